Background: an optimization exercise with open tools, aiming at small area, a short achievable clock period and few clock cycles. Do not read the settings as production practice.
In this exercise RTL edits were held to simulation tests only and were not proved equivalent to the original.
Runs are listed by start time; runs that overlapped did not see each other's results, and the first one shown may already differ from the original design.
Not every run is shown, and edits may drop behaviour that the tests do not exercise.

==> flow/design.v <==
`timescale 10ns / 10ns
module block_ram #(
    parameter DATA = 8,
    parameter SIZE = 65_536,
    localparam ADDR = $clog2(SIZE)
) (
    input clk,
    input write_enable,
    input [DATA - 1:0] data,
    input [ADDR - 1:0] addr,
    output [DATA - 1:0] data_out
);
    logic [DATA - 1:0] mem [SIZE - 1:0];
    logic [DATA - 1:0] out;
    always @ (posedge clk) begin
        if (write_enable) begin
            mem[addr] <= data;
        end
        out <= mem[addr];
    end
    assign data_out = out;
endmodule
`timescale 10ns / 10ns
module arrayblock #(
    parameter ARR_SIZE = 1024,
    localparam ADDR = $clog2(ARR_SIZE)
) (
    input clk,
    input rst,
    input write,
    input trigger,
    input [ADDR - 1:0] addr,
    input [31:0] writevalue,
    output [31:0] readvalue,
    output done
);
    logic [31:0] read_out;
    logic [31:0] write_in;
    logic [ADDR - 1:0] mem_addr;
    logic writing;
    block_ram #(
        .DATA(32),
        .SIZE(ARR_SIZE)
    ) arrmem (
        .clk(clk),
        .write_enable(writing),
        .data(write_in),
        .addr(mem_addr),
        .data_out(read_out)
    );
    logic [1:0] state;
    const logic [1:0] IDLE  = 2'b00;
    const logic [1:0] READ  = 2'b01;
    const logic [1:0] WRITE = 2'b10;
    logic is_done;
    always @ (posedge clk) begin
        case (state)
            IDLE: begin
                writing <= 0;
                is_done <= 0;
            end
            WRITE: begin
                state <= IDLE;
                is_done <= 1;
            end
            READ: begin
                state <= IDLE;
                is_done <= 1;
            end
            default: begin end
        endcase
        if (trigger) begin
            mem_addr <= addr;
            if (write) begin
                writing <= 1;
                state <= WRITE;
                write_in <= writevalue;
            end
            else begin
                writing <= 0;
                state <= READ;
            end
        end
        if (rst) begin
            state <= IDLE;
            write_in <= 32'h0000_0000;
            writing <= 0;
            is_done <= 0;
        end
    end
    assign readvalue[31:0] = read_out[31:0];
    assign done = is_done;
endmodule
`timescale 10ns / 10ns
module stack #(
    parameter STACKDATA = 32,
    parameter STACKSIZE = 65_536
) (
    input clk,
    input rst,
    input push,
    input trigger,
    input [STACKDATA - 1:0] writevalue,
    output [STACKDATA - 1:0] readvalue,
    output done
);
    logic writing;
    logic [STACKDATA - 1:0] word_in;
    logic [STACKDATA - 1:0] word_out;
    logic [15:0] addr;
    block_ram #(
        .DATA(STACKDATA),
        .SIZE(STACKSIZE)
    ) memory (
        .clk(clk),
        .write_enable(writing),
        .data(word_in),
        .addr(addr),
        .data_out(word_out)
    );
    logic [15:0] top_of_stack;
    logic [1:0] state;
    const logic [1:0] IDLE  = 2'b00;
    const logic [1:0] WRITE = 2'b01;
    const logic [1:0] READ  = 2'b10;
    logic is_done;
    always @ (posedge clk) begin
        case (state)
            IDLE: begin
                writing <= 0;
                is_done <= 0;
            end
            WRITE: begin
                top_of_stack <= top_of_stack + 1;
                state <= IDLE;
                is_done <= 1;
            end
            READ: begin
                top_of_stack <= top_of_stack - 1;
                state <= IDLE;
                is_done <= 1;
            end
            default: begin end
        endcase
        if (trigger) begin
            if (push) begin
                writing <= 1;
                state <= WRITE;
                word_in <= writevalue;
                addr <= top_of_stack;
            end
            else begin
                writing <= 0;
                state <= READ;
                addr <= top_of_stack - 1;
            end
        end
        if (rst) begin
            state <= IDLE;
            addr <= 16'h0000;
            top_of_stack <= 16'h0000;
            word_in <= 32'h0000_0000;
            writing <= 0;
            is_done <= 0;
        end
    end
    assign readvalue[STACKDATA - 1:0] = word_out[STACKDATA - 1:0];
    assign done = is_done;
endmodule
`timescale 10ns / 10ns
module alu(
    input [31:0] operand_a,
    input [31:0] operand_b,
    input [3:0] op_select,
    output logic [31:0] result
);
    const logic [3:0] IADD = 4'b0000;
    const logic [3:0] ISUB = 4'b0001;
    const logic [3:0] IMUL = 4'b0010;
    const logic [3:0] INEG = 4'b0101;
    const logic [3:0] ISHL = 4'b1100;
    const logic [3:0] ISHR = 4'b1101;
    const logic [3:0] IAND = 4'b1111;
    const logic [3:0] IOR  = 4'b1000;
    const logic [3:0] IXOR = 4'b1001;
    always_comb
        begin
            case (op_select)
                IADD: begin
                    result = operand_a + operand_b;
                end
                ISUB: begin
                    result = operand_a - operand_b;
                end
                IMUL: begin
                    result = operand_a[15:0] * operand_b[15:0];
                end
                IAND: begin
                    result = operand_a & operand_b;
                end
                IOR: begin
                    result = operand_a | operand_b;
                end
                IXOR: begin
                    result = operand_a ^ operand_b;
                end
                INEG: begin
                    result = ~operand_a + 1;
                end
                ISHL: begin
                    result = operand_a << (operand_b & 32'h0000_001f);
                end
                ISHR: begin
                    result = operand_a >> (operand_b & 32'h0000_001f);
                end
                default: begin
                    result = 32'hXXXX;
                end
            endcase
        end
endmodule
`timescale 10ns / 10ns
module divmod #(
    parameter WIDTH = 32
) (
    input clk,
    input rst,
    input trigger,
    output done,
    input [WIDTH - 1:0] a,
    input [WIDTH - 1:0] b,
    output [WIDTH - 1:0] q,
    output [WIDTH - 1:0] r
);
    logic calc, is_done;
    logic [WIDTH - 1:0] divisor;
    logic [WIDTH - 1:0] quot, rem, quot_next;
    logic [WIDTH:0] acc, acc_next;
    logic [$clog2(WIDTH) - 1:0] iter;
    always_comb begin
        if (acc >= { 1'b0, divisor }) begin
            acc_next = acc - divisor;
            { acc_next, quot_next } = { acc_next[WIDTH - 1:0], quot, 1'b1 };
        end else begin
            { acc_next, quot_next } = { acc, quot } << 1;
        end
    end
    always @ (posedge clk) begin
        if (is_done) begin
            is_done <= 0;
        end
        if (calc) begin
            if (iter == WIDTH - 1) begin
                is_done <= 1;
                calc <= 0;
                quot <= quot_next;
                rem <= acc_next[WIDTH:1];
            end else begin
                iter <= iter + 1;
                acc <= acc_next;
                quot <= quot_next;
            end
        end
        if (rst) begin
            calc <= 0;
            is_done <= 0;
        end
        if (trigger) begin
            calc <= 1;
            iter <= 0;
            divisor <= b;
            { acc, quot } <= { { WIDTH { 1'b0 } }, a, 1'b0 };
        end
    end
    assign q = quot;
    assign r = rem;
    assign done = is_done;
endmodule
localparam NOP = 8'h00;
localparam ICONST_M1 = 8'h02;
localparam ICONST_0  = 8'h03;
localparam ICONST_1  = 8'h04;
localparam ICONST_2  = 8'h05;
localparam ICONST_3  = 8'h06;
localparam ICONST_4  = 8'h07;
localparam ICONST_5  = 8'h08;
localparam BIPUSH = 8'h10;
localparam SIPUSH = 8'h11;
localparam LDC = 8'h12;
localparam ILOAD = 8'h15;
localparam ILOAD_0 = 8'h1a;
localparam ILOAD_1 = 8'h1b;
localparam ILOAD_2 = 8'h1c;
localparam ILOAD_3 = 8'h1d;
localparam ALOAD_0 = 8'h2a;
localparam ALOAD_1 = 8'h2b;
localparam ALOAD_2 = 8'h2c;
localparam ALOAD_3 = 8'h2d;
localparam IALOAD = 8'h2e;
localparam BALOAD = 8'h33;
localparam ISTORE = 8'h36;
localparam ISTORE_0 = 8'h3b;
localparam ISTORE_1 = 8'h3c;
localparam ISTORE_2 = 8'h3d;
localparam ISTORE_3 = 8'h3e;
localparam ASTORE_0 = 8'h4b;
localparam ASTORE_1 = 8'h4c;
localparam ASTORE_2 = 8'h4d;
localparam ASTORE_3 = 8'h4e;
localparam IASTORE = 8'h4f;
localparam BASTORE = 8'h54;
localparam POP = 8'h57;
localparam DUP = 8'h59;
localparam IADD = 8'h60;  
localparam ISUB = 8'h64;  
localparam IMUL = 8'h68;  
localparam IDIV = 8'h6c;  
localparam IREM = 8'h70;  
localparam INEG = 8'h74;  
localparam ISHL = 8'h78;  
localparam ISHR = 8'h7a;  
localparam IAND = 8'h7e;  
localparam IOR  = 8'h80;  
localparam IXOR = 8'h82;  
localparam IINC = 8'h84;  
localparam IFEQ = 8'h99;
localparam IFNE = 8'h9a;
localparam IFLT = 8'h9b;
localparam IFGE = 8'h9c;
localparam IFGT = 8'h9d;
localparam IFLE = 8'h9e;
localparam IF_ICMPEQ = 8'h9f;
localparam IF_ICMPNE = 8'ha0;
localparam IF_ICMPLT = 8'ha1;
localparam IF_ICMPGE = 8'ha2;
localparam IF_ICMPGT = 8'ha3;
localparam IF_ICMPLE = 8'ha4;
localparam GOTO = 8'ha7;
localparam IRETURN = 8'hac;
localparam ARETURN = 8'hb0;
localparam RETURN  = 8'hb1;
localparam INVOKESTATIC = 8'hb8;
localparam NEWARRAY = 8'hbc;
localparam EQ = 3'b000;
localparam NE = 3'b001;
localparam LT = 3'b010;
localparam LE = 3'b011;
localparam GE = 3'b100;
localparam GT = 3'b101;
`timescale 10ns / 10ns
module decoder(
    input [7:0] opcode,
    output [3:0] aluop,
    output isaluop,
    output isdivrem,
    output iscmp,
    output [3:0] cmptype,
    output isargpush,
    output isconstpush,
    output [2:0] constval,
    output isgoto,
    output islvaread,
    output islvawrite,
    output [1:0] lvaindex,
    output isnewarray,
    output isarrread,
    output isarrwrite,
    output ispop,
    output isdup,
    output isldc,
    output isiinc,
    output [1:0] argc,        
    output [1:0] stackargs,   
    output stackwb            
);
    logic [3:0] alu_op;
    logic is_aluop;
    logic is_divrem;
    logic is_cmp;
    logic [3:0] cmp_type;
    logic is_constpush;
    logic [31:0] const_val;
    logic is_argpush;
    logic is_goto;
    logic is_lvaread;
    logic is_lvawrite;
    logic [1:0] lva_index;
    logic is_newarray;
    logic is_arrread;
    logic is_arrwrite;
    logic is_pop;
    logic is_dup;
    logic is_ldc;
    logic is_iinc;
    logic [1:0] arg_c;
    logic [1:0] stack_args;
    logic stack_wb;
    always @ (opcode) begin
        alu_op = 4'h0;
        is_aluop = 0;
        is_divrem = 0;
        is_cmp = 0;
        cmp_type = 4'h0;
        is_argpush = 0;
        is_goto = 0;
        is_lvaread = 0;
        is_lvawrite = 0;
        lva_index = 2'b00;
        is_newarray = 0;
        is_arrread = 0;
        is_arrwrite = 0;
        is_pop = 0;
        is_dup = 0;
        is_ldc = 0;
        is_iinc = 0;
        arg_c = 2'b00;
        stack_args = 2'b00;
        stack_wb = 0;
        is_constpush = 0;
        const_val = 3'b000;
        casez (opcode)
            NOP: begin end  
              8'h0?: begin
                is_constpush = 1;
                case (opcode[3:0])
                    4'h2: begin const_val = 3'b111; end  
                    4'h3: begin const_val = 3'b000; end  
                    4'h4: begin const_val = 3'b001; end  
                    4'h5: begin const_val = 3'b010; end  
                    4'h6: begin const_val = 3'b011; end  
                    4'h7: begin const_val = 3'b100; end  
                    4'h8: begin const_val = 3'b101; end  
                    default: begin end
                endcase
                stack_wb = 1;
            end
            SIPUSH: begin
                is_argpush = 1;
                arg_c = 2'b10;
                stack_wb = 1;
            end
            BIPUSH: begin
                is_argpush = 1;
                arg_c = 2'b01;
                stack_wb = 1;
            end
            LDC: begin
                is_ldc = 1;
                arg_c = 2'b01;
                stack_wb = 1;
            end
            ILOAD: begin
                is_lvaread = 1;
                arg_c = 2'b01;
                stack_wb = 1;
            end
              8'h1?: begin
                is_lvaread = 1;
                case (opcode[3:0])
                    4'ha: begin lva_index = 2'b00; end  
                    4'hb: begin lva_index = 2'b01; end  
                    4'hc: begin lva_index = 2'b10; end  
                    4'hd: begin lva_index = 2'b11; end  
                    default: begin end
                endcase
                stack_wb = 1;
            end
            IALOAD: begin
                is_arrread = 1;
                stack_args = 2'b10;
                stack_wb = 1;
            end
              8'h2?: begin
                is_lvaread = 1;
                case (opcode[3:0])
                    4'ha: begin lva_index = 2'b00; end  
                    4'hb: begin lva_index = 2'b01; end  
                    4'hc: begin lva_index = 2'b10; end  
                    4'hd: begin lva_index = 2'b11; end  
                    default: begin end
                endcase
                stack_wb = 1;
            end
            BALOAD: begin
                is_arrread = 1;
                stack_args = 2'b10;
                stack_wb = 1;
            end
            ISTORE: begin
                is_lvawrite = 1;
                arg_c = 2'b01;
                stack_args = 2'b01;
            end
              8'h3?: begin
                is_lvawrite = 1;
                case (opcode[3:0])
                    4'hb: begin lva_index = 2'b00; end  
                    4'hc: begin lva_index = 2'b01; end  
                    4'hd: begin lva_index = 2'b10; end  
                    4'he: begin lva_index = 2'b11; end  
                    default: begin end
                endcase
                stack_args = 2'b01;
            end
            IASTORE: begin
                is_arrwrite = 1;
                stack_args = 2'b11;
            end
              8'h4?: begin
                is_lvawrite = 1;
                case (opcode[3:0])
                    4'hb: begin lva_index = 2'b00; end  
                    4'hc: begin lva_index = 2'b01; end  
                    4'hd: begin lva_index = 2'b10; end  
                    4'he: begin lva_index = 2'b11; end  
                    default: begin end
                endcase
                stack_args = 2'b01;
            end
            BASTORE: begin
                is_arrwrite = 1;
                stack_args = 2'b11;
            end
            POP: begin
                is_pop = 1;
                stack_args = 2'b01;
            end
            DUP: begin
                is_dup = 1;
                stack_args = 2'b01;
            end
              8'h6?: begin
                alu_op = {opcode[7], opcode[4], opcode[3], opcode[2]};
                is_aluop = 1;
                stack_args = 2'b10;
                stack_wb = 1;
                if (opcode == IDIV) begin
                    is_divrem = 1;
                end
            end
            INEG: begin
                alu_op = 4'b0101;
                is_aluop = 1;
                stack_args = 2'b01;
                stack_wb = 1;
            end
              8'h7?: begin
                if (opcode[3]) begin  
                    alu_op = {~opcode[7], opcode[4], opcode[2], opcode[1]};
                end
                else begin  
                    alu_op = {opcode[7], opcode[4], opcode[3], opcode[2]};
                    is_divrem = 1;
                end
                is_aluop = 1;
                stack_args = 2'b10;
                stack_wb = 1;
            end
            IINC: begin
                is_iinc = 1;
                arg_c = 2'b10;
            end
              8'h8?: begin
                alu_op = {opcode[7], opcode[4], opcode[2], opcode[1]};
                is_aluop = 1;
                stack_args = 2'b10;
                stack_wb = 1;
            end
            GOTO: begin
                arg_c = 2'b10;
                is_goto = 1;
            end
            IRETURN: begin end
            ARETURN: begin end
            RETURN: begin end
            NEWARRAY: begin
                is_newarray = 1;
                arg_c = 2'b01;
                stack_args = 2'b01;
                stack_wb = 1;
            end
              8'b10??????: begin
                if (opcode >= 8'h99 || opcode <= 8'ha4) begin
                    is_cmp = 1;
                    case (opcode[3:0])
                        4'h9: begin
                            stack_args = 2'b01;
                            cmp_type[2:0] = EQ;
                        end
                        4'ha: begin
                            stack_args = 2'b01;
                            cmp_type[2:0] = NE;
                        end
                        4'hb: begin
                            stack_args = 2'b01;
                            cmp_type[2:0] = LT;
                        end
                        4'hc: begin
                            stack_args = 2'b01;
                            cmp_type[2:0] = GE;
                        end
                        4'hd: begin
                            stack_args = 2'b01;
                            cmp_type[2:0] = GT;
                        end
                        4'he: begin
                            stack_args = 2'b01;
                            cmp_type[2:0] = LE;
                        end
                        4'hf: begin
                            stack_args = 2'b10;
                            cmp_type[3] = 1;
                            cmp_type[2:0] = EQ;
                        end
                        4'h0: begin
                            stack_args = 2'b10;
                            cmp_type[3] = 1;
                            cmp_type[2:0] = NE;
                        end
                        4'h1: begin
                            stack_args = 2'b10;
                            cmp_type[3] = 1;
                            cmp_type[2:0] = LT;
                        end
                        4'h2: begin
                            stack_args = 2'b10;
                            cmp_type[3] = 1;
                            cmp_type[2:0] = GE;
                        end
                        4'h3: begin
                            stack_args = 2'b10;
                            cmp_type[3] = 1;
                            cmp_type[2:0] = GT;
                        end
                        4'h4: begin
                            stack_args = 2'b10;
                            cmp_type[3] = 1;
                            cmp_type[2:0] = LE;
                        end
                        default: begin end
                    endcase
                    arg_c = 2'b10;
                end
            end
            default: begin
                alu_op = 4'hX;
            end
        endcase
    end
    assign aluop = alu_op;
    assign isaluop = is_aluop;
    assign isdivrem = is_divrem;
    assign iscmp = is_cmp;
    assign cmptype = cmp_type;
    assign isargpush = is_argpush;
    assign isgoto = is_goto;
    assign islvaread = is_lvaread;
    assign islvawrite = is_lvawrite;
    assign lvaindex = lva_index;
    assign isnewarray = is_newarray;
    assign isarrread = is_arrread;
    assign isarrwrite = is_arrwrite;
    assign ispop = is_pop;
    assign isdup = is_dup;
    assign isldc = is_ldc;
    assign isiinc = is_iinc;
    assign argc = arg_c;
    assign stackargs = stack_args;
    assign stackwb = stack_wb;
    assign isconstpush = is_constpush;
    assign constval = const_val;
endmodule
`timescale 10ns / 10ns
module control(
    input clk,
    input rst,
    input [7:0] op_code,             
    input [7:0] arg1,                
    input [7:0] arg2,                
    output [15:0] offset,            
    output op_done,                  
    input [31:0] ldconst,            
    output lvaop,                    
    output lvatrigger,               
    output [7:0] lvaindex,           
    input [31:0] lvaread,            
    output [31:0] lvawrite,          
    input lvadone,                   
    input lvamove,                   
    output lvamovedone,              
    output arrop,                    
    output arrtrigger,               
    output [15:0] arraddr,           
    input [31:0] arrreadvalue,       
    output [31:0] arrwritevalue,     
    input arrdone,                   
    output evalpush,                 
    output evaltrigger,              
    input [31:0] evalread,           
    output [31:0] evalwrite,         
    input evaldone,                  
    output idle                      
);
    logic done;                      
    logic [3:0] aluop;               
    logic isaluop;                   
    logic isdivrem;                  
    logic iscmp;                     
    logic [3:0] cmptype;             
    logic isconstpush;               
    logic [2:0] constval;            
    logic isargpush;                 
    logic isgoto;                    
    logic islvaread;                 
    logic islvawrite;                
    logic [1:0] lvadecodedindex;     
    logic isnewarray;                
    logic isarrread;                 
    logic isarrwrite;                
    logic ispop;                     
    logic isdup;                     
    logic isldc;                     
    logic islvainc;                  
    logic [1:0] argc;                
    logic [1:0] stackargs;           
    logic stackwb;                   
    decoder decoder (
        .opcode(op_code),
        .aluop(aluop),
        .isaluop(isaluop),
        .isdivrem(isdivrem),
        .iscmp(iscmp),
        .cmptype(cmptype),
        .isconstpush(isconstpush),
        .constval(constval),
        .isargpush(isargpush),
        .isgoto(isgoto),
        .islvaread(islvaread),
        .islvawrite(islvawrite),
        .lvaindex(lvadecodedindex),
        .isnewarray(isnewarray),
        .isarrread(isarrread),
        .isarrwrite(isarrwrite),
        .ispop(ispop),
        .isdup(isdup),
        .isldc(isldc),
        .isiinc(islvainc),
        .argc(argc),
        .stackargs(stackargs),
        .stackwb(stackwb)
    );
    logic [31:0] operand_a;          
    logic [31:0] operand_b;          
    logic [31:0] result;          
    alu alu (
        .operand_a(operand_a),
        .operand_b(operand_b),
        .op_select(aluop),
        .result(result)
    );
    logic divtrigger, divdone;
    logic [31:0] divquot, divrem;
    divmod #(
        .WIDTH(32)
    ) divider (
        .clk(clk),
        .rst(rst),
        .trigger(divtrigger),
        .done(divdone),
        .a(operand_a),
        .b(operand_b),
        .q(divquot),
        .r(divrem)
    );
    logic [1:0] stackarg_counter;    
    logic [1:0] stackwrite_counter;  
    logic [3:0] state;
    const logic [3:0] IDLE        = 4'b0000;
    const logic [3:0] FETCH       = 4'b0001;
    const logic [3:0] DECODE      = 4'b0010;
    const logic [3:0] S_LOAD      = 4'b0011;
    const logic [3:0] DIV_WAIT    = 4'b0100;
    const logic [3:0] LVA_START   = 4'b0101;
    const logic [3:0] LVA_WAIT    = 4'b0110;
    const logic [3:0] LVA_INC     = 4'b0111;
    const logic [3:0] LVA_INCWAIT = 4'b1000;
    const logic [3:0] ARR_START   = 4'b1001;
    const logic [3:0] ARR_WAIT    = 4'b1010;
    const logic [3:0] DUP_START   = 4'b1011;
    const logic [3:0] DUP_WAIT    = 4'b1100;
    const logic [3:0] COMP        = 4'b1101;
    const logic [3:0] EXEC        = 4'b1110;
    const logic [3:0] WRITE       = 4'b1111;
    const logic [1:0] FETCH_WAIT = 2'b11;
    logic [1:0] fetch_wait;
    logic [15:0] pc_offset;          
    logic [31:0] compvalue;          
    logic jump;                      
    logic stack_push;                
    logic [31:0] stack_write;        
    logic stack_trigger;             
    logic lva_op;                    
    logic [7:0] lva_index;           
    logic [31:0] lva_write;          
    logic lva_trigger;               
    logic arr_op;                    
    logic [15:0] arr_addr;           
    logic [31:0] arr_write;          
    logic arr_trigger;               
    logic [2:0] lvamove_state;
    const logic [2:0] LVAMOVE_IDLE      = 3'b000;
    const logic [2:0] LVAMOVE_STACKLOAD = 3'b001;
    const logic [2:0] LVAMOVE_STACKWAIT = 3'b010;
    const logic [2:0] LVAMOVE_WRITE     = 3'b011;
    const logic [2:0] LVAMOVE_WAIT      = 3'b100;
    logic lvamove_done;
    always @ (posedge clk) begin
        if (lvamove) begin
            lvamove_state <= LVAMOVE_STACKLOAD;
        end
        if (lvamove_state != LVAMOVE_IDLE) begin
            case (lvamove_state)
                LVAMOVE_STACKLOAD: begin
                    stack_push <= 0;
                    stack_trigger <= 1;
                    lvamove_state <= LVAMOVE_STACKWAIT;
                end
                LVAMOVE_STACKWAIT: begin
                    if (evaldone) begin
                        lva_op <= 1;
                        lvamove_state <= LVAMOVE_WRITE;
                        lva_write[31:0] <= evalread[31:0];
                    end
                    stack_trigger <= 0;
                end
                LVAMOVE_WRITE: begin
                    lva_trigger <= 1;
                    lvamove_state <= LVAMOVE_WAIT;
                end
                LVAMOVE_WAIT: begin
                    if (lvadone) begin
                        lvamove_done <= 1;
                        lvamove_state <= LVAMOVE_IDLE;
                    end
                    lva_op <= 0;
                    lva_trigger <= 0;
                end
                default: begin
                end
            endcase
        end
        else begin
            lvamove_done <= 0;
        end
        case (state)
            IDLE: begin
                done <= 0;
                jump <= 0;
                if (fetch_wait == 0) begin
                    if (op_code != NOP &&
                        op_code != INVOKESTATIC &&
                        op_code != IRETURN && 
                        op_code != ARETURN && 
                        op_code != RETURN) 
                    begin
                        state <= FETCH;
                    end
                    else begin
                        state <= IDLE;
                    end
                end
                fetch_wait <= fetch_wait - 1;
            end
            FETCH: begin
                if (isconstpush || isargpush || isgoto || islvaread || isldc || islvainc) begin
                    state <= DECODE;
                end
                else if (isaluop || iscmp || islvawrite || isnewarray || isarrread || isarrwrite || ispop || isdup) begin
                    state <= DECODE;
                    stackarg_counter <= stackargs;
                end
            end
            DECODE: begin
                if (isconstpush || isargpush || isgoto || isldc) begin
                    state <= EXEC;
                end
                if (isaluop || iscmp || ispop || isdup || islvawrite || isnewarray || isarrread || isarrwrite) begin
                    stack_push <= 0;
                    stack_trigger <= 1;
                    stackarg_counter <= stackarg_counter - 1;
                    state <= S_LOAD;
                end
                if (isgoto) begin
                    jump <= 1;
                end
                if (islvaread || islvawrite || islvainc) begin
                    if (argc > 2'b00) begin
                        lva_index <= arg1;
                    end
                    else begin
                        lva_index <= { { 6 { 1'b0 } }, lvadecodedindex };
                    end
                    if (islvaread || islvainc) begin
                        lva_op <= 0;
                        state <= LVA_START;
                    end
                end
            end
            S_LOAD: begin
                if (evaldone) begin
                    case (stackarg_counter)
                        2'b11: begin
                            stackarg_counter <= stackarg_counter - 1;
                        end
                        2'b10: begin
                            if (isarrwrite) begin
                                operand_b[31:0] <= evalread[31:0];
                            end
                            stack_push <= 0;
                            stack_trigger <= 1;
                            stackarg_counter <= stackarg_counter - 1;
                        end
                        2'b01: begin
                            if (isaluop || iscmp) begin
                                operand_b[31:0] <= evalread[31:0];
                            end
                            if (isarrread || isarrwrite) begin
                                operand_a[15:0] <= evalread[15:0];
                            end
                            stack_push <= 0;
                            stack_trigger <= 1;
                            stackarg_counter <= stackarg_counter - 1;
                        end
                        2'b00: begin
                            if (isaluop || iscmp) begin
                                operand_a[31:0] <= evalread[31:0];
                            end
                            if (iscmp) begin
                                compvalue[31:0] <= cmptype[3] ? operand_b : 32'h0000_0000;
                                state <= COMP;
                            end
                            else if (islvawrite) begin
                                lva_op <= 1;
                                operand_a[31:0] <= evalread[31:0];
                                state <= LVA_START;
                            end
                            else if (isarrread || isarrwrite) begin
                                arr_op <= isarrwrite;
                                state <= ARR_START;
                            end
                            else if (isnewarray) begin
                                stack_write[31:0] <= 32'h0000_0000;
                                state <= EXEC;
                            end
                            else if (isdup) begin
                                operand_a[31:0] <= evalread[31:0];
                                stackwrite_counter <= 2'b10;
                                state <= DUP_START;
                            end
                            else begin
                                if (isdivrem) begin
                                    divtrigger <= 1;
                                    state <= DIV_WAIT;
                                end else begin
                                    state <= EXEC;
                                end
                            end
                        end
                        default: begin end
                    endcase
                end
                else begin
                    stack_trigger <= 0;
                end
            end
            DIV_WAIT: begin
                divtrigger <= 0;
                if (divdone) begin
                    if (op_code == IDIV) begin
                        stack_write[31:0] <= divquot[31:0];
                    end else if (op_code == IREM) begin
                        stack_write[31:0] <= divrem[31:0];
                    end
                    stack_push <= 1;
                    state <= WRITE;
                    stack_trigger <= 1;
                end
            end
            LVA_START: begin
                lva_trigger <= 1;
                if (islvaread || islvainc) begin
                    state <= LVA_WAIT;
                end
                else if (islvawrite) begin
                    lva_write[31:0] <= operand_a[31:0];
                    state <= LVA_WAIT;
                end
            end
            LVA_WAIT: begin
                if (lvadone) begin
                    if (islvaread || islvawrite) begin
                        state <= EXEC;
                    end
                    else if (islvainc) begin
                        lva_write[31:0] <= lvaread[31:0] + arg2[7:0];
                        lva_op <= 1;
                        state <= LVA_INC;
                    end
                end
                lva_trigger <= 0;
            end
            LVA_INC: begin
                lva_trigger <= 1;
                state <= LVA_INCWAIT;
            end
            LVA_INCWAIT: begin
                if (lvadone) begin
                    lva_op <= 0;
                    state <= EXEC;
                end
                lva_trigger <= 0;
            end
            ARR_START: begin
                arr_write[31:0] <= operand_b[31:0];
                arr_addr[15:0] <= operand_a[15:0];
                arr_trigger <= 1;
                state <= ARR_WAIT;
            end
            ARR_WAIT: begin
                if (arrdone) begin
                    arr_op <= 0;
                    state <= EXEC;
                end
                arr_trigger <= 0;
            end
            DUP_START: begin
                if (stackwrite_counter == 2'b00) begin
                    state <= IDLE;
                    done <= 1;
                    fetch_wait <= FETCH_WAIT;
                end
                else begin
                    stack_push <= 1;
                    stack_write[31:0] <= operand_a[31:0];
                    stack_trigger <= 1;
                    state <= DUP_WAIT;
                end
            end
            DUP_WAIT: begin
                if (evaldone) begin
                    stackwrite_counter <= stackwrite_counter - 1;
                    state <= DUP_START;
                end
                stack_trigger <= 0;
            end
            COMP: begin  
                case (cmptype[2:0])
                    EQ: begin
                        jump <= operand_a == compvalue;
                    end
                    NE: begin
                        jump <= operand_a != compvalue;
                    end
                    LT: begin
                        if (operand_a[31] == 1 && compvalue[31] == 0) begin
                            jump <= 1;
                        end
                        else if (operand_a[31] == 0 && compvalue[31] == 1) begin
                            jump <= 0;
                        end
                        else begin
                            jump <= operand_a < compvalue;
                        end
                    end
                    LE: begin
                        if (operand_a[31] == 1 && compvalue[31] == 0) begin
                            jump <= 1;
                        end
                        else if (operand_a[31] == 0 && compvalue[31] == 1) begin
                            jump <= 0;
                        end
                        else begin
                            jump <= operand_a <= compvalue;
                        end
                    end
                    GE: begin
                        if (operand_a[31] == 1 && compvalue[31] == 0) begin
                            jump <= 0;
                        end
                        else if (operand_a[31] == 0 && compvalue[31] == 1) begin
                            jump <= 1;
                        end
                        else begin
                            jump <= operand_a >= compvalue;
                        end
                    end
                    GT: begin
                        if (operand_a[31] == 1 && compvalue[31] == 0) begin
                            jump <= 0;
                        end
                        else if (operand_a[31] == 0 && compvalue[31] == 1) begin
                            jump <= 1;
                        end
                        else begin
                            jump <= operand_a > compvalue;
                        end
                    end
                    default: begin end
                endcase
                state <= EXEC;
            end
            EXEC: begin
                if (isconstpush) begin
                    if (constval[2:0] == 3'b111) begin
                        stack_write[31:0] <= 32'hffff_ffff;
                    end
                    else begin
                        stack_write[31:0] <= { { 29 { 1'b0 } }, constval[2:0] };
                    end
                end
                if (isaluop) begin
                    stack_write[31:0] <= result[31:0];
                end
                if (isargpush) begin
                    if (argc == 2'b01) begin
                        stack_write[31:0] <= { { 24 { arg1[7] } }, arg1[7:0] };
                    end
                    else if (argc == 2'b10) begin
                        stack_write[31:0] <= { { 16 { arg1[7] } }, arg1[7:0], arg2[7:0] };
                    end
                end
                if (islvaread) begin
                    stack_write[31:0] <= lvaread[31:0];
                end
                if (isarrread) begin
                    stack_write[31:0] <= arrreadvalue[31:0];
                end
                if (isldc) begin
                    stack_write[31:0] <= ldconst[31:0];
                end
                if (stackwb) begin
                    stack_push <= 1;
                    state <= WRITE;
                    stack_trigger <= 1;
                end
                else begin
                    state <= IDLE;
                    done <= 1;
                    fetch_wait <= FETCH_WAIT;
                end
            end
            WRITE: begin
                if (stackwb) begin
                    if (evaldone) begin
                        state <= IDLE;
                        done <= 1;
                        fetch_wait <= FETCH_WAIT;
                    end
                    else begin
                        stack_trigger <= 0;
                    end
                end
            end
            default: begin end
        endcase
        if (jump) begin
            pc_offset <= {arg1, arg2};
        end
        else begin
            pc_offset <= argc + 1;
        end
        if (rst) begin
            state <= IDLE;
            pc_offset <= 16'h0000;
            compvalue <= 32'h0000_0000;
            jump <= 0;
            operand_a <= 32'h0000_0000;
            operand_b <= 32'h0000_0000;
            lvamove_state <= LVAMOVE_IDLE;
            lvamove_done <= 0;
            arr_op <= 0;
            arr_addr <= 16'h0000;
            arr_write <= 32'h0000_0000;
            arr_trigger <= 0;
            lva_op <= 0;
            lva_index <= 16'h0000;
            lva_write <= 32'h0000_0000;
            lva_trigger <= 0;
            stack_push <= 0;
            stack_write <= 32'h0000_0000;
            stack_trigger <= 0;
            fetch_wait <= FETCH_WAIT;
            done <= 0;
            divtrigger <= 0;
        end
    end
    assign op_done = done;
    assign idle = (state == IDLE) && (fetch_wait == 0);
    assign lvaindex = lva_index;
    assign lvaop = lva_op;
    assign lvawrite = lva_write;
    assign lvatrigger = lva_trigger;
    assign lvamovedone = lvamove_done;
    assign arrop = arr_op;
    assign arrtrigger = arr_trigger;
    assign arraddr = arr_addr;
    assign arrwritevalue = arr_write;
    assign evalpush = stack_push;
    assign evaltrigger = stack_trigger;
    assign evalwrite = stack_write;
    assign offset = pc_offset;
endmodule
`timescale 10ns / 10ns
module cpu(
    input clk,
    input rst,
    input [7:0] op_code,             
    input [7:0] arg1,                
    input [7:0] arg2,                
    input [31:0] dataparams,         
    output [15:0] dataindex,         
    output [15:0] program_counter,   
    output arr_trigger,              
    output arr_write,                
    output [15:0] arr_addr,          
    output [31:0] arr_wdata,         
    input [31:0] arr_rdata,          
    input arr_done,                  
    output halted                    
);
    logic arrwrite;                  
    logic arrtrigger;                
    logic [15:0] arraddr;            
    logic [31:0] arrwritevalue;      
    logic [31:0] arrreadvalue;       
    logic arrdone;                   
    assign arr_trigger = arrtrigger;
    assign arr_write = arrwrite;
    assign arr_addr = arraddr;
    assign arr_wdata = arrwritevalue;
    assign arrreadvalue = arr_rdata;
    assign arrdone = arr_done;
    logic lvawrite;                 
    logic lvatrigger;               
    logic [15:0] lvaaddr;           
    logic [31:0] lvain;             
    logic [31:0] lvaout;            
    logic lvadone;                  
    arrayblock #(
        .ARR_SIZE(32)
    ) localvars (
        .clk(clk),
        .rst(rst),
        .write(lvawrite),
        .trigger(lvatrigger),
        .addr(lvaaddr),
        .writevalue(lvain),
        .readvalue(lvaout),
        .done(lvadone)
    );
    logic [7:0] lvaindex;           
    logic [15:0] lvaoffset;         
    logic opdone;                   
    logic [15:0] offset;            
    logic [31:0] ldconst;
    logic evalpush;                  
    logic evaltrigger;               
    logic [31:0] evalread;           
    logic [31:0] evalwrite;          
    logic evaldone;                  
    logic lvamove;                   
    logic lvamovedone;               
    logic ctlidle;                   
    control control_unit (
        .clk(clk),
        .rst(rst),
        .op_code(op_code),
        .arg1(arg1),
        .arg2(arg2),
        .ldconst(ldconst),
        .lvadone(lvadone),
        .lvaread(lvaout),
        .lvawrite(lvain),
        .lvaindex(lvaindex),
        .lvaop(lvawrite),
        .lvatrigger(lvatrigger),
        .lvamove(lvamove),
        .lvamovedone(lvamovedone),
        .arrop(arrwrite),
        .arrtrigger(arrtrigger),
        .arraddr(arraddr),
        .arrwritevalue(arrwritevalue),
        .arrreadvalue(arrreadvalue),
        .arrdone(arrdone),
        .evalpush(evalpush),
        .evaltrigger(evaltrigger),
        .evalread(evalread),
        .evalwrite(evalwrite),
        .evaldone(evaldone),
        .offset(offset),
        .op_done(opdone),
        .idle(ctlidle)
    );
    logic callpush;                  
    logic calltrigger;               
    logic [39:0] callwrite;          
    logic [39:0] callread;           
    logic calldone;                  
    stack #(
        .STACKDATA(40),
        .STACKSIZE(16)
    ) callstack (
        .clk(clk),
        .rst(rst),
        .push(callpush),
        .trigger(calltrigger),
        .writevalue(callwrite),
        .readvalue(callread),
        .done(calldone)
    );
    stack #(
        .STACKDATA(32),
        .STACKSIZE(16)
    ) eval_stack (
        .clk(clk),
        .rst(rst),
        .push(evalpush),
        .trigger(evaltrigger),
        .writevalue(evalwrite),
        .readvalue(evalread),
        .done(evaldone)
    );
    logic [3:0] invoke_state;
    const logic [3:0] IDLE        = 4'b0000;
    const logic [3:0] LOADPARAMS  = 4'b0001;
    const logic [3:0] PARAMWAIT   = 4'b0010;
    const logic [3:0] FETCHPARAMS = 4'b0011;
    const logic [3:0] LVALOAD     = 4'b0100;
    const logic [3:0] LVAMOVE     = 4'b0101;
    const logic [3:0] LVAWAIT     = 4'b0110;
    const logic [3:0] LVADONE     = 4'b0111;
    const logic [3:0] CS_PUSH     = 4'b1000;
    const logic [3:0] CS_WAIT     = 4'b1001;
    const logic [3:0] INVOKE      = 4'b1010;
    const logic [3:0] RET         = 4'b1011;
    const logic [3:0] INVOKEDONE  = 4'b1100;
    logic [15:0] pc;                 
    logic [15:0] data_index;         
    logic [15:0] codeaddr;           
    logic [7:0] argcount;            
    logic [7:0] lvamax;              
    logic [7:0] lvamax_caller;       
    always @ (posedge clk) begin
        if (opdone) begin
            pc <= pc + offset;
        end
        if (op_code != INVOKESTATIC) begin
            lvaaddr <= lvaoffset - lvamax + lvaindex;
        end
        if (op_code == LDC) begin
            data_index[15:0] <= { 8'h00, arg1 };
            ldconst[31:0] <= dataparams[31:0];
        end
        case (invoke_state)
            IDLE: begin
                invoke_state <= IDLE;
            end
            LOADPARAMS: begin
                data_index[15:0] <= { arg1, arg2 };
                lvamax_caller[7:0] <= lvamax[7:0];
                invoke_state <= PARAMWAIT;
            end
            PARAMWAIT: begin
                invoke_state <= FETCHPARAMS;
            end
            FETCHPARAMS: begin
                codeaddr[15:0] <= dataparams[31:16];
                argcount[7:0] <= dataparams[15:8];
                lvamax[7:0] <= dataparams[7:0];
                invoke_state <= LVALOAD;
            end
            LVALOAD: begin
                lvaoffset <= lvaoffset + lvamax;
                invoke_state <= LVAMOVE;
            end
            LVAMOVE: begin
                if (argcount > 0) begin
                    lvamove <= 1;
                    lvaaddr <= lvaoffset - lvamax + argcount - 1;
                    invoke_state <= LVAWAIT;
                end
                else begin
                    invoke_state <= LVADONE;
                end
            end
            LVAWAIT: begin
                if (lvamovedone) begin
                    argcount <= argcount - 1;
                    invoke_state <= LVAMOVE;
                end
                lvamove <= 0;
            end
            LVADONE: begin
                invoke_state <= CS_PUSH;
            end
            CS_PUSH: begin
                callwrite[39:24] = pc + 3;
                callwrite[23:0] = { lvamax_caller, lvaoffset - lvamax };
                callpush <= 1;
                calltrigger <= 1;
                invoke_state <= CS_WAIT;
            end
            CS_WAIT: begin
                if (calldone) begin
                    callpush <= 0;
                    invoke_state <= INVOKE;
                end
                calltrigger <= 0;
            end
            INVOKE: begin
                pc <= codeaddr;
                invoke_state <= INVOKEDONE;
            end
            RET: begin
                if (calldone) begin
                    pc <= callread[39:24];
                    lvamax[7:0] <= callread[23:16];
                    lvaoffset <= callread[15:0];
                    invoke_state <= INVOKEDONE;
                end
                calltrigger <= 0;
            end
            INVOKEDONE: begin
                invoke_state <= IDLE;
            end
            default: begin
            end
        endcase
        if (op_code == INVOKESTATIC) begin
            if (invoke_state == IDLE) begin
                invoke_state <= LOADPARAMS;
            end
        end
        if (op_code == IRETURN || op_code == ARETURN || op_code == RETURN) begin
            if (invoke_state == IDLE) begin
                callpush <= 0;
                calltrigger <= 1;
                invoke_state <= RET;
            end
        end     
        if (rst) begin
            pc <= 16'h0000;
            data_index <= 16'h0000;
            lvaoffset <= 16'h0000;
            lvamax <= 8'h00;
            invoke_state <= PARAMWAIT;
            lvamove <= 0;
            callpush <= 0;
            calltrigger <= 0;
        end
    end
    logic halt_r;
    always @ (posedge clk) begin
        if (rst) begin
            halt_r <= 0;
        end
        else if (ctlidle && op_code == NOP && invoke_state == IDLE) begin
            halt_r <= 1;
        end
    end
    assign halted = halt_r;
    assign program_counter = pc;
    assign dataindex = data_index;
endmodule
==> flow/run.sh <==
#!/bin/bash
# synth_recipe.tcl (not shown) runs the flow's synth.tcl, then flattens the netlist and writes it again
# the make line also repeats each setting of config.mk as NAME=value (left out here)
make -C /OpenROAD-flow-scripts/flow DESIGN_CONFIG=/design/flow/config.mk WORK_HOME=/design/flow/orfs CLKGATE_MAP_FILE= SYNTH_SCRIPT=/design/flow/synth_recipe.tcl finish
==> flow/config.mk <==
export PLATFORM = sky130hd
export DESIGN_NAME = cpu
export DESIGN_NICKNAME = cpu
export VERILOG_FILES = /design/flow/design.v
export SDC_FILE = /design/flow/constraint.sdc
export NUM_CORES = 4
export LEC_CHECK = 0
export CAP_MARGIN = 20
export CORE_MARGIN = 2
export CORE_UTILIZATION = 40
export PLACE_DENSITY = 0.6
export SLEW_MARGIN = 20
==> flow/constraint.sdc <==
create_clock -name core_clock -period 9.0 [get_ports {clk}]
set_input_delay 1.8000 -clock core_clock [delete_from_list [all_inputs] [get_ports {clk}]]
set_output_delay 1.8000 -clock core_clock [all_outputs]
set_load 0.01 [all_outputs]
==> results of run 1 <==
==> through the flow <==
stage	instance area, µm²	hold WS [ns]	utilization	cells	worst slack, ns
detailed placement	135000	0.405	0.426	13400	1.07
finish	144000	0.417	0.458	13900	1.00
global placement	135000	0.400	0.426	13400	1.13
global route	144000	0.430	0.458	13900	0.505
floorplan	127000	0.400	-	9361	1.23
CTS	144000	0.420	0.457	13900	1.07
==> sequential cells by signal, indices dropped and copies added, names as in the netlist, 33 cells and up <==
signal / flops
localvars.arrmem.mem: 1024
callstack.memory.mem: 416
control_unit.divider.acc: 33
eval_stack.memory.mem: 512
==> metal layers <==
metal,track usage,up-vias,share of wire
met5,0,-,0.00023
li1,-,35700,-
met3,0.0505,971,0.083
met1,0.388,44400,0.40
met2,0.445,4361,0.45
met4,0.159,16,0.064
==> final cells by class <==
class	instances	share of cell area
multi-input cells	5576	0.333
well taps	4160	0.0360
diodes	19	0.000329
repair buffers	462	0.0274
clock inverters	126	0.00979
clock buffers	414	0.0579
flip-flops and latches	2695	0.523
inverters	493	0.0128
==> placed cells by master (no fill, tap or decap), types with 67 or more instances in the layout <==
| cell type | instances |
|---|---|
| o21ai_0 | 286 |
| ha_1 | 334 |
| xnor2_1 | 134 |
| a21oi_1 | 557 |
| clkbuf_16 | 306 |
| clkdlybuf4s50_1 | 172 |
| buf_4 | 285 |
| mux4_2 | 623 |
| o211ai_1 | 67 |
| inv_1 | 470 |
| nand3_1 | 145 |
| fa_1 | 207 |
| mux2i_1 | 153 |
| clkbuf_1 | 79 |
| edfxtp_1 | 2144 |
| nor2_1 | 696 |
| nand2_1 | 884 |
| a22oi_1 | 151 |
| a211oi_1 | 100 |
| dfxtp_1 | 524 |
| nor3_1 | 112 |
==> worst max path at each step <==
stage	end	cells past startpoint	slack, ns	startpoint
floorplan	control_unit.stack_write[27]	28	1.23	control_unit.operand_b[2]
global placement	control_unit.stack_write[20]	25	1.13	control_unit.operand_a[7]
detailed placement	control_unit.stack_write[20]	25	1.07	control_unit.operand_a[5]
CTS	control_unit.stack_write[20]	25	1.07	control_unit.operand_a[5]
global route	control_unit.stack_write[20]	25	0.51	control_unit.operand_a[5]
finish	control_unit.stack_write[20]	25	1.00	control_unit.operand_a[5]
==> cell families after synthesis <==
| kind of cell | Yosys count | synth area share |
|---|---|---|
| buffers and inverters | 1090 | 0.0333 |
| adders and majority gates | 541 | 0.0655 |
| AOI/OAI and AO/OA | 1738 | 0.0888 |
| muxes | 819 | 0.126 |
| and+or+nand+nor | 2288 | 0.0793 |
| DFF | 2695 | 0.594 |
| xor gates and xnor gates | 190 | 0.0131 |
==> summary.md, run 1 <==
| Metric | Value |
|---|---|
| Status | finished clean |
| Async S/R FF share, synth | 0 |
| Ranking of synthesized cells by area | edfxtp_1 51%, mux4_2 11%, dfxtp_1 8.7%, ha_1 3.3%, fa_1 3.3% |
| Nets | 10.2k |
| Final Setup Violations | 0 |
| EDFF count, synth | 2144 |
| Clock H-tree levels | 5 |
| WL final | 473 mm |
| Final setup TNS | 0 ns |
| Vias | 85.5k |
| Layout area overhead | 13.7% |
| Die height | 568 µm |
| Antenna violations before repair | 42 |
| Top-count cell post-synth | edfxtp_1 |
| Syn nets | 9993 |
| Most frequent cells after synthesis | 2144 x edfxtp_1, 889 x nand2_1, 756 x nor2_1 |
| Hold buffers post-CTS | 0 |
| Max cap viols | 0 |
| Count of cell types in the netlist | 106 |
| Longest Clk Path Bufs | 4 |
| Synthesized area | 127000 µm² |
| # IOs | 174 |
| R2r setup slk | 1.00 ns |
| Vias in the first global route | 83.6k |
| Final-report hold violation count | 0 |
| Synthesis-stage register bit count | 2695 |
| Crit path buf inv count | 6 |
| Core area | 315000 µm² |
| DRT iter0 DRCs | 11.1k |
| Vias/cell | 6.13 |
| Clock latency on the worst-skew pair | 0.96 ns |
| Worst slew pin tran | 1.27 ns |
| RSZ-0062 raised after global routing | false |
| WL/cell | 33.9 µm |
| Post-CTS setup repair buffer count | 0 |
| Worst path required time | 9.87 ns |
| Num CTS Buffers | 297 |
| Hold WC Path Type | register to register |
| CP most frequent cell | fa_1 |
| Worst Hold End | callwrite[20] |
| FILL cells | 27.8k |
| Sequential area share after synthesis | 0.594 |
| Final period utilization | 0.889 |
| Std-Cell Rows | 206 |
| First-pass GRT wire length | 660 mm |
| Worst Reg-to-Reg Cells | 25 |
| Synth Flop Type | edfxtp_1 |
| Number of port buffers | 173 |
| Worst EP arrival | 8.86 ns |
| Die area | 322000 µm² |
| Post-Syn Instances | 9361 |
| Largest net degree at the start of global routing | 143 |
| Worst r2r dst | control_unit.stack_write[20] |
| Reg area | 75500 µm² |
| Clock slew at reported path FFs | 0.07 ns |
| Slew HR | 0.147 |
| Clock Skew | 0.0719 ns |
| Synthesized area per cell | 13.6 µm² |
| HP Start | lvamax_caller[4] |
| Family with the most delay on the worst path | adder cells |
| Fmax | 125 MHz |
| DRT Pass-1 Iters | 6 |
| TritonCTS clock tree | done |
| Slowest cell delay on critical path | 0.79 ns |
| Critical path type | register to register |
| Initial Utilization | 0.403 |
| Hold Path Depth | 0 |
| Startpoint class of the critical path | register |
| Leading area contributor after synthesis | edfxtp_1 |
| Multi-input logic area | 48100 µm² |
| Post-synth top area share | 0.507 |
| Slew Limit Fails | 0 |
| Critical path capture point type | register |
| CP Max Fanout | 13 |
| Antenna viol nets, final | 0 |
| Worst r2r src | control_unit.operand_a[5] |
| Yosys warns | 14 |
| Total gr overflow | 0 |
| Clock root cell | clkbuf_16 |
| DRC | 0 |
| Die Wd | 568 µm |
| Final min period | 8.00 ns |
| Post-cts resize count | 0 |
| Routability Congestion | 1.04 |
| Gr usage total | 0.289 |
| CP max-delay cell | dfxtp_1 |
| Layout cells sized above 1 | 0.163 |
| TritonCTS Sinks | 2695 |
| Post-detail-place hpwl | 319 mm |
Testbench counts, summed over its fixed seeds: cycles 1,468,194.
Power of run 1 is not shown: the default activity estimate is doubtful for this run.
==> run 2, diff against run 1 <==
==> flow/design.v (replaced) <==
`timescale 10ns / 10ns
module cpu(
    input clk,
    input rst,
    input [7:0] op_code,
    input [7:0] arg1,
    input [7:0] arg2,
    input [31:0] dataparams,
    output [15:0] dataindex,
    output [15:0] program_counter,
    output arr_trigger,
    output arr_write,
    output [15:0] arr_addr,
    output [31:0] arr_wdata,
    input [31:0] arr_rdata,
    input arr_done,
    output halted
);
    localparam [1:0] S_BOOT0 = 2'd0, S_BOOT1 = 2'd1, S_RUN = 2'd2, S_HALT = 2'd3;
    reg [1:0] st;
    reg [1:0] ph;                    
    reg [15:0] cur_pc;               
    reg [15:0] tgt_r;                
    reg take_r;                      
    reg busy;                        
    reg [31:0] T, N;                 
    reg [31:0] sram [0:13];          
    reg [3:0] p;                     
    reg [31:0] lva [0:31];           
    reg [4:0] fb, ftop;              
    reg [20:0] cs [0:14];            
    reg [3:0] csp;
    reg [15:0] inv_addr;             
    reg [7:0] mcnt;                  
    reg [31:0] Q;                    
    reg [5:0] dcnt;                  
    function [32:0] kadd32(input [31:0] a, input [31:0] b, input cin);
        reg [31:0] g, pp, G, P, c;
        integer k, d;
        begin
            g = a & b;
            pp = a ^ b;
            G = g;
            P = pp;
            for (d = 1; d < 32; d = d * 2)
                for (k = 31; k >= d; k = k - 1) begin
                    G[k] = G[k] | (P[k] & G[k - d]);
                    P[k] = P[k] & P[k - d];
                end
            c[0] = cin;
            for (k = 1; k < 32; k = k + 1)
                c[k] = G[k - 1] | (P[k - 1] & cin);
            kadd32 = {G[31] | (P[31] & cin), pp ^ c};
        end
    endfunction
    function [15:0] kadd16(input [15:0] a, input [15:0] b);
        reg [15:0] g, pp, G, P, c;
        integer k, d;
        begin
            g = a & b;
            pp = a ^ b;
            G = g;
            P = pp;
            for (d = 1; d < 16; d = d * 2)
                for (k = 15; k >= d; k = k - 1) begin
                    G[k] = G[k] | (P[k] & G[k - d]);
                    P[k] = P[k] & P[k - d];
                end
            c[0] = 1'b0;
            for (k = 1; k < 16; k = k + 1)
                c[k] = G[k - 1];
            kadd16 = pp ^ c;
        end
    endfunction
    function [31:0] mul16(input [15:0] a, input [15:0] b);
        reg [31:0] c1_0, c1_1, c1_2, c1_3, c1_4, c2_0, c2_1, c2_2, c3_0, c3_1, c4_0, c4_1, c5_0, c6_0, r0, r1, r10, r11, r12, r13, r14, r15, r2, r3, r4, r5, r6, r7, r8, r9, s1_0, s1_1, s1_2, s1_3, s1_4, s2_0, s2_1, s2_2, s3_0, s3_1, s4_0, s4_1, s5_0, s6_0;
        reg [32:0] sum;
        begin
            r0 = b[0] ? ({16'd0, a} << 0) : 32'd0;
            r1 = b[1] ? ({16'd0, a} << 1) : 32'd0;
            r2 = b[2] ? ({16'd0, a} << 2) : 32'd0;
            r3 = b[3] ? ({16'd0, a} << 3) : 32'd0;
            r4 = b[4] ? ({16'd0, a} << 4) : 32'd0;
            r5 = b[5] ? ({16'd0, a} << 5) : 32'd0;
            r6 = b[6] ? ({16'd0, a} << 6) : 32'd0;
            r7 = b[7] ? ({16'd0, a} << 7) : 32'd0;
            r8 = b[8] ? ({16'd0, a} << 8) : 32'd0;
            r9 = b[9] ? ({16'd0, a} << 9) : 32'd0;
            r10 = b[10] ? ({16'd0, a} << 10) : 32'd0;
            r11 = b[11] ? ({16'd0, a} << 11) : 32'd0;
            r12 = b[12] ? ({16'd0, a} << 12) : 32'd0;
            r13 = b[13] ? ({16'd0, a} << 13) : 32'd0;
            r14 = b[14] ? ({16'd0, a} << 14) : 32'd0;
            r15 = b[15] ? ({16'd0, a} << 15) : 32'd0;
            s1_0 = r0 ^ r1 ^ r2;
            c1_0 = ((r0 & r1) | (r0 & r2) | (r1 & r2)) << 1;
            s1_1 = r3 ^ r4 ^ r5;
            c1_1 = ((r3 & r4) | (r3 & r5) | (r4 & r5)) << 1;
            s1_2 = r6 ^ r7 ^ r8;
            c1_2 = ((r6 & r7) | (r6 & r8) | (r7 & r8)) << 1;
            s1_3 = r9 ^ r10 ^ r11;
            c1_3 = ((r9 & r10) | (r9 & r11) | (r10 & r11)) << 1;
            s1_4 = r12 ^ r13 ^ r14;
            c1_4 = ((r12 & r13) | (r12 & r14) | (r13 & r14)) << 1;
            s2_0 = s1_0 ^ c1_0 ^ s1_1;
            c2_0 = ((s1_0 & c1_0) | (s1_0 & s1_1) | (c1_0 & s1_1)) << 1;
            s2_1 = c1_1 ^ s1_2 ^ c1_2;
            c2_1 = ((c1_1 & s1_2) | (c1_1 & c1_2) | (s1_2 & c1_2)) << 1;
            s2_2 = s1_3 ^ c1_3 ^ s1_4;
            c2_2 = ((s1_3 & c1_3) | (s1_3 & s1_4) | (c1_3 & s1_4)) << 1;
            s3_0 = s2_0 ^ c2_0 ^ s2_1;
            c3_0 = ((s2_0 & c2_0) | (s2_0 & s2_1) | (c2_0 & s2_1)) << 1;
            s3_1 = c2_1 ^ s2_2 ^ c2_2;
            c3_1 = ((c2_1 & s2_2) | (c2_1 & c2_2) | (s2_2 & c2_2)) << 1;
            s4_0 = s3_0 ^ c3_0 ^ s3_1;
            c4_0 = ((s3_0 & c3_0) | (s3_0 & s3_1) | (c3_0 & s3_1)) << 1;
            s4_1 = c3_1 ^ c1_4 ^ r15;
            c4_1 = ((c3_1 & c1_4) | (c3_1 & r15) | (c1_4 & r15)) << 1;
            s5_0 = s4_0 ^ c4_0 ^ s4_1;
            c5_0 = ((s4_0 & c4_0) | (s4_0 & s4_1) | (c4_0 & s4_1)) << 1;
            s6_0 = s5_0 ^ c5_0 ^ c4_1;
            c6_0 = ((s5_0 & c5_0) | (s5_0 & c4_1) | (c5_0 & c4_1)) << 1;
            sum = kadd32(s6_0, c6_0, 1'b0);
            mul16 = sum[31:0];
        end
    endfunction
    localparam [7:0]
        OP_NOP = 8'h00, OP_BIPUSH = 8'h10, OP_SIPUSH = 8'h11, OP_LDC = 8'h12,
        OP_ILOAD = 8'h15, OP_IALOAD = 8'h2e, OP_BALOAD = 8'h33, OP_ISTORE = 8'h36,
        OP_IASTORE = 8'h4f, OP_BASTORE = 8'h54, OP_POP = 8'h57, OP_DUP = 8'h59,
        OP_IADD = 8'h60, OP_ISUB = 8'h64, OP_IMUL = 8'h68, OP_IDIV = 8'h6c,
        OP_IREM = 8'h70, OP_INEG = 8'h74, OP_ISHL = 8'h78, OP_ISHR = 8'h7a,
        OP_IAND = 8'h7e, OP_IOR = 8'h80, OP_IXOR = 8'h82, OP_IINC = 8'h84,
        OP_GOTO = 8'ha7, OP_IRETURN = 8'hac, OP_ARETURN = 8'hb0, OP_RETURN = 8'hb1,
        OP_INVOKE = 8'hb8, OP_NEWARRAY = 8'hbc;
    wire [7:0] op = op_code;
    wire d_iconst  = (op >= 8'h02) && (op <= 8'h08);
    wire d_iload_n = (op >= 8'h1a && op <= 8'h1d) || (op >= 8'h2a && op <= 8'h2d);
    wire d_istore_n = (op >= 8'h3b && op <= 8'h3e) || (op >= 8'h4b && op <= 8'h4e);
    wire d_if      = (op >= 8'h99) && (op <= 8'h9e);
    wire d_ificmp  = (op >= 8'h9f) && (op <= 8'ha4);
    wire d_iload   = d_iload_n || op == OP_ILOAD;
    wire d_istore  = d_istore_n || op == OP_ISTORE;
    wire d_iaload  = op == OP_IALOAD || op == OP_BALOAD;
    wire d_iastore = op == OP_IASTORE || op == OP_BASTORE;
    wire d_ret     = op == OP_IRETURN || op == OP_ARETURN || op == OP_RETURN;
    wire d_div     = op == OP_IDIV || op == OP_IREM;
    wire d_alu2    = op == OP_IADD || op == OP_ISUB || op == OP_IMUL || op == OP_ISHL ||
                     op == OP_ISHR || op == OP_IAND || op == OP_IOR || op == OP_IXOR;
    reg [1:0] len;
    always @(*) begin
        if (op == OP_SIPUSH || op == OP_IINC || d_if || d_ificmp || op == OP_GOTO || op == OP_INVOKE)
            len = 2'd3;
        else if (op == OP_BIPUSH || op == OP_LDC || op == OP_ILOAD || op == OP_ISTORE || op == OP_NEWARRAY)
            len = 2'd2;
        else
            len = 2'd1;
    end
    reg [4:0] lidx;
    always @(*) begin
        if (op == OP_ILOAD || op == OP_ISTORE || op == OP_IINC)
            lidx = arg1[4:0];
        else if (d_iload_n)
            lidx = {3'b000, op[1:0] ^ 2'b10};
        else
            lidx = {3'b000, op[1:0] + 2'b01};
    end
    wire [3:0] pm1 = p - 4'd1;
    wire [3:0] pm2 = p - 4'd2;
    reg rd_sel2;
    wire [31:0] rd = sram[rd_sel2 ? pm2 : pm1];
    wire [4:0] laddr = fb + lidx;
    wire [31:0] lrd = lva[laddr];
    wire [20:0] cs_top = cs[csp - 4'd1];
    wire t_eqz = (T == 32'd0);
    wire t_ltz = T[31];
    wire nt_eq = (N == T);
    wire [32:0] nt_sub = kadd32(N, ~T, 1'b1);
    wire nt_lt = (N[31] != T[31]) ? N[31] : !nt_sub[32];
    reg cond;
    always @(*) begin
        case (op)
            8'h99: cond = t_eqz;
            8'h9a: cond = !t_eqz;
            8'h9b: cond = t_ltz;
            8'h9c: cond = !t_ltz;
            8'h9d: cond = !t_ltz && !t_eqz;
            8'h9e: cond = t_ltz || t_eqz;
            8'h9f: cond = nt_eq;
            8'ha0: cond = !nt_eq;
            8'ha1: cond = nt_lt;
            8'ha2: cond = !nt_lt;
            8'ha3: cond = !nt_lt && !nt_eq;
            default: cond = nt_lt || nt_eq;
        endcase
    end
    reg [4:0] msb_n, msb_t;
    integer i;
    always @(*) begin
        msb_n = 5'd0;
        msb_t = 5'd0;
        for (i = 0; i < 32; i = i + 1) begin
            if (N[i]) msb_n = i[4:0];
            if (T[i]) msb_t = i[4:0];
        end
    end
    wire div_zero = (N == 32'd0) || (msb_n < msb_t);    
    wire [4:0] dshift = msb_n - msb_t;
    wire [31:0] sh_in  = d_div ? T : N;
    wire [4:0]  sh_amt = d_div ? dshift : T[4:0];
    wire [31:0] shl = sh_in << sh_amt;
    wire [31:0] shr = N >> T[4:0];
    wire [32:0] sum_add = kadd32(N, T, 1'b0);
    reg [31:0] alu;
    always @(*) begin
        case (op)
            OP_IADD: alu = sum_add[31:0];
            OP_ISUB: alu = nt_sub[31:0];
            OP_IMUL: alu = mul16(N[15:0], T[15:0]);
            OP_ISHL: alu = shl;
            OP_ISHR: alu = shr;
            OP_IAND: alu = N & T;
            OP_IOR:  alu = N | T;
            default: alu = N ^ T;
        endcase
    end
    wire [32:0] dsub1 = kadd32(N, ~T, 1'b1);
    wire dge1 = dsub1[32];
    wire [31:0] dr1 = dge1 ? dsub1[31:0] : N;
    wire [31:0] dd1 = {1'b0, T[31:1]};
    wire [32:0] dsub2 = kadd32(dr1, ~dd1, 1'b1);
    wire dge2 = dsub2[32];
    wire [31:0] dr2 = dge2 ? dsub2[31:0] : dr1;
    wire [31:0] dd2 = {2'b00, T[31:2]};
    wire dtwo = (dcnt >= 6'd2);
    wire [31:0] dr_n = dtwo ? dr2 : dr1;
    wire [31:0] dd_n = dtwo ? dd2 : dd1;
    wire [31:0] dq_n = dtwo ? {Q[29:0], dge1, dge2} : {Q[30:0], dge1};
    wire dlast = (dcnt <= 6'd2);
    reg [15:0] pc_out;
    reg [1:0] st_n, ph_n;
    reg [31:0] T_n, N_n;
    reg [3:0] p_n;
    reg s_we;
    reg l_we;
    reg [4:0] l_wa;
    reg [31:0] l_wd;
    reg c_push, c_pop;
    reg [4:0] fb_n, ftop_n;
    reg take_n;
    reg trig, awr;
    reg [15:0] aaddr;
    reg halt_now;
    reg [15:0] inv_addr_n;
    reg [7:0] mcnt_n;
    reg [31:0] Q_n;
    reg [5:0] dcnt_n;
    wire [32:0] inc_sum = kadd32(lrd, {24'd0, arg2}, 1'b0);
    wire [32:0] neg_t = kadd32(32'd0, ~T, 1'b1);
    wire can_trig = !busy || arr_done;
    wire [15:0] pc_p1 = kadd16(cur_pc, 16'd1);
    wire [15:0] pc_p2 = kadd16(cur_pc, 16'd2);
    wire [15:0] pc_p3 = kadd16(cur_pc, 16'd3);
    wire [15:0] seq_pc = (len == 2'd3) ? pc_p3 : (len == 2'd2) ? pc_p2 : pc_p1;
    always @(*) begin
        pc_out = cur_pc;
        st_n = st;
        ph_n = 2'd0;
        T_n = T;
        N_n = N;
        p_n = p;
        s_we = 1'b0;
        rd_sel2 = 1'b0;
        l_we = 1'b0;
        l_wa = laddr;
        l_wd = T;
        c_push = 1'b0;
        c_pop = 1'b0;
        fb_n = fb;
        ftop_n = ftop;
        take_n = take_r;
        trig = 1'b0;
        awr = 1'b0;
        aaddr = T[15:0];
        halt_now = 1'b0;
        inv_addr_n = inv_addr;
        mcnt_n = mcnt;
        Q_n = Q;
        dcnt_n = dcnt;
        case (st)
            S_BOOT0: begin
                pc_out = 16'h0000;
                st_n = S_BOOT1;
            end
            S_BOOT1: begin
                pc_out = dataparams[31:16];
                fb_n = 5'd0;
                ftop_n = dataparams[4:0];
                st_n = S_RUN;
            end
            S_HALT: begin
                pc_out = cur_pc;
            end
            default: begin
                pc_out = seq_pc;
                if (op == OP_NOP) begin
                    pc_out = cur_pc;
                    if (can_trig) begin
                        halt_now = 1'b1;
                        st_n = S_HALT;
                    end
                end
                else if (d_iconst || op == OP_BIPUSH || op == OP_SIPUSH || d_iload) begin
                    s_we = 1'b1;
                    N_n = T;
                    p_n = p + 4'd1;
                    if (d_iconst)
                        T_n = {{24{op == 8'h02}}, op - 8'd3};
                    else if (op == OP_BIPUSH)
                        T_n = {{24{arg1[7]}}, arg1};
                    else if (op == OP_SIPUSH)
                        T_n = {{16{arg1[7]}}, arg1, arg2};
                    else
                        T_n = lrd;
                end
                else if (op == OP_LDC) begin
                    if (ph == 2'd0) begin
                        pc_out = cur_pc;
                        ph_n = 2'd1;
                    end else begin
                        s_we = 1'b1;
                        N_n = T;
                        p_n = p + 4'd1;
                        T_n = dataparams;
                    end
                end
                else if (d_istore) begin
                    l_we = 1'b1;
                    T_n = N;
                    N_n = rd;
                    p_n = pm1;
                end
                else if (op == OP_IINC) begin
                    l_we = 1'b1;
                    l_wd = inc_sum[31:0];
                end
                else if (d_alu2) begin
                    T_n = alu;
                    N_n = rd;
                    p_n = pm1;
                end
                else if (op == OP_INEG) begin
                    T_n = neg_t[31:0];
                end
                else if (op == OP_POP) begin
                    T_n = N;
                    N_n = rd;
                    p_n = pm1;
                end
                else if (op == OP_DUP) begin
                    s_we = 1'b1;
                    N_n = T;
                    p_n = p + 4'd1;
                end
                else if (op == OP_NEWARRAY) begin
                    T_n = 32'd0;
                end
                else if (op == OP_GOTO) begin
                    if (ph == 2'd0) begin
                        pc_out = cur_pc;
                        ph_n = 2'd1;
                    end else begin
                        pc_out = tgt_r;
                    end
                end
                else if (d_if) begin
                    if (ph == 2'd0) begin
                        T_n = N;
                        N_n = rd;
                        p_n = pm1;
                        if (cond) begin
                            pc_out = cur_pc;
                            ph_n = 2'd1;
                        end
                    end else begin
                        pc_out = tgt_r;
                    end
                end
                else if (d_ificmp) begin
                    if (ph == 2'd0) begin
                        take_n = cond;
                        T_n = rd;
                        p_n = pm1;
                        pc_out = cur_pc;
                        ph_n = 2'd1;
                    end else begin
                        N_n = rd;
                        p_n = pm1;
                        pc_out = take_r ? tgt_r : seq_pc;
                    end
                end
                else if (d_iaload) begin
                    pc_out = cur_pc;
                    if (ph == 2'd0) begin
                        ph_n = 2'd0;
                        if (can_trig) begin
                            trig = 1'b1;
                            N_n = rd;
                            p_n = pm1;
                            ph_n = 2'd1;
                        end
                    end else begin
                        ph_n = 2'd1;
                        if (arr_done) begin
                            T_n = arr_rdata;
                            pc_out = seq_pc;
                            ph_n = 2'd0;
                        end
                    end
                end
                else if (d_iastore) begin
                    aaddr = N[15:0];
                    awr = 1'b1;
                    if (ph == 2'd0) begin
                        pc_out = cur_pc;
                        if (can_trig) begin
                            trig = 1'b1;
                            rd_sel2 = 1'b1;
                            T_n = rd;
                            p_n = pm2;
                            ph_n = 2'd1;
                        end
                    end else begin
                        N_n = rd;
                        p_n = pm1;
                    end
                end
                else if (d_div) begin
                    if (ph == 2'd0) begin
                        if (div_zero) begin
                            T_n = (op == OP_IREM) ? N : 32'd0;
                            N_n = rd;
                            p_n = pm1;
                        end else begin
                            pc_out = cur_pc;
                            ph_n = 2'd1;
                            T_n = shl;
                            Q_n = 32'd0;
                            dcnt_n = {1'b0, dshift} + 6'd1;
                        end
                    end else begin
                        Q_n = dq_n;
                        dcnt_n = dcnt - (dtwo ? 6'd2 : 6'd1);
                        if (dlast) begin
                            T_n = (op == OP_IREM) ? dr_n : dq_n;
                            N_n = rd;
                            p_n = pm1;
                        end else begin
                            pc_out = cur_pc;
                            ph_n = 2'd1;
                            T_n = dd_n;
                            N_n = dr_n;
                        end
                    end
                end
                else if (d_ret) begin
                    pc_out = cs_top[20:5];
                    fb_n = cs_top[4:0];
                    ftop_n = fb;
                    c_pop = 1'b1;
                end
                else if (op == OP_INVOKE) begin
                    pc_out = cur_pc;
                    if (ph == 2'd0) begin
                        c_push = 1'b1;
                        ph_n = 2'd1;
                    end else if (ph == 2'd1) begin
                        inv_addr_n = dataparams[31:16];
                        fb_n = ftop;
                        ftop_n = ftop + dataparams[4:0];
                        if (dataparams[15:8] == 8'd0) begin
                            pc_out = dataparams[31:16];
                        end else begin
                            l_we = 1'b1;
                            l_wa = ftop + dataparams[12:8] - 5'd1;
                            T_n = N;
                            N_n = rd;
                            p_n = pm1;
                            mcnt_n = dataparams[15:8] - 8'd1;
                            if (dataparams[15:8] == 8'd1)
                                pc_out = dataparams[31:16];
                            else
                                ph_n = 2'd2;
                        end
                    end else begin
                        l_we = 1'b1;
                        l_wa = fb + mcnt[4:0] - 5'd1;
                        T_n = N;
                        N_n = rd;
                        p_n = pm1;
                        mcnt_n = mcnt - 8'd1;
                        if (mcnt == 8'd1)
                            pc_out = inv_addr;
                        else
                            ph_n = 2'd2;
                    end
                end
            end
        endcase
    end
    always @(posedge clk) begin
        cur_pc <= pc_out;
        tgt_r <= kadd16(cur_pc, {arg1, arg2});
        ph <= ph_n;
        st <= st_n;
        T <= T_n;
        N <= N_n;
        p <= p_n;
        fb <= fb_n;
        ftop <= ftop_n;
        take_r <= take_n;
        inv_addr <= inv_addr_n;
        mcnt <= mcnt_n;
        Q <= Q_n;
        dcnt <= dcnt_n;
        busy <= (busy && !arr_done) || trig;
        if (c_push)
            csp <= csp + 4'd1;
        else if (c_pop)
            csp <= csp - 4'd1;
        if (rst) begin
            st <= S_BOOT0;
            ph <= 2'd0;
            p <= 4'd14;
            csp <= 4'd0;
            busy <= 1'b0;
            cur_pc <= 16'h0000;
        end
    end
    always @(posedge clk) begin
        if (s_we && p < 4'd14)
            sram[p] <= N;
        if (l_we && !rst)
            lva[l_wa] <= l_wd;
        if (c_push && !rst)
            cs[csp] <= {seq_pc, fb};
    end
    assign program_counter = pc_out;
    assign dataindex = (st == S_RUN) ? ((op == OP_LDC) ? {8'h00, arg1} : {arg1, arg2}) : 16'h0000;
    assign halted = (st == S_HALT) || halt_now;
    assign arr_trigger = trig;
    assign arr_write = awr;
    assign arr_addr = aaddr;
    assign arr_wdata = T;
endmodule
--- a/flow/config.mk
+++ b/flow/config.mk
@@ -7,2 +7,3 @@
 export LEC_CHECK = 0
+export ABC_CLOCK_PERIOD_IN_PS = 5000
 export CAP_MARGIN = 20
@@ -11,2 +12,3 @@
 export PLACE_DENSITY = 0.6
+export SETUP_SLACK_MARGIN = 3
 export SLEW_MARGIN = 20
==> run 2 against run 1 <==
  * Highest routed layer unchanged
  * Register-to-register slack improved by 0.09 ns
  * Clock skew up 0.020 ns
  * First-iteration DRC count rose by 33%
  * Non-clock buffer count rose by 1071
  * Cell count is 3.0% higher
  * Worst hold slack better by 0.13 ns
  * Critical endpoint is now program_counter[8]
==> summary.md, run 2 <==
| Metric | Value |
|---|---|
| Vias/cell | 6.61 (+7.9%) |
| Top flop regs | lva: 1024 flops, sram: 448 flops, cs: 315 flops |
| Final-report hold violation count | 0 (unchanged) |
| # IOs | 174 (unchanged) |
| Count of cell types in the netlist | 134 (+26%) |
| Final Non-Filler Cells | 14.4k (+3.0%) |
| Total gr overflow | 0 (unchanged) |
| Max reg flops | 1024 (unchanged) |
| Post-Synth XOR/XNOR Area | 0.0171 (+0.00400) |
| Ranking of synthesized cells by area | edfxtp_1 51%, mux4_2 8.4%, fa_1 3.7%, ha_1 3.2%, mux2i_1 3.0% |
| Clock latency on the worst-skew pair | 0.94 ns (-0.02 ns) |
| Most common cell after layout, fill and taps aside | edfxtp_1 |
| Simple-Gate Fraction of Synth Area | 0.104 (+0.0242) |
| Num CTS Buffers | 214 (-28%) |
| Core area | 282000 µm² (-11%) |
| Clock Skew | 0.0918 ns (+0.0200 ns) |
| DRT iter0 DRCs | 14.8k (+33%) |
| RSZ-0062 raised after global routing | true |
| Initial Utilization | 0.401 (-0.00144) |
| Most frequent cells after synthesis | 1923 x edfxtp_1, 881 x nand2_1, 768 x nor2_1 |
| FILL cells | 24.3k (-13%) |
| Fmax | 124 MHz (-0.87%) |
| Syn nets | 9910 (-0.83%) |
| Adder-Cell Fraction of Synth Area | 0.0694 (+0.00387) |
| Synth Flop Type | edfxtp_1 |
| Layout cells sized above 1 | 0.281 (+0.119) |
| Longest Clk Path Bufs | 4 (unchanged) |
| Startpoint class of the critical path | register |
| WL/cell | 39.9 µm (+18%) |
| Placed cell count | 13.5k (+0.93%) |
| Post-synthesis mux area share | 0.121 (-0.00492) |
| CP Max Fanout | 11 (-2) |
| Layout Utilization | 0.505 (+0.0469) |
| EDFF count, synth | 1923 (-10%) |
| Worst EP arrival | 6.27 ns (-2.59 ns) |
| Final period utilization | 0.896 (+0.00779) |
| Antenna violations before repair | 64 (+52%) |
| TritonCTS clock tree | done |
| Post-synth top area share | 0.511 (+0.00391) |
| Std-Cell Rows | 195 (-5.3%) |
| Worst path required time | 7.20 ns (-2.67 ns) |
| Clock H-tree levels | 4 (-1) |
| Final min period | 8.07 ns (+0.0701 ns) |
| Clock root cell | clkbuf_16 |
| WL final | 573 mm (+21%) |
| Final Setup Violations | 0 (unchanged) |
| Hold buffers post-CTS | 0 (unchanged) |
| Async S/R FF share, synth | 0 (unchanged) |
| Max cap viols | 0 (unchanged) |
| Slew Limit Fails | 0 (unchanged) |
| Die Wd | 536 µm (-5.6%) |
| Synthesized area | 113000 µm² (-11%) |
| Number of port buffers | 173 (unchanged) |
| Gr usage total | 0.382 (+0.0932) |
| Synthesized area per cell | 12.1 µm² (-11%) |
| Leading area contributor after synthesis | edfxtp_1 |
| Synthesis-stage register bit count | 1968 (-27%) |
| Worst slew pin tran | 1.40 ns (+0.130 ns) |
| Largest net degree at the start of global routing | 77 (-46%) |
| Final setup TNS | 0 ns (unchanged) |
| Post-detail-place hpwl | 395 mm (+24%) |
| Yosys warns | 1 (-13) |
| DRT Pass-1 Iters | 7 (+1) |
| Routability Congestion | 1.10 (+6.0%) |
| Nets | 11.0k (+8.4%) |
| DRC | 0 (unchanged) |
| Largest family of logic cells by synthesized area | compound AO/OA/AOI/OAI gates |
| Top-count cell post-synth | edfxtp_1 |
| Slew HR | 0.0567 (-0.0907) |
| TritonCTS Sinks | 1968 (-27%) |
| Die height | 536 µm (-5.6%) |
| Post-Syn Instances | 9318 (-0.46%) |
| Layout area overhead | 25.8% |
| Biggest register | lva |
| First-pass GRT wire length | 754 mm (+14%) |
| Synth Area in Compound Gates | 0.129 (+0.0398) |
| Hold WC Path Type | register to register |
| Vias | 95.0k (+11%) |
| Antenna viol nets, final | 0 (unchanged) |
| Status | finished clean |
| Most frequent cells in the layout | 1923 x edfxtp_1, 1021 x buf_4, 854 x nand2_1 |
| Sequential area share after synthesis | 0.519 (-0.0750) |
| Die area | 287000 µm² (-11%) |
| Vias in the first global route | 87.8k (+5.0%) |
| Critical path capture point type | output port |
| Critical path type | register to output port |
| Clock slew at reported path FFs | 0.07 ns (about the same) |
[run 2: repair_timing]
item | CTS | global route
resized for setup | 576 | 684
hold endpoints to repair | 0 | 0
buffers inserted | 144 | 215
pin swaps | 175 | 274
setup endpoints to repair | 2297 | 2067
cloned | 11 | 64
[run 2: stage by stage]
step           area, µm²  setup slack, ns  hold WS [ns]
2_1_floorplan     114000            0.555         0.469
3_3_place_gp      125000          -0.0589         0.525
3_5_place_dp      125000           -0.198         0.540
4_1_cts           136000             1.01         0.548
5_1_grt           142000            0.813         0.585
6_report          142000            0.933         0.551
[run 2: area by class of cell]
cell class,instances,area (µm²),share of cell area
Sequential cell,1968,58700,0.412
Tap cell,3743,4680,0.0329
Clock inverter,123,1370,0.00960
Clock buffer,263,5630,0.0396
Antenna cell,30,75.1,0.000528
Timing Repair Buffer,1533,15200,0.107
Inverter,442,1770,0.0124
Multi-Input combinational cell,6260,54900,0.386
[run 2: worst paths after layout]
kind	from	endpoint	slack [ns]	cells after the start
setup / recovery	T[9]	program_counter[8]	0.93	24
hold / removal	st[1]	st[1]	0.55	2
setup reg to reg	N[3]	T[30]	1.09	35
hold reg to reg	st[1]	st[1]	0.55	2
[run 2: kinds of logic (layout without fill, tap and decap cells)]
| logic type | count (synthesis) | count (layout) |
|---|---|---|
| and+or+nand+nor | 2545 | 2545 |
| adders and majority gates | 501 | 501 |
| muxes | 831 | 837 |
| other | 0 | 30 |
| DFF | 1968 | 1968 |
| xor gates and xnor gates | 219 | 219 |
| buffers and inverters | 1119 | 2361 |
| AOI/OAI and AO/OA | 2135 | 2158 |
[run 2: per-layer routing]
metal,GRT usage,up-vias,share of wire
met5,0,-,0.00039
met4,0.240,38,0.081
met3,0.0927,1630,0.11
met2,0.562,6924,0.43
met1,0.506,48400,0.38
li1,-,38000,-
[run 2: critical path, cell delays in order, from the launching register on]
cell and delay [ns]:
edfxtp_1 0.42, buf_4 0.18, buf_4 0.56, nor4_1 0.13, buf_4 0.20, o41ai_1 0.07, nand2_1 0.10, a21boi_0 0.26
o211a_1 0.44, ha_1 0.39, a21oi_2 0.17, nand2_2 0.07, a211oi_2 0.20, buf_4 0.17, buf_6 0.10, o41ai_4 0.05
buf_6 0.17, buf_12 0.14, nor4_4 0.29, mux2i_1 0.11, o31ai_1 0.22, o211ai_1 0.15, a2111o_1 0.37, and3_4 0.23
buf_6 0.14
Testbench counts for the RTL of run 2, summed over its fixed seeds: cycles 141,372.
Power of run 2 is not shown: the default activity estimate is doubtful for this run.
==> run 3, diff against run 2 <==
--- a/flow/design.v
+++ b/flow/design.v
@@ -23,5 +23,9 @@
     reg [15:0] tgt_r;                
-    reg take_r;                      
     reg busy;                        
-    reg [31:0] T, N;                 
+    reg squash;                      
+    reg dz;                          
+    reg [31:0] T_r, N;               
+    reg byp_dp;                      
+    reg rd_wait;                     
+    wire [31:0] T = byp_dp ? dataparams : rd_wait ? arr_rdata : T_r;
     reg [31:0] sram [0:13];          
@@ -169,4 +173,5 @@
     wire [3:0] pm2 = p - 4'd2;
-    reg rd_sel2;
-    wire [31:0] rd = sram[rd_sel2 ? pm2 : pm1];
+    wire [3:0] pm3 = p - 4'd3;
+    wire [31:0] rd  = sram[d_iastore ? pm2 : pm1];
+    wire [31:0] rdb = sram[d_iastore ? pm3 : pm2];
     wire [4:0] laddr = fb + lidx;
@@ -206,3 +211,3 @@
     end
-    wire div_zero = (N == 32'd0) || (msb_n < msb_t);    
+    wire div_zero = !nt_sub[32];                         
     wire [4:0] dshift = msb_n - msb_t;
@@ -249,3 +254,2 @@
     reg [4:0] fb_n, ftop_n;
-    reg take_n;
     reg trig, awr;
@@ -257,2 +261,3 @@
     reg [5:0] dcnt_n;
+    reg byp_dp_n, rd_wait_n, squash_n, dz_n;
     wire [32:0] inc_sum = kadd32(lrd, {24'd0, arg2}, 1'b0);
@@ -272,3 +277,6 @@
         s_we = 1'b0;
-        rd_sel2 = 1'b0;
+        byp_dp_n = 1'b0;
+        rd_wait_n = rd_wait && !arr_done;
+        squash_n = 1'b0;
+        dz_n = dz;
         l_we = 1'b0;
@@ -280,3 +288,2 @@
         ftop_n = ftop;
-        take_n = take_r;
         trig = 1'b0;
@@ -305,3 +312,11 @@
                 pc_out = seq_pc;
-                if (op == OP_NOP) begin
+                if (squash) begin
+                    pc_out = tgt_r;
+                end
+                else if (rd_wait && !arr_done) begin
+                    pc_out = cur_pc;
+                    T_n = T_r;
+                    ph_n = ph;
+                end
+                else if (op == OP_NOP) begin
                     pc_out = cur_pc;
@@ -326,11 +341,6 @@
                 else if (op == OP_LDC) begin
-                    if (ph == 2'd0) begin
-                        pc_out = cur_pc;
-                        ph_n = 2'd1;
-                    end else begin
-                        s_we = 1'b1;
-                        N_n = T;
-                        p_n = p + 4'd1;
-                        T_n = dataparams;
-                    end
+                    s_we = 1'b1;
+                    N_n = T;
+                    p_n = p + 4'd1;
+                    byp_dp_n = 1'b1;
                 end
@@ -368,52 +378,24 @@
                 else if (op == OP_GOTO) begin
-                    if (ph == 2'd0) begin
-                        pc_out = cur_pc;
-                        ph_n = 2'd1;
-                    end else begin
-                        pc_out = tgt_r;
-                    end
+                    squash_n = 1'b1;
                 end
                 else if (d_if) begin
-                    if (ph == 2'd0) begin
-                        T_n = N;
-                        N_n = rd;
-                        p_n = pm1;
-                        if (cond) begin
-                            pc_out = cur_pc;
-                            ph_n = 2'd1;
-                        end
-                    end else begin
-                        pc_out = tgt_r;
-                    end
+                    T_n = N;
+                    N_n = rd;
+                    p_n = pm1;
+                    squash_n = cond;
                 end
                 else if (d_ificmp) begin
-                    if (ph == 2'd0) begin
-                        take_n = cond;
-                        T_n = rd;
-                        p_n = pm1;
-                        pc_out = cur_pc;
-                        ph_n = 2'd1;
-                    end else begin
-                        N_n = rd;
-                        p_n = pm1;
-                        pc_out = take_r ? tgt_r : seq_pc;
-                    end
+                    T_n = rd;
+                    N_n = rdb;
+                    p_n = pm2;
+                    squash_n = cond;
                 end
                 else if (d_iaload) begin
-                    pc_out = cur_pc;
-                    if (ph == 2'd0) begin
-                        ph_n = 2'd0;
-                        if (can_trig) begin
-                            trig = 1'b1;
-                            N_n = rd;
-                            p_n = pm1;
-                            ph_n = 2'd1;
-                        end
+                    if (can_trig) begin
+                        trig = 1'b1;
+                        N_n = rd;
+                        p_n = pm1;
+                        rd_wait_n = 1'b1;
                     end else begin
-                        ph_n = 2'd1;
-                        if (arr_done) begin
-                            T_n = arr_rdata;
-                            pc_out = seq_pc;
-                            ph_n = 2'd0;
-                        end
+                        pc_out = cur_pc;
                     end
@@ -423,14 +405,9 @@
                     awr = 1'b1;
-                    if (ph == 2'd0) begin
-                        pc_out = cur_pc;
-                        if (can_trig) begin
-                            trig = 1'b1;
-                            rd_sel2 = 1'b1;
-                            T_n = rd;
-                            p_n = pm2;
-                            ph_n = 2'd1;
-                        end
+                    if (can_trig) begin
+                        trig = 1'b1;
+                        T_n = rd;
+                        N_n = rdb;
+                        p_n = pm3;
                     end else begin
-                        N_n = rd;
-                        p_n = pm1;
+                        pc_out = cur_pc;
                     end
@@ -439,13 +416,8 @@
                     if (ph == 2'd0) begin
-                        if (div_zero) begin
-                            T_n = (op == OP_IREM) ? N : 32'd0;
-                            N_n = rd;
-                            p_n = pm1;
-                        end else begin
-                            pc_out = cur_pc;
-                            ph_n = 2'd1;
-                            T_n = shl;
-                            Q_n = 32'd0;
-                            dcnt_n = {1'b0, dshift} + 6'd1;
-                        end
+                        pc_out = cur_pc;
+                        ph_n = 2'd1;
+                        T_n = shl;
+                        Q_n = 32'd0;
+                        dz_n = div_zero;
+                        dcnt_n = {1'b0, dshift} + 6'd1;
                     end else begin
@@ -453,4 +425,7 @@
                         dcnt_n = dcnt - (dtwo ? 6'd2 : 6'd1);
-                        if (dlast) begin
-                            T_n = (op == OP_IREM) ? dr_n : dq_n;
+                        if (dlast || dz) begin
+                            if (dz)
+                                T_n = (op == OP_IREM) ? N : 32'd0;
+                            else
+                                T_n = (op == OP_IREM) ? dr_n : dq_n;
                             N_n = rd;
@@ -515,3 +490,7 @@
         st <= st_n;
-        T <= T_n;
+        T_r <= T_n;
+        byp_dp <= byp_dp_n;
+        rd_wait <= rd_wait_n;
+        squash <= squash_n;
+        dz <= dz_n;
         N <= N_n;
@@ -520,3 +499,2 @@
         ftop <= ftop_n;
-        take_r <= take_n;
         inv_addr <= inv_addr_n;
@@ -536,2 +514,5 @@
             busy <= 1'b0;
+            byp_dp <= 1'b0;
+            rd_wait <= 1'b0;
+            squash <= 1'b0;
             cur_pc <= 16'h0000;
==> run 3 against run 2 <==
  * Global-route usage fell by 1.2 points
  * Clock skew is 0.11 ns higher
  * Register-to-register slack improved by 0.05 ns
  * Clock-buffer cell count shrank 11
  * Now fails the layout checks on capacitance limit, slew limit
  * Utilization rose by 2.1 points
  * Routed wire length fell by 0.67%
==> summary.md, run 3 <==
| Metric | Value |
|---|---|
| Status | finished with violations |
| Violated checks | capacitance limit, slew limit |
| # IOs | 174 (unchanged) |
| Slew HR | -0.0313 (-0.0879) |
| Worst r2r dst | T_r[24] |
| Slew Limit Fails | 59 (+59) |
| Worst Reg-to-Reg Cells | 29 (-17%) |
| Pre-CTS setup slack | -1.41 ns (-1.21 ns) |
| Final min period | 8.09 ns (+0.0225 ns) |
| Hold Path Depth | 2 (unchanged) |
| WL final | 569 mm (-0.67%) |
| Routability Congestion | 1.11 (+0.32%) |
| Layout area overhead | 30.8% |
| Worst path required time | 9.65 ns (+2.45 ns) |
| Clock latency on the worst-skew pair | 1.03 ns (+0.09 ns) |
| Final instance area | 150000 µm² (+5.3%) |
| Max cap viols | 1 (+1) |
| Vias | 97.6k (+2.8%) |
| FILL cells | 24.1k (-0.94%) |
| Routed met3 length | 67.3 mm (+4.4%) |
| Synth Flop Type | edfxtp_1 |
| Largest net degree at the start of global routing | 82 (+6.5%) |
| Std-Cell Rows | 196 (+0.51%) |
| Clock H-tree levels | 4 (unchanged) |
| Post-Syn Instances | 9378 (+0.64%) |
| Count of cell types in the netlist | 120 (-10%) |
| Longest Clk Path Bufs | 4 (unchanged) |
| Antenna violations before repair | 43 (-33%) |
| Critical path type | input port to register |
| Number of port buffers | 173 (unchanged) |
| Yosys warns | 1 (unchanged) |
| TritonCTS Sinks | 1971 (+0.15%) |
| DR top layer | met5 |
| Worst Hold End | st[0] |
| Most frequent cells in the layout | 1923 x edfxtp_1, 1533 x buf_4, 843 x nand2_1 |
| Synthesized area | 114000 µm² (+1.2%) |
| M1 WL | 207 mm (-4.6%) |
| Sequential area share after synthesis | 0.513 (-0.00544) |
| R2r setup slk | 1.14 ns (+0.05 ns) |
| Final Setup Violations | 0 (unchanged) |
| Synthesized area per cell | 12.2 µm² (+0.52%) |
| Initial Utilization | 0.402 (+0.000509) |
| CP most frequent cell | buf_6 |
| Final Non-Filler Cells | 15.0k (+4.4%) |
| RSZ-0062 raised after global routing | true |
| Top flop regs | lva: 1024 flops, sram: 448 flops, cs: 315 flops |
| Family with the most delay on the worst path | adder cells |
| Post-synth top area share | 0.505 (-0.00587) |
| Fmax | 124 MHz (-0.28%) |
| Num CTS Buffers | 215 (+0.47%) |
| DRT iter0 DRCs | 14.4k (-2.5%) |
| Die height | 539 µm (+0.57%) |
| Die Wd | 539 µm (+0.57%) |
| DRT Pass-1 Iters | 6 (-1) |
| CP Max Fanout | 6 (-5) |
| Synthesis-stage register bit count | 1971 (+0.15%) |
| HP Start | st[0] |
| Clock Skew | 0.198 ns (+0.107 ns) |
| Worst EP arrival | 8.74 ns (+2.47 ns) |
| Max reg flops | 1024 (unchanged) |
| Layout Utilization | 0.526 (+0.0211) |
| Worst r2r src | rd_wait |
| TritonCTS clock tree | done |
| Vias in the first global route | 90.7k (+3.3%) |
| Startpoint class of the critical path | input port |
| Post-detail-place hpwl | 391 mm (-0.98%) |
| Async S/R FF share, synth | 0 (unchanged) |
| Critical path capture point type | register |
| Hold WC Path Type | register to register |
| Layout cells sized above 1 | 0.347 (+0.0657) |
| Most frequent cells after synthesis | 1923 x edfxtp_1, 908 x nand2_1, 795 x nor2_1 |
| Vias/cell | 6.51 (-1.6%) |
| Biggest register | lva |
| Core area | 285000 µm² (+1.0%) |
| Ranking of synthesized cells by area | edfxtp_1 50%, mux4_2 10%, fa_1 3.7%, ha_1 3.2%, mux2i_1 3.2% |
| Crit path buf inv count | 9 (+1) |
| Leading area contributor after synthesis | edfxtp_1 |
| Total gr overflow | 0 (unchanged) |
| Clock slew at reported path FFs | 0.06 ns (about the same) |
| Final period utilization | 0.899 (+0.00250) |
| Clock root cell | clkbuf_16 |
| DRC | 0 (unchanged) |
| Final-report hold violation count | 0 (unchanged) |
| Antenna viol nets, final | 0 (unchanged) |
| Dpl cell area | 131000 µm² (+4.4%) |
| First-pass GRT wire length | 747 mm (-0.92%) |
| CP max-delay cell | fa_2 |
| EDFF count, synth | 1923 (unchanged) |
| Placed cell count | 14.1k (+4.0%) |
| WL/cell | 37.9 µm (-4.9%) |
| Die area | 290000 µm² (+1.2%) |
| Most common cell after layout, fill and taps aside | edfxtp_1 |
| Fin worst setup slack | 0.911 ns (-0.0225 ns) |
| Worst slew pin tran | 1.55 ns (+0.147 ns) |
| Slowest cell delay on critical path | 0.60 ns (+0.04 ns) |
| Routed length on met2 | 249 mm (+1.8%) |
| Syn nets | 9973 (+0.64%) |
| Nets | 11.6k (+5.7%) |
| Gr usage total | 0.370 (-0.0122) |
| Top-count cell post-synth | edfxtp_1 |
| Hold buffers post-CTS | 0 (unchanged) |
[run 3: worst max path at each step]
stage,from,end,slack (ns),depth (start not counted)
final,arr_rdata[1],T_r[24],0.91,29
after global routing,arr_rdata[6],T_r[31],0.82,32
after CTS,op_code[0],program_counter[1],0.98,15
after detailed placement,arr_rdata[5],T_r[24],-1.41,29
after global placement,arr_rdata[5],T_r[24],-1.41,29
after floorplan,arr_rdata[2],T_r[31],0.58,31
[run 3: per-layer routing]
metal / global-route usage / vias to the layer above
li1: - / 39400
met1: 0.470 / 49600
met2: 0.558 / 6993
met3: 0.103 / 1656
met4: 0.230 / 32
met5: 0.00477 / -
[run 3: final cells by class]
cell class | instances | area (µm²) | share of cell area
clock inverter | 136 | 1390 | 0.00931
antenna | 26 | 65.1 | 0.000435
tap | 3762 | 4710 | 0.0314
inverter | 437 | 1710 | 0.0114
clock buffer | 252 | 5520 | 0.0369
multi-input combinational | 6313 | 57900 | 0.387
sequential | 1971 | 58700 | 0.392
timing repair buffer | 2103 | 19700 | 0.131
[run 3: repair_timing]
item	CTS	global route
gates resized for setup	581	1056
setup endpoints to repair	2134	2170
cloned	12	68
pin swaps	212	356
setup buffers	128	325
[run 3: through the flow]
step           TNS (ns)  hold slack, ns
3_5_place_dp     -43.78           0.536
3_3_place_gp     -26.40           0.520
5_1_grt               0           0.610
2_1_floorplan         0           0.500
6_report              0           0.570
4_1_cts               0           0.546
[run 3: worst reg2reg max path, delay by kind of cell, from the launching register on]
kind | cells | cell delay (ns)
fa+ha+maj | 7 | 3.34
buf+inv | 9 | 1.39
simple gates | 3 | 0.15
flops | 1 | 0.36
mux | 1 | 0.26
compound gates | 9 | 2.06
[run 3: logic make-up (layout without fill, tap and decap cells)]
logic type | count (synthesis) | in the layout | share of synthesized area
xor gates and xnor gates | 216 | 216 | 0.0168
DFF | 1971 | 1971 | 0.513
adders and majority gates | 504 | 504 | 0.0689
muxes | 940 | 940 | 0.139
other | 0 | 26 | 0
and+or+nand+nor | 2427 | 2427 | 0.0948
AOI/OAI and AO/OA | 2190 | 2226 | 0.126
buffers and inverters | 1130 | 2928 | 0.0407
Testbench counts for the RTL of run 3, summed over its fixed seeds: cycles 128,525.
Power of run 3 is left out: the tool's default activity adds up to more than one toggle a clock period on the data nets, which glitch-free logic cannot reach.
==> run 4, diff against run 3 <==
--- a/flow/design.v
+++ b/flow/design.v
@@ -78,5 +78,4 @@
     endfunction
-    function [31:0] mul16(input [15:0] a, input [15:0] b);
+    function [63:0] mulcs(input [15:0] a, input [15:0] b);
         reg [31:0] c1_0, c1_1, c1_2, c1_3, c1_4, c2_0, c2_1, c2_2, c3_0, c3_1, c4_0, c4_1, c5_0, c6_0, r0, r1, r10, r11, r12, r13, r14, r15, r2, r3, r4, r5, r6, r7, r8, r9, s1_0, s1_1, s1_2, s1_3, s1_4, s2_0, s2_1, s2_2, s3_0, s3_1, s4_0, s4_1, s5_0, s6_0;
-        reg [32:0] sum;
         begin
@@ -126,4 +125,3 @@
             c6_0 = ((s5_0 & c5_0) | (s5_0 & c4_1) | (c5_0 & c4_1)) << 1;
-            sum = kadd32(s6_0, c6_0, 1'b0);
-            mul16 = sum[31:0];
+            mulcs = {c6_0, s6_0};
         end
@@ -151,3 +149,3 @@
     wire d_div     = op == OP_IDIV || op == OP_IREM;
-    wire d_alu2    = op == OP_IADD || op == OP_ISUB || op == OP_IMUL || op == OP_ISHL ||
+    wire d_alu2    = op == OP_IADD || op == OP_ISUB || op == OP_ISHL ||
                      op == OP_ISHR || op == OP_IAND || op == OP_IOR || op == OP_IXOR;
@@ -223,3 +221,2 @@
             OP_ISUB: alu = nt_sub[31:0];
-            OP_IMUL: alu = mul16(N[15:0], T[15:0]);
             OP_ISHL: alu = shl;
@@ -239,7 +236,12 @@
     wire [31:0] dd2 = {2'b00, T[31:2]};
-    wire dtwo = (dcnt >= 6'd2);
-    wire [31:0] dr_n = dtwo ? dr2 : dr1;
-    wire [31:0] dd_n = dtwo ? dd2 : dd1;
-    wire [31:0] dq_n = dtwo ? {Q[29:0], dge1, dge2} : {Q[30:0], dge1};
-    wire dlast = (dcnt <= 6'd2);
+    wire [32:0] dsub3 = kadd32(dr2, ~dd2, 1'b1);
+    wire dge3 = dsub3[32];
+    wire [31:0] dr3 = dge3 ? dsub3[31:0] : dr2;
+    wire [31:0] dd3 = {3'b000, T[31:3]};
+    wire dthree = (dcnt >= 6'd3);
+    wire dtwo = (dcnt == 6'd2);
+    wire [31:0] dr_n = dthree ? dr3 : dtwo ? dr2 : dr1;
+    wire [31:0] dd_n = dthree ? dd3 : dtwo ? dd2 : dd1;
+    wire [31:0] dq_n = dthree ? {Q[28:0], dge1, dge2, dge3} : dtwo ? {Q[29:0], dge1, dge2} : {Q[30:0], dge1};
+    wire dlast = (dcnt <= 6'd3);
     reg [15:0] pc_out;
@@ -262,3 +264,5 @@
     reg byp_dp_n, rd_wait_n, squash_n, dz_n;
-    wire [32:0] inc_sum = kadd32(lrd, {24'd0, arg2}, 1'b0);
+    wire [32:0] inc_sum = kadd32(Q, {24'd0, arg2}, 1'b0);
+    wire [63:0] mul_cs = mulcs(N[15:0], T[15:0]);
+    wire [32:0] mul_sum = kadd32(T_r, Q, 1'b0);
     wire [32:0] neg_t = kadd32(32'd0, ~T, 1'b1);
@@ -353,4 +357,22 @@
                 else if (op == OP_IINC) begin
-                    l_we = 1'b1;
-                    l_wd = inc_sum[31:0];
+                    if (ph == 2'd0) begin
+                        pc_out = cur_pc;
+                        ph_n = 2'd1;
+                        Q_n = lrd;
+                    end else begin
+                        l_we = 1'b1;
+                        l_wd = inc_sum[31:0];
+                    end
+                end
+                else if (op == OP_IMUL) begin
+                    if (ph == 2'd0) begin
+                        pc_out = cur_pc;
+                        ph_n = 2'd1;
+                        T_n = mul_cs[31:0];
+                        Q_n = mul_cs[63:32];
+                    end else begin
+                        T_n = mul_sum[31:0];
+                        N_n = rd;
+                        p_n = pm1;
+                    end
                 end
@@ -424,3 +446,3 @@
                         Q_n = dq_n;
-                        dcnt_n = dcnt - (dtwo ? 6'd2 : 6'd1);
+                        dcnt_n = dcnt - (dthree ? 6'd3 : dtwo ? 6'd2 : 6'd1);
                         if (dlast || dz) begin
--- a/flow/config.mk
+++ b/flow/config.mk
@@ -8,3 +8,3 @@
 export ABC_CLOCK_PERIOD_IN_PS = 5000
-export CAP_MARGIN = 20
+export CAP_MARGIN = 35
 export CORE_MARGIN = 2
@@ -12,3 +12,3 @@
 export PLACE_DENSITY = 0.6
-export SETUP_SLACK_MARGIN = 3
-export SLEW_MARGIN = 20
+export SETUP_SLACK_MARGIN = 2
+export SLEW_MARGIN = 35
==> run 4 against run 3 <==
  * Fails layout checks on setup timing
  * Highest routed layer unchanged
  * Critical endpoint is now T_r[0]
  * Maximum frequency down 18%
  * Cell count is 10% higher
  * Cell area grew 1.5%
  * Area after synthesis is 4.3% higher
  * First-iteration DRC count grew 28%
==> summary.md, run 4 <==
| Metric | Value |
|---|---|
| Clock H-tree levels | 4 (unchanged) |
| Number of port buffers | 173 (unchanged) |
| Synthesis-stage register bit count | 1972 (+0.051%) |
| RSZ-0062 raised after global routing | true |
| Yosys warns | 1 (unchanged) |
| Fmax | 101 MHz (-18%) |
| Most frequent cells in the layout | 1924 x edfxtp_1, 1771 x buf_4, 1448 x nand2_1 |
| DRT iter0 DRCs | 18.4k (+28%) |
| Core area | 297000 µm² (+4.2%) |
| Vias | 111k (+13%) |
| Most common cell after layout, fill and taps aside | edfxtp_1 |
| DRT Pass-1 Iters | 10 (+4) |
| R2r setup slk | -0.72 ns (-1.86 ns) |
| Longest Clk Path Bufs | 4 (unchanged) |
| Count of cell types in the netlist | 135 (+13%) |
| Clock Skew | 0.142 ns (-0.0560 ns) |
| Final-report hold violation count | 0 (unchanged) |
| Die Wd | 550 µm (+2.1%) |
| Status | finished with violations |
| Ranking of synthesized cells by area | edfxtp_1 48%, mux4_2 6.8%, nand2_1 4.7%, fa_1 3.5%, ha_1 3.5% |
| Top flop regs | lva: 1024 flops, sram: 448 flops, cs: 315 flops |
| # IOs | 174 (unchanged) |
| Slew HR | 0.198 (+0.229) |
| Routability Congestion | 1.14 (+2.9%) |
| Top-count cell post-synth | edfxtp_1 |
| Antenna violations before repair | 91 (+110%) |
| Worst EP arrival | 10.67 ns (+1.93 ns) |
| Post-Syn Instances | 10.8k (+15%) |
| Syn nets | 11.4k (+14%) |
| Leading area contributor after synthesis | edfxtp_1 |
| Biggest register | lva |
| WL/cell | 42.4 µm (+12%) |
| Num CTS Buffers | 210 (-2.3%) |
| Sequential area share after synthesis | 0.492 (-0.0209) |
| Layout cells sized above 1 | 0.283 (-0.0636) |
| First-pass GRT wire length | 924 mm (+24%) |
| Nets | 13.0k (+12%) |
| Async S/R FF share, synth | 0 (unchanged) |
| Worst Reg-to-Reg Cells | 42 (+45%) |
| Violated checks | setup timing |
| Fin worst setup slack | -0.915 ns (-1.83 ns) |
| Layout Utilization | 0.512 (-0.0136) |
| Std-Cell Rows | 200 (+2.0%) |
| Worst slew pin tran | 1.20 ns (-0.344 ns) |
| TritonCTS Sinks | 1972 (+0.051%) |
| TritonCTS clock tree | done |
| CP max-delay cell | xnor2_1 |
| EDFF count, synth | 1924 (+0.052%) |
| Final Setup Violations | 65 (+65) |
| Largest net degree at the start of global routing | 102 (+24%) |
| Post-synth top area share | 0.484 (-0.0205) |
| Max cap viols | 0 (-1) |
| Total gr overflow | 0 (unchanged) |
| Vias in the first global route | 104k (+15%) |
| Worst r2r dst | T_r[0] |
| Synthesized area | 119000 µm² (+4.3%) |
| Critical path type | input port to register |
| Antenna viol nets, final | 0 (unchanged) |
| Vias/cell | 6.70 (+2.9%) |
| Clock root cell | clkbuf_16 |
| Layout area overhead | 27.4% |
| Worst path required time | 9.76 ns (+0.11 ns) |
| Initial Utilization | 0.402 (about the same) |
| Gr usage total | 0.451 (+0.0820) |
| Die height | 550 µm (+2.1%) |
| FILL cells | 26.1k (+8.2%) |
| Slowest cell delay on critical path | 0.79 ns (+0.19 ns) |
| Hold WC Path Type | register to register |
| CP Max Fanout | 6 (unchanged) |
| Post-detail-place hpwl | 519 mm (+33%) |
| Startpoint class of the critical path | input port |
| Synth Flop Type | edfxtp_1 |
| Worst r2r src | T_r[4] |
| Clock latency on the worst-skew pair | 0.99 ns (-0.04 ns) |
| Synthesized area per cell | 11.1 µm² (-9.3%) |
| Final min period | 9.91 ns (+1.83 ns) |
| Most frequent cells after synthesis | 1924 x edfxtp_1, 1481 x nand2_1, 795 x nor2_1 |
| Max reg flops | 1024 (unchanged) |
| Die area | 303000 µm² (+4.3%) |
| Setup crit end | T_r[0] |
| WL final | 700 mm (+23%) |
| Clock slew at reported path FFs | 0.06 ns (about the same) |
| DRC | 0 (unchanged) |
| Worst Setup SP | arr_rdata[4] |
| Slew Limit Fails | 0 (-100%) |
| Critical path capture point type | register |
| Final period utilization | 1.10 (+0.203) |
-- run 4: cell type report --
class / instances / area, µm² / area share
Multi-Input combinational cell: 7565 / 60300 / 0.397
Sequential cell: 1972 / 58700 / 0.387
Timing Repair Buffer: 2212 / 19600 / 0.129
Clock buffer: 256 / 5430 / 0.0357
Tap cell: 3939 / 4930 / 0.0324
Inverter: 433 / 1640 / 0.0108
Clock inverter: 107 / 1210 / 0.00796
Antenna cell: 46 / 115 / 0.000757
Timing Repair inverter: 1 / 8.76 / 0.0000576
-- run 4: how the worst min path moves through the flow --
stage	to	slack (ns)	startpoint	depth (start not counted)
2_1_floorplan	tgt_r[0]	0.49	cur_pc[0]	1
3_3_place_gp	cur_pc[4]	0.51	tgt_r[4]	2
3_5_place_dp	cur_pc[4]	0.54	tgt_r[4]	2
4_1_cts	st[0]	0.57	st[0]	2
5_1_grt	st[1]	0.60	st[1]	2
6_report	st[0]	0.58	st[0]	2
-- run 4: metal layers --
| metal | wire, µm | up-vias | part of all wire | track usage |
|---|---|---|---|---|
| met4 | 61500 | 26 | 0.088 | 0.324 |
| met5 | 401 | - | 0.00057 | 0.00578 |
| li1 | - | 44100 | - | - |
| met3 | 82800 | 1957 | 0.12 | 0.131 |
| met2 | 290000 | 8516 | 0.41 | 0.641 |
| met1 | 266000 | 56100 | 0.38 | 0.589 |
-- run 4: logic make-up after synthesis --
family | Yosys count | synth area share
buffers and inverters | 1247 | 0.0419
muxes | 765 | 0.103
adders and majority gates | 541 | 0.0700
xor gates and xnor gates | 246 | 0.0182
and+or+nand+nor | 3393 | 0.127
AOI/OAI and AO/OA | 2620 | 0.148
DFF | 1972 | 0.492
-- run 4: repair_timing --
action | CTS | global route
hold buffers | 0 | 0
pin swaps | 154 | 217
resized for setup | 519 | 411
setup buffers | 85 | 89
cloned | 3 | 1
hold endpoints to repair | 0 | 0
endpoints found under the setup margin | 709 | 254
-- run 4: per-stage QoR --
step                instance area (µm²)  cells  worst slack (ns)  hold slack (ns)  TNS [ns]
detailed placement               140000  15900             -2.47            0.536   -144.82
finish                           152000  16500            -0.915            0.579    -38.23
floorplan                        120000  10800             -1.17            0.491    -62.23
global placement                 140000  15900             -2.26            0.512   -133.13
CTS                              149000  16400            -0.581            0.573    -24.74
global route                     152000  16500            -0.953            0.601    -46.06
-- run 4: worst max-delay path, delay by kind of cell --
family	cells	cell delay (ns)
multiplexers	2	0.28
adder cells (fa/ha/maj)	3	0.81
AND/OR/NAND/NOR	10	2.03
buffers and inverters	10	1.54
XOR/XNOR	1	0.79
AO/OA/AOI/OAI	16	3.37
Testbench counts for the RTL of run 4, summed over its fixed seeds: cycles 129,690.
Power of run 4 is not shown: the default activity estimate is doubtful for this run.
==> run 5, diff against run 4 <==
--- a/flow/design.v
+++ b/flow/design.v
@@ -165,5 +165,5 @@
         else if (d_iload_n)
-            lidx = {3'b000, op[1:0] ^ 2'b10};
+            lidx = {3'b000, ~op[1], op[0]};
         else
-            lidx = {3'b000, op[1:0] + 2'b01};
+            lidx = {3'b000, op[1] ^ op[0], ~op[0]};
     end
@@ -199,15 +199,24 @@
     end
-    reg [4:0] msb_n, msb_t;
-    integer i;
-    always @(*) begin
-        msb_n = 5'd0;
-        msb_t = 5'd0;
-        for (i = 0; i < 32; i = i + 1) begin
-            if (N[i]) msb_n = i[4:0];
-            if (T[i]) msb_t = i[4:0];
+    function [4:0] msb32(input [31:0] x);
+        reg [15:0] y16;
+        reg [7:0] y8;
+        reg [3:0] y4;
+        reg [1:0] y2;
+        begin
+            msb32[4] = |x[31:16];
+            y16 = msb32[4] ? x[31:16] : x[15:0];
+            msb32[3] = |y16[15:8];
+            y8 = msb32[3] ? y16[15:8] : y16[7:0];
+            msb32[2] = |y8[7:4];
+            y4 = msb32[2] ? y8[7:4] : y8[3:0];
+            msb32[1] = |y4[3:2];
+            y2 = msb32[1] ? y4[3:2] : y4[1:0];
+            msb32[0] = y2[1];
         end
-    end
-    wire div_zero = !nt_sub[32];                         
+    endfunction
+    wire [4:0] msb_n = msb32(N);
+    wire [4:0] msb_t = msb32(T_r);
+    wire div_zero = !dsub1[32];                          
     wire [4:0] dshift = msb_n - msb_t;
-    wire [31:0] sh_in  = d_div ? T : N;
+    wire [31:0] sh_in  = d_div ? T_r : N;
     wire [4:0]  sh_amt = d_div ? dshift : T[4:0];
@@ -228,6 +237,6 @@
     end
-    wire [32:0] dsub1 = kadd32(N, ~T, 1'b1);
+    wire [32:0] dsub1 = kadd32(N, ~T_r, 1'b1);
     wire dge1 = dsub1[32];
     wire [31:0] dr1 = dge1 ? dsub1[31:0] : N;
-    wire [31:0] dd1 = {1'b0, T[31:1]};
+    wire [31:0] dd1 = {1'b0, T_r[31:1]};
     wire [32:0] dsub2 = kadd32(dr1, ~dd1, 1'b1);
@@ -235,3 +244,3 @@
     wire [31:0] dr2 = dge2 ? dsub2[31:0] : dr1;
-    wire [31:0] dd2 = {2'b00, T[31:2]};
+    wire [31:0] dd2 = {2'b00, T_r[31:2]};
     wire [32:0] dsub3 = kadd32(dr2, ~dd2, 1'b1);
@@ -239,3 +248,3 @@
     wire [31:0] dr3 = dge3 ? dsub3[31:0] : dr2;
-    wire [31:0] dd3 = {3'b000, T[31:3]};
+    wire [31:0] dd3 = {3'b000, T_r[31:3]};
     wire dthree = (dcnt >= 6'd3);
@@ -246,3 +255,3 @@
     wire dlast = (dcnt <= 6'd3);
-    reg [15:0] pc_out;
+    reg [15:0] pc_ref;
     reg [1:0] st_n, ph_n;
@@ -273,4 +282,41 @@
     wire [15:0] seq_pc = (len == 2'd3) ? pc_p3 : (len == 2'd2) ? pc_p2 : pc_p1;
+    reg [31:0] iconst_val;
+    always @(*) begin
+        case (op[3:0])
+            4'h2: iconst_val = 32'hffff_ffff;
+            4'h4: iconst_val = 32'd1;
+            4'h5: iconst_val = 32'd2;
+            4'h6: iconst_val = 32'd3;
+            4'h7: iconst_val = 32'd4;
+            4'h8: iconst_val = 32'd5;
+            default: iconst_val = 32'd0;
+        endcase
+    end
+    wire f_nop   = (op == OP_NOP);
+    wire f_arr   = d_iaload || d_iastore;
+    wire f_two   = (op == OP_IINC) || (op == OP_IMUL);
+    wire f_inv   = (op == OP_INVOKE);
+    wire div_fin = (ph != 2'd0) && (dlast || dz);
+    wire inv_dp  = f_inv && (ph == 2'd1) && (dataparams[15:9] == 7'd0);
+    wire inv_r   = f_inv && (ph == 2'd2) && (mcnt == 8'd1);
+    wire p_hold  = f_nop || (f_arr && !can_trig) || (f_two && ph == 2'd0) ||
+                   (d_div && !div_fin) || (f_inv && !inv_dp && !inv_r);
+    wire p_adv3  = (len == 2'd3) && !f_inv && !(op == OP_IINC && ph == 2'd0);
+    wire p_adv2  = (len == 2'd2);
+    wire p_adv1  = !(p_hold || p_adv2 || p_adv3 || d_ret || inv_dp || inv_r);
+    wire [15:0] pc_run = ({16{p_adv1}} & pc_p1) | ({16{p_adv2}} & pc_p2) | ({16{p_adv3}} & pc_p3) |
+                         ({16{p_hold}} & cur_pc) | ({16{d_ret}} & cs_top[20:5]) |
+                         ({16{inv_dp}} & dataparams[31:16]) | ({16{inv_r}} & inv_addr);
+    wire [15:0] pc_reg = squash ? tgt_r : cur_pc;
+    reg [15:0] pc_out;
     always @(*) begin
-        pc_out = cur_pc;
+        case (st)
+            S_BOOT0: pc_out = 16'h0000;
+            S_BOOT1: pc_out = dataparams[31:16];
+            S_HALT:  pc_out = cur_pc;
+            default: pc_out = (squash || (rd_wait && !arr_done)) ? pc_reg : pc_run;
+        endcase
+    end
+    always @(*) begin
+        pc_ref = cur_pc;
         st_n = st;
@@ -302,3 +348,3 @@
             S_BOOT0: begin
-                pc_out = 16'h0000;
+                pc_ref = 16'h0000;
                 st_n = S_BOOT1;
@@ -306,3 +352,3 @@
             S_BOOT1: begin
-                pc_out = dataparams[31:16];
+                pc_ref = dataparams[31:16];
                 fb_n = 5'd0;
@@ -312,11 +358,11 @@
             S_HALT: begin
-                pc_out = cur_pc;
+                pc_ref = cur_pc;
             end
             default: begin
-                pc_out = seq_pc;
+                pc_ref = seq_pc;
                 if (squash) begin
-                    pc_out = tgt_r;
+                    pc_ref = tgt_r;
                 end
                 else if (rd_wait && !arr_done) begin
-                    pc_out = cur_pc;
+                    pc_ref = cur_pc;
                     T_n = T_r;
@@ -325,3 +371,3 @@
                 else if (op == OP_NOP) begin
-                    pc_out = cur_pc;
+                    pc_ref = cur_pc;
                     if (can_trig) begin
@@ -336,3 +382,3 @@
                     if (d_iconst)
-                        T_n = {{24{op == 8'h02}}, op - 8'd3};
+                        T_n = iconst_val;
                     else if (op == OP_BIPUSH)
@@ -358,3 +404,3 @@
                     if (ph == 2'd0) begin
-                        pc_out = cur_pc;
+                        pc_ref = cur_pc;
                         ph_n = 2'd1;
@@ -368,3 +414,3 @@
                     if (ph == 2'd0) begin
-                        pc_out = cur_pc;
+                        pc_ref = cur_pc;
                         ph_n = 2'd1;
@@ -421,3 +467,3 @@
                     end else begin
-                        pc_out = cur_pc;
+                        pc_ref = cur_pc;
                     end
@@ -433,3 +479,3 @@
                     end else begin
-                        pc_out = cur_pc;
+                        pc_ref = cur_pc;
                     end
@@ -437,4 +483,7 @@
                 else if (d_div) begin
-                    if (ph == 2'd0) begin
-                        pc_out = cur_pc;
+                    if (ph == 2'd0 && (byp_dp || rd_wait)) begin
+                        pc_ref = cur_pc;
+                    end
+                    else if (ph == 2'd0) begin
+                        pc_ref = cur_pc;
                         ph_n = 2'd1;
@@ -455,3 +504,3 @@
                         end else begin
-                            pc_out = cur_pc;
+                            pc_ref = cur_pc;
                             ph_n = 2'd1;
@@ -463,3 +512,3 @@
                 else if (d_ret) begin
-                    pc_out = cs_top[20:5];
+                    pc_ref = cs_top[20:5];
                     fb_n = cs_top[4:0];
@@ -469,3 +518,3 @@
                 else if (op == OP_INVOKE) begin
-                    pc_out = cur_pc;
+                    pc_ref = cur_pc;
                     if (ph == 2'd0) begin
@@ -478,3 +527,3 @@
                         if (dataparams[15:8] == 8'd0) begin
-                            pc_out = dataparams[31:16];
+                            pc_ref = dataparams[31:16];
                         end else begin
@@ -487,3 +536,3 @@
                             if (dataparams[15:8] == 8'd1)
-                                pc_out = dataparams[31:16];
+                                pc_ref = dataparams[31:16];
                             else
@@ -499,3 +548,3 @@
                         if (mcnt == 8'd1)
-                            pc_out = inv_addr;
+                            pc_ref = inv_addr;
                         else
==> flow/flow/run.sh (new file) <==
#!/bin/bash
# Standard layout, with the port buffers made of plain buf cells instead of
# the delay-buffer cells buffer_ports picks by default.
set -euo pipefail
bash standard.sh BUFFER_PORTS_ARGS="-buffer_cell sky130_fd_sc_hd__buf_4" finish > standard.log 2>&1
==> flow/standard.sh (new file) <==
#!/bin/bash
# synth_recipe.tcl (not shown) runs the flow's synth.tcl, then flattens the netlist and writes it again
# the make line also repeats each setting of config.mk as NAME=value (left out here)
make -C /OpenROAD-flow-scripts/flow DESIGN_CONFIG=/design/flow/config.mk WORK_HOME=/design/flow/orfs CLKGATE_MAP_FILE= SYNTH_SCRIPT=/design/flow/synth_recipe.tcl "${@:-finish}"
removed: flow/run.sh
==> run 5 against run 4 <==
  * Synthesized cell count fell by 7.5%
  * First-iteration DRC count fell by 26%
  * The run now finishes clean
  * Worst hold slack got worse by 0.014 ns
  * Cell area decreased by 6.6%
  * Clock skew decreased by 0.055 ns
==> summary.md, run 5 <==
| Metric | Value |
|---|---|
| Status | finished clean |
| Clock Skew | 0.0872 ns (-0.0552 ns) |
| Async S/R FF share, synth | 0 (unchanged) |
| Vias/cell | 6.62 (-1.1%) |
| Core area | 294000 µm² (-0.92%) |
| Critical path capture point type | register |
| Most frequent cells in the layout | 1924 x edfxtp_1, 1256 x buf_4, 929 x nand2_1 |
| Initial Utilization | 0.402 (about the same) |
| Vias in the first global route | 94.3k (-9.5%) |
| Yosys warns | 1 (unchanged) |
| Hold WC Path Type | register to register |
| Worst path required time | 9.57 ns (-0.19 ns) |
| Routability Congestion | 1.12 (-1.1%) |
| # IOs | 174 (unchanged) |
| Synthesis-stage register bit count | 1972 (unchanged) |
| Max cap viols | 0 (unchanged) |
| Final instance area | 142000 µm² (-6.6%) |
| Hold WS | 0.565 ns (-0.0144 ns) |
| RSZ-0062 raised after global routing | true |
| Layout area overhead | 20.0% |
| Slowest cell delay on critical path | 0.51 ns (-0.28 ns) |
| DRC | 0 (unchanged) |
| Worst Reg-to-Reg Cells | 32 (-24%) |
| Top flop regs | lva: 1024 flops, sram: 448 flops, cs: 315 flops |
| Leading area contributor after synthesis | edfxtp_1 |
| Fmax | 121 MHz (+20%) |
| Clock H-tree levels | 4 (unchanged) |
| DRT Pass-1 Iters | 7 (-3) |
| Final min period | 8.26 ns (-1.65 ns) |
| Layout cells sized above 1 | 0.257 (-0.0261) |
| Most frequent cells after synthesis | 1924 x edfxtp_1, 947 x nand2_1, 853 x nor2_1 |
| Post-synth top area share | 0.489 (+0.00417) |
| Post-Syn Instances | 9970 (-7.5%) |
| Slew Limit Fails | 0 (unchanged) |
| Count of cell types in the netlist | 126 (-6.7%) |
| Die area | 300000 µm² (-0.85%) |
| Final period utilization | 0.918 (-0.184) |
| EDFF count, synth | 1924 (unchanged) |
| TritonCTS clock tree | done |
| Synth Flop Type | edfxtp_1 |
| CP Max Fanout | 24 (+18) |
| Synthesized area per cell | 11.9 µm² (+7.2%) |
| Clock slew at reported path FFs | 0.07 ns (about the same) |
| Die Wd | 548 µm (-0.42%) |
| Syn nets | 10.6k (-6.8%) |
| Max reg flops | 1024 (unchanged) |
| Total gr overflow | 0 (unchanged) |
| Post-detail-place hpwl | 450 mm (-13%) |
| WL/cell | 40.8 µm (-3.8%) |
| Instance count on the critical path | 32 (-24%) |
| Slew HR | 0.211 (+0.0127) |
| Antenna viol nets, final | 0 (unchanged) |
| First-pass GRT wire length | 818 mm (-11%) |
| TritonCTS Sinks | 1972 (unchanged) |
| CP max-delay cell | edfxtp_1 |
| WL final | 610 mm (-13%) |
| Biggest register | lva |
| Std-Cell Rows | 199 (-0.50%) |
| Top-count cell post-synth | edfxtp_1 |
| Ranking of synthesized cells by area | edfxtp_1 49%, mux4_2 9.3%, mux2i_1 4.0%, ha_1 3.9%, fa_1 3.6% |
| Hold Path Depth | 2 (unchanged) |
| Family with the most delay on the worst path | compound AO/OA/AOI/OAI gates |
| Largest net degree at the start of global routing | 89 (-13%) |
| Critical path type | register to register |
| Dpl cell area | 132000 µm² (-6.1%) |
| Sequential area share after synthesis | 0.497 (+0.00424) |
| Startpoint class of the critical path | register |
| Pre-CTS setup slack | 0.211 ns (+2.68 ns) |
| Nets | 11.5k (-12%) |
| Num CTS Buffers | 208 (-0.95%) |
| Clock latency on the worst-skew pair | 0.93 ns (-0.06 ns) |
| Fin worst setup slack | 0.739 ns (+1.65 ns) |
| Vias | 99.2k (-10%) |
| Gr usage total | 0.397 (-0.0544) |
| Crit path buf inv count | 7 (-3) |
| Final Setup Violations | 0 (-100%) |
| CP most frequent cell | buf_4 |
| Most common cell after layout, fill and taps aside | edfxtp_1 |
| DRT iter0 DRCs | 13.6k (-26%) |
| Number of port buffers | 173 (unchanged) |
| Antenna violations before repair | 83 (-8.8%) |
| Worst EP arrival | 8.83 ns (-1.84 ns) |
| Synthesized area | 118000 µm² (-0.85%) |
| Longest Clk Path Bufs | 4 (unchanged) |
| Final-report hold violation count | 0 (unchanged) |
| R2r setup slk | 0.74 ns (+1.46 ns) |
| Die height | 548 µm (-0.42%) |
| Clock root cell | clkbuf_16 |
| Worst slew pin tran | 1.18 ns (-0.0190 ns) |
-- run 5: cell families (layout without fill, tap and decap cells) --
logic type      Yosys count  after routing  synth area share
simple gates           2548           2549            0.0951
compound gates         2449           2449             0.136
flops                  1972           1972             0.497
buf+inv                1166           2198            0.0410
mux                     998            998             0.137
fa+ha+maj               577            577            0.0744
xor+xnor                260            260            0.0194
other cells               0             47                 0
-- run 5: routing by layer --
| layer | up-vias | track usage | share of wire |
|---|---|---|---|
| li1 | 40000 | - | - |
| met1 | 50900 | 0.510 | 0.38 |
| met2 | 6516 | 0.592 | 0.44 |
| met3 | 1711 | 0.0973 | 0.098 |
| met4 | 24 | 0.274 | 0.083 |
| met5 | - | 0 | 0.00026 |
-- run 5: per-stage QoR --
| stage | std cells | util | setup TNS (ns) |
|---|---|---|---|
| global placement | 14400 | 0.446 | -0.770 |
| detailed placement | 14400 | 0.447 | 0 |
| finish | 15000 | 0.483 | 0 |
| CTS | 14900 | 0.477 | 0 |
| global route | 14900 | 0.482 | 0 |
| floorplan | 9970 | - | 0 |
-- run 5: final timing paths --
check	from	endpoint
hold / removal	st[1]	st[1]
setup / recovery	T_r[31]	T_r[21]
hold reg to reg	st[1]	st[1]
setup reg to reg	T_r[31]	T_r[21]
-- run 5: timing repair --
action / 4_1_cts / 5_1_grt
setup buffers: 71 / 62
endpoints found under the setup margin: 82 / 86
hold buffers: 0 / 0
pin swaps: 104 / 133
gates resized for setup: 273 / 207
cloned: 3 / 2
-- run 5: area by class of cell --
type | instances | area [µm²]
multi-input combinational | 6833 | 58300
clock buffer | 245 | 5410
fill | 26200 | 152000
timing repair buffer | 1380 | 11500
clock inverter | 119 | 1200
tap | 3919 | 4900
antenna | 47 | 118
sequential | 1972 | 58700
inverter | 454 | 1730
-- run 5: tightest hold or removal path, delay by kind of cell (launching register included) --
kind / cells / cell delay, ns
DFF: 1 / 0.36
AOI/OAI and AO/OA: 2 / 0.15
Testbench counts for the RTL of run 5, summed over its fixed seeds: cycles 129,690.
Power of run 5 is not shown: the default activity estimate is doubtful for this run.
==> run 6, diff against run 5 <==
--- a/flow/design.v
+++ b/flow/design.v
@@ -26,2 +26,3 @@
     reg dz;                          
+    reg [4:0] dsh;                   
     reg [31:0] T_r, N;               
@@ -221,3 +222,3 @@
     wire [31:0] sh_in  = d_div ? T_r : N;
-    wire [4:0]  sh_amt = d_div ? dshift : T[4:0];
+    wire [4:0]  sh_amt = d_div ? dsh : T[4:0];
     wire [31:0] shl = sh_in << sh_amt;
@@ -245,12 +246,7 @@
     wire [31:0] dd2 = {2'b00, T_r[31:2]};
-    wire [32:0] dsub3 = kadd32(dr2, ~dd2, 1'b1);
-    wire dge3 = dsub3[32];
-    wire [31:0] dr3 = dge3 ? dsub3[31:0] : dr2;
-    wire [31:0] dd3 = {3'b000, T_r[31:3]};
-    wire dthree = (dcnt >= 6'd3);
-    wire dtwo = (dcnt == 6'd2);
-    wire [31:0] dr_n = dthree ? dr3 : dtwo ? dr2 : dr1;
-    wire [31:0] dd_n = dthree ? dd3 : dtwo ? dd2 : dd1;
-    wire [31:0] dq_n = dthree ? {Q[28:0], dge1, dge2, dge3} : dtwo ? {Q[29:0], dge1, dge2} : {Q[30:0], dge1};
-    wire dlast = (dcnt <= 6'd3);
+    wire dtwo = (dcnt >= 6'd2);
+    wire [31:0] dr_n = dtwo ? dr2 : dr1;
+    wire [31:0] dd_n = dtwo ? dd2 : dd1;
+    wire [31:0] dq_n = dtwo ? {Q[29:0], dge1, dge2} : {Q[30:0], dge1};
+    wire dlast = (dcnt <= 6'd2);
     reg [15:0] pc_ref;
@@ -273,2 +269,3 @@
     reg byp_dp_n, rd_wait_n, squash_n, dz_n;
+    reg [4:0] dsh_n;
     wire [32:0] inc_sum = kadd32(Q, {24'd0, arg2}, 1'b0);
@@ -298,23 +295,34 @@
     wire f_inv   = (op == OP_INVOKE);
-    wire div_fin = (ph != 2'd0) && (dlast || dz);
-    wire inv_dp  = f_inv && (ph == 2'd1) && (dataparams[15:9] == 7'd0);
-    wire inv_r   = f_inv && (ph == 2'd2) && (mcnt == 8'd1);
-    wire p_hold  = f_nop || (f_arr && !can_trig) || (f_two && ph == 2'd0) ||
-                   (d_div && !div_fin) || (f_inv && !inv_dp && !inv_r);
-    wire p_adv3  = (len == 2'd3) && !f_inv && !(op == OP_IINC && ph == 2'd0);
-    wire p_adv2  = (len == 2'd2);
-    wire p_adv1  = !(p_hold || p_adv2 || p_adv3 || d_ret || inv_dp || inv_r);
-    wire [15:0] pc_run = ({16{p_adv1}} & pc_p1) | ({16{p_adv2}} & pc_p2) | ({16{p_adv3}} & pc_p3) |
-                         ({16{p_hold}} & cur_pc) | ({16{d_ret}} & cs_top[20:5]) |
-                         ({16{inv_dp}} & dataparams[31:16]) | ({16{inv_r}} & inv_addr);
-    wire [15:0] pc_reg = squash ? tgt_r : cur_pc;
-    reg [15:0] pc_out;
+    reg k_iinc, k_imul, k_div, k_inv;
+    always @(posedge clk) begin
+        k_iinc <= (op == OP_IINC);
+        k_imul <= (op == OP_IMUL);
+        k_div <= d_div;
+        k_inv <= f_inv;
+    end
+    wire div_fin = (ph == 2'd1 && dz) || (ph == 2'd2 && dlast);
+    wire inv_dp  = (ph == 2'd1) && (dataparams[15:9] == 7'd0);
+    wire inv_r   = (ph == 2'd2) && (mcnt == 8'd1);
+    wire rd_stall = rd_wait && !arr_done;
+    reg [15:0] pc_alt;
     always @(*) begin
-        case (st)
-            S_BOOT0: pc_out = 16'h0000;
-            S_BOOT1: pc_out = dataparams[31:16];
-            S_HALT:  pc_out = cur_pc;
-            default: pc_out = (squash || (rd_wait && !arr_done)) ? pc_reg : pc_run;
-        endcase
+        if (st == S_BOOT0)      pc_alt = 16'h0000;
+        else if (st == S_BOOT1) pc_alt = dataparams[31:16];
+        else if (st == S_HALT)  pc_alt = cur_pc;
+        else if (squash)        pc_alt = tgt_r;
+        else if (rd_stall)      pc_alt = cur_pc;
+        else if (k_iinc)        pc_alt = pc_p3;
+        else if (k_imul)        pc_alt = pc_p1;
+        else if (k_div)         pc_alt = div_fin ? pc_p1 : cur_pc;
+        else if (k_inv)         pc_alt = inv_dp ? dataparams[31:16] : inv_r ? inv_addr : cur_pc;
+        else                    pc_alt = cur_pc;
     end
+    wire use_alt = (st != S_RUN) || squash || rd_stall || (ph != 2'd0);
+    wire c_hold = f_nop || f_two || d_div || f_inv || (f_arr && !can_trig);
+    wire c_l2   = (len == 2'd2);
+    wire c_l3   = (len == 2'd3) && (op != OP_IINC) && !f_inv;
+    wire c_l1   = !(c_hold || c_l2 || c_l3 || d_ret);
+    wire [15:0] pc_dec = ({16{c_l1}} & pc_p1) | ({16{c_l2}} & pc_p2) | ({16{c_l3}} & pc_p3) |
+                         ({16{c_hold}} & cur_pc) | ({16{d_ret}} & cs_top[20:5]);
+    wire [15:0] pc_out = use_alt ? pc_alt : pc_dec;
     always @(*) begin
@@ -331,2 +339,3 @@
         dz_n = dz;
+        dsh_n = dsh;
         l_we = 1'b0;
@@ -489,9 +498,14 @@
                         ph_n = 2'd1;
-                        T_n = shl;
                         Q_n = 32'd0;
                         dz_n = div_zero;
+                        dsh_n = dshift;
                         dcnt_n = {1'b0, dshift} + 6'd1;
+                    end
+                    else if (ph == 2'd1 && !dz) begin
+                        pc_ref = cur_pc;
+                        ph_n = 2'd2;
+                        T_n = shl;
                     end else begin
                         Q_n = dq_n;
-                        dcnt_n = dcnt - (dthree ? 6'd3 : dtwo ? 6'd2 : 6'd1);
+                        dcnt_n = dcnt - (dtwo ? 6'd2 : 6'd1);
                         if (dlast || dz) begin
@@ -505,3 +519,3 @@
                             pc_ref = cur_pc;
-                            ph_n = 2'd1;
+                            ph_n = 2'd2;
                             T_n = dd_n;
@@ -566,2 +580,3 @@
         dz <= dz_n;
+        dsh <= dsh_n;
         N <= N_n;
@@ -600,7 +615,7 @@
     assign program_counter = pc_out;
-    assign dataindex = (st == S_RUN) ? ((op == OP_LDC) ? {8'h00, arg1} : {arg1, arg2}) : 16'h0000;
+    assign dataindex = (st == S_RUN) ? (op[7] ? {arg1, arg2} : {8'h00, arg1}) : 16'h0000;
     assign halted = (st == S_HALT) || halt_now;
     assign arr_trigger = trig;
-    assign arr_write = awr;
-    assign arr_addr = aaddr;
+    assign arr_write = op[6];
+    assign arr_addr = op[6] ? N[15:0] : T[15:0];
     assign arr_wdata = T;
==> run 6 against run 5 <==
  * Area after synthesis decreased by 0.42%
  * Utilization down 1.6 points
  * Synthesized cell count decreased by 0.76%
  * Cell count is 3.3% lower
  * Routed wire length grew 4.4%
  * Maximum frequency up 14%
  * Critical endpoint is now T_r[17]
==> summary.md, run 6 <==
| Metric | Value |
|---|---|
| Routability Congestion | 1.22 (+8.8%) |
| Synth Flop Type | edfxtp_1 |
| Total gr overflow | 0 (unchanged) |
| Vias in the first global route | 94.0k (-0.31%) |
| Slew HR | 0.195 (-0.0152) |
| Most frequent cells in the layout | 1929 x edfxtp_1, 904 x nand2_1, 845 x buf_4 |
| Most common cell after layout, fill and taps aside | edfxtp_1 |
| Hold buffers post-CTS | 0 (unchanged) |
| Gr usage total | 0.417 (+0.0197) |
| RSZ-0062 raised after global routing | true |
| Multi-input logic area | 56200 µm² (-3.7%) |
| Clock H-tree levels | 4 (unchanged) |
| Clock latency on the worst-skew pair | 0.96 ns (+0.03 ns) |
| Biggest register | lva |
| Simple-Gate Fraction of Synth Area | 0.0974 (+0.00232) |
| WL/cell | 44.0 µm (+7.9%) |
| DRT Pass-1 Iters | 10 (+3) |
| Post-detail-place hpwl | 455 mm (+1.1%) |
| Syn nets | 10.5k (-1.0%) |
| CP Max Fanout | 16 (-33%) |
| Synth Area in Compound Gates | 0.144 (+0.00763) |
| Most frequent cells after synthesis | 1929 x edfxtp_1, 911 x nand2_1, 777 x nor2_1 |
| Yosys warns | 1 (unchanged) |
| Worst path required time | 9.72 ns (+0.15 ns) |
| TritonCTS Sinks | 1981 (+0.46%) |
| Reg area | 59000 µm² (+0.40%) |
| Die height | 547 µm (-0.21%) |
| Synthesis-stage register bit count | 1981 (+0.46%) |
| Hold WC Path Type | register to register |
| Top flop regs | lva: 1024 flops, sram: 448 flops, cs: 315 flops |
| Async S/R FF share, synth | 0 (unchanged) |
| TritonCTS clock tree | done |
| # IOs | 174 (unchanged) |
| Initial Utilization | 0.402 (-0.000678) |
| Layout area overhead | 16.2% |
| Largest family of logic cells by synthesized area | compound AO/OA/AOI/OAI gates |
| Final setup TNS | 0 ns (unchanged) |
| Count of cell types in the netlist | 125 (-0.79%) |
| Max reg flops | 1024 (unchanged) |
| Synthesized area per cell | 11.9 µm² (+0.34%) |
| Longest Clk Path Bufs | 4 (unchanged) |
| Dpl cell area | 128000 µm² (-2.8%) |
| Final-report hold violation count | 0 (unchanged) |
| Post-synthesis mux area share | 0.128 (-0.00870) |
| DRT iter0 DRCs | 15.1k (+11%) |
| Num CTS Buffers | 214 (+2.9%) |
| Post-Synth XOR/XNOR Area | 0.0172 (-0.00217) |
| First-pass GRT wire length | 846 mm (+3.4%) |
| Final period utilization | 0.804 (-0.114) |
| Fmax | 138 MHz (+14%) |
| Clock slew at reported path FFs | 0.08 ns (about the same) |
| Final Non-Filler Cells | 14.5k (-3.3%) |
| Adder-Cell Fraction of Synth Area | 0.0714 (-0.00298) |
| EDFF count, synth | 1929 (+0.26%) |
| Worst EP arrival | 7.95 ns (-0.88 ns) |
| Sequential area share after synthesis | 0.501 (+0.00406) |
| Largest net degree at the start of global routing | 70 (-21%) |
| Critical path capture point type | register |
| Final instance area | 137000 µm² (-3.5%) |
| Final Setup Violations | 0 (unchanged) |
| Vias/cell | 6.90 (+4.2%) |
| Max cap viols | 0 (unchanged) |
| Status | finished clean |
| Clock root cell | clkbuf_16 |
| Clock Skew | 0.0992 ns (+0.0120 ns) |
| Ranking of synthesized cells by area | edfxtp_1 49%, mux4_2 9.4%, fa_1 3.6%, ha_1 3.6%, nand2_1 2.9% |
| Final min period | 7.23 ns (-1.03 ns) |
| Antenna viol nets, final | 0 (unchanged) |
| Vias | 99.9k (+0.78%) |
| Layout cells sized above 1 | 0.211 (-0.0462) |
| Die area | 299000 µm² (-0.42%) |
| Critical path type | register to register |
| Antenna violations before repair | 99 (+19%) |
| Number of port buffers | 173 (unchanged) |
| Post-Syn Instances | 9894 (-0.76%) |
| Std-Cell Rows | 199 (unchanged) |
| Nets | 10.9k (-4.9%) |
| Top-count cell post-synth | edfxtp_1 |
| Slew Limit Fails | 0 (unchanged) |
| FILL cells | 26.6k (+1.5%) |
| Leading area contributor after synthesis | edfxtp_1 |
| DRC | 0 (unchanged) |
| Worst slew pin tran | 1.20 ns (+0.0136 ns) |
| Synthesized area | 118000 µm² (-0.42%) |
| WL final | 637 mm (+4.4%) |
| Post-synth top area share | 0.492 (+0.00335) |
| Core area | 293000 µm² (-0.25%) |
| Placed cell count | 13.9k (-3.4%) |
| Die Wd | 547 µm (-0.21%) |
| Startpoint class of the critical path | register |
==> run 6: cell count changes in the layout (fill, tap and decap cells not counted), moves of 28 or more <==
cell,before,now
buf_4,1256,845
mux2i_1,462,309
a211oi_1,157,240
and2_1,12,90
nor2_1,773,720
o221ai_1,112,59
o211ai_1,103,144
a31oi_1,82,117
a21oi_2,61,30
ha_4,34,5
o21ai_0,429,401
==> run 6: through the flow <==
step / util / hold slack [ns] / worst slack (ns)
3_5_place_dp: 0.436 / 0.557 / 0.385
5_1_grt: 0.466 / 0.621 / 1.77
6_report: 0.467 / 0.578 / 1.77
2_1_floorplan: - / 0.492 / 2.00
4_1_cts: 0.463 / 0.568 / 1.80
3_3_place_gp: 0.434 / 0.508 / -0.284
==> run 6: worst paths after layout <==
| path | start | endpoint | slack (ns) | cells past startpoint |
|---|---|---|---|---|
| worst max-delay path | T_r[23] | T_r[17] | 1.77 | 25 |
| worst min register to register | st[0] | st[0] | 0.58 | 2 |
| worst max register to register | T_r[23] | T_r[17] | 1.77 | 25 |
| worst min-delay path | st[0] | st[0] | 0.58 | 2 |
==> run 6: repair_timing <==
item / 4_1_cts / 5_1_grt
endpoints found under the hold margin: 0 / 0
cloned: 0 / 2
gates resized for setup: 80 / 77
pin swaps: 10 / 17
setup endpoints to repair: 58 / 241
setup buffers: 41 / 34
==> run 6: cell families (layout without fill, tap and decap cells) <==
| family | count (synthesis) | count (layout) |
|---|---|---|
| xor gates and xnor gates | 229 | 230 |
| AOI/OAI and AO/OA | 2533 | 2533 |
| adders and majority gates | 546 | 546 |
| buffers and inverters | 1177 | 1770 |
| and+or+nand+nor | 2544 | 2545 |
| other | 0 | 74 |
| muxes | 884 | 884 |
| DFF | 1981 | 1981 |
==> run 6: metal layers <==
layer / GRT usage / vias up / routed length [µm]
li1: - / 39100 / -
met1: 0.495 / 50800 / 227000
met2: 0.605 / 7632 / 270000
met3: 0.155 / 2345 / 75100
met4: 0.339 / 40 / 64500
met5: 0.00190 / - / 290
==> run 6: critical path, cell delays in order, from the launching register on <==
cell and delay [ns]:
edfxtp_1 0.69, inv_1 0.21, ha_1 0.39, nand4_1 0.14, nor4_2 0.36, o311ai_2 0.19
o2111ai_2 0.25, a31o_1 0.20, buf_6 0.19, nor2_1 0.06, a21oi_1 0.25, ha_1 0.33
o21ai_0 0.26, a22o_1 0.24, o22ai_1 0.15, or4_1 0.59, nand4_1 0.16, and3_4 0.26
a21oi_4 0.13, buf_4 0.27, a211oi_1 0.21, buf_4 0.18, o21ai_0 0.15, a211o_2 0.53
a221oi_4 0.36, buf_6 0.21
==> run 6: cell type report <==
cell class,count,share of cell area
inverters,445,0.0125
multi-input cells,6738,0.410
clock inverters,140,0.0110
diodes,74,0.00135
repair buffers,932,0.0574
clock buffers,253,0.0408
flip-flops and latches,1981,0.431
well taps,3919,0.0358
Testbench counts for the RTL of run 6, summed over its fixed seeds: cycles 135,839.
Power of run 6 is not shown: the default activity estimate is doubtful for this run.
==> run 7, diff against run 6 <==
--- a/flow/config.mk
+++ b/flow/config.mk
@@ -7,7 +7,6 @@
 export LEC_CHECK = 0
-export ABC_CLOCK_PERIOD_IN_PS = 5000
 export CAP_MARGIN = 35
 export CORE_MARGIN = 2
-export CORE_UTILIZATION = 40
-export PLACE_DENSITY = 0.6
+export CORE_UTILIZATION = 60
+export PLACE_DENSITY = 0.75
 export SETUP_SLACK_MARGIN = 2
==> run 7 against run 6 <==
  * The run now fails in global routing
  * Area after synthesis unchanged
  * Synthesized cell count unchanged
==> summary.md, run 7 <==
| Metric | Value |
|---|---|
| Yosys warns | 1 (unchanged) |
| Post-Syn Instances | 9894 (unchanged) |
| Post-synthesis mux area share | 0.128 (unchanged) |
| Sequential area share after synthesis | 0.501 (unchanged) |
| Post-detail-place hpwl | 439 mm (-3.6%) |
| Synth Area in Compound Gates | 0.144 (unchanged) |
| Syn nets | 10.5k (unchanged) |
| Routability Congestion | 1.28 (+4.9%) |
| Clock root cell | clkbuf_16 |
| Post-synth top area share | 0.492 (unchanged) |
| Clock H-tree levels | 4 (unchanged) |
| Status | aborted with a tool error |
| Last stage | global routing |
| Most frequent cells after synthesis | 1929 x edfxtp_1, 911 x nand2_1, 777 x nor2_1 |
| Post-Synth XOR/XNOR Area | 0.0172 (unchanged) |
| Leading area contributor after synthesis | edfxtp_1 |
| Async S/R FF share, synth | 0 (unchanged) |
| Synthesis-stage register bit count | 1981 (unchanged) |
| EDFF count, synth | 1929 (unchanged) |
| Count of cell types in the netlist | 125 (unchanged) |
| Gr usage total | 0.823 |
| Synth Flop Type | edfxtp_1 |
| Std-Cell Rows | 162 (-19%) |
| Dpl cell area | 125000 µm² (-2.0%) |
| Synthesized area | 118000 µm² (unchanged) |
| Die height | 447 µm (-18%) |
| Die Wd | 447 µm (-18%) |
| Error | [ERROR GRT-0232] Routing congestion too high. Check the congestion heatmap in the GUI. |
| # IOs | 174 (unchanged) |
| Top-count cell post-synth | edfxtp_1 |
| Number of port buffers | 173 (unchanged) |
| Num CTS Buffers | 195 (-8.9%) |
| TritonCTS Sinks | 1981 (unchanged) |
| Synthesized area per cell | 11.9 µm² (unchanged) |
| Initial Utilization | 0.604 (+0.202) |
| Simple-Gate Fraction of Synth Area | 0.0974 (unchanged) |
| Hold buffers post-CTS | 0 (unchanged) |
| Adder-Cell Fraction of Synth Area | 0.0714 (unchanged) |
| Ranking of synthesized cells by area | edfxtp_1 49%, mux4_2 9.4%, fa_1 3.6%, ha_1 3.6%, nand2_1 2.9% |
| Largest family of logic cells by synthesized area | compound AO/OA/AOI/OAI gates |
| Longest Clk Path Bufs | 3 (-1) |
| Largest net degree at the start of global routing | 81 |
| Total gr overflow | 97 |
## run 7: worst max path at each step
stage	startpoint	end
CTS	op_code[1]	program_counter[4]
detailed placement	op_code[1]	T_r[8]
global placement	arr_rdata[4]	T_r[13]
floorplan	arr_rdata[0]	T_r[13]
## run 7: logic make-up after synthesis
logic type | count (synthesis)
compound gates | 2533
xor+xnor | 229
fa+ha+maj | 546
buf+inv | 1177
flops | 1981
mux | 884
simple gates | 2544
## run 7: metrics by stage
stage,std cells,utilization,hold slack (ns),setup WS [ns]
floorplan,9894,-,0.492,2.00
global placement,12600,0.641,0.505,0.804
detailed placement,12600,0.643,0.546,0.650
CTS,13000,0.680,0.586,1.76
## run 7: layer usage
layer,GRT overflow,track usage
met1,5,0.829
met4,42,0.815
met5,1,0.487
met3,7,0.711
met2,42,0.938
## run 7: timing repair
| action | CTS |
|---|---|
| gates resized for setup | 77 |
| pin swaps | 9 |
| endpoints found under the setup margin | 678 |
| buffers inserted | 43 |
| gates cloned | 2 |
==> run 8, diff against run 7 <==
--- a/flow/design.v
+++ b/flow/design.v
@@ -271,3 +271,3 @@
     wire [32:0] inc_sum = kadd32(Q, {24'd0, arg2}, 1'b0);
-    wire [63:0] mul_cs = mulcs(N[15:0], T[15:0]);
+    wire [63:0] mul_cs = mulcs(N[15:0], T_r[15:0]);
     wire [32:0] mul_sum = kadd32(T_r, Q, 1'b0);
@@ -422,3 +422,6 @@
                 else if (op == OP_IMUL) begin
-                    if (ph == 2'd0) begin
+                    if (ph == 2'd0 && (byp_dp || rd_wait)) begin
+                        pc_ref = cur_pc;
+                    end
+                    else if (ph == 2'd0) begin
                         pc_ref = cur_pc;
@@ -616,4 +619,5 @@
     assign dataindex = (st == S_RUN) ? (op[7] ? {arg1, arg2} : {8'h00, arg1}) : 16'h0000;
-    assign halted = (st == S_HALT) || halt_now;
-    assign arr_trigger = trig;
+    wire run_ok = (st == S_RUN) && !squash && !rd_stall;
+    assign halted = (st == S_HALT) || (run_ok && f_nop && can_trig);
+    assign arr_trigger = run_ok && f_arr && can_trig;
     assign arr_write = op[6];
--- a/flow/config.mk
+++ b/flow/config.mk
@@ -7,6 +7,7 @@
 export LEC_CHECK = 0
+export ABC_CLOCK_PERIOD_IN_PS = 5000
 export CAP_MARGIN = 35
 export CORE_MARGIN = 2
-export CORE_UTILIZATION = 60
-export PLACE_DENSITY = 0.75
+export CORE_UTILIZATION = 40
+export PLACE_DENSITY = 0.6
 export SETUP_SLACK_MARGIN = 2
==> run 8 against run 7 <==
  * The run now finishes clean
  * Area after synthesis rose by 0.82%
  * Synthesized cell count rose by 1.9%
==> summary.md, run 8 <==
| Metric | Value |
|---|---|
| Largest family of logic cells by synthesized area | compound AO/OA/AOI/OAI gates |
| Clock latency on the worst-skew pair | 0.97 ns |
| Worst EP arrival | 7.85 ns |
| Critical path capture point type | register |
| Largest net degree at the start of global routing | 90 |
| Clock slew at reported path FFs | 0.07 ns |
| Worst r2r src | T_r[8] |
| Final period utilization | 0.784 |
| Final-report hold violation count | 0 |
| Top flop regs | lva: 1024 flops, sram: 448 flops, cs: 315 flops |
| Initial Utilization | 0.401 (-0.203) |
| WL/cell | 44.4 µm |
| Count of cell types in the netlist | 127 (+1.6%) |
| Worst slew pin tran | 1.18 ns |
| Die height | 549 µm (+23%) |
| DRT iter0 DRCs | 15.6k |
| Post-Synth XOR/XNOR Area | 0.0189 (+0.00165) |
| CP most frequent cell | o21ai_2 |
| Synth Area in Compound Gates | 0.139 (-0.00477) |
| Leading area contributor after synthesis | edfxtp_1 |
| Num CTS Buffers | 213 (+9.2%) |
| Post-synthesis mux area share | 0.133 (+0.00465) |
| EDFF count, synth | 1929 (unchanged) |
| Startpoint class of the critical path | register |
| Syn nets | 10.7k (+2.0%) |
| Core area | 296000 µm² |
| HP Start | st[1] |
| Slew Limit Fails | 0 |
| Simple-Gate Fraction of Synth Area | 0.0987 (+0.00125) |
| DRT Pass-1 Iters | 6 |
| RSZ-0062 raised after global routing | false |
| Vias in the first global route | 97.0k |
| DRC | 0 |
| Ranking of synthesized cells by area | edfxtp_1 49%, mux4_2 9.1%, ha_1 3.7%, mux2i_1 3.6%, fa_1 3.5% |
| Worst Reg-to-Reg Cells | 24 |
| Yosys warns | 1 (unchanged) |
| WL final | 654 mm |
| Worst r2r dst | T_r[10] |
| Clock H-tree levels | 4 (unchanged) |
| Vias/cell | 6.88 |
| Final setup TNS | 0 ns |
| Post-synth top area share | 0.488 (-0.00402) |
| Die area | 301000 µm² |
| Biggest register | lva |
| Sequential area share after synthesis | 0.497 (-0.00409) |
| Fmax | 142 MHz |
| Most common cell after layout, fill and taps aside | edfxtp_1 |
| Slew HR | 0.206 |
| Worst path required time | 9.79 ns |
| Antenna viol nets, final | 0 |
| Top-count cell post-synth | edfxtp_1 |
| CP Max Fanout | 16 |
| Clock root cell | clkbuf_16 |
| Hold WC Path Type | register to register |
| CP Cell Sequence | clkinv_1, ha_1, and3_1, nand4_1, o21ai_2, and3b_4, or2_4, buf_4, mux2_2, ha_1, nand3_1, or4_1, o211ai_4, a41oi_2, o21ai_2, o21ai_2, a21oi_4, buf_12, buf_12, mux2i_2, buf_4, o21ai_1, a221o_1, a211oi_2 |
| Synthesis-stage register bit count | 1981 (unchanged) |
| Slowest cell delay on critical path | 0.60 ns |
| Hold buffers post-CTS | 0 (unchanged) |
| Number of port buffers | 173 (unchanged) |
| Status | finished clean |
| Clock Skew | 0.0916 ns |
| Async S/R FF share, synth | 0 (unchanged) |
| Die Wd | 549 µm (+23%) |
| Post-Syn Instances | 10.1k (+1.9%) |
| # IOs | 174 (unchanged) |
| Hold Path Depth | 2 |
| Most frequent cells after synthesis | 1929 x edfxtp_1, 1084 x nand2_1, 800 x nor2_1 |
| Adder-Cell Fraction of Synth Area | 0.0726 (+0.00121) |
| R2r setup slk | 1.94 ns |
| Synthesized area | 119000 µm² (+0.82%) |
| Max reg flops | 1024 |
| Routability Congestion | 1.15 (-11%) |
| Post-detail-place hpwl | 466 mm (+6.1%) |
| Synth Flop Type | edfxtp_1 |
| Layout cells sized above 1 | 0.208 |
| CP max-delay cell | edfxtp_1 |
| Most frequent cells in the layout | 1929 x edfxtp_1, 1080 x nand2_1, 923 x buf_4 |
| Synthesized area per cell | 11.8 µm² (-1.1%) |
| TritonCTS Sinks | 1981 (unchanged) |
| Total gr overflow | 0 |
| Final min period | 7.06 ns |
| Worst Hold End | st[1] |
| Nets | 11.2k |
| Gr usage total | 0.428 |
| Antenna violations before repair | 104 |
| Vias | 102k |
| Std-Cell Rows | 200 (+23%) |
| Max cap viols | 0 |
| Critical path type | register to register |
| Final Setup Violations | 0 |
| TritonCTS clock tree | done |
| First-pass GRT wire length | 872 mm |
| Longest Clk Path Bufs | 4 (+1) |
| Layout area overhead | 16.2% |
## run 8: cell types whose count changed after synthesis, sizes merged, moves of 27 or more
cell and change:
o221ai +35, and2 -60, a211oi -43, a21oi +41
nor2b -27, mux2i +98, nand2 +172, o211ai -32
nand3 +34
## run 8: what timing repair did
item	CTS	global route
gates resized for setup	65	64
gates cloned	3	0
hold endpoints to repair	0	0
pin swaps	8	7
endpoints found under the setup margin	57	204
buffers inserted	21	15
## run 8: cells by family after synthesis
| group | count (synthesis) |
|---|---|
| AOI/OAI and AO/OA | 2474 |
| xor gates and xnor gates | 254 |
| adders and majority gates | 563 |
| and+or+nand+nor | 2661 |
| buffers and inverters | 1188 |
| muxes | 964 |
| DFF | 1981 |
## run 8: cell type report
cell class | count | area (µm²)
clock inverters | 142 | 1550
repair buffers | 1008 | 8520
multi-input cells | 6917 | 56600
well taps | 3939 | 4930
flip-flops and latches | 1981 | 59000
fillers | 26800 | 158000
clock buffers | 249 | 5490
diodes | 73 | 183
inverters | 444 | 1690
## run 8: metal layers
metal | wire length [µm] | vias up | GRT usage | part of all wire
li1 | - | 39600 | - | -
met1 | 230000 | 51500 | 0.505 | 0.35
met2 | 281000 | 7899 | 0.628 | 0.43
met3 | 75900 | 2438 | 0.147 | 0.12
met4 | 66600 | 58 | 0.357 | 0.10
met5 | 760 | - | 0.00981 | 0.0012
## run 8: worst max path at each step
stage	from	slack, ns	to	cells after the start
floorplan	op_code[0]	1.57	lva[22][0]	22
detailed placement	op_code[1]	0.48	T_r[27]	27
global placement	op_code[1]	0.36	T_r[27]	27
global route	T_r[29]	1.99	T_r[10]	27
finish	T_r[8]	1.94	T_r[10]	24
CTS	op_code[1]	1.94	T_r[2]	25
## run 8: critical path, delay by kind of cell (launching register included)
kind                     cells  cell delay, ns
AO/OA/AOI/OAI                9            2.21
multiplexers                 2            0.64
AND/OR/NAND/NOR              6            1.68
flip-flops                   1            0.60
adder cells (fa/ha/maj)      2            0.74
buffers and inverters        5            1.00
## run 8: through the flow
step	hold slack [ns]	area [µm²]	setup slack, ns	utilization	cells
floorplan	0.512	119000	1.57	-	10100
global placement	0.555	129000	0.364	0.436	14200
detailed placement	0.577	130000	0.478	0.438	14200
CTS	0.589	137000	1.94	0.463	14700
global route	0.624	138000	1.99	0.466	14700
finish	0.614	138000	1.94	0.466	14800
Testbench counts for the RTL of run 8, summed over its fixed seeds: cycles 136,365.
Power of run 8 is not shown: the default activity estimate is doubtful for this run.
==> run 9, diff against run 8 <==
--- a/flow/design.v
+++ b/flow/design.v
@@ -270,5 +270,5 @@
     reg [4:0] dsh_n;
-    wire [32:0] inc_sum = kadd32(Q, {24'd0, arg2}, 1'b0);
+    wire [32:0] inc_sum = kadd32(lrd, {24'd0, arg2}, 1'b0);
     wire [63:0] mul_cs = mulcs(N[15:0], T_r[15:0]);
-    wire [32:0] mul_sum = kadd32(T_r, Q, 1'b0);
+    wire [32:0] mul_sum = kadd32(mul_cs[31:0], mul_cs[63:32], 1'b0);
     wire [32:0] neg_t = kadd32(32'd0, ~T, 1'b1);
@@ -293,8 +293,6 @@
     wire f_arr   = d_iaload || d_iastore;
-    wire f_two   = (op == OP_IINC) || (op == OP_IMUL);
+    wire f_mulw  = (op == OP_IMUL) && (byp_dp || rd_wait);
     wire f_inv   = (op == OP_INVOKE);
-    reg k_iinc, k_imul, k_div, k_inv;
+    reg k_div, k_inv;
     always @(posedge clk) begin
-        k_iinc <= (op == OP_IINC);
-        k_imul <= (op == OP_IMUL);
         k_div <= d_div;
@@ -313,4 +311,2 @@
         else if (rd_stall)      pc_alt = cur_pc;
-        else if (k_iinc)        pc_alt = pc_p3;
-        else if (k_imul)        pc_alt = pc_p1;
         else if (k_div)         pc_alt = div_fin ? pc_p1 : cur_pc;
@@ -320,5 +316,5 @@
     wire use_alt = (st != S_RUN) || squash || rd_stall || (ph != 2'd0);
-    wire c_hold = f_nop || f_two || d_div || f_inv || (f_arr && !can_trig);
+    wire c_hold = f_nop || f_mulw || d_div || f_inv || (f_arr && !can_trig);
     wire c_l2   = (len == 2'd2);
-    wire c_l3   = (len == 2'd3) && (op != OP_IINC) && !f_inv;
+    wire c_l3   = (len == 2'd3) && !f_inv;
     wire c_l1   = !(c_hold || c_l2 || c_l3 || d_ret);
@@ -412,20 +408,8 @@
                 else if (op == OP_IINC) begin
-                    if (ph == 2'd0) begin
-                        pc_ref = cur_pc;
-                        ph_n = 2'd1;
-                        Q_n = lrd;
-                    end else begin
-                        l_we = 1'b1;
-                        l_wd = inc_sum[31:0];
-                    end
+                    l_we = 1'b1;
+                    l_wd = inc_sum[31:0];
                 end
                 else if (op == OP_IMUL) begin
-                    if (ph == 2'd0 && (byp_dp || rd_wait)) begin
-                        pc_ref = cur_pc;
-                    end
-                    else if (ph == 2'd0) begin
+                    if (byp_dp || rd_wait) begin
                         pc_ref = cur_pc;
-                        ph_n = 2'd1;
-                        T_n = mul_cs[31:0];
-                        Q_n = mul_cs[63:32];
                     end else begin
==> run 9 against run 8 <==
  * Global-route usage is 4.7 points lower
  * Worst hold slack worse by 0.018 ns
  * Via count decreased by 6.2%
  * Clock-buffer cell count is 11 higher
  * Critical path depth grew 9
  * Highest routed layer unchanged
  * Critical path type is now input port to register
  * First-iteration DRC count shrank 13%
  * Cell count shrank 3.9%
  * Sequential share of layout area decreased by 0.97 points
  * Flip-flop and latch count decreased by 3
  * Area after synthesis fell by 2.2%
  * Non-clock buffer count rose by 280
==> summary.md, run 9 <==
| Metric | Value |
|---|---|
| Status | finished clean |
| Ranking of synthesized cells by area | edfxtp_1 50%, mux4_2 10%, mux2i_1 4.9%, ha_1 3.7%, fa_1 3.6% |
| Fmax | 134 MHz (-5.6%) |
| Multi-input logic area | 56600 µm² (about the same) |
| Die height | 543 µm (-1.1%) |
| Slew Limit Fails | 0 (unchanged) |
| Num CTS Buffers | 213 (unchanged) |
| # IOs | 174 (unchanged) |
| Post-detail-place hpwl | 397 mm (-15%) |
| Worst slew pin tran | 1.11 ns (-0.0706 ns) |
| Post-Synth XOR/XNOR Area | 0.0171 (-0.00177) |
| Number of port buffers | 173 (unchanged) |
| Biggest register | lva |
| Final setup TNS | 0 ns (unchanged) |
| Slew HR | 0.257 (+0.0504) |
| TritonCTS clock tree | done |
| Sequential area share after synthesis | 0.507 (+0.0106) |
| Worst EP arrival | 8.12 ns (+0.27 ns) |
| Antenna viol nets, final | 0 (unchanged) |
| Critical path type | input port to register |
| Vias in the first global route | 90.5k (-6.7%) |
| Yosys warns | 1 (unchanged) |
| Clock root cell | clkbuf_16 |
| Die area | 295000 µm² (-2.2%) |
| Core area | 288000 µm² (-2.6%) |
| DRT Pass-1 Iters | 7 (+1) |
| Layout cells sized above 1 | 0.272 (+0.0634) |
| Crit path buf inv count | 12 (+7) |
| DRC | 0 (unchanged) |
| Clock H-tree levels | 4 (unchanged) |
| Nets | 10.8k (-3.4%) |
| Synth Area in Compound Gates | 0.126 (-0.0130) |
| WL final | 577 mm (-12%) |
| Top-count cell post-synth | edfxtp_1 |
| Clock slew at reported path FFs | 0.06 ns (about the same) |
| Leading area contributor after synthesis | edfxtp_1 |
| Max cap viols | 0 (unchanged) |
| Worst path required time | 9.64 ns (-0.15 ns) |
| Top flop regs | lva: 1024 flops, sram: 448 flops, cs: 315 flops |
| Post-Syn Instances | 9303 (-7.8%) |
| Clock Skew | 0.0713 ns (-0.0203 ns) |
| Vias | 95.2k (-6.2%) |
| Synth Flop Type | edfxtp_1 |
| Largest family of logic cells by synthesized area | multiplexers |
| Antenna violations before repair | 68 (-35%) |
| Count of cell types in the netlist | 121 (-4.7%) |
| Simple-Gate Fraction of Synth Area | 0.0804 (-0.0183) |
| CP Max Fanout | 8 (-8) |
| Total gr overflow | 0 (unchanged) |
| DRT iter0 DRCs | 13.5k (-13%) |
| Vias/cell | 6.72 (-2.4%) |
| Post-synth top area share | 0.499 (+0.0108) |
| Final-report hold violation count | 0 (unchanged) |
| Synthesis-stage register bit count | 1978 (-0.15%) |
| FILL cells | 25.1k (-6.4%) |
| Final min period | 7.47 ns (+0.418 ns) |
| Syn nets | 9950 (-7.3%) |
| Slowest cell delay on critical path | 0.85 ns (+0.25 ns) |
| Die Wd | 543 µm (-1.1%) |
| Most common cell after layout, fill and taps aside | edfxtp_1 |
| Max reg flops | 1024 (unchanged) |
| Hold WC Path Type | register to register |
| EDFF count, synth | 1928 (-0.052%) |
| RSZ-0062 raised after global routing | true |
| Family with the most delay on the worst path | buffers and inverters |
| Longest Clk Path Bufs | 4 (unchanged) |
| Dpl cell area | 127000 µm² (-1.7%) |
| Final period utilization | 0.830 (+0.0465) |
| Hold buffers post-CTS | 0 (unchanged) |
| First-pass GRT wire length | 772 mm (-11%) |
| Critical path capture point type | register |
| Largest net degree at the start of global routing | 86 (-4.4%) |
| Gr usage total | 0.381 (-0.0469) |
| Synthesized area | 116000 µm² (-2.2%) |
| WL/cell | 40.7 µm (-8.3%) |
| Synthesized area per cell | 12.5 µm² (+6.0%) |
| Initial Utilization | 0.403 (+0.00151) |
| Async S/R FF share, synth | 0 (unchanged) |
| Post-synthesis mux area share | 0.157 (+0.0236) |
| Final Setup Violations | 0 (unchanged) |
| CP most frequent cell | buf_6 |
| Layout area overhead | 21.4% |
| Final instance area | 141000 µm² (+2.2%) |
| CP max-delay cell | fa_4 |
| Std-Cell Rows | 197 (-1.5%) |
| Routability Congestion | 1.08 (-6.0%) |
| Clock latency on the worst-skew pair | 0.90 ns (-0.07 ns) |
| Most frequent cells after synthesis | 1928 x edfxtp_1, 767 x nor2_1, 687 x nand2_1 |
| TritonCTS Sinks | 1978 (-0.15%) |
| Reg area | 58900 µm² (-0.12%) |
| Most frequent cells in the layout | 1928 x edfxtp_1, 1042 x buf_4, 666 x nor2_1 |
| Adder-Cell Fraction of Synth Area | 0.0735 (+0.000890) |
| Startpoint class of the critical path | input port |
-- run 9: layer usage --
metal | share of wire | GRT usage | vias up
li1 | - | - | 37900
met1 | 0.37 | 0.482 | 48700
met2 | 0.43 | 0.561 | 6767
met3 | 0.11 | 0.110 | 1927
met4 | 0.088 | 0.267 | 28
met5 | 0.00060 | 0.00132 | -
-- run 9: final cells by class --
class,instances,area share
antenna,49,0.000870
clock buffer,260,0.0392
inverter,474,0.0135
timing repair inverter,1,0.0000532
multi-input combinational,6229,0.401
tap,3781,0.0335
timing repair buffer,1288,0.0856
clock inverter,123,0.00824
sequential,1978,0.418
-- run 9: final timing paths --
kind / depth (start not counted) / startpoint / endpoint / slack (ns)
setup reg to reg: 28 / T_r[6] / T_r[27] / 1.64
setup / recovery: 33 / op_code[1] / lva[5][20] / 1.53
hold / removal: 2 / st[0] / st[0] / 0.60
hold reg to reg: 2 / st[0] / st[0] / 0.60
-- run 9: what timing repair did --
action	4_1_cts	5_1_grt
setup endpoints to repair	882	838
pin swaps	114	194
gates resized for setup	368	344
buffers inserted	134	120
cloned	30	22
-- run 9: kinds of logic after synthesis --
logic type,after synthesis
adders and majority gates,556
xor gates and xnor gates,224
and+or+nand+nor,2089
buffers and inverters,1114
AOI/OAI and AO/OA,2196
DFF,1978
muxes,1146
-- run 9: metrics by stage --
step	hold WS (ns)	setup slack (ns)	utilization	std cells
3_5_place_dp	0.584	0.0334	0.442	13400
2_1_floorplan	0.535	0.603	-	9303
6_report	0.596	1.53	0.489	14200
4_1_cts	0.594	1.56	0.477	14000
3_3_place_gp	0.547	0.0399	0.441	13400
5_1_grt	0.620	1.38	0.489	14100
-- run 9: worst register-to-register path: cells and delay by family (launching register included) --
family	cells	cell delay [ns]
buffers and inverters	10	1.35
AO/OA/AOI/OAI	8	1.81
flip-flops	1	0.38
AND/OR/NAND/NOR	2	0.13
XOR/XNOR	1	0.14
adder cells (fa/ha/maj)	7	3.30
Testbench counts for the RTL of run 9, summed over its fixed seeds: cycles 130,903.
Power of run 9 is not shown: the default activity estimate is doubtful for this run.
==> run 10, diff against run 9 <==
--- a/flow/design.v
+++ b/flow/design.v
@@ -238,15 +238,40 @@
     end
-    wire [32:0] dsub1 = kadd32(N, ~T_r, 1'b1);
+    reg [32:0] M3;
+    wire [32:0] dsub1 = kadd32(N, ~T_r, 1'b1);                  
+    wire [32:0] dsubh = kadd32(N, ~{1'b0, T_r[31:1]}, 1'b1);    
+    wire [32:0] dsub3 = kadd32(N, ~M3[31:0], 1'b1);             
+    wire dgeh = dsubh[32];
     wire dge1 = dsub1[32];
-    wire [31:0] dr1 = dge1 ? dsub1[31:0] : N;
-    wire [31:0] dd1 = {1'b0, T_r[31:1]};
-    wire [32:0] dsub2 = kadd32(dr1, ~dd1, 1'b1);
-    wire dge2 = dsub2[32];
-    wire [31:0] dr2 = dge2 ? dsub2[31:0] : dr1;
-    wire [31:0] dd2 = {2'b00, T_r[31:2]};
+    wire dge3 = !M3[32] && dsub3[32];
     wire dtwo = (dcnt >= 6'd2);
-    wire [31:0] dr_n = dtwo ? dr2 : dr1;
-    wire [31:0] dd_n = dtwo ? dd2 : dd1;
-    wire [31:0] dq_n = dtwo ? {Q[29:0], dge1, dge2} : {Q[30:0], dge1};
+    reg [31:0] dr_n;
+    reg [1:0] ddig;
+    always @(*) begin
+        if (!dtwo) begin
+            ddig = {1'b0, dge1};
+            dr_n = dge1 ? dsub1[31:0] : N;
+        end else if (dge3) begin
+            ddig = 2'd3;
+            dr_n = dsub3[31:0];
+        end else if (dge1) begin
+            ddig = 2'd2;
+            dr_n = dsub1[31:0];
+        end else if (dgeh) begin
+            ddig = 2'd1;
+            dr_n = dsubh[31:0];
+        end else begin
+            ddig = 2'd0;
+            dr_n = N;
+        end
+    end
+    wire [31:0] dd_n = dtwo ? {2'b00, T_r[31:2]} : {1'b0, T_r[31:1]};
+    wire [31:0] dq_n = dtwo ? {Q[29:0], ddig} : {Q[30:0], ddig[0]};
     wire dlast = (dcnt <= 6'd2);
+    wire [32:0] m3_init = kadd32(shl, {1'b0, shl[31:1]}, 1'b0);
+    always @(posedge clk) begin
+        if (d_div && ph == 2'd1)
+            M3 <= m3_init;
+        else if (d_div && ph == 2'd2)
+            M3 <= {2'b00, M3[32:2]};
+    end
     reg [15:0] pc_ref;
@@ -270,5 +295,5 @@
     reg [4:0] dsh_n;
-    wire [32:0] inc_sum = kadd32(lrd, {24'd0, arg2}, 1'b0);
+    wire [32:0] inc_sum = kadd32(Q, {24'd0, arg2}, 1'b0);
     wire [63:0] mul_cs = mulcs(N[15:0], T_r[15:0]);
-    wire [32:0] mul_sum = kadd32(mul_cs[31:0], mul_cs[63:32], 1'b0);
+    wire [32:0] mul_sum = kadd32(T_r, Q, 1'b0);
     wire [32:0] neg_t = kadd32(32'd0, ~T, 1'b1);
@@ -293,6 +318,8 @@
     wire f_arr   = d_iaload || d_iastore;
-    wire f_mulw  = (op == OP_IMUL) && (byp_dp || rd_wait);
+    wire f_two   = (op == OP_IINC) || (op == OP_IMUL);
     wire f_inv   = (op == OP_INVOKE);
-    reg k_div, k_inv;
+    reg k_iinc, k_imul, k_div, k_inv;
     always @(posedge clk) begin
+        k_iinc <= (op == OP_IINC);
+        k_imul <= (op == OP_IMUL);
         k_div <= d_div;
@@ -311,2 +338,4 @@
         else if (rd_stall)      pc_alt = cur_pc;
+        else if (k_iinc)        pc_alt = pc_p3;
+        else if (k_imul)        pc_alt = pc_p1;
         else if (k_div)         pc_alt = div_fin ? pc_p1 : cur_pc;
@@ -316,5 +345,5 @@
     wire use_alt = (st != S_RUN) || squash || rd_stall || (ph != 2'd0);
-    wire c_hold = f_nop || f_mulw || d_div || f_inv || (f_arr && !can_trig);
+    wire c_hold = f_nop || f_two || d_div || f_inv || (f_arr && !can_trig);
     wire c_l2   = (len == 2'd2);
-    wire c_l3   = (len == 2'd3) && !f_inv;
+    wire c_l3   = (len == 2'd3) && (op != OP_IINC) && !f_inv;
     wire c_l1   = !(c_hold || c_l2 || c_l3 || d_ret);
@@ -408,8 +437,20 @@
                 else if (op == OP_IINC) begin
-                    l_we = 1'b1;
-                    l_wd = inc_sum[31:0];
+                    if (ph == 2'd0) begin
+                        pc_ref = cur_pc;
+                        ph_n = 2'd1;
+                        Q_n = lrd;
+                    end else begin
+                        l_we = 1'b1;
+                        l_wd = inc_sum[31:0];
+                    end
                 end
                 else if (op == OP_IMUL) begin
-                    if (byp_dp || rd_wait) begin
+                    if (ph == 2'd0 && (byp_dp || rd_wait)) begin
+                        pc_ref = cur_pc;
+                    end
+                    else if (ph == 2'd0) begin
                         pc_ref = cur_pc;
+                        ph_n = 2'd1;
+                        T_n = mul_cs[31:0];
+                        Q_n = mul_cs[63:32];
                     end else begin
==> run 10 against run 9 <==
  * Register-to-register slack got worse by 0.21 ns
  * Non-clock buffer count fell by 351
  * Via count rose by 9.4%
  * Sequential share of layout area rose by 0.39 points
  * Critical endpoint is now T_r[23]
==> summary.md, run 10 <==
| Metric | Value |
|---|---|
| Die height | 558 µm (+2.7%) |
| Count of cell types in the netlist | 102 (-16%) |
| CP max-delay cell | nor4b_1 |
| Post-Syn Instances | 10.5k (+12%) |
| Post-synth top area share | 0.481 (-0.0181) |
| Synth Area in Compound Gates | 0.146 (+0.0197) |
| Layout cells sized above 1 | 0.198 (-0.0737) |
| Vias in the first global route | 97.4k (+7.6%) |
| Vias | 104k (+9.4%) |
| Most frequent cells in the layout | 1962 x edfxtp_1, 898 x nand2_1, 835 x buf_4 |
| Clock H-tree levels | 4 (unchanged) |
| DRT iter0 DRCs | 16.2k (+20%) |
| Status | finished clean |
| Multi-input logic area | 59600 µm² (+5.3%) |
| Largest family of logic cells by synthesized area | compound AO/OA/AOI/OAI gates |
| RSZ-0062 raised after global routing | false |
| Sequential area share after synthesis | 0.489 (-0.0182) |
| Synthesized area per cell | 11.7 µm² (-6.1%) |
| Post-Synth XOR/XNOR Area | 0.0216 (+0.00452) |
| Syn nets | 11.2k (+13%) |
| Clock Skew | 0.0863 ns (+0.0151 ns) |
| Num CTS Buffers | 221 (+3.8%) |
| Die Wd | 558 µm (+2.7%) |
| CP most frequent cell | buf_4 |
| Layout area overhead | 16.0% |
| Post-synthesis mux area share | 0.136 (-0.0209) |
| DRT Pass-1 Iters | 8 (+1) |
| WL final | 648 mm (+12%) |
| # IOs | 174 (unchanged) |
| Final-report hold violation count | 0 (unchanged) |
| Slew HR | 0.241 (-0.0157) |
| CP Cell Sequence | buf_4, mux2i_1, o21a_2, buf_4, nand3_1, nor4b_1, and2_1, nand2_1, nor3_1, xnor2_1, a221o_1, a221oi_1, o211ai_1, and3_1 |
| Slowest cell delay on critical path | 0.95 ns (+0.10 ns) |
| Hold WC Path Type | register to register |
| Yosys warns | 1 (unchanged) |
| Post-detail-place hpwl | 468 mm (+18%) |
| Final min period | 7.57 ns (+0.100 ns) |
| Top flop regs | lva: 1024 flops, sram: 448 flops, cs: 315 flops |
| Gr usage total | 0.408 (+0.0270) |
| Critical path type | register to register |
| Slew Limit Fails | 0 (unchanged) |
| EDFF count, synth | 1962 (+1.8%) |
| Leading area contributor after synthesis | edfxtp_1 |
| Core area | 305000 µm² (+5.9%) |
| Total gr overflow | 0 (unchanged) |
| Die area | 311000 µm² (+5.6%) |
| Clock slew at reported path FFs | 0.06 ns (about the same) |
| Biggest register | lva |
| Synthesized area | 123000 µm² (+5.6%) |
| Top-count cell post-synth | edfxtp_1 |
| Placed cell count | 14.7k (+9.7%) |
| Clock root cell | clkbuf_16 |
| Synthesis-stage register bit count | 2014 (+1.8%) |
| Routability Congestion | 1.15 (+6.9%) |
| Longest Clk Path Bufs | 4 (unchanged) |
| Vias/cell | 6.82 (+1.5%) |
| Worst EP arrival | 8.22 ns (+0.10 ns) |
| Largest net degree at the start of global routing | 91 (+5.8%) |
| DRC | 0 (unchanged) |
| Final period utilization | 0.842 (+0.0111) |
| Startpoint class of the critical path | register |
| Adder-Cell Fraction of Synth Area | 0.0787 (+0.00525) |
| Max cap viols | 0 (unchanged) |
| Number of port buffers | 173 (unchanged) |
| Ranking of synthesized cells by area | edfxtp_1 48%, mux4_2 9.5%, ha_1 4.4%, mux2i_1 3.5%, fa_1 3.4% |
| FILL cells | 27.7k (+10%) |
| Worst r2r src | rd_wait |
| TritonCTS clock tree | done |
| Worst slew pin tran | 1.13 ns (+0.0223 ns) |
| Worst path required time | 9.65 ns (about the same) |
| CP Max Fanout | 24 (+16) |
| Fmax | 132 MHz (-1.3%) |
| WL/cell | 42.4 µm (+4.2%) |
| Final Non-Filler Cells | 15.3k (+7.8%) |
| Clock latency on the worst-skew pair | 0.97 ns (+0.07 ns) |
| Hold buffers post-CTS | 0 (unchanged) |
| TritonCTS Sinks | 2014 (+1.8%) |
| Most frequent cells after synthesis | 1962 x edfxtp_1, 905 x nand2_1, 869 x nor2_1 |
| Nets | 11.6k (+7.5%) |
| Async S/R FF share, synth | 0 (unchanged) |
| Antenna violations before repair | 108 (+59%) |
| Initial Utilization | 0.402 (-0.00102) |
| Max reg flops | 1024 (unchanged) |
| Most common cell after layout, fill and taps aside | edfxtp_1 |
| Critical path capture point type | register |
| Final setup TNS | 0 ns (unchanged) |
| Synth Flop Type | edfxtp_1 |
| Reg area | 60000 µm² (+1.8%) |
| Std-Cell Rows | 203 (+3.0%) |
| Final Setup Violations | 0 (unchanged) |
| First-pass GRT wire length | 862 mm (+12%) |
| Worst Setup SP | rd_wait |
| Antenna viol nets, final | 0 (unchanged) |
| HP Start | M3[12] |
| Simple-Gate Fraction of Synth Area | 0.0905 (+0.0101) |
-- run 10: cell count changes after synthesis, sizes merged, moves of 32 or more --
cell    before   now
a21oi      513   754
nand2      687   905
o21ai      433   579
mux2i      569   433
nor2       767   870
ha         346   434
clkbuf     444   512
nand3      115   163
a21o        55   102
xor2        69   114
edfxtp    1928  1962
inv        445   477
xnor2      154   186
-- run 10: stage by stage --
step                hold WS [ns]  worst slack, ns  utilization  area (µm²)
finish                     0.518             1.43        0.466      142000
global route               0.573             1.97        0.465      142000
CTS                        0.539             2.00        0.463      141000
detailed placement         0.552            0.589        0.438      134000
global placement           0.552            0.605        0.437      133000
floorplan                  0.505             1.17            -      123000
-- run 10: kinds of logic (layout without fill, tap and decap cells) --
family / count (synthesis) / after routing
and+or+nand+nor: 2523 / 2524
adders and majority gates: 645 / 645
buffers and inverters: 1208 / 1836
xor gates and xnor gates: 301 / 301
DFF: 2014 / 2014
muxes: 1007 / 1007
other: 0 / 97
AOI/OAI and AO/OA: 2762 / 2763
-- run 10: worst paths after layout --
| path | to | slack, ns | cells past startpoint |
|---|---|---|---|
| max | T_r[23] | 1.43 | 14 |
| min | M3[10] | 0.52 | 2 |
| max reg2reg | T_r[23] | 1.43 | 14 |
| min reg2reg | M3[10] | 0.52 | 2 |
-- run 10: final cells by class --
| type | instances | area share |
|---|---|---|
| antenna | 97 | 0.00171 |
| clock buffer | 253 | 0.0399 |
| clock inverter | 155 | 0.0114 |
| inverter | 491 | 0.0130 |
| multi-input combinational | 7240 | 0.419 |
| sequential | 2014 | 0.422 |
| tap | 4100 | 0.0361 |
| timing repair buffer | 937 | 0.0574 |
-- run 10: critical path, delay by kind of cell, from the launching register on --
kind / cells / cell delay (ns)
simple gates: 6 / 2.92
compound gates: 4 / 1.71
buf+inv: 2 / 0.97
flops: 1 / 0.90
mux: 1 / 0.56
xor+xnor: 1 / 0.16
-- run 10: what timing repair did --
action	4_1_cts	5_1_grt
pin swaps	7	13
resized for setup	28	63
buffers inserted	17	17
gates cloned	3	1
endpoints found under the setup margin	38	51
-- run 10: per-layer routing --
layer | track usage | vias to the layer above | share of wire
met5 | 0.000772 | - | 0.00054
met4 | 0.297 | 42 | 0.089
met3 | 0.138 | 2071 | 0.12
met2 | 0.582 | 7812 | 0.42
met1 | 0.515 | 53100 | 0.38
li1 | - | 41100 | -
Testbench counts for the RTL of run 10, summed over its fixed seeds: cycles 136,365.
Power of run 10 is not shown: the default activity estimate is doubtful for this run.
==> run 11, diff against run 10 <==
--- a/flow/design.v
+++ b/flow/design.v
@@ -336,4 +336,2 @@
         else if (st == S_HALT)  pc_alt = cur_pc;
-        else if (squash)        pc_alt = tgt_r;
-        else if (rd_stall)      pc_alt = cur_pc;
         else if (k_iinc)        pc_alt = pc_p3;
@@ -344,3 +342,3 @@
     end
-    wire use_alt = (st != S_RUN) || squash || rd_stall || (ph != 2'd0);
+    wire use_alt = (st != S_RUN) || (ph != 2'd0);
     wire c_hold = f_nop || f_two || d_div || f_inv || (f_arr && !can_trig);
@@ -351,3 +349,4 @@
                          ({16{c_hold}} & cur_pc) | ({16{d_ret}} & cs_top[20:5]);
-    wire [15:0] pc_out = use_alt ? pc_alt : pc_dec;
+    wire [15:0] pc_y = use_alt ? pc_alt : pc_dec;
+    wire [15:0] pc_out = squash ? tgt_r : rd_stall ? cur_pc : pc_y;
     always @(*) begin
@@ -529,3 +528,2 @@
                         dsh_n = dshift;
-                        dcnt_n = {1'b0, dshift} + 6'd1;
                     end
@@ -535,2 +533,3 @@
                         T_n = shl;
+                        dcnt_n = {1'b0, dsh} + 6'd1;
                     end else begin
==> run 11 against run 10 <==
  * Still clean
  * Critical endpoint is now T_r[1]
  * Global-route usage rose by 1.3 points
  * Area after synthesis rose by 0.47%
  * Utilization rose by 0.066 points
==> summary.md, run 11 <==
| Metric | Value |
|---|---|
| Worst Reg-to-Reg Cells | 17 (+3) |
| RSZ-0062 raised after global routing | true |
| WL/cell | 44.2 µm (+4.3%) |
| Die height | 559 µm (+0.23%) |
| Std-Cell Rows | 203 (unchanged) |
| Yosys warns | 1 (unchanged) |
| Post-Syn Instances | 10.5k (+0.53%) |
| Number of port buffers | 173 (unchanged) |
| Layout cells sized above 1 | 0.202 (+0.00362) |
| Total gr overflow | 0 (unchanged) |
| Largest net degree at the start of global routing | 73 (-20%) |
| Syn nets | 11.3k (+0.49%) |
| Synthesized area | 123000 µm² (+0.47%) |
| DRT iter0 DRCs | 16.7k (+3.0%) |
| Top-count cell post-synth | edfxtp_1 |
| Vias/cell | 6.97 (+2.3%) |
| Sequential area share after synthesis | 0.487 (-0.00229) |
| Ranking of synthesized cells by area | edfxtp_1 48%, mux4_2 9.6%, ha_1 4.4%, fa_1 3.4%, mux2i_1 3.0% |
| TritonCTS Sinks | 2014 (unchanged) |
| Vias | 107k (+2.5%) |
| Max reg flops | 1024 (unchanged) |
| First-pass GRT wire length | 898 mm (+4.2%) |
| CP Max Fanout | 20 (-17%) |
| FILL cells | 27.5k (-0.54%) |
| Hold Path Depth | 2 (unchanged) |
| Count of cell types in the netlist | 105 (+2.9%) |
| Vias in the first global route | 100k (+2.8%) |
| WL final | 677 mm (+4.6%) |
| Layout area overhead | 15.9% (about the same) |
| Worst slew pin tran | 1.08 ns (-0.0537 ns) |
| Final-report hold violation count | 0 (unchanged) |
| Fmax | 138 MHz (+4.7%) |
| Synth Flop Type | edfxtp_1 |
| Top flop regs | lva: 1024 flops, sram: 448 flops, cs: 315 flops |
| Post-detail-place hpwl | 488 mm (+4.3%) |
| Antenna viol nets, final | 0 (unchanged) |
| Synthesized area per cell | 11.7 µm² (about the same) |
| Routability Congestion | 1.12 (-2.8%) |
| DRT Pass-1 Iters | 8 (unchanged) |
| TritonCTS clock tree | done |
| Gr usage total | 0.421 (+0.0130) |
| Nets | 11.7k (+0.54%) |
| DRC | 0 (unchanged) |
| # IOs | 174 (unchanged) |
| Worst path required time | 9.75 ns (+0.10 ns) |
| Status | finished clean |
| EDFF count, synth | 1962 (unchanged) |
| Critical path capture point type | register |
| Core area | 306000 µm² (+0.25%) |
| Critical path type | input port to register |
| Final period utilization | 0.804 (-0.0380) |
| HP Start | tgt_r[10] |
| Slew HR | 0.262 (+0.0211) |
| Async S/R FF share, synth | 0 (unchanged) |
| Biggest register | lva |
| Clock Skew | 0.103 ns (+0.0162 ns) |
| Die Wd | 559 µm (+0.23%) |
| Worst r2r src | N[8] |
| Max cap viols | 0 (unchanged) |
| Longest Clk Path Bufs | 4 (unchanged) |
| Clock root cell | clkbuf_16 |
| Die area | 312000 µm² (+0.47%) |
| Startpoint class of the critical path | input port |
| Hold WC Path Type | register to register |
| Post-synth top area share | 0.478 (-0.00225) |
| Leading area contributor after synthesis | edfxtp_1 |
| R2r setup slk | 1.83 ns (+0.40 ns) |
| Most common cell after layout, fill and taps aside | edfxtp_1 |
| Worst r2r dst | T_r[18] |
| Num CTS Buffers | 215 (-2.7%) |
| Final setup TNS | 0 ns (unchanged) |
| Clock slew at reported path FFs | 0.07 ns (about the same) |
| Clock latency on the worst-skew pair | 0.95 ns (-0.02 ns) |
| Slew Limit Fails | 0 (unchanged) |
| Worst EP arrival | 7.99 ns (-0.23 ns) |
| Initial Utilization | 0.402 (+0.000885) |
| Clock H-tree levels | 4 (unchanged) |
| Final Setup Violations | 0 (unchanged) |
| Worst Hold End | cur_pc[10] |
| Most frequent cells after synthesis | 1962 x edfxtp_1, 882 x nor2_1, 879 x nand2_1 |
| Synthesis-stage register bit count | 2014 (unchanged) |
| Antenna violations before repair | 108 (unchanged) |
| Most frequent cells in the layout | 1962 x edfxtp_1, 884 x buf_4, 868 x nand2_1 |
| Final min period | 7.23 ns (-0.342 ns) |
run 11: changes by cell type in the layout (fill, tap and decap cells not counted), moves of 22 or more:
cell,previous run,this run
a21oi_1,735,659
mux2i_1,413,351
buf_4,835,884
a211oi_1,199,247
and2_1,40,88
nand3_1,158,192
xor2_1,108,75
nand2_1,898,868
o22ai_1,131,103
o211ai_1,141,168
o221ai_1,74,97
buf_12,77,55
run 11: layout make-up:
cell class / instances / area [µm²] / area share
Timing Repair Buffer: 971 / 8240 / 0.0577
Multi-Input combinational cell: 7263 / 60200 / 0.422
Sequential cell: 2014 / 60000 / 0.420
Antenna cell: 84 / 210 / 0.00147
Clock buffer: 260 / 5590 / 0.0391
Clock inverter: 128 / 1510 / 0.0106
Inverter: 503 / 1920 / 0.0134
Tap cell: 4100 / 5130 / 0.0359
run 11: what timing repair did:
item	CTS	global route
setup buffers	30	24
gates resized for setup	111	55
cloned	1	1
pin swaps	23	20
hold buffers	0	0
endpoints found under the setup margin	75	113
run 11: worst max-delay path by stage:
stage	startpoint	end
3_5_place_dp	op_code[0]	M3[32]
5_1_grt	op_code[0]	M3[32]
6_report	op_code[0]	T_r[1]
3_3_place_gp	op_code[0]	lva[24][29]
4_1_cts	op_code[1]	program_counter[7]
2_1_floorplan	op_code[0]	lva[18][0]
run 11: per-stage QoR:
stage / instances / worst slack, ns / area [µm²] / hold WS, ns / util
after floorplan: 10500 / 1.38 / 123000 / 0.444 / -
after global routing: 15300 / 1.93 / 143000 / 0.522 / 0.466
after detailed placement: 14800 / 0.471 / 134000 / 0.480 / 0.438
after global placement: 14800 / 0.146 / 134000 / 0.477 / 0.436
final: 15300 / 1.77 / 143000 / 0.480 / 0.467
after CTS: 15200 / 1.94 / 142000 / 0.483 / 0.464
run 11: critical path, stage by stage:
cell and delay, ns:
buf_12 0.12, inv_2 0.10, ha_4 0.15, or3b_4 0.40, o22a_4 0.34, inv_4 0.11
buf_12 0.13, buf_12 0.11, buf_4 0.27, buf_4 0.52, nor2_1 0.33, a22oi_1 0.24
buf_4 0.40, nand2_1 0.59, a221oi_1 1.08, a211oi_1 0.19, nor2_1 0.14, o211ai_1 0.32
a31o_2 0.38, a21oi_1 0.17
run 11: kinds of logic (layout without fill, tap and decap cells):
kind of cell | Yosys count | count (layout) | synth area share
AO/OA/AOI/OAI | 2809 | 2809 | 0.150
AND/OR/NAND/NOR | 2592 | 2592 | 0.0941
flip-flops | 2014 | 2014 | 0.487
buffers and inverters | 1238 | 1862 | 0.0399
multiplexers | 938 | 938 | 0.130
adder cells (fa/ha/maj) | 645 | 645 | 0.0784
XOR/XNOR | 279 | 279 | 0.0199
other | 0 | 84 | 0
run 11: metal layers:
layer	GRT usage	wire (µm)
met1	0.530	252000
met2	0.611	284000
met3	0.136	80600
met5	0.00274	524
met4	0.299	60500
Testbench counts for the RTL of run 11, summed over its fixed seeds: cycles 136,365.
Power of run 11 is not shown: the default activity estimate is doubtful for this run.
==> run 12, diff against run 11 <==
--- a/flow/config.mk
+++ b/flow/config.mk
@@ -7,3 +7,2 @@
 export LEC_CHECK = 0
-export ABC_CLOCK_PERIOD_IN_PS = 5000
 export CAP_MARGIN = 35
@@ -12,3 +11,3 @@
 export PLACE_DENSITY = 0.6
-export SETUP_SLACK_MARGIN = 2
+export SETUP_SLACK_MARGIN = 1
 export SLEW_MARGIN = 35
==> run 12 against run 11 <==
  * Still clean
  * Worst hold slack worse by 0.012 ns
  * Cell area is 1.1% lower
  * Non-clock buffer count is 51 lower
  * Clock-buffer cell count is 5 lower
  * Worst setup slack worse by 0.54 ns
  * Maximum frequency is 7.0% lower
  * Sequential share of layout area is 0.45 points higher
  * Die area stayed put
  * Area after synthesis stayed put
  * Synthesized cell count stayed put
  * Register-to-register slack worse by 0.55 ns
==> summary.md, run 12 <==
| Metric | Value |
|---|---|
| Status | finished clean |
| Max cap viols | 0 (unchanged) |
| Final period utilization | 0.864 (+0.0602) |
| Top flop regs | lva: 1024 flops, sram: 448 flops, cs: 315 flops |
| Layout area overhead | 14.7% |
| WL/cell | 43.7 µm (-1.2%) |
| CP Max Fanout | 14 (-30%) |
| Final-report hold violation count | 0 (unchanged) |
| Async S/R FF share, synth | 0 (unchanged) |
| Top-count cell post-synth | edfxtp_1 |
| Largest net degree at the start of global routing | 93 (+27%) |
| Worst slew pin tran | 1.15 ns (+0.0719 ns) |
| Vias | 105k (-1.5%) |
| TritonCTS Sinks | 2014 (unchanged) |
| Biggest register | lva |
| Fmax | 129 MHz (-7.0%) |
| Die height | 559 µm (unchanged) |
| Final Setup Violations | 0 (unchanged) |
| Max reg flops | 1024 (unchanged) |
| # IOs | 174 (unchanged) |
| Synthesized area | 123000 µm² (unchanged) |
| Gr usage total | 0.415 (-0.00625) |
| Final setup TNS | 0 ns (unchanged) |
| Post-synth top area share | 0.478 (unchanged) |
| Synth Flop Type | edfxtp_1 |
| Yosys warns | 1 (unchanged) |
| Final instance area | 141000 µm² (-1.1%) |
| Clock latency on the worst-skew pair | 0.96 ns (about the same) |
| Die area | 312000 µm² (unchanged) |
| Longest Clk Path Bufs | 4 (unchanged) |
| DRT iter0 DRCs | 16.5k (-0.66%) |
| Die Wd | 559 µm (unchanged) |
| Post-Syn Instances | 10.5k (unchanged) |
| Post-detail-place hpwl | 483 mm (-1.0%) |
| FILL cells | 27.8k (+0.93%) |
| Total gr overflow | 0 (unchanged) |
| Most frequent cells after synthesis | 1962 x edfxtp_1, 882 x nor2_1, 879 x nand2_1 |
| Routability Congestion | 1.12 (-0.12%) |
| Hold WC Path Type | register to register |
| Critical path type | input port to output port |
| Count of cell types in the netlist | 105 (unchanged) |
| Initial Utilization | 0.402 (unchanged) |
| Critical path capture point type | output port |
| Vias in the first global route | 99.2k (-0.88%) |
| TritonCTS clock tree | done |
| RSZ-0062 raised after global routing | false |
| Post-CTS setup repair buffer count | 0 (-100%) |
| Worst path required time | 7.20 ns (-2.55 ns) |
| WL final | 667 mm (-1.5%) |
| Clock H-tree levels | 4 (unchanged) |
| Synthesized area per cell | 11.7 µm² (unchanged) |
| EDFF count, synth | 1962 (unchanged) |
| Clock Skew | 0.116 ns (+0.0136 ns) |
| Ranking of synthesized cells by area | edfxtp_1 48%, mux4_2 9.6%, ha_1 4.4%, fa_1 3.4%, mux2i_1 3.0% |
| Startpoint class of the critical path | input port |
| Dpl cell area | 134000 µm² (about the same) |
| Syn nets | 11.3k (unchanged) |
| Clock slew at reported path FFs | 0.06 ns (about the same) |
| Worst EP arrival | 5.97 ns (-2.02 ns) |
| Number of port buffers | 173 (unchanged) |
| Antenna viol nets, final | 0 (unchanged) |
| Antenna violations before repair | 105 (-2.8%) |
| Clock root cell | clkbuf_16 |
| Vias/cell | 6.89 (-1.2%) |
| Std-Cell Rows | 203 (unchanged) |
| Slew Limit Fails | 0 (unchanged) |
| Layout cells sized above 1 | 0.188 (-0.0134) |
| Core area | 306000 µm² (unchanged) |
| Final min period | 7.77 ns (+0.542 ns) |
| Synthesis-stage register bit count | 2014 (unchanged) |
| Most common cell after layout, fill and taps aside | edfxtp_1 |
| Most frequent cells in the layout | 1962 x edfxtp_1, 871 x nand2_1, 851 x buf_4 |
| Slew HR | 0.235 (-0.0274) |
| DRT Pass-1 Iters | 9 (+1) |
| Num CTS Buffers | 216 (+0.47%) |
| First-pass GRT wire length | 888 mm (-1.2%) |
| Nets | 11.7k (-0.43%) |
| DRC | 0 (unchanged) |
| Sequential area share after synthesis | 0.487 (unchanged) |
| Leading area contributor after synthesis | edfxtp_1 |
## run 12: cell count changes in the layout (fill, tap and decap cells not counted), sizes merged, moves of 7 or more
cell | previous run | this run
bufinv | 27 | 15
clkinv | 103 | 128
diode | 84 | 76
buf | 968 | 920
inv | 485 | 492
clkbuf | 262 | 255
## run 12: logic make-up (layout without fill, tap and decap cells)
| kind of cell | count (synthesis) | in the layout | synth area share |
|---|---|---|---|
| AO/OA/AOI/OAI | 2809 | 2809 | 0.150 |
| AND/OR/NAND/NOR | 2592 | 2592 | 0.0941 |
| flip-flops | 2014 | 2014 | 0.487 |
| buffers and inverters | 1238 | 1820 | 0.0399 |
| multiplexers | 938 | 938 | 0.130 |
| adder cells (fa/ha/maj) | 645 | 645 | 0.0784 |
| XOR/XNOR | 279 | 279 | 0.0199 |
| other | 0 | 76 | 0 |
## run 12: final timing paths
| check | startpoint | endpoint | slack (ns) | depth (start not counted) |
|---|---|---|---|---|
| worst max-delay path | op_code[0] | program_counter[8] | 1.23 | 18 |
| worst max register to register | N[15] | T_r[15] | 1.28 | 17 |
| worst min-delay path | tgt_r[10] | cur_pc[10] | 0.47 | 2 |
| worst min register to register | tgt_r[10] | cur_pc[10] | 0.47 | 2 |
## run 12: critical path, stage by stage
cell	delay [ns]
buf_4	0.15
inv_1	0.10
ha_1	0.22
buf_4	0.19
nand3_1	0.15
o22a_4	0.48
inv_2	0.14
buf_4	0.24
nor3_1	0.26
o211ai_1	0.29
buf_4	0.30
nor2_1	0.28
nand4_1	0.12
nor4b_1	0.17
a211oi_1	0.27
a31oi_1	0.07
a21oi_1	0.48
buf_4	0.22
## run 12: layer usage
metal	global-route usage	routed length, µm	up-vias
met5	0.00137	630	-
met1	0.526	251000	53700
met3	0.135	78100	2169
met4	0.295	59300	80
li1	-	-	41400
met2	0.596	277000	7861
## run 12: what timing repair did
item	4_1_cts	5_1_grt
hold buffers	0	0
endpoints found under the hold margin	0	0
gates resized for setup	0	5
setup endpoints to repair	0	11
## run 12: area by class of cell
cell class / instances / area [µm²] / area share
clock inverter: 142 / 1230 / 0.00870
antenna: 76 / 190 / 0.00135
tap: 4100 / 5130 / 0.0363
multi-input combinational: 7263 / 59600 / 0.422
inverter: 503 / 1890 / 0.0134
clock buffer: 255 / 5570 / 0.0394
sequential: 2014 / 60000 / 0.424
timing repair buffer: 920 / 7690 / 0.0544
## run 12: through the flow
stage,std cells,utilization,setup slack [ns],hold WS (ns)
floorplan,10500,-,0.612,0.444
global placement,14800,0.436,0.337,0.453
detailed placement,14800,0.438,0.475,0.459
CTS,15200,0.460,1.07,0.467
global route,15200,0.461,1.04,0.474
finish,15300,0.462,1.23,0.469
Power of run 12 is not shown: the default activity estimate is doubtful for this run.
==> run 13, diff against run 12 <==
==> flow/design.v: back to that of run 8 <==
==> run 13 against run 12 <==
  * Still clean
  * Worst setup slack got worse by 0.088 ns
  * Non-clock buffer count fell by 21
  * Critical path depth fell by 1
  * Flip-flop and latch count fell by 33
  * Via count fell by 4.1%
  * Global-route usage fell by 0.71 points
  * Sequential share of layout area rose by 0.73 points
  * Area after synthesis fell by 3.6%
  * Highest routed layer unchanged
==> summary.md, run 13 <==
| Metric | Value |
|---|---|
| Status | finished clean |
| Vias in the first global route | 96.1k (-3.1%) |
| Number of port buffers | 173 (unchanged) |
| Most frequent cells after synthesis | 1929 x edfxtp_1, 1084 x nand2_1, 800 x nor2_1 |
| Max reg flops | 1024 (unchanged) |
| Layout area overhead | 15.0% |
| Worst Reg-to-Reg Cells | 17 (unchanged) |
| Final setup TNS | 0 ns (unchanged) |
| Async S/R FF share, synth | 0 (unchanged) |
| FILL cells | 26.7k (-3.7%) |
| WL final | 624 mm (-6.4%) |
| Synth Flop Type | edfxtp_1 |
| Worst EP arrival | 8.61 ns (+2.64 ns) |
| Yosys warns | 1 (unchanged) |
| Worst r2r dst | dcnt[5] |
| Post-Syn Instances | 10.1k (-4.1%) |
| DRT iter0 DRCs | 15.4k (-6.8%) |
| Antenna viol nets, final | 0 (unchanged) |
| Top flop regs | lva: 1024 flops, sram: 448 flops, cs: 315 flops |
| Biggest register | lva |
| Fmax | 127 MHz (-1.1%) |
| Critical path type | register to register |
| Leading area contributor after synthesis | edfxtp_1 |
| Final Setup Violations | 0 (unchanged) |
| Total gr overflow | 0 (unchanged) |
| Synthesized area | 119000 µm² (-3.6%) |
| Top-count cell post-synth | edfxtp_1 |
| Die Wd | 549 µm (-1.8%) |
| Post-synth top area share | 0.488 (+0.00956) |
| Startpoint class of the critical path | register |
| Longest Clk Path Bufs | 4 (unchanged) |
| Post-detail-place hpwl | 445 mm (-8.0%) |
| Clock H-tree levels | 4 (unchanged) |
| Layout cells sized above 1 | 0.193 (+0.00487) |
| Routability Congestion | 1.18 (+5.5%) |
| TritonCTS clock tree | done |
| Initial Utilization | 0.401 (-0.00138) |
| Hold WC Path Type | register to register |
| Final-report hold violation count | 0 (unchanged) |
| # IOs | 174 (unchanged) |
| Syn nets | 10.7k (-4.6%) |
| Vias/cell | 6.89 (about the same) |
| Nets | 11.1k (-4.7%) |
| WL/cell | 42.6 µm (-2.4%) |
| Synthesis-stage register bit count | 1981 (-1.6%) |
| Worst Setup SP | N[16] |
| RSZ-0062 raised after global routing | false |
| Clock root cell | clkbuf_16 |
| Vias | 101k (-4.1%) |
| Most common cell after layout, fill and taps aside | edfxtp_1 |
| Critical path capture point type | register |
| Num CTS Buffers | 213 (-1.4%) |
| CP Max Fanout | 16 (+2) |
| EDFF count, synth | 1929 (-1.7%) |
| Clock Skew | 0.0831 ns (-0.0331 ns) |
| Antenna violations before repair | 99 (-5.7%) |
| Clock latency on the worst-skew pair | 0.98 ns (+0.02 ns) |
| TritonCTS Sinks | 1981 (-1.6%) |
| DRT Pass-1 Iters | 10 (+1) |
| Worst path required time | 9.74 ns (+2.54 ns) |
| R2r setup slk | 1.14 ns (-0.14 ns) |
| Clock slew at reported path FFs | 0.07 ns (about the same) |
| Most frequent cells in the layout | 1929 x edfxtp_1, 1081 x nand2_1, 820 x buf_4 |
| Worst r2r src | N[16] |
| Synthesized area per cell | 11.8 µm² (+0.50%) |
| Sequential area share after synthesis | 0.497 (+0.00987) |
| Die area | 301000 µm² (-3.6%) |
| Max cap viols | 0 (unchanged) |
| Largest net degree at the start of global routing | 101 (+8.6%) |
| Count of cell types in the netlist | 127 (+21%) |
| First-pass GRT wire length | 837 mm (-5.7%) |
| DRC | 0 (unchanged) |
| Die height | 549 µm (-1.8%) |
| Std-Cell Rows | 200 (-1.5%) |
| Core area | 296000 µm² (-3.3%) |
| Gr usage total | 0.408 (-0.00713) |
| Worst slew pin tran | 1.15 ns (+0.00632 ns) |
| Final period utilization | 0.874 (+0.00976) |
| Slew Limit Fails | 0 (unchanged) |
| Setup crit end | dcnt[5] |
| Slew HR | 0.230 (-0.00421) |
| Ranking of synthesized cells by area | edfxtp_1 49%, mux4_2 9.1%, ha_1 3.7%, mux2i_1 3.6%, fa_1 3.5% |
| Final min period | 7.86 ns (+0.0878 ns) |
[run 13: how the worst min path moves through the flow]
stage | start | slack [ns] | end | cells after the start
after floorplan | cur_pc[0] | 0.51 | tgt_r[0] | 1
after global placement | st[1] | 0.55 | st[1] | 2
after detailed placement | st[1] | 0.58 | st[1] | 2
after CTS | st[1] | 0.59 | st[1] | 2
after global routing | st[1] | 0.65 | st[1] | 2
final | st[1] | 0.60 | st[1] | 2
[run 13: layout make-up]
type	instances	area, µm²	share of cell area
flip-flops and latches	1981	59000	0.432
multi-input cells	6916	56200	0.411
repair buffers	899	7620	0.0558
clock buffers	254	5530	0.0405
well taps	3939	4930	0.0361
inverters	444	1670	0.0122
clock inverters	142	1490	0.0109
diodes	69	173	0.00126
[run 13: worst max-delay path: stages (launching register included)]
cell       delay [ns]
edfxtp_1         0.65
nor4_1           0.67
nand2_1          0.23
nor2_4           0.57
a21o_1           0.66
o21ai_0          0.30
a2111oi_0        0.78
nand2_1          0.60
o21ai_1          0.34
o21bai_1         0.12
a31oi_2          0.66
ha_1             0.28
inv_1            0.07
fa_1             0.40
xor2_1           0.38
nand3_1          0.17
or4b_2           0.65
o22ai_1          0.15
[run 13: logic make-up (layout without fill, tap and decap cells)]
| kind of cell | after synthesis | after routing | share of synthesized area |
|---|---|---|---|
| flip-flops | 1981 | 1981 | 0.497 |
| XOR/XNOR | 254 | 254 | 0.0189 |
| other | 0 | 69 | 0 |
| multiplexers | 964 | 964 | 0.133 |
| AND/OR/NAND/NOR | 2661 | 2661 | 0.0987 |
| AO/OA/AOI/OAI | 2474 | 2474 | 0.139 |
| buffers and inverters | 1188 | 1739 | 0.0410 |
| adder cells (fa/ha/maj) | 563 | 563 | 0.0726 |
[run 13: repair_timing]
item / CTS / global route
resized for setup: 0 / 2
buffers inserted: 0 / 3
hold buffers: 0 / 0
setup endpoints to repair: 0 / 9
[run 13: per-stage QoR]
step	hold slack, ns	cells	instance area (µm²)	util	worst slack (ns)
2_1_floorplan	0.512	10100	119000	-	1.26
3_3_place_gp	0.546	14200	129000	0.434	0.933
3_5_place_dp	0.585	14200	129000	0.436	0.902
4_1_cts	0.594	14600	136000	0.460	1.02
5_1_grt	0.645	14600	136000	0.461	1.00
6_report	0.603	14600	137000	0.461	1.14
[run 13: per-layer routing]
layer | routed length, µm | track usage | vias to the layer above | share of wire
met5 | 592 | 0.00665 | - | 0.00095
met2 | 265000 | 0.592 | 7831 | 0.42
met1 | 220000 | 0.475 | 51100 | 0.35
li1 | - | - | 39400 | -
met4 | 64800 | 0.344 | 56 | 0.10
met3 | 74500 | 0.156 | 2585 | 0.12
Testbench counts for the RTL of run 13, summed over its fixed seeds: cycles 136,365.
Power of run 13 is not shown: the default activity estimate is doubtful for this run.
==> run 14, diff against run 13 <==
--- a/flow/design.v
+++ b/flow/design.v
@@ -311,4 +311,2 @@
         else if (st == S_HALT)  pc_alt = cur_pc;
-        else if (squash)        pc_alt = tgt_r;
-        else if (rd_stall)      pc_alt = cur_pc;
         else if (k_iinc)        pc_alt = pc_p3;
@@ -319,3 +317,3 @@
     end
-    wire use_alt = (st != S_RUN) || squash || rd_stall || (ph != 2'd0);
+    wire use_alt = (st != S_RUN) || (ph != 2'd0);
     wire c_hold = f_nop || f_two || d_div || f_inv || (f_arr && !can_trig);
@@ -326,3 +324,4 @@
                          ({16{c_hold}} & cur_pc) | ({16{d_ret}} & cs_top[20:5]);
-    wire [15:0] pc_out = use_alt ? pc_alt : pc_dec;
+    wire [15:0] pc_y = use_alt ? pc_alt : pc_dec;
+    wire [15:0] pc_out = squash ? tgt_r : rd_stall ? cur_pc : pc_y;
     always @(*) begin
@@ -504,3 +503,2 @@
                         dsh_n = dshift;
-                        dcnt_n = {1'b0, dshift} + 6'd1;
                     end
@@ -510,2 +508,3 @@
                         T_n = shl;
+                        dcnt_n = {1'b0, dsh} + 6'd1;
                     end else begin
--- a/flow/config.mk
+++ b/flow/config.mk
@@ -7,2 +7,3 @@
 export LEC_CHECK = 0
+export ABC_CLOCK_PERIOD_IN_PS = 5000
 export CAP_MARGIN = 35
@@ -11,3 +12,3 @@
 export PLACE_DENSITY = 0.6
-export SETUP_SLACK_MARGIN = 1
+export SETUP_SLACK_MARGIN = 2
 export SLEW_MARGIN = 35
==> run 14 against run 13 <==
  * Register-to-register slack gained 0.82 ns
  * Non-clock buffer count grew 21
  * Critical endpoint is now T_r[27]
  * Area after synthesis shrank 0.50%
  * Clock skew shrank 0.0013 ns
==> summary.md, run 14 <==
| Metric | Value |
|---|---|
| WL final | 604 mm (-3.3%) |
| Multi-input logic area | 56200 µm² (about the same) |
| Synth Flop Type | edfxtp_1 |
| Num CTS Buffers | 215 (+0.94%) |
| Layout area overhead | 16.1% |
| Final-report hold violation count | 0 (unchanged) |
| Post-synthesis mux area share | 0.155 (+0.0224) |
| Count of cell types in the netlist | 111 (-13%) |
| Hold buffers post-CTS | 0 (unchanged) |
| Clock latency on the worst-skew pair | 0.96 ns (-0.02 ns) |
| Worst Reg-to-Reg Cells | 17 (unchanged) |
| Total gr overflow | 0 (unchanged) |
| Max reg flops | 1024 (unchanged) |
| Worst r2r src | rd_wait |
| Async S/R FF share, synth | 0 (unchanged) |
| Family with the most delay on the worst path | compound AO/OA/AOI/OAI gates |
| HP Start | st[0] |
| Post-Syn Instances | 9725 (-3.6%) |
| Sequential area share after synthesis | 0.499 (+0.00249) |
| First-pass GRT wire length | 809 mm (-3.4%) |
| Synthesized area per cell | 12.1 µm² (+3.2%) |
| Synthesis-stage register bit count | 1981 (unchanged) |
| Clock Skew | 0.0817 ns (-0.00135 ns) |
| Placed cell count | 13.8k (-2.6%) |
| Adder-Cell Fraction of Synth Area | 0.0731 (+0.000470) |
| Most frequent cells after synthesis | 1929 x edfxtp_1, 816 x nor2_1, 777 x nand2_1 |
| DRC | 0 (unchanged) |
| Worst Setup SP | rd_wait |
| Die Wd | 547 µm (-0.25%) |
| Largest net degree at the start of global routing | 91 (-9.9%) |
| Initial Utilization | 0.402 (+0.00102) |
| Reg area | 59000 µm² (unchanged) |
| Fmax | 142 MHz (+12%) |
| EDFF count, synth | 1929 (unchanged) |
| Slew Limit Fails | 0 (unchanged) |
| Largest family of logic cells by synthesized area | multiplexers |
| Slowest cell delay on critical path | 0.78 ns (about the same) |
| Final period utilization | 0.782 (-0.0912) |
| Worst Hold End | st[0] |
| DRT Pass-1 Iters | 18 (+8) |
| Vias in the first global route | 92.0k (-4.3%) |
| Die area | 300000 µm² (-0.50%) |
| Clock H-tree levels | 4 (unchanged) |
| Critical path capture point type | register |
| Hold WS | 0.579 ns (-0.0245 ns) |
| Synthesized area | 118000 µm² (-0.50%) |
| Nets | 10.8k (-2.6%) |
| R2r setup slk | 1.96 ns (+0.82 ns) |
| Most frequent cells in the layout | 1929 x edfxtp_1, 843 x buf_4, 772 x nand2_1 |
| Critical path type | register to register |
| TritonCTS Sinks | 1981 (unchanged) |
| TritonCTS clock tree | done |
| Status | finished clean |
| Clock root cell | clkbuf_16 |
| Slew HR | 0.223 (-0.00717) |
| Routability Congestion | 1.15 (-2.8%) |
| # IOs | 174 (unchanged) |
| Leading area contributor after synthesis | edfxtp_1 |
| Worst r2r dst | T_r[27] |
| Post-synth top area share | 0.490 (+0.00245) |
| Final Non-Filler Cells | 14.3k (-2.1%) |
| Max cap viols | 0 (unchanged) |
| CP Cell Sequence | buf_4, mux2i_2, o21a_4, ha_1, o21ai_0, nor4_1, nor2_1, o41a_1, o21ai_2, a311oi_1, buf_4, o31ai_1, a21oi_1, xnor2_1, o21ai_0, buf_4, a41o_1 |
| Final setup TNS | 0 ns (unchanged) |
| Gr usage total | 0.395 (-0.0132) |
| Std-Cell Rows | 199 (-0.50%) |
| WL/cell | 42.1 µm (-1.2%) |
| Crit path buf inv count | 3 (+2) |
| Post-Synth XOR/XNOR Area | 0.0181 (-0.000731) |
| DRT iter0 DRCs | 14.7k (-4.6%) |
| Hold WC Path Type | register to register |
| Antenna viol nets, final | 0 (unchanged) |
| Yosys warns | 1 (unchanged) |
| Vias/cell | 6.78 (-1.6%) |
| Antenna violations before repair | 86 (-13%) |
| Final Setup Violations | 0 (unchanged) |
| Clock slew at reported path FFs | 0.07 ns (about the same) |
| Final min period | 7.04 ns (-0.821 ns) |
| Worst slew pin tran | 1.15 ns (-0.00143 ns) |
| Layout Utilization | 0.467 (+0.00559) |
| Longest Clk Path Bufs | 4 (unchanged) |
| Ranking of synthesized cells by area | edfxtp_1 49%, mux4_2 10%, mux2i_1 4.8%, ha_1 3.7%, fa_1 3.6% |
| Die height | 547 µm (-0.25%) |
| Biggest register | lva |
| Layout cells sized above 1 | 0.210 (+0.0170) |
| Worst path required time | 9.80 ns (+0.06 ns) |
| CP Max Fanout | 20 (+4) |
| Syn nets | 10.4k (-3.3%) |
| Hold Path Depth | 2 (unchanged) |
| Top-count cell post-synth | edfxtp_1 |
| Post-detail-place hpwl | 431 mm (-3.0%) |
| Worst EP arrival | 7.84 ns (-0.77 ns) |
| Number of port buffers | 173 (unchanged) |
| CP max-delay cell | dfxtp_2 |
| CP most frequent cell | buf_4 |
| Top flop regs | lva: 1024 flops, sram: 448 flops, cs: 315 flops |
| RSZ-0062 raised after global routing | false |
| Startpoint class of the critical path | register |
| Core area | 294000 µm² (-0.75%) |
| FILL cells | 26.2k (-1.8%) |
| Synth Area in Compound Gates | 0.130 (-0.00949) |
| Simple-Gate Fraction of Synth Area | 0.0850 (-0.0137) |
| Vias | 97.2k (-3.7%) |
| Most common cell after layout, fill and taps aside | edfxtp_1 |
run 14: changes by cell type after synthesis, moves of 35 or more:
cell      change
nand3_1     -106
clkbuf_1     -35
mux2i_1     +138
mux4_2       +52
nand2_1     -307
a311oi_1     -61
run 14: worst max-delay path by stage:
stage	endpoint	cells past startpoint
finish	T_r[27]	17
global route	T_r[1]	29
CTS	program_counter[5]	15
detailed placement	T_r[27]	21
global placement	T_r[28]	16
floorplan	lva[20][0]	18
run 14: repair_timing:
item | 4_1_cts | 5_1_grt
resized for setup | 37 | 54
endpoints found under the setup margin | 53 | 76
buffers inserted | 28 | 41
pin swaps | 3 | 11
cloned | 0 | 1
run 14: layer usage:
layer,track usage,wire length [µm]
met1,0.488,222000
met2,0.575,258000
met3,0.135,70900
met4,0.285,53000
met5,0.00269,345
run 14: kinds of logic after synthesis:
| logic type | after synthesis |
|---|---|
| compound gates | 2366 |
| xor+xnor | 243 |
| simple gates | 2259 |
| mux | 1156 |
| flops | 1981 |
| fa+ha+maj | 564 |
| buf+inv | 1156 |
run 14: final cells by class:
cell class | instances | area share
sequential | 1981 | 0.430
multi-input combinational | 6589 | 0.410
timing repair buffer | 920 | 0.0571
clock buffer | 246 | 0.0405
tap | 3919 | 0.0357
clock inverter | 155 | 0.0132
inverter | 456 | 0.0128
antenna | 65 | 0.00119
run 14: worst min-delay path: cells and delay by family (launching register included):
family	cells	cell delay, ns
AND/OR/NAND/NOR	1	0.12
AO/OA/AOI/OAI	1	0.05
flip-flops	1	0.36
run 14: metrics by stage:
| stage | area, µm² | worst slack (ns) |
|---|---|---|
| after floorplan | 118000 | 1.49 |
| after global placement | 128000 | 0.571 |
| after detailed placement | 128000 | 0.921 |
| after CTS | 136000 | 2.01 |
| after global routing | 137000 | 1.98 |
| final | 137000 | 1.96 |
Testbench counts for the RTL of run 14, summed over its fixed seeds: cycles 136,365.
Power of run 14 is not shown: the default activity estimate is doubtful for this run.

separate check: timing with driven ports:
Ports are ideal in the flow. The routed layouts listed here were re-timed in OpenROAD. Step 1: set_driving_cell puts a clkbuf_16 on clk and a buf_2 on each other input, an assumption about the parent block. Step 2 times the ports against the registers' clock, not the clock port: input delays grow and output delays shrink by t, the midpoint of the rising clock arrivals with the driver on. Slacks: ideal / step 1 / step 2; pairs: ideal / step 1.
run | t (ns) | setup WS [ns] | worst setup path at the end | slew at the worst register clock pin (ns)
run 1 | 1.002 | 1.003 / 1.003 / 1.003 | register to register | 0.07 / 0.07
run 2 | 0.986 | 0.933 / 0.840 / 0.311 | input to register | 0.08 / 0.08
run 3 | 1.018 | 0.911 / 0.964 / -0.054 | input to register | 0.08 / 0.08
run 4 | 1.036 | -0.915 / -0.831 / -1.867 | input to register | 0.08 / 0.08
run 5 | 0.988 | 0.739 / 0.739 / -0.040 | input to register | 0.07 / 0.07
run 6 | 1.020 | 1.767 / 1.767 / 0.892 | input to register | 0.08 / 0.08
run 8 | 1.040 | 1.944 / 1.944 / 1.192 | input to register | 0.09 / 0.09
run 9 | 0.981 | 1.526 / 1.588 / 0.607 | input to register | 0.08 / 0.08
run 10 | 1.032 | 1.426 / 1.426 / 0.888 | input to register | 0.09 / 0.09
run 11 | 1.014 | 1.768 / 1.812 / 0.797 | input to register | 0.09 / 0.09
run 12 | 1.019 | 1.226 / 1.099 / 0.447 | input to register | 0.08 / 0.08
run 13 | 1.046 | 1.138 / 1.138 / 0.670 | input to register | 0.08 / 0.08
run 14 | 1.006 | 1.959 / 1.959 / 1.212 | input to register | 0.08 / 0.08
For run 11, which loses most, drivers alone change the setup slack by +0.044 ns; drivers and shift together by -0.971 ns.
